Background: an optimization exercise with open tools, aiming at small area and a short achievable clock period. Do not read the settings as production practice.
Where RTL was checked, it was by simulation tests only, not by an equivalence proof against the original.
Runs are listed by start time; runs that overlapped did not see each other's results, and the first one shown may already differ from the original design.
The series may have gaps, and a smaller design here may also do less where the tests do not look.
For runs 2 and 5 to 7, only the layout was checked, not whether the RTL still works.
Power and IR drop assume default switching activity.

### flow/config.mk
export PLATFORM = sky130hd
export DESIGN_NAME = riscv_cpu
export DESIGN_NICKNAME = riscv_cpu
export VERILOG_FILES = /design/flow/design.v
export SDC_FILE = /design/flow/constraint.sdc
export NUM_CORES = 4
export LEC_CHECK = 0
export CAP_MARGIN = 20
export CORE_MARGIN = 2
export CORE_UTILIZATION = 40
export PLACE_DENSITY = 0.6
export SLEW_MARGIN = 20
### flow/constraint.sdc
create_clock -name core_clock -period 26.0 [get_ports {clk_i}]
set_input_delay 5.2000 -clock core_clock [delete_from_list [all_inputs] [get_ports {clk_i}]]
set_output_delay 5.2000 -clock core_clock [all_outputs]
set_load 0.01 [all_outputs]
### flow/design.v
package alu_opcodes_pkg;
localparam ALU_OP_WIDTH = 5;
localparam ALU_ADD  = 5'b00000;
localparam ALU_SUB  = 5'b01000;
localparam ALU_XOR  = 5'b00100;
localparam ALU_OR   = 5'b00110;
localparam ALU_AND  = 5'b00111;
localparam ALU_SRA  = 5'b01101;
localparam ALU_SRL  = 5'b00101;
localparam ALU_SLL  = 5'b00001;
localparam ALU_LTS  = 5'b11100;
localparam ALU_LTU  = 5'b11110;
localparam ALU_GES  = 5'b11101;
localparam ALU_GEU  = 5'b11111;
localparam ALU_EQ   = 5'b11000;
localparam ALU_NE   = 5'b11001;
localparam ALU_SLTS = 5'b00010;
localparam ALU_SLTU = 5'b00011;
endpackage
package csr_pkg;
  localparam CSR_RW          = 3'b001;
  localparam CSR_RS          = 3'b010;
  localparam CSR_RC          = 3'b011;
  localparam CSR_RWI         = 3'b101;
  localparam CSR_RSI         = 3'b110;
  localparam CSR_RCI         = 3'b111;
  localparam MIE_ADDR        = 12'h304;
  localparam MTVEC_ADDR      = 12'h305;
  localparam MSCRATCH_ADDR   = 12'h340;
  localparam MEPC_ADDR       = 12'h341;
  localparam MCAUSE_ADDR     = 12'h342;
endpackage
package decoder_pkg;
  localparam LOAD_OPCODE     = 5'b00_000;
  localparam MISC_MEM_OPCODE = 5'b00_011;
  localparam OP_IMM_OPCODE   = 5'b00_100;
  localparam AUIPC_OPCODE    = 5'b00_101;
  localparam STORE_OPCODE    = 5'b01_000;
  localparam OP_OPCODE       = 5'b01_100;
  localparam LUI_OPCODE      = 5'b01_101;
  localparam BRANCH_OPCODE   = 5'b11_000;
  localparam JALR_OPCODE     = 5'b11_001;
  localparam JAL_OPCODE      = 5'b11_011;
  localparam SYSTEM_OPCODE   = 5'b11_100;
  localparam LDST_B          = 3'b000;
  localparam LDST_H          = 3'b001;
  localparam LDST_W          = 3'b010;
  localparam LDST_BU         = 3'b100;
  localparam LDST_HU         = 3'b101;
  localparam OP_A_RS1        = 2'b00;
  localparam OP_A_CURR_PC    = 2'b01;
  localparam OP_A_ZERO       = 2'b10;
  localparam OP_B_RS2        = 3'b000;
  localparam OP_B_IMM_I      = 3'b001;
  localparam OP_B_IMM_U      = 3'b010;
  localparam OP_B_IMM_S      = 3'b011;
  localparam OP_B_INCR       = 3'b100;
  localparam WB_EX_RESULT    = 2'd0;
  localparam WB_LSU_DATA     = 2'd1;
  localparam WB_CSR_DATA     = 2'd2;
endpackage
module full_adder(
                    input logic a,
                    input logic b,
                    input logic c_in,
                    output logic res,
                    output logic c_out
    );
    assign res = a ^ b ^ c_in;
    assign c_out = (a & b) | (a & c_in) | (b & c_in);
endmodule
module fulladder32(
    input logic [31:0]  a_i,
    input logic [31:0]  b_i,
    input logic         carry_i,
    output logic [31:0] sum_o,
    output logic        carry_o
    );
logic [30:0] c_in;
full_adder sum_0(
            .a(a_i[0]),
            .b(b_i[0]),
            .c_in(carry_i),
            .res(sum_o[0]),
            .c_out(c_in[0]));
full_adder full_adder_array[29:0](
                    .a(a_i[30:1]),
                    .b(b_i[30:1]),
                    .c_in(c_in[29:0]),
                    .res(sum_o[30:1]),
                    .c_out(c_in[30:1])
                    );
full_adder sum_31(
            .a(a_i[31]),
            .b(b_i[31]),
            .c_in(c_in[30]),
            .res(sum_o[31]),
            .c_out(carry_o));                  
endmodule
module alu_riscv(
  input  logic [31:0]  a_i,
  input  logic [31:0]  b_i,
  input  logic [4:0]   alu_op_i,
  output  logic          flag_o,
  output logic [31:0]  result_o
);
logic [31:0] B;
assign B = alu_op_i[3]? ~b_i: b_i;
logic [31:0] ADDER;
fulladder32 sub(.a_i(a_i[31:0]), .b_i(B[31:0]), .carry_i(alu_op_i[3]), .sum_o(ADDER[31:0]));
always_comb
 begin
case (alu_op_i)
alu_opcodes_pkg::ALU_ADD: result_o = ADDER;
alu_opcodes_pkg::ALU_SUB: result_o = ADDER;
alu_opcodes_pkg::ALU_XOR: result_o = a_i ^ b_i;
alu_opcodes_pkg::ALU_OR:  result_o = a_i | b_i;
alu_opcodes_pkg::ALU_AND: result_o = a_i & b_i;
alu_opcodes_pkg::ALU_SLL: result_o = a_i << b_i[4:0];
alu_opcodes_pkg::ALU_SRL: result_o = a_i >> b_i[4:0];
alu_opcodes_pkg::ALU_SRA: result_o = $signed(a_i) >>> b_i[4:0];
alu_opcodes_pkg::ALU_SLTS: result_o = {31'b0, ($signed(a_i)<$signed(b_i))};
alu_opcodes_pkg::ALU_SLTU: result_o = {31'b0, (a_i<b_i)};
default: result_o = 0;
endcase 
end
always_comb 
begin
case (alu_op_i)
alu_opcodes_pkg::ALU_EQ:     flag_o = a_i == b_i;                        
alu_opcodes_pkg::ALU_NE:     flag_o = a_i != b_i;                        
alu_opcodes_pkg::ALU_LTS:    flag_o = $signed(a_i) < $signed(b_i);      
alu_opcodes_pkg::ALU_GES:    flag_o = $signed(a_i) >= $signed(b_i);      
alu_opcodes_pkg::ALU_LTU:    flag_o = a_i < b_i;                         
alu_opcodes_pkg::ALU_GEU:    flag_o = a_i >= b_i;                         
default:    flag_o = 0;
endcase
end
endmodule
module decoder_riscv(
  input  logic [31:0]  fetched_instr_i,
  output logic [1:0]   a_sel_o,
  output logic [2:0]   b_sel_o,
  output logic [4:0]   alu_op_o,
  output logic [2:0]   csr_op_o,
  output logic         csr_we_o,
  output logic         mem_req_o,
  output logic         mem_we_o,
  output logic [2:0]   mem_size_o,
  output logic         gpr_we_o,
  output logic [1:0]   wb_sel_o,
  output logic         illegal_instr_o,
  output logic         branch_o,
  output logic         jal_o,
  output logic         jalr_o,
  output logic         mret_o
);
logic JALR;
logic JAL;
logic NOP;
logic UI;
logic uiPC;
logic BRANCH;
logic [1:0] SYSTEM;
logic LOAD;
logic STORE;
logic RR;
logic RI;
logic shift_i;
always_comb
case (fetched_instr_i[6:2])
decoder_pkg::LOAD_OPCODE:
    begin
             LOAD = ((&fetched_instr_i[14:13])|(&fetched_instr_i[13:12]))? 1'b0 : 1'b1; JALR = 1'b0;  RR = 1'b0; RI = 1'b0;
             NOP = 1'b0; BRANCH = 1'b0; SYSTEM = 2'b0;  STORE  = 1'b0;   UI = 1'b0; uiPC = 1'b0; JAL = 1'b0; shift_i = 1'b0;  
    end
decoder_pkg::STORE_OPCODE:    
            begin
            STORE = (fetched_instr_i[14]|&fetched_instr_i[13:12])? 1'b0: 1'b1; JALR = 1'b0; JAL = 1'b0; shift_i = 1'b0; NOP = 1'b0; BRANCH = 1'b0; 
            SYSTEM = 2'b0; LOAD = 1'b0; RR = 1'b0; RI = 1'b0; UI = 1'b0; uiPC = 1'b0;
            end
decoder_pkg::MISC_MEM_OPCODE:  
       begin
            NOP = (|fetched_instr_i[14:12])? 1'b0: 1'b1 ; JALR = 1'b0; JAL = 1'b0; shift_i = 1'b0; BRANCH = 1'b0; SYSTEM = 2'b0;
            LOAD = 1'b0; STORE  = 1'b0;  RR = 1'b0; RI = 1'b0; UI = 1'b0; uiPC = 1'b0;
       end
decoder_pkg::OP_IMM_OPCODE:
    case (fetched_instr_i[14:12])
        3'b001: 
            case (fetched_instr_i[31:25])
                   7'b0: begin   shift_i = 1'b0; RI=1'b1; JALR = 1'b0; JAL = 1'b0; NOP = 1'b0; BRANCH = 1'b0;
                    SYSTEM = 2'b0; LOAD = 1'b0; STORE  = 1'b0;  RR = 1'b0; UI = 1'b0; uiPC = 1'b0;
                   end  
                   default: begin
                        JALR = 1'b0; JAL = 1'b0; shift_i = 1'b0; NOP = 1'b0; BRANCH = 1'b0; SYSTEM = 2'b0; 
                        LOAD = 1'b0; STORE  = 1'b0;  RR = 1'b0; RI = 1'b0; UI = 1'b0; uiPC = 1'b0;
                   end
            endcase
        3'b101:
            case (fetched_instr_i[31:25])
                   7'b0, 7'b0100000: begin shift_i = 1'b1; RI = 1'b1;
                   JALR = 1'b0; JAL = 1'b0; NOP = 1'b0; BRANCH = 1'b0; SYSTEM = 2'b0; LOAD = 1'b0; STORE  = 1'b0;  RR = 1'b0; UI = 1'b0; uiPC = 1'b0;
                   end        
                   default: begin
                        JALR = 1'b0; JAL = 1'b0; shift_i = 1'b0; NOP = 1'b0; BRANCH = 1'b0; SYSTEM = 2'b0; 
                        LOAD = 1'b0; STORE  = 1'b0;  RR = 1'b0; RI = 1'b0; UI = 1'b0; uiPC = 1'b0;
                   end
            endcase
        default: begin shift_i = 1'b0; RI = 1'b1;
        JALR = 1'b0; JAL = 1'b0; NOP = 1'b0; BRANCH = 1'b0; SYSTEM = 2'b0; LOAD = 1'b0; STORE  = 1'b0;  RR = 1'b0; UI = 1'b0; uiPC = 1'b0;
        end
    endcase
decoder_pkg::AUIPC_OPCODE: 
    begin
    uiPC = 1'b1; JALR = 1'b0; JAL = 1'b0; shift_i = 1'b0; NOP = 1'b0; BRANCH = 1'b0;
    SYSTEM = 2'b0; LOAD = 1'b0; STORE  = 1'b0;  RR = 1'b0; RI = 1'b0; UI = 1'b0; 
    end
decoder_pkg::OP_OPCODE:
    case (fetched_instr_i[31:25])
        7'b0: begin RR = 1'b1;
        JALR = 1'b0; JAL = 1'b0; shift_i = 1'b0; NOP = 1'b0; BRANCH = 1'b0; 
        SYSTEM = 2'b0; LOAD = 1'b0; STORE  = 1'b0; RI = 1'b0; UI = 1'b0; uiPC = 1'b0;
        end       
        7'b0100000: 
        case(fetched_instr_i[14:12])
            3'b000, 3'b101: begin RR = 1'b1; 
            JALR = 1'b0; JAL = 1'b0; shift_i = 1'b0; NOP = 1'b0; BRANCH = 1'b0; 
            SYSTEM = 2'b0; LOAD = 1'b0; STORE  = 1'b0; RI = 1'b0; UI = 1'b0; uiPC = 1'b0;
            end  
            default: 
                   begin
                        JALR = 1'b0; JAL = 1'b0; shift_i = 1'b0; NOP = 1'b0; BRANCH = 1'b0; SYSTEM = 2'b0; 
                        LOAD = 1'b0; STORE  = 1'b0;  RR = 1'b0; RI = 1'b0; UI = 1'b0; uiPC = 1'b0;
                   end
        endcase
    default:       begin
                        JALR = 1'b0; JAL = 1'b0; shift_i = 1'b0; NOP = 1'b0; BRANCH = 1'b0; SYSTEM = 2'b0; 
                        LOAD = 1'b0; STORE  = 1'b0;  RR = 1'b0; RI = 1'b0; UI = 1'b0; uiPC = 1'b0;
                   end
    endcase
decoder_pkg::LUI_OPCODE:    begin  
    UI = 1'b1; JALR = 1'b0; JAL = 1'b0; shift_i = 1'b0; NOP = 1'b0; BRANCH = 1'b0;
    SYSTEM = 2'b0; LOAD = 1'b0; STORE  = 1'b0;  RR = 1'b0; RI = 1'b0; uiPC = 1'b0;
    end 
decoder_pkg::BRANCH_OPCODE: 
    begin
        BRANCH = (~fetched_instr_i[14]&fetched_instr_i[13])? 1'b0: 1'b1;  shift_i = 1'b0; NOP = 1'b0; SYSTEM = 2'b0;
        LOAD = 1'b0; STORE  = 1'b0;  RR = 1'b0; RI = 1'b0; UI = 1'b0; uiPC = 1'b0; JALR = 1'b0; JAL = 1'b0;
    end
decoder_pkg::JALR_OPCODE:
 begin
        JALR = (|fetched_instr_i[14:12])?1'b0 : 1'b1; JAL = 1'b0; shift_i = 1'b0; NOP = 1'b0; BRANCH = 1'b0; SYSTEM = 2'b0;
        LOAD = 1'b0; STORE  = 1'b0;  RR = 1'b0; RI = 1'b0; UI = 1'b0; uiPC = 1'b0;
 end
decoder_pkg::JAL_OPCODE:    
    begin
    JAL = 1'b1; JALR = 1'b0; shift_i = 1'b0; NOP = 1'b0; BRANCH = 1'b0; SYSTEM = 2'b0;
    LOAD = 1'b0; STORE  = 1'b0;  RR = 1'b0; RI = 1'b0; UI = 1'b0; uiPC = 1'b0;
    end
decoder_pkg::SYSTEM_OPCODE: 
    case (fetched_instr_i[14:12])
        3'b100: 
                begin
                     JALR = 1'b0; JAL = 1'b0; shift_i = 1'b0; NOP = 1'b0; BRANCH = 1'b0; SYSTEM = 2'b0;
                     LOAD = 1'b0; STORE  = 1'b0;  RR = 1'b0; RI = 1'b0; UI = 1'b0; uiPC = 1'b0; 
                end
        3'b000: 
        case(fetched_instr_i[31:7])
            25'b10000000000000, 25'b0: 
            begin
                 JALR = 1'b0; JAL = 1'b0; shift_i = 1'b1; NOP = 1'b0; BRANCH = 1'b0; SYSTEM = 2'b01;
                 LOAD = 1'b0; STORE  = 1'b0;  RR = 1'b0; RI = 1'b0; UI = 1'b0; uiPC = 1'b0; 
            end
            25'b0011000000100000000000000: 
            begin
                 JALR = 1'b0; JAL = 1'b0; shift_i = 1'b0; NOP = 1'b0; BRANCH = 1'b0; SYSTEM = 2'b10;
                 LOAD = 1'b0; STORE  = 1'b0;  RR = 1'b0; RI = 1'b0; UI = 1'b0; uiPC = 1'b0;
            end 
            default: 
            begin 
                 JALR = 1'b0; JAL = 1'b0; shift_i = 1'b0; NOP = 1'b0; BRANCH = 1'b0; SYSTEM = 2'b0;
                  LOAD = 1'b0; STORE  = 1'b0;  RR = 1'b0; RI = 1'b0; UI = 1'b0; uiPC = 1'b0;
             end
        endcase
        default:
        begin
            SYSTEM = 2'b11; JALR = 1'b0; JAL = 1'b0; shift_i = 1'b0; NOP = 1'b0; BRANCH = 1'b0;
            LOAD = 1'b0; STORE  = 1'b0;  RR = 1'b0; RI = 1'b0; UI = 1'b0; uiPC = 1'b0;
        end
    endcase
default: 
    begin 
        JALR = 1'b0; JAL = 1'b0; shift_i = 1'b0; NOP = 1'b0; BRANCH = 1'b0; SYSTEM = 2'b0;
        LOAD = 1'b0; STORE  = 1'b0;  RR = 1'b0; RI = 1'b0; UI = 1'b0; uiPC = 1'b0; 
    end
endcase
assign illegal_instr_o = ~(JALR|JAL|NOP|BRANCH|SYSTEM[1]|LOAD|STORE|RR|RI|UI|uiPC)|(~(&fetched_instr_i[1:0]))|(SYSTEM[0]&shift_i);
assign mret_o   = SYSTEM[1]&(~SYSTEM[0]);
assign wb_sel_o = SYSTEM[1]? decoder_pkg::WB_CSR_DATA : (LOAD? decoder_pkg::WB_LSU_DATA : decoder_pkg::WB_EX_RESULT);
assign a_sel_o  = (JAL|JALR|uiPC)?(decoder_pkg::OP_A_CURR_PC):((UI|NOP? decoder_pkg::OP_A_ZERO : decoder_pkg::OP_A_RS1)); 
assign b_sel_o  = (JAL|JALR)?decoder_pkg::OP_B_INCR:((UI|uiPC)? decoder_pkg::OP_B_IMM_U :((RR|BRANCH)? decoder_pkg::OP_B_RS2 : (STORE? decoder_pkg::OP_B_IMM_S: decoder_pkg::OP_B_IMM_I)) );
assign alu_op_o = (RR)? {fetched_instr_i[31:30],fetched_instr_i[14:12]} : (RI?(shift_i? {fetched_instr_i[31:30], fetched_instr_i[14:12]}:{2'b0, fetched_instr_i[14:12]}) : (BRANCH? {2'b11, fetched_instr_i[14:12]} : alu_opcodes_pkg::ALU_ADD));
assign gpr_we_o   = ((!illegal_instr_o)&((&SYSTEM) |JAL|JALR|LOAD|RI|RR|UI|uiPC))? 1'b1: 1'b0;
assign csr_we_o   = (&SYSTEM) &(!illegal_instr_o)? 1'b1 : 1'b0;
assign csr_op_o   = (&SYSTEM)&(!illegal_instr_o)? fetched_instr_i[14:12] : 3'b0;
assign jal_o      = JAL &(!illegal_instr_o)? 1'b1 : 1'b0 ;
assign jalr_o     = JALR &(!illegal_instr_o)? 1'b1 : 1'b0;
assign branch_o   = BRANCH &(!illegal_instr_o)? 1'b1 : 1'b0;
assign mem_req_o  = (LOAD|STORE)&(!illegal_instr_o)? 1'b1 : 1'b0;
assign mem_size_o = (LOAD|STORE)&(!illegal_instr_o)? fetched_instr_i[14:12] : 3'b0;
assign mem_we_o   = STORE&(!illegal_instr_o)? 1'b1 : 1'b0;
endmodule
module rf_riscv(
  input  logic        clk_i,
  input  logic        write_enable_i,
  input  logic [4:0] write_addr_i,
  input  logic [4:0] read_addr1_i,
  input  logic [4:0] read_addr2_i,
  input  logic [31:0] write_data_i,
  output logic [31:0] read_data1_o,
  output logic [31:0] read_data2_o
);
logic [31:0] rf_mem [0:31];
logic wa;
assign wa = |write_addr_i;
always_ff @(posedge clk_i) begin
if (write_enable_i & wa) rf_mem [write_addr_i] <= write_data_i;
end
assign read_data1_o = (|read_addr1_i) ? rf_mem[read_addr1_i] : 32'b0;
assign read_data2_o = (|read_addr2_i) ? rf_mem[read_addr2_i] : 32'b0;
endmodule
module csr_controller(
  input  logic        clk_i,
  input  logic        rst_i,
  input  logic        trap_i,
  input  logic [ 2:0] opcode_i,
  input  logic [11:0] addr_i,
  input  logic [31:0] pc_i,
  input  logic [31:0] mcause_i,
  input  logic [31:0] rs1_data_i,
  input  logic [31:0] imm_data_i,
  input  logic        write_enable_i,
  output logic [31:0] read_data_o,
  output logic [31:0] mie_o,
  output logic [31:0] mepc_o,
  output logic [31:0] mtvec_o
);
logic [31:0] mux_rd;
logic [4:0] we;
reg [31:0] mie_reg;
reg [31:0] mepc_reg;
reg [31:0] mtvec_reg;
reg [31:0] mcause_reg;
reg [31:0] mscratch_reg;
always_comb
case (opcode_i)
    csr_pkg::CSR_RW:  mux_rd = rs1_data_i;
    csr_pkg::CSR_RS:  mux_rd = rs1_data_i | read_data_o;
    csr_pkg::CSR_RC:  mux_rd = ~rs1_data_i & read_data_o;
    csr_pkg::CSR_RWI: mux_rd = imm_data_i;
    csr_pkg::CSR_RSI: mux_rd = imm_data_i | read_data_o;
    default:  mux_rd = ~imm_data_i & read_data_o;
endcase
always_comb
case (addr_i)
    csr_pkg::MIE_ADDR:      we = {4'b0000, write_enable_i};    
    csr_pkg::MTVEC_ADDR:    we = {3'b000, write_enable_i, 1'b0};
    csr_pkg::MSCRATCH_ADDR: we = {2'b00, write_enable_i, 2'b00};
    csr_pkg::MEPC_ADDR:     we = {1'b0, write_enable_i, 3'b000};
    default:       we = {write_enable_i, 4'b0000};
endcase
always_comb
case (addr_i)
    csr_pkg::MIE_ADDR:      read_data_o = mie_reg;
    csr_pkg::MTVEC_ADDR:    read_data_o = mtvec_reg;
    csr_pkg::MSCRATCH_ADDR: read_data_o = mscratch_reg;
    csr_pkg::MEPC_ADDR:     read_data_o = mepc_reg;
    default:       read_data_o = mcause_reg;
endcase
always_ff @(posedge clk_i)
    begin
        if (rst_i) mie_reg <=32'b0;      else if (we[0])             mie_reg <= mux_rd; 
        if (rst_i) mtvec_reg <=32'b0;    else if (we[1])           mtvec_reg <= mux_rd; 
        if (rst_i) mscratch_reg <=32'b0; else if (we[2])        mscratch_reg <= mux_rd; 
        if (rst_i) mepc_reg <=32'b0;     else if (we[3] | trap_i)   mepc_reg <= trap_i? pc_i : mux_rd; 
        if (rst_i) mcause_reg <=32'b0;   else if (we[4] | trap_i) mcause_reg <= trap_i? mcause_i : mux_rd; 
    end
assign mie_o = mie_reg;
assign mepc_o = mepc_reg;
assign mtvec_o = mtvec_reg;
endmodule
module daisy_chain(
input logic clk_i, 
input logic rst_i, 
input logic ready_i, 
input logic irq_ret_i,
input logic [15:0] masked_irq_i,
output logic  irq_o,
output logic [15:0] irq_ret_o,
output logic [31:0] irq_cause_o   
 );
logic [15:0] cause;
logic [15:0] ready;
reg   [15:0] irq_ret;
assign ready[0] = ready_i;
genvar i;
generate
  for(i = 0; i < 16; i++) begin
    assign cause[i] = ready[i] & masked_irq_i[i];
  end
endgenerate
genvar j;
generate
  for(j = 0; j < 15; j++) begin
    assign ready[j+1] = ~cause[j] & ready[j];
  end
endgenerate
assign irq_o = |cause;
assign irq_cause_o = {12'h800, cause, 4'h0};
assign irq_ret_o = irq_ret_i? irq_ret : 16'b0;
always_ff @(posedge clk_i)
if (rst_i)       irq_ret <= 16'b0;
else if (irq_o)  irq_ret <= cause;
else             irq_ret <= irq_ret;
endmodule
module interrupt_controller(
  input  logic        clk_i,
  input  logic        rst_i,
  input  logic        exception_i,
  input  logic [15:0] irq_req_i,
  input  logic [15:0] mie_i,
  input  logic        mret_i,
  output logic [15:0] irq_ret_o,
  output logic [31:0] irq_cause_o,
  output logic        irq_o
);
reg exc_h;
reg irq_h;
logic exc_set;
assign exc_set = exception_i | exc_h;
always_ff @(posedge clk_i)
exc_h <= exc_set & ~mret_i & ~rst_i;
always_ff @(posedge clk_i)
irq_h <= (irq_h | irq_o) & ~(mret_i & ~exc_set) & ~rst_i;
daisy_chain daisy_chain(
.clk_i(clk_i), 
.rst_i(rst_i), 
.ready_i(~(irq_h | exc_set)), 
.irq_ret_i(mret_i & ~exc_set),
.masked_irq_i(irq_req_i & mie_i),
.irq_o(irq_o),
.irq_ret_o(irq_ret_o),
.irq_cause_o(irq_cause_o)   
 );
endmodule
module riscv_core (
  input  logic        clk_i,
  input  logic        rst_i,
  input  logic        stall_i,
  input  logic [31:0] instr_i,
  input  logic [31:0] mem_rd_i,
  input  logic [15:0] irq_req_i,
  output logic [31:0] instr_addr_o,
  output logic [31:0] mem_addr_o,
  output logic [ 2:0] mem_size_o,
  output logic        mem_req_o,
  output logic        mem_we_o,
  output logic [31:0] mem_wd_o,
  output logic [15:0] irq_ret_o
);
logic [31:0] imm_I;
logic [31:0] imm_U;
logic [31:0] imm_S;
logic [31:0] imm_B;
logic [31:0] imm_J;
logic [31:0] imm_Z;
assign imm_I ={ {20{instr_i[31]}}, instr_i[31:20]};
assign imm_U = {instr_i[31:12], 12'h000}; 
assign imm_S ={ {20{instr_i[31]}}, instr_i[31:25], instr_i[11:7]};
assign imm_B ={ {20{instr_i[31]}}, instr_i[7], instr_i[30:25], instr_i[11:8], 1'b0};
assign imm_J ={ {12{instr_i[31]}}, instr_i[19:12], instr_i[20], instr_i[30:21], 1'b0};
assign imm_Z = { 27'b0, instr_i[19:15]};
logic [31:0] PC_jr;
reg   [31:0] PC;
logic [31:0] prev_next_PC;
logic [31:0] next_PC;
logic [31:0] PC_j;
logic [31:0] imm_PC_j;
logic [31:0] mepc;
logic [31:0] mtvec;
logic [31:0] PC_mepc;
logic [31:0] PC_mtvec;
logic [1:0] a_sel;
logic [2:0] b_sel; 
logic [1:0] wb_sel; 
logic [31:0] wb_data;
logic [31:0] rd_1;
logic        gpr_we;
logic        we_r;
logic        mem_we;
logic        mem_req;
logic jal;
logic jalr;
logic branch; 
logic alu_flag;            
logic [31:0] a_alu;
logic [31:0] b_alu;
logic [31:0] alu_result;
logic [4:0]  ALU_OP;
logic ill_instr;
logic irq;
logic [31:0] irq_cause;
logic trap;
logic mret;
logic [31:0] mie;
logic [31:0] csr_wd;
logic [2:0] csr_op;
logic csr_we;
assign trap = ill_instr | irq;
logic jump_flag;
assign jump_flag = jal | (alu_flag & branch);
assign we_r = gpr_we & ~(stall_i | trap);
assign PC_j     = branch? imm_B : imm_J;
assign imm_PC_j = jump_flag? PC_j : 32'b100;
assign PC_mtvec  = jalr? {PC_jr[31:1], 1'b0}: prev_next_PC;  
assign PC_mepc = trap? mtvec : PC_mtvec;
assign next_PC = mret? mepc: PC_mepc;
assign instr_addr_o = PC;
assign mem_we_o     = mem_we & ~trap; 
assign mem_req_o    = mem_req & ~trap;
always_comb
case (wb_sel)
    2'b00: wb_data   = alu_result;
    2'b01: wb_data   = mem_rd_i;
    default: wb_data = csr_wd;
endcase
always_comb
case (a_sel)
    2'b00: a_alu   = rd_1;
    2'b01: a_alu   = PC;
    default: a_alu = 32'b0;
endcase
always_comb
case (b_sel)
    3'b000: b_alu  = mem_wd_o;
    3'b001: b_alu  = imm_I;
    3'b010: b_alu  = imm_U;
    3'b011: b_alu  = imm_S;
    default: b_alu = 32'b100;
endcase
assign mem_addr_o = alu_result;
always_ff @(posedge clk_i)   
begin       
if (rst_i) PC <= 32'b0; 
else if (~stall_i | trap) begin
    PC <= next_PC;
 end
end
fulladder32 PC_jalr(.a_i(rd_1),
             .b_i(imm_I),
             .carry_i(1'b0),
             .sum_o(PC_jr));
fulladder32 PC_jump (.a_i(PC),
                  .b_i(imm_PC_j),
                  .carry_i(1'b0),
                  .sum_o(prev_next_PC));
csr_controller crs_cntrl(
 .clk_i(clk_i),
 .rst_i(rst_i),
 .trap_i(trap),
 .opcode_i(csr_op),
 .addr_i(instr_i[31:20]),
 .pc_i(PC),
 .mcause_i(ill_instr? 32'h0000_0002 : irq_cause),
 .rs1_data_i(rd_1),
 .imm_data_i(imm_Z),
 .write_enable_i(csr_we),
 .read_data_o(csr_wd),
 .mie_o(mie),
 .mepc_o(mepc),
 .mtvec_o(mtvec)
);
interrupt_controller irq_cntr(
                      .clk_i(clk_i),
                      .rst_i(rst_i),
                      .exception_i(ill_instr),
                      .irq_req_i(irq_req_i),
                      .mie_i(mie[15:0]),
                      .mret_i(mret),
                      .irq_ret_o(irq_ret_o),
                      .irq_cause_o(irq_cause),
                      .irq_o(irq)
);    
decoder_riscv decoder (.fetched_instr_i (instr_i),
             .a_sel_o (a_sel),
             .b_sel_o (b_sel),
             .alu_op_o (ALU_OP),
             .csr_op_o (csr_op),
             .csr_we_o (csr_we),
             .mem_req_o (mem_req),
             .mem_we_o (mem_we),
             .mem_size_o (mem_size_o),
             .gpr_we_o (gpr_we),
             .wb_sel_o (wb_sel),
             .illegal_instr_o (ill_instr),
             .branch_o (branch),
             .jal_o (jal),
             .jalr_o (jalr),
             .mret_o (mret));
rf_riscv register_file (.clk_i(clk_i),
                        .write_enable_i(we_r),
                        .write_addr_i(instr_i[11:7]),
                        .read_addr1_i(instr_i[19:15]),
                        .read_addr2_i(instr_i[24:20]),
                        .write_data_i(wb_data),
                        .read_data1_o(rd_1),
                        .read_data2_o(mem_wd_o));
alu_riscv ALU (.a_i(a_alu),
               .b_i(b_alu),
               .alu_op_i(ALU_OP),
               .flag_o(alu_flag),
               .result_o(alu_result));
endmodule
module riscv_lsu(
  input logic clk_i,
  input logic rst_i,
  input  logic        core_req_i,
  input  logic        core_we_i,
  input  logic [ 2:0] core_size_i,
  input  logic [31:0] core_addr_i,
  input  logic [31:0] core_wd_i,
  output logic [31:0] core_rd_o,
  output logic        core_stall_o,
  output logic        mem_req_o,
  output logic        mem_we_o,
  output logic [ 3:0] mem_be_o,
  output logic [31:0] mem_addr_o,
  output logic [31:0] mem_wd_o,
  input  logic [31:0] mem_rd_i,
  input  logic        mem_ready_i
);
reg stall_reg; 
assign mem_addr_o = core_addr_i;
assign mem_we_o   = core_we_i;
assign mem_req_o  = core_req_i;
assign core_stall_o = ~(mem_ready_i&stall_reg)&core_req_i;
always_ff @(posedge clk_i)
    stall_reg <= ~rst_i & core_stall_o;
always_comb
    case (core_size_i)
        decoder_pkg::LDST_B:  mem_be_o = 4'b0001<<core_addr_i[1:0];
        decoder_pkg::LDST_H:  mem_be_o = core_addr_i[1]? 4'b1100: 4'b0011;
        default: mem_be_o = 4'b1111;
    endcase
 always_comb
    case (core_size_i)
        decoder_pkg::LDST_B:  mem_wd_o = {{4{core_wd_i[7:0]}}};
        decoder_pkg::LDST_H:  mem_wd_o = {{2{core_wd_i[15:0]}}};
        default: mem_wd_o = core_wd_i;
   endcase
always_comb
    case (core_size_i)
        decoder_pkg::LDST_B:
               case (core_addr_i[1:0])
                   2'b00:    core_rd_o = {{24{mem_rd_i[7]}}, mem_rd_i[7:0]};
                   2'b01:    core_rd_o = {{24{mem_rd_i[15]}}, mem_rd_i[15:8]};
                   2'b10:    core_rd_o = {{24{mem_rd_i[23]}}, mem_rd_i[23:16]};
                   default:  core_rd_o = {{24{mem_rd_i[31]}}, mem_rd_i[31:24]};
               endcase
        decoder_pkg::LDST_BU:
               case (core_addr_i[1:0])
                   2'b00:    core_rd_o = {24'b0, mem_rd_i[7:0]};
                   2'b01:    core_rd_o = {24'b0, mem_rd_i[15:8]};
                   2'b10:    core_rd_o = {24'b0, mem_rd_i[23:16]};
                   default:  core_rd_o = {24'b0, mem_rd_i[31:24]};
               endcase
        decoder_pkg::LDST_H:  core_rd_o = (core_addr_i[1])? {{16{mem_rd_i[31]}}, mem_rd_i[31:16]} : { {16{mem_rd_i[15]}}, mem_rd_i[15:0]};
        decoder_pkg::LDST_HU:  core_rd_o = (core_addr_i[1])? {16'b0, mem_rd_i[31:16]} : {16'b0, mem_rd_i[15:0]};
        default: core_rd_o = mem_rd_i;
    endcase
endmodule
module riscv_cpu (
  input  logic        clk_i,
  input  logic        rst_i,
  output logic [31:0] instr_addr_o,
  input  logic [31:0] instr_i,
  output logic        mem_req_o,
  output logic        mem_we_o,
  output logic [ 3:0] mem_be_o,
  output logic [31:0] mem_addr_o,
  output logic [31:0] mem_wd_o,
  input  logic [31:0] mem_rd_i,
  input  logic        mem_ready_i,
  input  logic [15:0] irq_req_i,
  output logic [15:0] irq_ret_o
);
logic        stall;
logic [31:0] core_rd;
logic [31:0] core_addr;
logic [ 2:0] core_size;
logic        core_req;
logic        core_we;
logic [31:0] core_wd;
riscv_core core (
  .clk_i        (clk_i),
  .rst_i        (rst_i),
  .stall_i      (stall),
  .instr_i      (instr_i),
  .mem_rd_i     (core_rd),
  .irq_req_i    (irq_req_i),
  .instr_addr_o (instr_addr_o),
  .mem_addr_o   (core_addr),
  .mem_size_o   (core_size),
  .mem_req_o    (core_req),
  .mem_we_o     (core_we),
  .mem_wd_o     (core_wd),
  .irq_ret_o    (irq_ret_o)
);
riscv_lsu lsu (
  .clk_i        (clk_i),
  .rst_i        (rst_i),
  .core_req_i   (core_req),
  .core_we_i    (core_we),
  .core_size_i  (core_size),
  .core_addr_i  (core_addr),
  .core_wd_i    (core_wd),
  .core_rd_o    (core_rd),
  .core_stall_o (stall),
  .mem_req_o    (mem_req_o),
  .mem_we_o     (mem_we_o),
  .mem_be_o     (mem_be_o),
  .mem_addr_o   (mem_addr_o),
  .mem_wd_o     (mem_wd_o),
  .mem_rd_i     (mem_rd_i),
  .mem_ready_i  (mem_ready_i)
);
endmodule
### flow/run.sh
#!/bin/bash
# synth_recipe.tcl (not shown) runs the flow's synth.tcl, then flattens the netlist and writes it again
# the make line also repeats each setting of config.mk as NAME=value (left out here)
make -C /OpenROAD-flow-scripts/flow DESIGN_CONFIG=/design/flow/config.mk WORK_HOME=/design/flow/orfs CLKGATE_MAP_FILE= SYNTH_SCRIPT=/design/flow/synth_recipe.tcl finish
==> results of run 1 <==
power by group:
part	internal (mW)	switching [mW]	total [mW]
Clock	1.05	0.843	1.90
Sequential	2.36	0.00906	2.37
Combinational	0.421	0.912	1.33
how the worst max path moves through the flow:
stage	start	endpoint	slack, ps	depth (start not counted)
finish	instr_i[6]	mem_addr_o[31]	340	49
global route	instr_i[6]	mem_addr_o[31]	20	47
CTS	instr_i[6]	mem_addr_o[31]	50	47
detailed placement	instr_i[6]	mem_addr_o[31]	-1130	47
global placement	instr_i[6]	mem_addr_o[31]	-1220	47
floorplan	instr_i[3]	mem_addr_o[31]	20	47
per-stage QoR:
stage          hold WS (ps)  power [mW]  setup TNS [ps]  worst slack, ps
3_5_place_dp            445        3.70           -3010            -1130
4_1_cts                 453        5.57               0             48.1
3_3_place_gp            439        3.69           -2940            -1220
2_1_floorplan           431        3.06               0             23.2
5_1_grt                 468        5.75               0             22.8
6_report                451        5.60               0              339
metal layers:
metal,share of wire,track usage,vias to the layer above
met5,0.00023,0,-
met4,0.072,0.201,10
met3,0.11,0.0744,827
met2,0.45,0.507,3734
met1,0.37,0.427,28300
li1,-,-,22700
repair_timing:
action / in CTS / in global routing
hold buffers: 0 / 0
gates cloned: 0 / 0
gates resized for setup: 16 / 10
setup buffers: 0 / 0
setup endpoints to repair: 4 / 4
pin swaps: 9 / 13
logic make-up after synthesis:
| kind of cell | after synthesis | synth area share |
|---|---|---|
| AOI/OAI and AO/OA | 1297 | 0.129 |
| DFF | 1229 | 0.495 |
| and+or+nand+nor | 1294 | 0.0844 |
| muxes | 967 | 0.201 |
| buffers and inverters | 626 | 0.0423 |
| other | 1 | 0.0000534 |
| xor gates and xnor gates | 40 | 0.00499 |
| adders and majority gates | 188 | 0.0430 |
Yosys cell counts (all sizes together) (18+ instances only):
library cell	instances	share of area
o22ai	67	0.0060
a21o	41	0.0045
and2	19	0.0017
nor2b	51	0.0045
nor4	32	0.0029
nand2	396	0.021
clkbuf	272	0.015
edfxtp	1018	0.44
xnor2	22	0.0027
o211ai	39	0.0042
dfxtp	211	0.060
ha	99	0.018
nand2b	22	0.0020
a211oi	186	0.020
nand3	119	0.0092
a221oi	98	0.012
mux4	339	0.11
mux2	108	0.017
nand4	39	0.0035
o221ai	18	0.0022
a221o	20	0.0029
and3	34	0.0030
xor2	18	0.0022
buf	223	0.021
nor2	443	0.024
a22o	59	0.0077
nor3	69	0.0053
or3	29	0.0026
fa	89	0.025
a222oi	33	0.0047
inv	128	0.0068
o21ai	147	0.010
a22oi	115	0.012
a21oi	316	0.023
mux2i	520	0.075
a31oi	28	0.0025
worst reg2reg max path: cells and delay by family (launching register included):
family          cells  cell delay, ps
fa+ha+maj          31           12790
mux                 2             980
buf+inv             5             600
flops               1             390
simple gates        7            1680
xor+xnor            1             170
compound gates     12            2420
layout make-up:
class                      instances  share of cell area
antenna                           10            0.000308
clock buffer                     167              0.0437
clock inverter                    76             0.00911
inverter                         131             0.00614
multi-input combinational       3812               0.408
sequential                      1229               0.428
tap                             2325              0.0358
timing repair buffer             654              0.0686
==> metrics.md, run 1 <==
| Metric | Value |
|---|---|
| Run status | `complete, no violations` |
| Total Wirelength | `302000 um` |
| Syn_area_per_cell | `12.4 um2` |
| Vias in the first global route | `52800` |
| Filler cell count | `15600` |
| Slowest stage cell, crit path | `clkdlybuf4s50_1` |
| DIE WIDTH | `423 um` |
| Longest Clk Path Bufs | `3` |
| Critical setup path kind | `in2out` |
| Cell Count, Final, Fillers Out | `8404` |
| Hold violation count in the final report | `0` |
| Layout Utilization | `0.467` |
| Reg-to-reg endpoint | `core.PC[31]` |
| Sequential fraction of the synthesis area | `0.495` |
| CP Max Fanout | `8` |
| Worst-Margin Slew | `1280 ps` |
| DRT antenna net count | `0` |
| Sequential cell area | `0.0348 mm2` |
| VDD IR-drop max | `0.0885 mV` |
| Startpoint types | `input pin` |
| Die Area | `0.179 mm2` |
| DP Wirelength | `198000 um` |
| Max transition margin | `0.147` |
| Share of layout cells above drive strength 1 | `0.211` |
| Distinct cell type count after synthesis | `105` |
| Clock slew seen by the registers of the worst setup and hold paths | `60 ps` |
| Max cap viols | `0` |
| Fin crit period | `25660 ps` |
| Cell family with most CP delay | `adder cells` |
| Grt ovf | `0` |
| Most frequent cells in the layout | `1018 x edfxtp_1, 516 x mux2i_1, 441 x buf_4` |
| Max H-tree Level | `4` |
| Final Wtd Congestion | `1.04` |
| Period utilization | `0.987` |
| Io pins | `201` |
| Mapped Cells | `5642` |
| Via Count | `55600` |
| Post-synth EDFFs | `1018` |
| Critical Path RT | `20800 ps` |
| Site row count | `153` |
| Via density per instance | `6.61` |
| Core Region | `0.174 mm2` |
| Max Slew Vio Count | `0` |
| Worst Skew | `59.1 ps` |
| Yosys warns | `8` |
| First-pass DRT Iterations | `8` |
| DIE HEIGHT | `423 um` |
| Hold Path Class | `reg2reg` |
| CTS tree | `built` |
| Hold_sp | `core.irq_cntr.daisy_chain.irq_ret[15]` |
| CP dominant cell by count | `fa_2` |
| Clock root buffer | `clkbuf_16` |
| RSZ-0062 raised after global routing | `no` |
| Commonest non-fill, non-tap cell in the layout | `edfxtp_1` |
| Wire length per cell | `36.0 um` |
| FF+latch count, synth | `1229` |
| Largest net degree at the start of global routing | `108` |
| Number of antenna violations at the first check in global routing | `23` |
| CP Capture Type | `output port` |
| Worst Hold Path Cells | `2` |
| Area of the multi-input gates | `0.0332 mm2` |
| Worst path arrival time | `20460 ps` |
| PwrDens | `68.9 mW/mm2` |
| CTS sink cnt | `1229` |
| Reg with most FFs | `core.register_file.rf_mem` |
| Nets | `6234` |
| Setup slack, reg-to-reg | `6860 ps` |
| Critical path buffer and inverter count | `8` |
| Total CTS buffers | `135` |
| 1st-iter DRT viols | `8116` |
| PortBufs | `200` |
| First-pass GRT wire length | `418000 um` |
| Clock Latency Late Sink | `810 ps` |
| Max reg flops | `1018` |
| Ys async rst share | `0` |
| Post-route cell area | `0.0813 mm2` |
| End of the worst hold path | `core.irq_cntr.daisy_chain.irq_ret[15]` |
| DRC | `0` |
| Total track usage | `0.331` |
| Placement Cell Area | `0.0768 mm2` |
| Placed Cells | `8151` |
| Fmax | `39.0 MHz` |
| Leak | `28.6 nW` |
| Initial core utilization | `0.403` |
| Largest stage delay, worst path | `460 ps` |
| Predominant post-synthesis flop cell | `edfxtp_1` |
| Worst Reg-to-Reg Cells | `58` |
| Worst R2R Start | `core.register_file.rf_mem[15][25]` |
| Setup violators final | `0` |
| Area delta synth->final | `15.7%` |
| Cell Area, Synth | `0.0702 mm2` |
==> run 2, diff against run 1 <==
==> flow/design.v (replaced) <==
package alu_opcodes_pkg;
localparam ALU_OP_WIDTH = 5;
localparam ALU_ADD  = 5'b00000;
localparam ALU_SUB  = 5'b01000;
localparam ALU_XOR  = 5'b00100;
localparam ALU_OR   = 5'b00110;
localparam ALU_AND  = 5'b00111;
localparam ALU_SRA  = 5'b01101;
localparam ALU_SRL  = 5'b00101;
localparam ALU_SLL  = 5'b00001;
localparam ALU_LTS  = 5'b11100;
localparam ALU_LTU  = 5'b11110;
localparam ALU_GES  = 5'b11101;
localparam ALU_GEU  = 5'b11111;
localparam ALU_EQ   = 5'b11000;
localparam ALU_NE   = 5'b11001;
localparam ALU_SLTS = 5'b00010;
localparam ALU_SLTU = 5'b00011;
endpackage
package csr_pkg;
  localparam CSR_RW          = 3'b001;
  localparam CSR_RS          = 3'b010;
  localparam CSR_RC          = 3'b011;
  localparam CSR_RWI         = 3'b101;
  localparam CSR_RSI         = 3'b110;
  localparam CSR_RCI         = 3'b111;
  localparam MIE_ADDR        = 12'h304;
  localparam MTVEC_ADDR      = 12'h305;
  localparam MSCRATCH_ADDR   = 12'h340;
  localparam MEPC_ADDR       = 12'h341;
  localparam MCAUSE_ADDR     = 12'h342;
endpackage
package decoder_pkg;
  localparam LOAD_OPCODE     = 5'b00_000;
  localparam MISC_MEM_OPCODE = 5'b00_011;
  localparam OP_IMM_OPCODE   = 5'b00_100;
  localparam AUIPC_OPCODE    = 5'b00_101;
  localparam STORE_OPCODE    = 5'b01_000;
  localparam OP_OPCODE       = 5'b01_100;
  localparam LUI_OPCODE      = 5'b01_101;
  localparam BRANCH_OPCODE   = 5'b11_000;
  localparam JALR_OPCODE     = 5'b11_001;
  localparam JAL_OPCODE      = 5'b11_011;
  localparam SYSTEM_OPCODE   = 5'b11_100;
  localparam LDST_B          = 3'b000;
  localparam LDST_H          = 3'b001;
  localparam LDST_W          = 3'b010;
  localparam LDST_BU         = 3'b100;
  localparam LDST_HU         = 3'b101;
  localparam OP_A_RS1        = 2'b00;
  localparam OP_A_CURR_PC    = 2'b01;
  localparam OP_A_ZERO       = 2'b10;
  localparam OP_B_RS2        = 3'b000;
  localparam OP_B_IMM_I      = 3'b001;
  localparam OP_B_IMM_U      = 3'b010;
  localparam OP_B_IMM_S      = 3'b011;
  localparam OP_B_INCR       = 3'b100;
  localparam WB_EX_RESULT    = 2'd0;
  localparam WB_LSU_DATA     = 2'd1;
  localparam WB_CSR_DATA     = 2'd2;
endpackage
module rf_riscv(
  input  logic        clk_i,
  input  logic        write_enable_i,
  input  logic [4:0] write_addr_i,
  input  logic [4:0] read_addr1_i,
  input  logic [4:0] read_addr2_i,
  input  logic [31:0] write_data_i,
  output logic [31:0] read_data1_o,
  output logic [31:0] read_data2_o
);
logic [31:1][31:0] rf_q;
genvar i, b;
generate
  for (i = 1; i < 32; i++) begin : g_reg
    always_ff @(posedge clk_i)
      if (write_enable_i && write_addr_i == i) rf_q[i] <= write_data_i;
  end
endgenerate
logic [31:0] sel1_n, sel2_n;
rf_dec dec1 (.a_i(read_addr1_i), .sel_n_o(sel1_n));
rf_dec dec2 (.a_i(read_addr2_i), .sel_n_o(sel2_n));
generate
  for (b = 0; b < 32; b++) begin : g_bit
    logic [31:1] col;
    for (i = 1; i < 32; i++) begin : g_col
      assign col[i] = rf_q[i][b];
    end
    rf_mux m1 (.d_i(col), .sel_n_i(sel1_n), .y_o(read_data1_o[b]));
    rf_mux m2 (.d_i(col), .sel_n_i(sel2_n), .y_o(read_data2_o[b]));
  end
endgenerate
endmodule
module rf_dec(
  input  logic [4:0]  a_i,
  output logic [31:0] sel_n_o
);
assign sel_n_o = ~(32'b1 << a_i);
endmodule
module rf_mux(
  input  logic [31:1] d_i,
  input  logic [31:0] sel_n_i,
  output logic        y_o
);
assign y_o = sel_n_i[0] & (&(d_i | sel_n_i[31:1]));
endmodule
module riscv_core (
  input  logic        clk_i,
  input  logic        rst_i,
  input  logic [31:0] instr_i,
  input  logic [15:0] irq_req_i,
  output logic [31:0] instr_addr_o,
  output logic        mem_req_o,
  output logic        mem_we_o,
  output logic [ 3:0] mem_be_o,
  output logic [31:0] mem_addr_o,
  output logic [31:0] mem_wd_o,
  input  logic [31:0] mem_rd_i,
  input  logic        mem_ready_i,
  output logic [15:0] irq_ret_o
);
logic [31:0] PC;
logic ill_instr;
logic mret;
logic gpr_we;
logic csr_we;
logic [2:0] csr_op;
logic jal;
logic jalr;
logic branch;
logic mem_req;
logic mem_we;
logic JALR;
logic JAL;
logic NOP;
logic UI;
logic uiPC;
logic BRANCH;
logic [1:0] SYSTEM;
logic LOAD;
logic STORE;
logic RR;
logic RI;
logic shift_i;
always_comb
case (instr_i[6:2])
decoder_pkg::LOAD_OPCODE:
    begin
             LOAD = ((&instr_i[14:13])|(&instr_i[13:12]))? 1'b0 : 1'b1; JALR = 1'b0;  RR = 1'b0; RI = 1'b0;
             NOP = 1'b0; BRANCH = 1'b0; SYSTEM = 2'b0;  STORE  = 1'b0;   UI = 1'b0; uiPC = 1'b0; JAL = 1'b0; shift_i = 1'b0;  
    end
decoder_pkg::STORE_OPCODE:    
            begin
            STORE = (instr_i[14]|&instr_i[13:12])? 1'b0: 1'b1; JALR = 1'b0; JAL = 1'b0; shift_i = 1'b0; NOP = 1'b0; BRANCH = 1'b0; 
            SYSTEM = 2'b0; LOAD = 1'b0; RR = 1'b0; RI = 1'b0; UI = 1'b0; uiPC = 1'b0;
            end
decoder_pkg::MISC_MEM_OPCODE:  
       begin
            NOP = (|instr_i[14:12])? 1'b0: 1'b1 ; JALR = 1'b0; JAL = 1'b0; shift_i = 1'b0; BRANCH = 1'b0; SYSTEM = 2'b0;
            LOAD = 1'b0; STORE  = 1'b0;  RR = 1'b0; RI = 1'b0; UI = 1'b0; uiPC = 1'b0;
       end
decoder_pkg::OP_IMM_OPCODE:
    case (instr_i[14:12])
        3'b001: 
            case (instr_i[31:25])
                   7'b0: begin   shift_i = 1'b0; RI=1'b1; JALR = 1'b0; JAL = 1'b0; NOP = 1'b0; BRANCH = 1'b0;
                    SYSTEM = 2'b0; LOAD = 1'b0; STORE  = 1'b0;  RR = 1'b0; UI = 1'b0; uiPC = 1'b0;
                   end  
                   default: begin
                        JALR = 1'b0; JAL = 1'b0; shift_i = 1'b0; NOP = 1'b0; BRANCH = 1'b0; SYSTEM = 2'b0; 
                        LOAD = 1'b0; STORE  = 1'b0;  RR = 1'b0; RI = 1'b0; UI = 1'b0; uiPC = 1'b0;
                   end
            endcase
        3'b101:
            case (instr_i[31:25])
                   7'b0, 7'b0100000: begin shift_i = 1'b1; RI = 1'b1;
                   JALR = 1'b0; JAL = 1'b0; NOP = 1'b0; BRANCH = 1'b0; SYSTEM = 2'b0; LOAD = 1'b0; STORE  = 1'b0;  RR = 1'b0; UI = 1'b0; uiPC = 1'b0;
                   end        
                   default: begin
                        JALR = 1'b0; JAL = 1'b0; shift_i = 1'b0; NOP = 1'b0; BRANCH = 1'b0; SYSTEM = 2'b0; 
                        LOAD = 1'b0; STORE  = 1'b0;  RR = 1'b0; RI = 1'b0; UI = 1'b0; uiPC = 1'b0;
                   end
            endcase
        default: begin shift_i = 1'b0; RI = 1'b1;
        JALR = 1'b0; JAL = 1'b0; NOP = 1'b0; BRANCH = 1'b0; SYSTEM = 2'b0; LOAD = 1'b0; STORE  = 1'b0;  RR = 1'b0; UI = 1'b0; uiPC = 1'b0;
        end
    endcase
decoder_pkg::AUIPC_OPCODE: 
    begin
    uiPC = 1'b1; JALR = 1'b0; JAL = 1'b0; shift_i = 1'b0; NOP = 1'b0; BRANCH = 1'b0;
    SYSTEM = 2'b0; LOAD = 1'b0; STORE  = 1'b0;  RR = 1'b0; RI = 1'b0; UI = 1'b0; 
    end
decoder_pkg::OP_OPCODE:
    case (instr_i[31:25])
        7'b0: begin RR = 1'b1;
        JALR = 1'b0; JAL = 1'b0; shift_i = 1'b0; NOP = 1'b0; BRANCH = 1'b0; 
        SYSTEM = 2'b0; LOAD = 1'b0; STORE  = 1'b0; RI = 1'b0; UI = 1'b0; uiPC = 1'b0;
        end       
        7'b0100000: 
        case(instr_i[14:12])
            3'b000, 3'b101: begin RR = 1'b1; 
            JALR = 1'b0; JAL = 1'b0; shift_i = 1'b0; NOP = 1'b0; BRANCH = 1'b0; 
            SYSTEM = 2'b0; LOAD = 1'b0; STORE  = 1'b0; RI = 1'b0; UI = 1'b0; uiPC = 1'b0;
            end  
            default: 
                   begin
                        JALR = 1'b0; JAL = 1'b0; shift_i = 1'b0; NOP = 1'b0; BRANCH = 1'b0; SYSTEM = 2'b0; 
                        LOAD = 1'b0; STORE  = 1'b0;  RR = 1'b0; RI = 1'b0; UI = 1'b0; uiPC = 1'b0;
                   end
        endcase
    default:       begin
                        JALR = 1'b0; JAL = 1'b0; shift_i = 1'b0; NOP = 1'b0; BRANCH = 1'b0; SYSTEM = 2'b0; 
                        LOAD = 1'b0; STORE  = 1'b0;  RR = 1'b0; RI = 1'b0; UI = 1'b0; uiPC = 1'b0;
                   end
    endcase
decoder_pkg::LUI_OPCODE:    begin  
    UI = 1'b1; JALR = 1'b0; JAL = 1'b0; shift_i = 1'b0; NOP = 1'b0; BRANCH = 1'b0;
    SYSTEM = 2'b0; LOAD = 1'b0; STORE  = 1'b0;  RR = 1'b0; RI = 1'b0; uiPC = 1'b0;
    end 
decoder_pkg::BRANCH_OPCODE: 
    begin
        BRANCH = (~instr_i[14]&instr_i[13])? 1'b0: 1'b1;  shift_i = 1'b0; NOP = 1'b0; SYSTEM = 2'b0;
        LOAD = 1'b0; STORE  = 1'b0;  RR = 1'b0; RI = 1'b0; UI = 1'b0; uiPC = 1'b0; JALR = 1'b0; JAL = 1'b0;
    end
decoder_pkg::JALR_OPCODE:
 begin
        JALR = (|instr_i[14:12])?1'b0 : 1'b1; JAL = 1'b0; shift_i = 1'b0; NOP = 1'b0; BRANCH = 1'b0; SYSTEM = 2'b0;
        LOAD = 1'b0; STORE  = 1'b0;  RR = 1'b0; RI = 1'b0; UI = 1'b0; uiPC = 1'b0;
 end
decoder_pkg::JAL_OPCODE:    
    begin
    JAL = 1'b1; JALR = 1'b0; shift_i = 1'b0; NOP = 1'b0; BRANCH = 1'b0; SYSTEM = 2'b0;
    LOAD = 1'b0; STORE  = 1'b0;  RR = 1'b0; RI = 1'b0; UI = 1'b0; uiPC = 1'b0;
    end
decoder_pkg::SYSTEM_OPCODE: 
    case (instr_i[14:12])
        3'b100: 
                begin
                     JALR = 1'b0; JAL = 1'b0; shift_i = 1'b0; NOP = 1'b0; BRANCH = 1'b0; SYSTEM = 2'b0;
                     LOAD = 1'b0; STORE  = 1'b0;  RR = 1'b0; RI = 1'b0; UI = 1'b0; uiPC = 1'b0; 
                end
        3'b000: 
        case(instr_i[31:7])
            25'b10000000000000, 25'b0: 
            begin
                 JALR = 1'b0; JAL = 1'b0; shift_i = 1'b1; NOP = 1'b0; BRANCH = 1'b0; SYSTEM = 2'b01;
                 LOAD = 1'b0; STORE  = 1'b0;  RR = 1'b0; RI = 1'b0; UI = 1'b0; uiPC = 1'b0; 
            end
            25'b0011000000100000000000000: 
            begin
                 JALR = 1'b0; JAL = 1'b0; shift_i = 1'b0; NOP = 1'b0; BRANCH = 1'b0; SYSTEM = 2'b10;
                 LOAD = 1'b0; STORE  = 1'b0;  RR = 1'b0; RI = 1'b0; UI = 1'b0; uiPC = 1'b0;
            end 
            default: 
            begin 
                 JALR = 1'b0; JAL = 1'b0; shift_i = 1'b0; NOP = 1'b0; BRANCH = 1'b0; SYSTEM = 2'b0;
                  LOAD = 1'b0; STORE  = 1'b0;  RR = 1'b0; RI = 1'b0; UI = 1'b0; uiPC = 1'b0;
             end
        endcase
        default:
        begin
            SYSTEM = 2'b11; JALR = 1'b0; JAL = 1'b0; shift_i = 1'b0; NOP = 1'b0; BRANCH = 1'b0;
            LOAD = 1'b0; STORE  = 1'b0;  RR = 1'b0; RI = 1'b0; UI = 1'b0; uiPC = 1'b0;
        end
    endcase
default: 
    begin 
        JALR = 1'b0; JAL = 1'b0; shift_i = 1'b0; NOP = 1'b0; BRANCH = 1'b0; SYSTEM = 2'b0;
        LOAD = 1'b0; STORE  = 1'b0;  RR = 1'b0; RI = 1'b0; UI = 1'b0; uiPC = 1'b0; 
    end
endcase
assign ill_instr = ~(JALR|JAL|NOP|BRANCH|SYSTEM[1]|LOAD|STORE|RR|RI|UI|uiPC)|(~(&instr_i[1:0]))|(SYSTEM[0]&shift_i);
assign mret   = SYSTEM[1]&(~SYSTEM[0]);
assign gpr_we   = ((!ill_instr)&((&SYSTEM) |JAL|JALR|LOAD|RI|RR|UI|uiPC))? 1'b1: 1'b0;
assign csr_we   = (&SYSTEM) &(!ill_instr)? 1'b1 : 1'b0;
assign csr_op   = (&SYSTEM)&(!ill_instr)? instr_i[14:12] : 3'b0;
assign jal      = JAL &(!ill_instr)? 1'b1 : 1'b0 ;
assign jalr     = JALR &(!ill_instr)? 1'b1 : 1'b0;
assign branch   = BRANCH &(!ill_instr)? 1'b1 : 1'b0;
assign mem_req  = (LOAD|STORE)&(!ill_instr)? 1'b1 : 1'b0;
assign mem_we   = STORE&(!ill_instr)? 1'b1 : 1'b0;
logic [2:0] f3;
assign f3 = instr_i[14:12];
logic op6, op5, op4, op3, op2;
assign {op6, op5, op4, op3, op2} = instr_i[6:2];
logic store_fmt;
assign store_fmt = ~op6 & op5 & ~op4;
logic [31:0] imm_I;
logic [31:0] imm_U;
logic [31:0] imm_B;
logic [31:0] imm_J;
logic [31:0] imm_LS;
logic [31:0] imm_PC;
assign imm_I  = { {20{instr_i[31]}}, instr_i[31:20]};
assign imm_U  = {instr_i[31:12], 12'h000};
assign imm_B  = { {20{instr_i[31]}}, instr_i[7], instr_i[30:25], instr_i[11:8], 1'b0};
assign imm_J  = { {12{instr_i[31]}}, instr_i[19:12], instr_i[20], instr_i[30:21], 1'b0};
assign imm_LS = { {21{instr_i[31]}}, instr_i[30:25], store_fmt ? instr_i[11:7] : instr_i[24:20]};
assign imm_PC = op3 ? imm_J : (op4 ? imm_U : imm_B);
logic [31:0] rd_1;
logic [31:0] rd_2;
logic [31:0] wb_data;
logic        we_r;
rf_riscv register_file (.clk_i(clk_i),
                        .write_enable_i(we_r),
                        .write_addr_i(instr_i[11:7]),
                        .read_addr1_i(instr_i[19:15]),
                        .read_addr2_i(instr_i[24:20]),
                        .write_data_i(wb_data),
                        .read_data1_o(rd_1),
                        .read_data2_o(rd_2));
logic [31:0] alu_b;
logic        alu_sub;
logic        alu_flag;
logic [31:0] alu_result;
assign alu_b   = (op5 & ~op2 & (op4 | op6)) ? rd_2 : imm_I;
assign alu_sub = (op6 & ~op4 & ~op2) |
                 (~op6 & op4 & ~op2 & ((f3[2:1] == 2'b01) | ((f3 == 3'b000) & op5 & instr_i[30])));
logic [32:0] alu_sum;
assign alu_sum = {1'b0, rd_1} + {1'b0, alu_b ^ {32{alu_sub}}} + {32'b0, alu_sub};
logic ltu, lts, eq;
assign ltu = ~alu_sum[32];
assign lts = (rd_1[31] ^ alu_b[31]) ? rd_1[31] : alu_sum[31];
assign eq  = (rd_1 == alu_b);
logic        sh_left;
logic [31:0] sh_in, sh_out, sh_rev;
logic [32:0] sh_ext;
assign sh_left = ~f3[2];
always_comb
  for (int k = 0; k < 32; k++) sh_in[k] = sh_left ? rd_1[31-k] : rd_1[k];
assign sh_ext = $signed({instr_i[30] & rd_1[31] & ~sh_left, sh_in}) >>> alu_b[4:0];
assign sh_out = sh_ext[31:0];
always_comb
  for (int k = 0; k < 32; k++) sh_rev[k] = sh_out[31-k];
always_comb
  case (f3)
    3'b000:  alu_result = alu_sum[31:0];
    3'b001:  alu_result = sh_rev;
    3'b010:  alu_result = {31'b0, lts};
    3'b011:  alu_result = {31'b0, ltu};
    3'b100:  alu_result = rd_1 ^ alu_b;
    3'b101:  alu_result = sh_out;
    3'b110:  alu_result = rd_1 | alu_b;
    default: alu_result = rd_1 & alu_b;
  endcase
always_comb
  case (f3)
    3'b000:  alu_flag = eq;
    3'b001:  alu_flag = ~eq;
    3'b100:  alu_flag = lts;
    3'b101:  alu_flag = ~lts;
    3'b110:  alu_flag = ltu;
    3'b111:  alu_flag = ~ltu;
    default: alu_flag = 1'b0;
  endcase
logic        irq;
logic        trap;
logic        exc_set;
logic        exc_h;
logic        irq_h;
logic        irq_ready;
logic [15:0] masked_irq;
logic [15:0] cause;
logic [15:0] irq_ret;
logic [31:0] mie;
assign exc_set    = ill_instr | exc_h;
assign irq_ready  = ~(irq_h | exc_set);
assign masked_irq = irq_req_i & mie[15:0];
always_comb begin
  cause = 16'b0;
  for (int k = 15; k >= 0; k--)
    if (masked_irq[k]) cause = 16'b1 << k;
  cause = cause & {16{irq_ready}};
end
assign irq  = |cause;
assign trap = ill_instr | irq;
always_ff @(posedge clk_i)
  exc_h <= exc_set & ~mret & ~rst_i;
always_ff @(posedge clk_i)
  irq_h <= (irq_h | irq) & ~(mret & ~exc_set) & ~rst_i;
always_ff @(posedge clk_i)
  if (rst_i)    irq_ret <= 16'b0;
  else if (irq) irq_ret <= cause;
assign irq_ret_o = (mret & ~exc_set) ? irq_ret : 16'b0;
logic [31:0] mtvec;
logic [31:0] mscratch;
logic [31:0] mepc;
logic [31:0] mcause;
logic [31:0] csr_rd;
logic [31:0] csr_src;
logic [31:0] csr_wd;
logic [31:0] trap_cause;
logic        sel_mie, sel_mtvec, sel_mscratch, sel_mepc, sel_mcause;
logic [11:0] csr_addr;
assign csr_addr     = instr_i[31:20];
assign sel_mie      = csr_addr == csr_pkg::MIE_ADDR;
assign sel_mtvec    = csr_addr == csr_pkg::MTVEC_ADDR;
assign sel_mscratch = csr_addr == csr_pkg::MSCRATCH_ADDR;
assign sel_mepc     = csr_addr == csr_pkg::MEPC_ADDR;
assign sel_mcause   = ~(sel_mie | sel_mtvec | sel_mscratch | sel_mepc);
assign csr_rd = ({32{sel_mie}}      & mie)      |
                ({32{sel_mtvec}}    & mtvec)    |
                ({32{sel_mscratch}} & mscratch) |
                ({32{sel_mepc}}     & mepc)     |
                ({32{sel_mcause}}   & mcause);
assign csr_src = csr_op[2] ? {27'b0, instr_i[19:15]} : rd_1;
always_comb
  case (csr_op[1:0])
    2'b01:   csr_wd = csr_src;
    2'b10:   csr_wd = csr_src | csr_rd;
    default: csr_wd = ~csr_src & csr_rd;
  endcase
assign trap_cause = ill_instr ? 32'h0000_0002 : {12'h800, cause, 4'h0};
always_ff @(posedge clk_i) begin
  if (rst_i) mie      <= 32'b0; else if (csr_we & sel_mie)      mie      <= csr_wd;
  if (rst_i) mtvec    <= 32'b0; else if (csr_we & sel_mtvec)    mtvec    <= csr_wd;
  if (rst_i) mscratch <= 32'b0; else if (csr_we & sel_mscratch) mscratch <= csr_wd;
  if (rst_i) mepc     <= 32'b0; else if (trap) mepc   <= PC;         else if (csr_we & sel_mepc)   mepc   <= csr_wd;
  if (rst_i) mcause   <= 32'b0; else if (trap) mcause <= trap_cause; else if (csr_we & sel_mcause) mcause <= csr_wd;
end
logic [31:0] next_PC;
logic [31:0] PC_4;
logic [31:0] PC_target;
logic [31:0] agu;
logic        stall;
logic        stall_reg;
logic        jump_flag;
assign agu       = rd_1 + imm_LS;
assign PC_target = PC + imm_PC;
assign PC_4      = {PC[31:2] + 30'd1, PC[1:0]};
assign jump_flag = jal | (alu_flag & branch);
assign next_PC = mret ? mepc :
                 trap ? mtvec :
                 jalr ? {agu[31:1], 1'b0} :
                 jump_flag ? PC_target : PC_4;
always_ff @(posedge clk_i)
  if (rst_i) PC <= 32'b0;
  else if (~stall | trap) PC <= next_PC;
assign instr_addr_o = PC;
assign we_r = gpr_we & ~(stall | trap);
logic [31:0] load_data;
always_comb
  if (op6)       wb_data = op4 ? csr_rd : PC_4;             
  else if (~op4) wb_data = load_data;                       
  else if (op2)  wb_data = op5 ? imm_U : PC_target;         
  else           wb_data = alu_result;                      
assign mem_req_o  = mem_req & ~trap;
assign mem_we_o   = mem_we & ~trap;
assign mem_addr_o = agu;
assign stall = ~(mem_ready_i & stall_reg) & mem_req_o;
always_ff @(posedge clk_i)
  stall_reg <= ~rst_i & stall;
always_comb
  case (f3)
    decoder_pkg::LDST_B: mem_be_o = 4'b0001 << agu[1:0];
    decoder_pkg::LDST_H: mem_be_o = agu[1] ? 4'b1100 : 4'b0011;
    default:             mem_be_o = 4'b1111;
  endcase
always_comb
  case (f3)
    decoder_pkg::LDST_B: mem_wd_o = {4{rd_2[7:0]}};
    decoder_pkg::LDST_H: mem_wd_o = {2{rd_2[15:0]}};
    default:             mem_wd_o = rd_2;
  endcase
logic [7:0]  ld_byte;
logic [15:0] ld_half;
assign ld_byte = mem_rd_i[8*agu[1:0] +: 8];
assign ld_half = agu[1] ? mem_rd_i[31:16] : mem_rd_i[15:0];
always_comb
  case (f3)
    decoder_pkg::LDST_B:  load_data = {{24{ld_byte[7]}}, ld_byte};
    decoder_pkg::LDST_BU: load_data = {24'b0, ld_byte};
    decoder_pkg::LDST_H:  load_data = {{16{ld_half[15]}}, ld_half};
    decoder_pkg::LDST_HU: load_data = {16'b0, ld_half};
    default:              load_data = mem_rd_i;
  endcase
endmodule
module riscv_cpu (
  input  logic        clk_i,
  input  logic        rst_i,
  output logic [31:0] instr_addr_o,
  input  logic [31:0] instr_i,
  output logic        mem_req_o,
  output logic        mem_we_o,
  output logic [ 3:0] mem_be_o,
  output logic [31:0] mem_addr_o,
  output logic [31:0] mem_wd_o,
  input  logic [31:0] mem_rd_i,
  input  logic        mem_ready_i,
  input  logic [15:0] irq_req_i,
  output logic [15:0] irq_ret_o
);
riscv_core core (
  .clk_i        (clk_i),
  .rst_i        (rst_i),
  .instr_i      (instr_i),
  .irq_req_i    (irq_req_i),
  .instr_addr_o (instr_addr_o),
  .mem_req_o    (mem_req_o),
  .mem_we_o     (mem_we_o),
  .mem_be_o     (mem_be_o),
  .mem_addr_o   (mem_addr_o),
  .mem_wd_o     (mem_wd_o),
  .mem_rd_i     (mem_rd_i),
  .mem_ready_i  (mem_ready_i),
  .irq_ret_o    (irq_ret_o)
);
endmodule
==> flow/flow/run.sh (new file) <==
#!/bin/bash
# The standard layout (standard.sh), with two changes to how the layout
# is optimised; the clock period, SDC and all constraints are unchanged:
#  * repair_timing aims for extra setup slack, so the flow works on the real
#    critical paths instead of stopping once the 26 ns period is met;
#  * port buffers are plain buffers rather than clock-delay cells.
set -o pipefail
export SETUP_SLACK_MARGIN=11
export BUFFER_PORTS_ARGS="-buffer_cell sky130_fd_sc_hd__buf_2"
bash standard.sh > standard.log 2>&1
==> flow/standard.sh (new file) <==
#!/bin/bash
# synth_recipe.tcl (not shown) runs the flow's synth.tcl, then flattens the netlist and writes it again
# the make line also repeats each setting of config.mk as NAME=value (left out here)
make -C /OpenROAD-flow-scripts/flow DESIGN_CONFIG=/design/flow/config.mk WORK_HOME=/design/flow/orfs CLKGATE_MAP_FILE= SYNTH_SCRIPT=/design/flow/synth_recipe.tcl "${@:-finish}"
--- a/flow/config.mk
+++ b/flow/config.mk
@@ -8,5 +8,7 @@
 export CAP_MARGIN = 20
 export CORE_MARGIN = 2
 export CORE_UTILIZATION = 40
+export CTS_BUF_LIST = sky130_fd_sc_hd__clkbuf_8
 export PLACE_DENSITY = 0.6
 export SLEW_MARGIN = 20
+export SYNTH_HIERARCHICAL = 1
removed: flow/run.sh
==> run 2 against run 1 <==
Compared with the run above:
- still clean
- cell area down 8.6%
- flip-flop and latch count fell by 26
- combinational power is about 20% lower
- first-iteration DRC count increased by 36%
- sequential share of layout area up 3.0 points
- setup slack better by 11000 ps
- register-to-register slack improved by 11000 ps
- synthesized area is 8.8% lower
- maximum frequency increased by 71%
- critical path depth decreased by 30
- worst hold slack worse by 1.6 ps
- die area shrank 8.7%
- critical endpoint unchanged
- largest power group unchanged
==> metrics.md, run 2 <==
| Metric | Value |
|---|---|
| FF+latch count, synth | `1203 (-2.1%)` |
| Worst Hold Path Cells | `2 (unchanged)` |
| Commonest non-fill, non-tap cell in the layout | `edfxtp_1` |
| First-pass DRT Iterations | `7 (-1)` |
| RSZ-0062 raised after global routing | `yes` |
| Hold_sp | `core.mcause[27]` |
| Clock slew seen by the registers of the worst setup and hold paths | `50 ps (about the same)` |
| 1st-iter DRT viols | `11100 (+36%)` |
| Crit path from | `instr_i[15]` |
| CP Capture Type | `output port` |
| Max cap viols | `0 (unchanged)` |
| Total CTS buffers | `198 (+47%)` |
| Slowest stage cell, crit path | `nor2_1` |
| Predominant post-synthesis flop cell | `edfxtp_1` |
| DP Wirelength | `201000 um (+1.6%)` |
| Setup violators final | `0 (unchanged)` |
| Period utilization | `0.577 (-0.410)` |
| Via Count | `62300 (+12%)` |
| Layout Utilization | `0.468 (+0.00116)` |
| PwrDens | `64.8 mW/mm2 (-5.9%)` |
| Area delta synth->final | `16.0%` |
| Startpoint types | `input pin` |
| Leak | `26.4 nW (-7.9%)` |
| Worst-Margin Slew | `1230 ps (-47.6 ps)` |
| Yosys warns | `8 (unchanged)` |
| Reg-to-reg endpoint | `core.PC[23]` |
| Longest Clk Path Bufs | `3 (unchanged)` |
| Fmax | `66.6 MHz (+71%)` |
| Final Wtd Congestion | `1.05 (+1.5%)` |
| Reg with most FFs | `core.register_file.rf_q` |
| Max reg flops | `992 (-2.6%)` |
| Core Region | `0.159 mm2 (-8.9%)` |
| Filler cell count | `14700 (-6.0%)` |
| DIE HEIGHT | `404 um (-4.5%)` |
| Sequential Power Share | `0.442 (+0.019)` |
| Critical path buffer and inverter count | `4 (-4)` |
| Max Slew Vio Count | `0 (unchanged)` |
| Via density per instance | `6.94 (+4.9%)` |
| Yosys top cell by area | `edfxtp_1` |
| Cell depth of the worst setup path | `19 (-61%)` |
| Pre-CTS setup slack | `10300 ps (+11440 ps)` |
| Max transition margin | `0.175 (+0.0287)` |
| Worst Reg-to-Reg Cells | `21 (-64%)` |
| Hold Path Class | `reg2reg` |
| Site row count | `146 (-4.6%)` |
| Cell Chain, Critical Path | `buf_6 -> nor3b_4 -> buf_4 -> nand2_1 -> buf_12 -> o22ai_1 -> nor4_1 -> nand3_1 -> nor2_1 -> ha_1 -> a21o_1 -> a21o_1 -> a21oi_1 -> o21ai_0 -> a21oi_1 -> a31oi_1 -> a31oi_1 -> xnor2_1 -> buf_2` |
| Post-route cell area | `0.0743 mm2 (-8.6%)` |
| Total track usage | `0.355 (+0.0248)` |
| First-pass GRT wire length | `416000 um (-0.52%)` |
| Worst Skew | `83.8 ps (+24.7 ps)` |
| Worst R2R Start | `core.register_file.rf_q[450]` |
| CTS sink cnt | `1203 (-2.1%)` |
| Mapped Cells | `6293 (+12%)` |
| Largest stage delay, worst path | `610 ps (+150 ps)` |
| Net switching power | `1.58 mW (-10%)` |
| Cell family with most CP delay | `simple AND/OR/NAND/NOR gates` |
| Share of the synthesized area in the top cell type | `0.465 (+0.0299)` |
| Most frequent cells in the layout | `992 x edfxtp_1, 979 x o22ai_1, 715 x nor2_1` |
| Syn_area_per_cell | `10.2 um2 (-18%)` |
| Largest net degree at the start of global routing | `85 (-21%)` |
| Clk pwr share | `0.335 (-0.003)` |
| DRC | `0 (unchanged)` |
| PortBufs | `200 (unchanged)` |
| Cell Area, Synth | `0.0640 mm2 (-8.8%)` |
| CP Max Fanout | `32 (+24)` |
| Max H-tree Level | `4 (unchanged)` |
| DRT antenna net count | `0 (unchanged)` |
| Run status | `complete, no violations` |
| Grt ovf | `0 (unchanged)` |
| Setup_tns | `0 ps (unchanged)` |
| Clock Latency Late Sink | `970 ps (+160 ps)` |
| Critical setup path kind | `in2out` |
| Die Area | `0.163 mm2 (-8.7%)` |
| Comb pwr share | `0.222 (-0.016)` |
| Distinct cell type count after synthesis | `97 (-7.6%)` |
| Switching part of the total | `0.329 (+0.0141)` |
| CTS tree | `built` |
| Number of antenna violations at the first check in global routing | `23 (unchanged)` |
| Worst path arrival time | `9810 ps (-10650 ps)` |
| Synth top area cells | `edfxtp_1 47%, o22ai_1 9.6%, dfxtp_1 6.6%` |
| Setup slack, reg-to-reg | `18060 ps (+11200 ps)` |
| Hold buffer count at cts | `0 (unchanged)` |
| Share of layout cells above drive strength 1 | `0.149 (-0.0620)` |
| Fin crit period | `15010 ps (-10650 ps)` |
| Wire length per cell | `34.2 um (-4.8%)` |
| VDD IR-drop max | `0.0608 mV (-31%)` |
| Total Wirelength | `307000 um (+1.7%)` |
| Clock root buffer | `clkbuf_8` |
| Nets | `6984 (+12%)` |
| Initial core utilization | `0.403 (about the same)` |
| Pint | `3.23 mW (-16%)` |
| Min setup slack post-route | `10990 ps (+10650 ps)` |
| Sequential fraction of the synthesis area | `0.531 (+0.0357)` |
| Hold violation count in the final report | `0 (unchanged)` |
| Io pins | `201 (unchanged)` |
| Ys async rst share | `0 (unchanged)` |
| Placement Cell Area | `0.0688 mm2 (-10%)` |
| Critical Path End | `mem_addr_o[31]` |
| Post-synth EDFFs | `992 (-2.6%)` |
| Critical Path RT | `20800 ps (about the same)` |
| Count leader, synth | `edfxtp_1` |
| Commonest cells in the netlist | `992 x edfxtp_1, 980 x o22ai_1, 748 x nor2_1, 662 x nand2_1, 419 x a21oi_1` |
| Vias in the first global route | `56200 (+6.5%)` |
| DIE WIDTH | `404 um (-4.5%)` |
[run 2: cell types whose count changed after synthesis, sizes merged, moves of 60 or more]
cell | before | now
o22ai | 67 | 980
mux2i | 520 | 60
mux4 | 339 | 26
nor2 | 443 | 750
nand2 | 396 | 662
buf | 223 | 80
a211oi | 186 | 54
o21ai | 147 | 271
a21oi | 316 | 422
clkbuf | 272 | 175
a22oi | 115 | 26
fa | 89 | 3
xnor2 | 22 | 90
ha | 99 | 159
[run 2: worst min path at each step]
stage | end | slack [ps]
4_1_cts | core.mscratch[14] | 450
5_1_grt | core.mcause[27] | 470
3_5_place_dp | core.irq_ret[4] | 440
2_1_floorplan | core.irq_ret[10] | 430
6_report | core.mcause[27] | 450
3_3_place_gp | core.mie[23] | 440
[run 2: routing by layer]
metal	global-route usage	vias up	wire length, um
li1	-	25700	-
met1	0.472	30300	115000
met2	0.508	5279	126000
met3	0.133	1025	47300
met4	0.172	18	18700
met5	0.00624	-	104
[run 2: final cells by class]
class                      count  area, um2  share of cell area
multi-input combinational   4722      29300               0.395
tap                         2072       2590              0.0349
timing repair buffer         501       4110              0.0554
clock inverter               146        922              0.0124
inverter                     113        424             0.00571
sequential                  1203      34000               0.458
antenna                       16       40.0            0.000539
clock buffer                 206       2840              0.0382
[run 2: power by group through the flow]
stage | logic (mW) | registers [mW] | clock network (mW)
2_1_floorplan | 0.536 | 2.17 | 0
3_3_place_gp | 0.975 | 2.17 | 0
3_5_place_dp | 0.979 | 2.17 | 0
4_1_cts | 0.986 | 2.13 | 1.62
5_1_grt | 1.09 | 2.13 | 1.71
6_report | 1.07 | 2.13 | 1.61
[run 2: worst reg2reg max path, stage by stage (launching register included)]
cell       delay, ps
edfxtp_1         360
o22ai_1           90
nor4_1           340
nand3_1          170
nor2_1           790
mux2_2           300
buf_4            450
inv_2             60
buf_4            280
xnor2_1          190
ha_1             370
a211o_1          360
a2111oi_0        510
or4_1            390
a211oi_1         170
nor3_1           520
o2111ai_1        250
o2111ai_2        230
o21ai_1          300
a21oi_2          960
o21ai_0          280
a221o_1          390
[run 2: logic make-up after synthesis]
logic type	share of synthesized area
mux	0.0277
simple gates	0.143
compound gates	0.224
fa+ha+maj	0.0320
buf+inv	0.0228
xor+xnor	0.0189
flops	0.531
[run 2: Yosys stat by module (local to each module, per instance), a selection]
module,cells inside,flops+latches,times used
rf_mux,26,0,64
rf_dec,47,0,2
rf_riscv,1041,992,1
riscv_core,3494,211,1
[run 2: what timing repair did]
action,CTS,global route
gates resized for setup,51,153
pin swaps,2,33
gates cloned,0,17
setup buffers,0,47
endpoints found under the setup margin,15,16
[run 2: per-stage QoR]
step,total power [mW],hold slack [ps],cells
6_report,4.81,449,8979
4_1_cts,4.74,451,8897
2_1_floorplan,2.71,427,6293
3_3_place_gp,3.14,438,8543
3_5_place_dp,3.15,442,8545
5_1_grt,4.93,466,8969
==> run 3, diff against run 2 <==
--- a/flow/design.v
+++ b/flow/design.v
@@ -425,7 +425,7 @@
 logic        stall;
 logic        stall_reg;
 logic        jump_flag;
-assign agu       = rd_1 + imm_LS;
+riscv_agu agu_unit (.rs1_i(rd_1), .imm_i(imm_LS[11:0]), .sum_o(agu));
 assign PC_target = PC + imm_PC;
 assign PC_4      = {PC[31:2] + 30'd1, PC[1:0]};
 assign jump_flag = jal | (alu_flag & branch);
@@ -475,6 +475,22 @@
     default:              load_data = mem_rd_i;
   endcase
 endmodule
+module riscv_agu (
+  input  logic [31:0] rs1_i,
+  input  logic [11:0] imm_i,
+  output logic [31:0] sum_o
+);
+logic [12:0] lo;
+logic [19:0] hi_inc, hi_dec;
+assign lo     = {1'b0, rs1_i[11:0]} + {1'b0, imm_i};
+always_comb
+  for (int k = 0; k < 20; k++) begin
+    hi_inc[k] = rs1_i[12+k] ^ (&(rs1_i[12 +: 20] | ~(20'hfffff >> (20 - k))));
+    hi_dec[k] = rs1_i[12+k] ^ ~(|(rs1_i[12 +: 20] & (20'hfffff >> (20 - k))));
+  end
+assign sum_o  = {(imm_i[11] == lo[12]) ? rs1_i[31:12] :
+                 (lo[12] ? hi_inc : hi_dec), lo[11:0]};
+endmodule
 module riscv_cpu (
   input  logic        clk_i,
   input  logic        rst_i,
--- a/flow/flow/run.sh
+++ b/flow/flow/run.sh
@@ -5,6 +5,6 @@
 #    critical paths instead of stopping once the 26 ns period is met;
 #  * port buffers are plain buffers rather than clock-delay cells.
 set -o pipefail
-export SETUP_SLACK_MARGIN=11
+export SETUP_SLACK_MARGIN=12
 export BUFFER_PORTS_ARGS="-buffer_cell sky130_fd_sc_hd__buf_2"
 bash standard.sh > standard.log 2>&1
--- a/flow/config.mk
+++ b/flow/config.mk
@@ -8,7 +8,7 @@
 export CAP_MARGIN = 20
 export CORE_MARGIN = 2
 export CORE_UTILIZATION = 40
-export CTS_BUF_LIST = sky130_fd_sc_hd__clkbuf_8
+export CTS_BUF_LIST = sky130_fd_sc_hd__clkbuf_4
 export PLACE_DENSITY = 0.6
 export SLEW_MARGIN = 20
 export SYNTH_HIERARCHICAL = 1
==> run 3 against run 2 <==
Compared with the run above:
- synthesized area is 0.88% lower
- largest cell class unchanged
- combinational power up 7%
- via count increased by 2.5%
- cell count is 2.0% higher
- sequential power hardly changed
- critical path type unchanged
- die area shrank 0.87%
==> metrics.md, run 3 <==
| Metric | Value |
|---|---|
| Run status | `complete, no violations` |
| VDD IR-drop max | `0.0540 mV (-11%)` |
| Max transition margin | `0.141 (-0.0347)` |
| Site row count | `146 (unchanged)` |
| Wire length per cell | `36.2 um (+5.6%)` |
| Most frequent cells in the layout | `1004 x o22ai_1, 992 x edfxtp_1, 805 x nor2_1` |
| CTS sink cnt | `1203 (unchanged)` |
| Synth top area cells | `edfxtp_1 47%, o22ai_1 10%, dfxtp_1 6.7%` |
| Pint | `3.30 mW (+2.2%)` |
| Net switching power | `1.61 mW (+1.8%)` |
| Fmax | `70.3 MHz (+5.5%)` |
| Pre-CTS setup slack | `10500 ps (+202 ps)` |
| First-pass DRT Iterations | `8 (+1)` |
| DIE WIDTH | `402 um (-0.44%)` |
| Area delta synth->final | `21.7%` |
| Post-synthesis adder-cell area fraction | `0.0285 (-0.00346)` |
| Comb pwr share | `0.231 (+0.009)` |
| PwrDens | `63.6 mW/mm2 (-1.9%)` |
| Worst path arrival time | `9020 ps (-790 ps)` |
| Die Area | `0.162 mm2 (-0.87%)` |
| Via density per instance | `6.98 (+0.53%)` |
| Cell Count, Final, Fillers Out | `9155 (+2.0%)` |
| CP Max Fanout | `13 (-59%)` |
| Hold WS | `446 ps (-3.18 ps)` |
| CTS tree | `built` |
| Share of layout cells above drive strength 1 | `0.218 (+0.0688)` |
| Placement Cell Area | `0.0681 mm2 (-0.99%)` |
| Post-Synth XOR/XNOR Area | `0.0204 (+0.00155)` |
| Sequential Power Share | `0.432 (-0.010)` |
| Switching part of the total | `0.328 (-0.000788)` |
| Via Count | `63900 (+2.5%)` |
| Layout Utilization | `0.489 (+0.0211)` |
| Slowest stage cell, crit path | `nor4_1` |
| Grt ovf | `0 (unchanged)` |
| Largest net degree at the start of global routing | `88 (+3.5%)` |
| Total Wirelength | `331000 um (+7.6%)` |
| Max reg flops | `992 (unchanged)` |
| Total track usage | `0.392 (+0.0370)` |
| Critical path buffer and inverter count | `8 (+4)` |
| Critical setup path kind | `in2out` |
| Clock slew seen by the registers of the worst setup and hold paths | `50 ps (about the same)` |
| Largest family of logic cells by synthesized area | `compound AO/OA/AOI/OAI gates` |
| DIE HEIGHT | `402 um (-0.44%)` |
| Clk pwr share | `0.337 (+0.002)` |
| Share of the synthesized area in the top cell type | `0.469 (+0.00412)` |
| Max H-tree Level | `5 (+1)` |
| Yosys warns | `9 (+1)` |
| Max cap viols | `0 (unchanged)` |
| Cell Chain, Critical Path | `buf_16 -> and3b_4 -> nand2_8 -> buf_6 -> buf_12 -> buf_16 -> buf_12 -> o22ai_1 -> nor4_1 -> nand3_1 -> nor2_2 -> buf_4 -> nand2_1 -> nor4b_4 -> buf_6 -> a41oi_4 -> xnor2_2 -> buf_2` |
| Initial core utilization | `0.402 (-0.00169)` |
| 1st-iter DRT viols | `11100 (+0.16%)` |
| Io pins | `201 (unchanged)` |
| DRC | `0 (unchanged)` |
| CP Capture Type | `output port` |
| Cell Area, Synth | `0.0635 mm2 (-0.88%)` |
| PortBufs | `200 (unchanged)` |
| Filler cell count | `14400 (-1.9%)` |
| Post-synth EDFFs | `992 (unchanged)` |
| Power Total | `4.91 mW (+2.0%)` |
| Critical Path RT | `20800 ps (about the same)` |
| Setup_tns | `0 ps (unchanged)` |
| DP Wirelength | `203000 um (+1.2%)` |
| Distinct cell type count after synthesis | `105 (+8.2%)` |
| Number of antenna violations at the first check in global routing | `27 (+17%)` |
| Fin crit period | `14230 ps (-782 ps)` |
| Predominant post-synthesis flop cell | `edfxtp_1` |
| Mapped Cells | `6149 (-2.3%)` |
| Post-route cell area | `0.0772 mm2 (+4.0%)` |
| Nets | `7085 (+1.4%)` |
| Multiplexer share of the synthesized area | `0.0308 (+0.00304)` |
| Sequential fraction of the synthesis area | `0.536 (+0.00470)` |
| Reg with most FFs | `core.register_file.rf_q` |
| Placed Cells | `8360 (-2.2%)` |
| Min setup slack post-route | `11780 ps (+782 ps)` |
| Max Slew Vio Count | `0 (unchanged)` |
| Commonest cells in the netlist | `1024 x o22ai_1, 992 x edfxtp_1, 875 x nor2_1, 420 x nand2_1, 313 x a21oi_1` |
| Worst-Margin Slew | `1280 ps (+49.6 ps)` |
| Vias in the first global route | `58200 (+3.7%)` |
| Largest stage delay, worst path | `660 ps (+50 ps)` |
| Worst Skew | `152 ps (+67.8 ps)` |
| Core Region | `0.158 mm2 (-0.46%)` |
| Clock Latency Late Sink | `1450 ps (+480 ps)` |
| FF+latch count, synth | `1203 (unchanged)` |
| Period utilization | `0.547 (-0.0301)` |
| Yosys top cell by area | `edfxtp_1` |
| Ys async rst share | `0 (unchanged)` |
| Hold buffer count at cts | `0 (unchanged)` |
| First-pass GRT wire length | `450000 um (+8.2%)` |
| Setup violators final | `0 (unchanged)` |
| Commonest non-fill, non-tap cell in the layout | `o22ai_1` |
| RSZ-0062 raised after global routing | `yes` |
| Simple-gate share of the synthesized area | `0.139 (-0.00470)` |
| Total CTS buffers | `328 (+66%)` |
| DRT antenna net count | `0 (unchanged)` |
| Leak | `27.5 nW (+4.4%)` |
| Clock root buffer | `clkbuf_4` |
| Syn_area_per_cell | `10.3 um2 (+1.4%)` |
| Final Wtd Congestion | `1.12 (+6.8%)` |
| Count leader, synth | `o22ai_1` |
| Post-synthesis compound-gate area fraction | `0.220 (-0.00371)` |
| Cell family with most CP delay | `simple AND/OR/NAND/NOR gates` |
| Hold violation count in the final report | `0 (unchanged)` |
| Longest Clk Path Bufs | `4 (+1)` |
| Hold Path Class | `reg2reg` |
| Startpoint types | `input pin` |
run 3: cell type report:
type | count | area (um2) | area share
multi-input cells | 4554 | 29900 | 0.387
diodes | 21 | 52.6 | 0.000680
well taps | 2072 | 2590 | 0.0336
inverters | 99 | 372 | 0.00481
repair buffers | 673 | 6480 | 0.0838
flip-flops and latches | 1203 | 34000 | 0.440
clock inverters | 83 | 460 | 0.00596
clock buffers | 450 | 3380 | 0.0437
run 3: cell families after synthesis:
family / count (synthesis)
fa+ha+maj: 143
mux: 166
buf+inv: 396
xor+xnor: 148
flops: 1203
simple gates: 1938
compound gates: 2155
run 3: modules after synthesis, one instance, submodules excluded, excerpt:
module      copies in the design  flip-flops and latches
rf_mux                        64                       0
rf_dec                         2                       0
rf_riscv                       1                     992
riscv_agu                      1                       0
riscv_core                     1                     211
run 3: routing by layer:
layer,part of all wire,wire length [um],global-route usage,vias up
li1,-,-,-,26000
met1,0.35,117000,0.498,30900
met2,0.41,134000,0.554,5538
met3,0.16,53900,0.167,1311
met4,0.075,24800,0.232,42
met5,0.0013,425,0.00506,-
run 3: what timing repair did:
item | in CTS | in global routing
setup endpoints to repair | 46 | 44
pin swaps | 95 | 93
gates cloned | 38 | 1
gates resized for setup | 389 | 101
buffers inserted | 144 | 57
run 3: worst reg2reg max path, cell delays in order, from the launching register on:
cell and delay [ps]:
edfxtp_1 360, o22ai_1 90, nor2_1 180, nand4_1 330
nor2_1 760, mux2_2 290, buf_4 390, clkinv_1 400
buf_4 330, xnor2_1 180, ha_1 620, a211o_1 200
o211ai_1 140, a21o_1 240, o31ai_1 880, a31oi_1 350
o41ai_1 670, a311oi_1 210, xnor2_1 180, a221oi_1 760
o21ai_2 110, buf_4 310
run 3: worst paths after layout:
kind                                              startpoint                     endpoint  slack (ps)  cells after the start
worst min register to register              core.irq_ret[11]             core.irq_ret[11]         450                      2
worst max-delay path                             instr_i[16]               mem_addr_o[31]       11780                     18
worst max register to register  core.register_file.rf_q[322]  core.register_file.rf_q[28]       17620                     21
worst min-delay path                        core.irq_ret[11]             core.irq_ret[11]         450                      2
run 3: power by group through the flow:
| stage | sequential, mW | combinational, mW | clock (mW) |
|---|---|---|---|
| floorplan | 2.16 | 0.496 | 0 |
| global placement | 2.16 | 0.947 | 0 |
| detailed placement | 2.16 | 0.942 | 0 |
| CTS | 2.12 | 1.04 | 1.67 |
| global route | 2.12 | 1.14 | 1.77 |
| finish | 2.12 | 1.14 | 1.66 |
==> run 4, diff against run 3 <==
--- a/flow/flow/run.sh
+++ b/flow/flow/run.sh
@@ -5,6 +5,6 @@
 #    critical paths instead of stopping once the 26 ns period is met;
 #  * port buffers are plain buffers rather than clock-delay cells.
 set -o pipefail
-export SETUP_SLACK_MARGIN=12
+export SETUP_SLACK_MARGIN=11
 export BUFFER_PORTS_ARGS="-buffer_cell sky130_fd_sc_hd__buf_2"
 bash standard.sh > standard.log 2>&1
==> run 4 against run 3 <==
Compared with the run above:
- synthesized cell count unchanged
- critical endpoint is now mem_addr_o[29]
- sequential share of layout area increased by 3.1 points
- highest routed layer unchanged
- flip-flop and latch count unchanged
- die area unchanged
- still clean on timing, DRC and antenna
==> metrics.md, run 4 <==
| Metric | Value |
|---|---|
| Run status | `complete, no violations` |
| Setup slack, reg-to-reg | `17880 ps (+260 ps)` |
| Clock root buffer | `clkbuf_4` |
| Final Wtd Congestion | `1.10 (-2.0%)` |
| RSZ-0062 raised after global routing | `no` |
| Placement Cell Area | `0.0681 mm2 (about the same)` |
| CTS tree | `built` |
| First-pass GRT wire length | `427000 um (-5.1%)` |
| DRC | `0 (unchanged)` |
| Worst Reg-to-Reg Cells | `20 (-4.8%)` |
| Site row count | `146 (unchanged)` |
| Yosys top cell by area | `edfxtp_1` |
| Clk pwr share | `0.345 (+0.008)` |
| Longest Clk Path Bufs | `4 (unchanged)` |
| Startpoint types | `input pin` |
| Grt ovf | `0 (unchanged)` |
| Max reg flops | `992 (unchanged)` |
| Max Slew Vio Count | `0 (unchanged)` |
| Min setup slack post-route | `10900 ps (-878 ps)` |
| Period utilization | `0.581 (+0.0338)` |
| DRT antenna net count | `0 (unchanged)` |
| FF+latch count, synth | `1203 (unchanged)` |
| Ys async rst share | `0 (unchanged)` |
| Syn_area_per_cell | `10.3 um2 (unchanged)` |
| End of the worst hold path | `core.irq_ret[3]` |
| Post-CTS setup buffer count | `0 (-100%)` |
| Reg with most FFs | `core.register_file.rf_q` |
| Distinct cell type count after synthesis | `105 (unchanged)` |
| Core Region | `0.158 mm2 (unchanged)` |
| Critical Path RT | `20800 ps (about the same)` |
| Most frequent cells in the layout | `1024 x o22ai_1, 992 x edfxtp_1, 834 x nor2_1` |
| Predominant post-synthesis flop cell | `edfxtp_1` |
| Wire length per cell | `35.0 um (-3.2%)` |
| Commonest cells in the netlist | `1024 x o22ai_1, 992 x edfxtp_1, 875 x nor2_1, 420 x nand2_1, 313 x a21oi_1` |
| Die Area | `0.162 mm2 (unchanged)` |
| Io pins | `201 (unchanged)` |
| Largest stage delay, worst path | `590 ps (-70 ps)` |
| Share of layout cells above drive strength 1 | `0.167 (-0.0504)` |
| Mapped Cells | `6149 (unchanged)` |
| 1st-iter DRT viols | `11100 (-0.0090%)` |
| Share of the synthesized area in the top cell type | `0.469 (unchanged)` |
| Total Wirelength | `312000 um (-5.7%)` |
| Via density per instance | `6.90 (-1.0%)` |
| Hold Path Class | `reg2reg` |
| CP Max Fanout | `32 (+19)` |
| Commonest non-fill, non-tap cell in the layout | `o22ai_1` |
| DP Wirelength | `207000 um (+2.0%)` |
| Total CTS buffers | `333 (+1.5%)` |
| DIE WIDTH | `402 um (unchanged)` |
| Hold_sp | `core.irq_ret[3]` |
| Post-route cell area | `0.0722 mm2 (-6.5%)` |
| Max H-tree Level | `5 (unchanged)` |
| PwrDens | `66.4 mW/mm2 (+4.5%)` |
| Simple-gate share of the synthesized area | `0.139 (unchanged)` |
| Number of antenna violations at the first check in global routing | `28 (+3.7%)` |
| Sequential fraction of the synthesis area | `0.536 (unchanged)` |
| Cell Area, Synth | `0.0635 mm2 (unchanged)` |
| Post-Synth XOR/XNOR Area | `0.0204 (unchanged)` |
| Yosys warns | `9 (unchanged)` |
| Setup_tns | `0 ps (unchanged)` |
| Max cap viols | `0 (unchanged)` |
| Post-synthesis compound-gate area fraction | `0.220 (unchanged)` |
| PortBufs | `200 (unchanged)` |
| Pre-CTS setup slack | `10820 ps (+312 ps)` |
| Worst R2R Start | `core.register_file.rf_q[356]` |
| Post-synthesis adder-cell area fraction | `0.0285 (unchanged)` |
| Sequential Power Share | `0.442 (+0.010)` |
| Largest net degree at the start of global routing | `74 (-16%)` |
| Reg-to-reg endpoint | `core.register_file.rf_q[28]` |
| Largest family of logic cells by synthesized area | `compound AO/OA/AOI/OAI gates` |
| Total track usage | `0.371 (-0.0215)` |
| Worst Hold Path Cells | `2 (unchanged)` |
| Fmax | `66.2 MHz (-5.8%)` |
| Pint | `3.24 mW (-1.9%)` |
| Worst Skew | `166 ps (+14.8 ps)` |
| Area delta synth->final | `13.8%` |
| Cell Chain, Critical Path | `buf_2 -> nor2b_4 -> nand2_1 -> buf_4 -> o22ai_1 -> nor4_1 -> nand3_2 -> nor2_1 -> buf_4 -> and4b_1 -> nand3_2 -> or4_4 -> nor4b_4 -> a31oi_1 -> xnor2_1 -> buf_2` |
| Hold violation count in the final report | `0 (unchanged)` |
| CP Capture Type | `output port` |
| Clock Latency Late Sink | `1450 ps (about the same)` |
| Initial core utilization | `0.402 (unchanged)` |
| Placed Cells | `8366 (+0.072%)` |
| Via Count | `61500 (-3.6%)` |
| Fin crit period | `15100 ps (+878 ps)` |
| Slowest stage cell, crit path | `or4_4` |
| Hold WS | `447 ps (+0.622 ps)` |
| Filler cell count | `14900 (+3.6%)` |
| CTS sink cnt | `1203 (unchanged)` |
| Hold buffer count at cts | `0 (unchanged)` |
| Vias in the first global route | `55600 (-4.6%)` |
| Synth top area cells | `edfxtp_1 47%, o22ai_1 10%, dfxtp_1 6.7%` |
| Max transition margin | `0.143 (+0.00248)` |
| VDD IR-drop max | `0.0499 mV (-7.5%)` |
| Leak | `25.1 nW (-9.0%)` |
| First-pass DRT Iterations | `8 (unchanged)` |
| Clock slew seen by the registers of the worst setup and hold paths | `60 ps (about the same)` |
| Comb pwr share | `0.213 (-0.018)` |
| Post-synth EDFFs | `992 (unchanged)` |
| Cell Count, Final, Fillers Out | `8914 (-2.6%)` |
| Critical setup path kind | `in2out` |
| DIE HEIGHT | `402 um (unchanged)` |
| Net switching power | `1.56 mW (-3.2%)` |
| Switching part of the total | `0.325 (-0.00308)` |
| Nets | `6857 (-3.2%)` |
| Worst-Margin Slew | `1280 ps (-1.47 ps)` |
| Worst path arrival time | `9900 ps (+880 ps)` |
| Setup violators final | `0 (unchanged)` |
| Multiplexer share of the synthesized area | `0.0308 (unchanged)` |
| Count leader, synth | `o22ai_1` |
[run 4: cell counts after synthesis]
Identical to the previous run, type by type.
[run 4: per-stage QoR]
stage	util	total power, mW
after global routing	0.457	4.93
after CTS	0.456	4.76
final	0.457	4.80
after floorplan	-	2.66
after global placement	0.431	3.12
after detailed placement	0.431	3.12
[run 4: logic make-up after synthesis]
kind of cell | Yosys count
buf+inv | 396
fa+ha+maj | 143
compound gates | 2155
flops | 1203
xor+xnor | 148
simple gates | 1938
mux | 166
[run 4: how the worst max path moves through the flow]
stage / from / end / slack, ps / cells past startpoint
after CTS: instr_i[17] / mem_addr_o[29] / 11010 / 17
after global routing: instr_i[16] / mem_addr_o[29] / 11000 / 17
final: instr_i[19] / mem_addr_o[29] / 10900 / 16
after detailed placement: instr_i[17] / mem_addr_o[23] / 10820 / 18
after floorplan: instr_i[17] / mem_addr_o[31] / 11850 / 13
after global placement: instr_i[17] / mem_addr_o[27] / 10830 / 18
[run 4: layout make-up]
cell class,count,area (um2),share of cell area
clock inverter,65,337,0.00466
antenna,12,30.0,0.000416
clock buffer,469,3520,0.0488
inverter,99,372,0.00515
tap,2072,2590,0.0359
multi-input combinational,4550,28400,0.393
timing repair buffer,444,2930,0.0406
sequential,1203,34000,0.471
[run 4: modules after synthesis, one instance, submodules excluded, excerpt]
module / cell area [um2] / flops+latches / cells / times used
rf_riscv: 30000 / 992 / 1041 / 1
riscv_agu: 1090 / 0 / 151 / 1
rf_mux: 143 / 0 / 26 / 64
riscv_core: 22700 / 211 / 3199 / 1
rf_dec: 236 / 0 / 47 / 2
[run 4: critical path: cells and delay by family]
family	cells	cell delay, ps
AOI/OAI and AO/OA	2	340
xor gates and xnor gates	1	300
buffers and inverters	4	1410
and+or+nand+nor	9	2570
[run 4: power groups by stage]
| stage | Clock (mW) | Combinational, mW | Sequential [mW] |
|---|---|---|---|
| 2_1_floorplan | 0 | 0.496 | 2.16 |
| 3_3_place_gp | 0 | 0.962 | 2.16 |
| 3_5_place_dp | 0 | 0.955 | 2.16 |
| 4_1_cts | 1.68 | 0.960 | 2.12 |
| 5_1_grt | 1.78 | 1.03 | 2.12 |
| 6_report | 1.65 | 1.02 | 2.12 |
[run 4: routing by layer]
| metal | part of all wire | global-route usage |
|---|---|---|
| met5 | 0.00051 | 0 |
| met1 | 0.38 | 0.509 |
| met2 | 0.41 | 0.525 |
| met3 | 0.15 | 0.129 |
| met4 | 0.052 | 0.166 |
[run 4: what timing repair did]
item                       in CTS  in global routing
pin swaps                       0                  3
gates resized for setup        11                 32
setup endpoints to repair      14                 20
gates cloned                    0                  0
==> run 5, diff against run 4 <==
--- a/flow/design.v
+++ b/flow/design.v
@@ -102,7 +102,25 @@
   input  logic [31:0] sel_n_i,
   output logic        y_o
 );
-assign y_o = sel_n_i[0] & (&(d_i | sel_n_i[31:1]));
+logic [15:0] g_n;
+rf_grp  grp (.d_i(d_i), .sel_n_i(sel_n_i), .g_n_o(g_n));
+rf_and16 red (.g_n_i(g_n), .y_o(y_o));
+endmodule
+module rf_grp(
+  input  logic [31:1] d_i,
+  input  logic [31:0] sel_n_i,
+  output logic [15:0] g_n_o
+);
+logic [31:0] t;
+assign t = {d_i, 1'b0} | sel_n_i;
+always_comb
+  for (int k = 0; k < 16; k++) g_n_o[k] = ~(t[2*k] & t[2*k+1]);
+endmodule
+module rf_and16(
+  input  logic [15:0] g_n_i,
+  output logic        y_o
+);
+assign y_o = ~(|g_n_i);
 endmodule
 module riscv_core (
   input  logic        clk_i,
--- a/flow/flow/run.sh
+++ b/flow/flow/run.sh
@@ -5,6 +5,6 @@
 #    critical paths instead of stopping once the 26 ns period is met;
 #  * port buffers are plain buffers rather than clock-delay cells.
 set -o pipefail
-export SETUP_SLACK_MARGIN=11
+export SETUP_SLACK_MARGIN=11.5
 export BUFFER_PORTS_ARGS="-buffer_cell sky130_fd_sc_hd__buf_2"
 bash standard.sh > standard.log 2>&1
==> run 5 against run 4 <==
Compared with the run above:
- now fails the layout checks on antenna violations
- die area down 1.0%
- power up 0.29%
- sequential share of layout area down 1.2 points
- global-route usage up 1.0 points
- synthesized cell count down 5.2%
- maximum frequency up 3.1%
- critical path type unchanged
- critical path depth down 6
- sequential power about the same
- register-to-register slack worse by 380 ps
- wire length up 3.9%
- cell count down 2.5%
- synthesized area down 1.0%
==> metrics.md, run 5 <==
| Metric | Value |
|---|---|
| Cell Chain, Critical Path | `buf_2 -> nor2_1 -> nand2_1 -> buf_4 -> o22ai_1 -> nor4_1 -> and4_1 -> nor2_1 -> a21oi_1 -> buf_2` |
| Site row count | `145 (-0.68%)` |
| PwrDens | `64.9 mW/mm2 (-2.3%)` |
| CTS sink cnt | `1203 (unchanged)` |
| DRC | `0 (unchanged)` |
| Max cap viols | `0 (unchanged)` |
| CP Capture Type | `output port` |
| Initial core utilization | `0.403 (+0.00102)` |
| Reg with most FFs | `core.register_file.rf_q` |
| Hold_sp | `core.irq_ret[14]` |
| Net switching power | `1.57 mW (+0.87%)` |
| Cell Area, Synth | `0.0628 mm2 (-1.0%)` |
| First-pass DRT Iterations | `10 (+2)` |
| Via density per instance | `7.22 (+4.6%)` |
| Startpoint types | `input pin` |
| Violated checks | `antenna violations` |
| Run status | `complete, but fails checks` |
| Mapped Cells | `5829 (-5.2%)` |
| Fmax | `68.2 MHz (+3.1%)` |
| Post-synthesis compound-gate area fraction | `0.223 (+0.00225)` |
| Total Wirelength | `324000 um (+3.9%)` |
| Critical Path RT | `20800 ps (about the same)` |
| Die Area | `0.160 mm2 (-1.0%)` |
| Layout Utilization | `0.475 (+0.0180)` |
| Largest family of logic cells by synthesized area | `compound AO/OA/AOI/OAI gates` |
| Io pins | `201 (unchanged)` |
| Placement Cell Area | `0.0680 mm2 (-0.17%)` |
| Setup violators final | `0 (unchanged)` |
| Yosys warns | `10 (+1)` |
| Cell family with most CP delay | `simple AND/OR/NAND/NOR gates` |
| DIE WIDTH | `400 um (-0.50%)` |
| DP Wirelength | `211000 um (+1.8%)` |
| Number of antenna violations at the first check in global routing | `70 (+150%)` |
| Post-synthesis adder-cell area fraction | `0.0288 (+0.000291)` |
| Max Slew Vio Count | `0 (unchanged)` |
| Yosys top cell by area | `edfxtp_1` |
| Sequential Power Share | `0.441 (about the same)` |
| VDD IR-drop max | `0.0514 mV (+3.0%)` |
| FF+latch count, synth | `1203 (unchanged)` |
| Clk pwr share | `0.340 (-0.005)` |
| Clock slew seen by the registers of the worst setup and hold paths | `60 ps (about the same)` |
| Worst R2R Start | `core.register_file.rf_q[736]` |
| Period utilization | `0.564 (-0.0173)` |
| Hold Path Class | `reg2reg` |
| CP Max Fanout | `19 (-41%)` |
| Distinct cell type count after synthesis | `105 (unchanged)` |
| Max H-tree Level | `5 (unchanged)` |
| Setup_tns | `0 ps (unchanged)` |
| Syn_area_per_cell | `10.8 um2 (+4.4%)` |
| Critical path buffer and inverter count | `3 (-1)` |
| Comb pwr share | `0.220 (+0.007)` |
| Leak | `25.7 nW (+2.4%)` |
| Placed Cells | `8061 (-3.6%)` |
| Total CTS buffers | `331 (-0.60%)` |
| Ys async rst share | `0 (unchanged)` |
| Most frequent cells in the layout | `1022 x o22ai_1, 992 x edfxtp_1, 444 x clkbuf_4` |
| Nets | `6616 (-3.5%)` |
| Worst Hold Path Cells | `2 (unchanged)` |
| Via Count | `62700 (+1.9%)` |
| Share of layout cells above drive strength 1 | `0.202 (+0.0353)` |
| Worst Reg-to-Reg Cells | `21 (+5.0%)` |
| Vias in the first global route | `56400 (+1.4%)` |
| Wire length per cell | `37.3 um (+6.6%)` |
| Share of the synthesized area in the top cell type | `0.474 (+0.00478)` |
| Largest stage delay, worst path | `760 ps (+170 ps)` |
| CTS tree | `built` |
| Multiplexer share of the synthesized area | `0.0311 (+0.000314)` |
| Final Wtd Congestion | `1.13 (+2.5%)` |
| Fin crit period | `14650 ps (-449 ps)` |
| Setup slack, reg-to-reg | `17500 ps (-380 ps)` |
| Clock root buffer | `clkbuf_4` |
| Grt ovf | `0 (unchanged)` |
| Worst-Margin Slew | `1320 ps (+44.0 ps)` |
| Commonest non-fill, non-tap cell in the layout | `o22ai_1` |
| Post-route cell area | `0.0741 mm2 (+2.6%)` |
| Hold buffer count at cts | `0 (unchanged)` |
| Worst Skew | `249 ps (+82.2 ps)` |
| Hold violation count in the final report | `0 (unchanged)` |
| Max transition margin | `0.110 (-0.0335)` |
| DIE HEIGHT | `400 um (-0.50%)` |
| 1st-iter DRT viols | `12100 (+8.8%)` |
| First-pass GRT wire length | `436000 um (+2.2%)` |
| Max reg flops | `992 (unchanged)` |
| Pint | `3.24 mW (about the same)` |
| Worst path arrival time | `9450 ps (-450 ps)` |
| Predominant post-synthesis flop cell | `edfxtp_1` |
| Count leader, synth | `o22ai_1` |
| End of the worst hold path | `core.irq_ret[14]` |
| Reg-to-reg endpoint | `core.register_file.rf_q[696]` |
| Simple-gate share of the synthesized area | `0.130 (-0.00878)` |
| Largest net degree at the start of global routing | `84 (+14%)` |
| RSZ-0062 raised after global routing | `yes` |
| PortBufs | `200 (unchanged)` |
| Post-synth EDFFs | `992 (unchanged)` |
| DRT antenna net count | `1 (+1)` |
| Synth top area cells | `edfxtp_1 47%, o22ai_1 10%, dfxtp_1 6.7%` |
| Commonest cells in the netlist | `1024 x o22ai_1, 992 x edfxtp_1, 427 x nor2_1, 420 x nand2_1, 313 x a21oi_1` |
| Area delta synth->final | `17.9%` |
| Longest Clk Path Bufs | `4 (unchanged)` |
| Slowest stage cell, crit path | `nand2_1` |
| Clock Latency Late Sink | `1480 ps (+30 ps)` |
| Core Region | `0.156 mm2 (-1.3%)` |
| Critical setup path kind | `in2out` |
| Cell Count, Final, Fillers Out | `8687 (-2.5%)` |
| Switching part of the total | `0.327 (+0.00186)` |
| Total track usage | `0.381 (+0.00998)` |
| Post-Synth XOR/XNOR Area | `0.0206 (+0.000208)` |
| Sequential fraction of the synthesis area | `0.541 (+0.00546)` |
==> run 5: kinds of logic after synthesis <==
logic type               Yosys count
AND/OR/NAND/NOR                 1618
flip-flops                      1203
AO/OA/AOI/OAI                   2155
XOR/XNOR                         148
multiplexers                     166
buffers and inverters            396
adder cells (fa/ha/maj)          143
==> run 5: what timing repair did <==
| action | CTS | global route |
|---|---|---|
| pin swaps | 22 | 28 |
| endpoints found under the hold margin | 0 | 0 |
| cloned | 1 | 13 |
| gates resized for setup | 198 | 98 |
| setup buffers | 16 | 22 |
| endpoints found under the setup margin | 34 | 20 |
==> run 5: metal layers <==
layer,global-route usage,part of all wire,vias up
li1,-,-,25100
met1,0.484,0.35,30100
met2,0.523,0.40,6000
met3,0.170,0.17,1448
met4,0.244,0.082,55
met5,0,0.0012,-
==> run 5: how the worst max path moves through the flow <==
stage / startpoint / to / cells past startpoint
3_5_place_dp: instr_i[15] / mem_addr_o[23] / 15
6_report: instr_i[22] / mem_wd_o[25] / 10
3_3_place_gp: instr_i[15] / mem_addr_o[11] / 15
5_1_grt: instr_i[18] / mem_addr_o[30] / 18
4_1_cts: instr_i[19] / mem_addr_o[31] / 17
2_1_floorplan: instr_i[19] / mem_addr_o[25] / 15
==> run 5: tightest hold or removal path: stages (launching register included) <==
cell,delay (ps)
dfxtp_1,310
nand2_1,50
a21oi_1,50
==> run 5: area by class of cell <==
type	instances	area (um2)
tap	2058	2570
antenna	37	92.6
clock buffer	444	3330
multi-input combinational	4231	29000
inverter	99	372
sequential	1203	34000
clock inverter	91	465
timing repair buffer	524	4220
fill	14300	81900
==> run 5: Yosys stat by module (local to each module, per instance), excerpt <==
module,flip-flops and latches,cell area (um2),times used,cells inside
riscv_agu,0,1090,1,151
rf_grp,0,98.8,64,16
rf_riscv,992,30000,1,1041
riscv_core,211,22700,1,3199
rf_and16,0,33.8,64,5
rf_dec,0,236,2,47
==> run 5: stage by stage <==
stage | worst slack [ps] | power (mW) | hold slack (ps)
after floorplan | 12000 | 2.66 | 427
after global placement | 10180 | 3.10 | 439
after detailed placement | 10140 | 3.10 | 444
after CTS | 11520 | 4.73 | 452
after global routing | 11460 | 4.92 | 475
final | 11350 | 4.81 | 451
==> run 5: power by group through the flow <==
stage               clock network (mW)  logic, mW  registers (mW)
finish                            1.64       1.06            2.12
detailed placement                   0      0.942            2.16
global placement                     0      0.940            2.16
floorplan                            0      0.491            2.16
global route                      1.74       1.06            2.12
CTS                               1.64      0.965            2.12
==> run 6, diff against run 5 <==
--- a/flow/config.mk
+++ b/flow/config.mk
@@ -8,7 +8,9 @@
 export CAP_MARGIN = 20
 export CORE_MARGIN = 2
 export CORE_UTILIZATION = 40
-export CTS_BUF_LIST = sky130_fd_sc_hd__clkbuf_4
+export CTS_BUF_LIST = sky130_fd_sc_hd__clkbuf_8
+export CTS_CLUSTER_DIAMETER = 60
+export CTS_CLUSTER_SIZE = 16
 export PLACE_DENSITY = 0.6
 export SLEW_MARGIN = 20
 export SYNTH_HIERARCHICAL = 1
==> run 6 against run 5 <==
Compared with the run above:
- now clean on timing, DRC and antenna
- utilization fell by 0.88 points
- synthesized cell count did not move
- sequential power barely moved
- highest routed layer unchanged
==> metrics.md, run 6 <==
| Metric | Value |
|---|---|
| Fin crit period | `14610 ps (-44.5 ps)` |
| Wire length per cell | `38.6 um (+3.5%)` |
| Clock root buffer | `clkbuf_8` |
| Total Wirelength | `322000 um (-0.81%)` |
| Cell Area, Synth | `0.0628 mm2 (unchanged)` |
| Min setup slack post-route | `11390 ps (+44.5 ps)` |
| Cell Chain, Critical Path | `buf_2 -> nor2_1 -> nand2_1 -> buf_4 -> o22ai_1 -> nor4_1 -> and4_1 -> nor2_1 -> a21oi_1 -> buf_2` |
| Share of layout cells above drive strength 1 | `0.165 (-0.0374)` |
| Hold buffer count at cts | `0 (unchanged)` |
| Max cap viols | `0 (unchanged)` |
| Core Region | `0.156 mm2 (unchanged)` |
| Mapped Cells | `5829 (unchanged)` |
| Count leader, synth | `o22ai_1` |
| Area delta synth->final | `15.7%` |
| Clock slew seen by the registers of the worst setup and hold paths | `90 ps (+30 ps)` |
| Largest net degree at the start of global routing | `84 (unchanged)` |
| Startpoint types | `input pin` |
| Distinct cell type count after synthesis | `105 (unchanged)` |
| Post-route cell area | `0.0727 mm2 (-1.9%)` |
| Most frequent cells in the layout | `1023 x o22ai_1, 992 x edfxtp_1, 399 x nor2_1` |
| DRC | `0 (unchanged)` |
| Ys async rst share | `0 (unchanged)` |
| VDD IR-drop max | `0.0390 mV (-24%)` |
| Setup violators final | `0 (unchanged)` |
| Initial core utilization | `0.403 (unchanged)` |
| Largest stage delay, worst path | `770 ps (about the same)` |
| Max reg flops | `992 (unchanged)` |
| Number of antenna violations at the first check in global routing | `70 (unchanged)` |
| Via density per instance | `7.31 (+1.3%)` |
| Worst Reg-to-Reg Cells | `21 (unchanged)` |
| DP Wirelength | `211000 um (unchanged)` |
| CP Capture Type | `output port` |
| Predominant post-synthesis flop cell | `edfxtp_1` |
| Vias in the first global route | `54300 (-3.6%)` |
| Period utilization | `0.562 (-0.00171)` |
| Worst-Margin Slew | `1340 ps (+11.8 ps)` |
| Hold WS | `458 ps (+7.35 ps)` |
| Critical Path RT | `20800 ps (about the same)` |
| Fmax | `68.4 MHz (+0.30%)` |
| PwrDens | `60.8 mW/mm2 (-6.4%)` |
| CTS tree | `built` |
| Post-synth EDFFs | `992 (unchanged)` |
| Worst Skew | `113 ps (-135 ps)` |
| Reg with most FFs | `core.register_file.rf_q` |
| FF+latch count, synth | `1203 (unchanged)` |
| Share of the synthesized area in the top cell type | `0.474 (unchanged)` |
| Slowest stage cell, crit path | `nand2_1` |
| CTS sink cnt | `1203 (unchanged)` |
| Total CTS buffers | `103 (-69%)` |
| Grt ovf | `0 (unchanged)` |
| Max H-tree Level | `3 (-2)` |
| Hold Path Class | `reg2reg` |
| Total track usage | `0.376 (-0.00532)` |
| Io pins | `201 (unchanged)` |
| Pre-CTS setup slack | `10140 ps (unchanged)` |
| Commonest non-fill, non-tap cell in the layout | `o22ai_1` |
| Final Wtd Congestion | `1.13 (unchanged)` |
| Synth top area cells | `edfxtp_1 47%, o22ai_1 10%, dfxtp_1 6.7%` |
| Site row count | `145 (unchanged)` |
| Setup_tns | `0 ps (unchanged)` |
| RSZ-0062 raised after global routing | `yes` |
| Max transition margin | `0.101 (-0.00875)` |
| Syn_area_per_cell | `10.8 um2 (unchanged)` |
| Via Count | `60900 (-3.0%)` |
| Hold violation count in the final report | `0 (unchanged)` |
| PortBufs | `200 (unchanged)` |
| Longest Clk Path Bufs | `3 (-1)` |
| Max Slew Vio Count | `0 (unchanged)` |
| Sequential fraction of the synthesis area | `0.541 (unchanged)` |
| First-pass GRT wire length | `431000 um (-1.3%)` |
| Leak | `24.7 nW (-3.9%)` |
| Nets | `6395 (-3.3%)` |
| DIE HEIGHT | `400 um (unchanged)` |
| Yosys warns | `10 (unchanged)` |
| Placement Cell Area | `0.0680 mm2 (unchanged)` |
| Commonest cells in the netlist | `1024 x o22ai_1, 992 x edfxtp_1, 427 x nor2_1, 420 x nand2_1, 313 x a21oi_1` |
| Worst path arrival time | `9410 ps (-40 ps)` |
| First-pass DRT Iterations | `9 (-1)` |
| DIE WIDTH | `400 um (unchanged)` |
| CP Max Fanout | `19 (unchanged)` |
| Critical setup path kind | `in2out` |
| Die Area | `0.160 mm2 (unchanged)` |
| Yosys top cell by area | `edfxtp_1` |
| Run status | `complete, no violations` |
| Worst Hold Path Cells | `2 (unchanged)` |
| Clock Latency Late Sink | `940 ps (-540 ps)` |
| 1st-iter DRT viols | `12300 (+2.1%)` |
| DRT antenna net count | `0 (-1)` |
==> run 6: layout make-up <==
class / instances / area [um2]
repair buffers: 532 / 4350
diodes: 32 / 80.1
well taps: 2058 / 2570
inverters: 99 / 372
fillers: 14200 / 83300
clock buffers: 103 / 1420
multi-input cells: 4230 / 29000
flip-flops and latches: 1203 / 34000
clock inverters: 66 / 885
==> run 6: path summary, 6_finish.rpt <==
kind	startpoint	end	slack [ps]
worst max-delay path	instr_i[22]	mem_wd_o[25]	11390
worst min register to register	core.irq_ret[4]	core.irq_ret[4]	460
worst max register to register	core.register_file.rf_q[736]	core.register_file.rf_q[344]	18010
worst min-delay path	core.irq_ret[4]	core.irq_ret[4]	460
==> run 6: repair_timing <==
item	in CTS	in global routing
pin swaps	20	26
buffers inserted	15	23
gates cloned	0	20
setup endpoints to repair	34	20
gates resized for setup	194	109
==> run 6: cell families (layout without fill, tap and decap cells) <==
| family | Yosys count | after routing | synth area share |
|---|---|---|---|
| DFF | 1203 | 1203 | 0.541 |
| muxes | 166 | 166 | 0.0311 |
| AOI/OAI and AO/OA | 2155 | 2155 | 0.223 |
| adders and majority gates | 143 | 143 | 0.0288 |
| xor gates and xnor gates | 148 | 148 | 0.0206 |
| and+or+nand+nor | 1618 | 1618 | 0.130 |
| other | 0 | 32 | 0 |
| buffers and inverters | 396 | 800 | 0.0257 |
==> run 6: worst max-delay path: cells and delay by family <==
kind                   cells  cell delay [ps]
AND/OR/NAND/NOR            5             2730
buffers and inverters      3             1140
AO/OA/AOI/OAI              2              320
==> run 6: per-stage QoR <==
stage / std cells / util / total power [mW]
final: 8323 / 0.466 / 4.42
after global routing: 8297 / 0.466 / 4.49
after CTS: 8245 / 0.458 / 4.33
after detailed placement: 8061 / 0.436 / 3.10
after global placement: 8060 / 0.436 / 3.10
after floorplan: 5829 / - / 2.66
==> run 6: power by group <==
group          internal [mW]  switching [mW]  leakage, nW
clock                  0.534           0.716         1.20
combinational          0.293           0.758         12.8
sequential              2.12        0.000795         10.6
total                   2.94            1.48         24.7
==> run 6: metal layers <==
layer / global-route usage / vias to the layer above / share of wire
met5: 0 / - / 0.0012
met4: 0.234 / 58 / 0.079
met3: 0.152 / 1225 / 0.17
met2: 0.517 / 5655 / 0.39
met1: 0.489 / 29500 / 0.36
li1: - / 24400 / -
==> run 6: per-module statistics from Yosys (local to each module, per instance), a selection <==
module      area (um2)  times used
rf_riscv         30000           1
riscv_core       22700           1
riscv_agu         1090           1
rf_dec             236           2
rf_grp            98.8          64
rf_and16          33.8          64
==> run 7, diff against run 6 <==
--- a/flow/config.mk
+++ b/flow/config.mk
@@ -9,8 +9,9 @@
 export CORE_MARGIN = 2
 export CORE_UTILIZATION = 40
 export CTS_BUF_LIST = sky130_fd_sc_hd__clkbuf_8
-export CTS_CLUSTER_DIAMETER = 60
-export CTS_CLUSTER_SIZE = 16
+export CTS_CLUSTER_DIAMETER = 50
+export CTS_CLUSTER_SIZE = 14
 export PLACE_DENSITY = 0.6
 export SLEW_MARGIN = 20
 export SYNTH_HIERARCHICAL = 1
+export TNS_END_PERCENT = 10
==> run 7 against run 6 <==
Compared with the run above:
- synthesized cell count did not move
- still clean
- power up 2.6%
- cell area rose by 0.20%
- synthesized area did not move
- die area stayed put
- largest cell class unchanged
- global-route usage rose by 0.22 points
- maximum frequency barely moved
- combinational power about the same
- first-iteration DRC count decreased by 6.8%
- sequential share of layout area fell by 0.095 points
- count of clock-buffer cells in the layout up 31
==> metrics.md, run 7 <==
| Metric | Value |
|---|---|
| Reg-to-reg endpoint | `core.register_file.rf_q[536]` |
| Setup_tns | `0 ps (unchanged)` |
| Commonest non-fill, non-tap cell in the layout | `o22ai_1` |
| Hold violation count in the final report | `0 (unchanged)` |
| VDD IR-drop max | `0.0532 mV (+36%)` |
| Grt ovf | `0 (unchanged)` |
| Die Area | `0.160 mm2 (unchanged)` |
| Largest net degree at the start of global routing | `84 (unchanged)` |
| Distinct cell type count after synthesis | `105 (unchanged)` |
| Leak | `24.7 nW (+0.12%)` |
| Longest Clk Path Bufs | `3 (unchanged)` |
| Wire length per cell | `38.6 um (-0.11%)` |
| Setup slack, reg-to-reg | `17810 ps (-200 ps)` |
| Cell Chain, Critical Path | `buf_4 -> nor2b_4 -> buf_4 -> nand2_4 -> buf_12 -> o22ai_1 -> nor4_1 -> and4_1 -> buf_4 -> nand2_1 -> or4_4 -> nor4b_4 -> buf_4 -> a32oi_1 -> xnor2_1 -> buf_2` |
| Setup violators final | `0 (unchanged)` |
| Hold Path Class | `reg2reg` |
| Worst Hold Path Cells | `2 (unchanged)` |
| DIE HEIGHT | `400 um (unchanged)` |
| Io pins | `201 (unchanged)` |
| Max H-tree Level | `4 (+1)` |
| Startpoint types | `input pin` |
| RSZ-0062 raised after global routing | `yes` |
| Clock slew seen by the registers of the worst setup and hold paths | `70 ps (-20 ps)` |
| Via density per instance | `7.33 (+0.27%)` |
| Via Count | `61300 (+0.64%)` |
| Syn_area_per_cell | `10.8 um2 (unchanged)` |
| CTS sink cnt | `1203 (unchanged)` |
| Synth top area cells | `edfxtp_1 47%, o22ai_1 10%, dfxtp_1 6.7%` |
| Core Region | `0.156 mm2 (unchanged)` |
| Vias in the first global route | `54600 (+0.45%)` |
| Count leader, synth | `o22ai_1` |
| Area delta synth->final | `16.0%` |
| Fmax | `68.5 MHz (about the same)` |
| Critical setup path kind | `in2out` |
| CTS tree | `built` |
| Critical Path RT | `20800 ps (about the same)` |
| Predominant post-synthesis flop cell | `edfxtp_1` |
| Most frequent cells in the layout | `1024 x o22ai_1, 992 x edfxtp_1, 399 x nor2_1` |
| Worst-Margin Slew | `1300 ps (-33.3 ps)` |
| CP Capture Type | `output port` |
| Mapped Cells | `5829 (unchanged)` |
| Commonest cells in the netlist | `1024 x o22ai_1, 992 x edfxtp_1, 427 x nor2_1, 420 x nand2_1, 313 x a21oi_1` |
| Power Total | `4.53 mW (+2.6%)` |
| Cell Area, Synth | `0.0628 mm2 (unchanged)` |
| Clock Latency Late Sink | `950 ps (about the same)` |
| Total track usage | `0.378 (+0.00215)` |
| Ys async rst share | `0 (unchanged)` |
| Site row count | `145 (unchanged)` |
| PwrDens | `62.2 mW/mm2 (+2.4%)` |
| Clock root buffer | `clkbuf_8` |
| CP dominant cell by count | `buf_4` |
| GRT met2 Usage | `0.519 (+0.00256)` |
| PortBufs | `200 (unchanged)` |
| Max transition margin | `0.124 (+0.0232)` |
| DIE WIDTH | `400 um (unchanged)` |
| End of the worst hold path | `core.irq_ret[14]` |
| Final Wtd Congestion | `1.13 (unchanged)` |
| Met3 usage | `0.160 (+0.00814)` |
| Fin crit period | `14600 ps (-13.3 ps)` |
| Nets | `6406 (+0.17%)` |
| Hold buffer count at cts | `0 (unchanged)` |
| Filler cell count | `14200 (+0.21%)` |
| Post-synth EDFFs | `992 (unchanged)` |
| Reg with most FFs | `core.register_file.rf_q` |
| Initial core utilization | `0.403 (unchanged)` |
| GR Layer Usage met1 | `0.488 (-0.000572)` |
| DRC | `0 (unchanged)` |
| Run status | `complete, no violations` |
| Gr busiest metal | `met2` |
| Sequential fraction of the synthesis area | `0.541 (unchanged)` |
| First-pass DRT Iterations | `9 (unchanged)` |
| CP Max Fanout | `16 (-3)` |
| Max cap viols | `0 (unchanged)` |
| Max Slew Vio Count | `0 (unchanged)` |
| First-pass GRT wire length | `432000 um (+0.40%)` |
| Yosys warns | `10 (unchanged)` |
| Worst Skew | `99.0 ps (-14.4 ps)` |
| Slowest stage cell, crit path | `nor4_1` |
| Number of antenna violations at the first check in global routing | `69 (-1.4%)` |
| Worst R2R Start | `core.register_file.rf_q[736]` |
| Worst path arrival time | `9400 ps (about the same)` |
| Period utilization | `0.561 (about the same)` |
| Share of layout cells above drive strength 1 | `0.169 (+0.00432)` |
| Hold_sp | `core.irq_ret[14]` |
| Max reg flops | `992 (unchanged)` |
| FF+latch count, synth | `1203 (unchanged)` |
| 1st-iter DRT viols | `11500 (-6.8%)` |
| DP Wirelength | `211000 um (unchanged)` |
| Total Wirelength | `322000 um (+0.26%)` |
| Worst Reg-to-Reg Cells | `21 (unchanged)` |
| DRT antenna net count | `0 (unchanged)` |
| Total CTS buffers | `131 (+27%)` |
| Yosys top cell by area | `edfxtp_1` |
| Largest stage delay, worst path | `690 ps (-80 ps)` |
| Share of the synthesized area in the top cell type | `0.474 (unchanged)` |
==> run 7: cell counts after synthesis <==
Identical to the previous run, type by type.
==> run 7: timing repair <==
item,in CTS,in global routing
endpoints found under the setup margin,34,22
setup buffers,15,9
cloned,1,16
pin swaps,21,21
resized for setup,193,100
==> run 7: final cells by class <==
type / count / area [um2] / area share
flip-flops and latches: 1203 / 34000 / 0.467
multi-input cells: 4231 / 29000 / 0.398
repair buffers: 514 / 4080 / 0.0560
well taps: 2058 / 2570 / 0.0353
clock buffers: 134 / 1840 / 0.0253
clock inverters: 88 / 886 / 0.0122
inverters: 99 / 372 / 0.00510
diodes: 27 / 67.6 / 0.000927
==> run 7: modules after synthesis, one instance, submodules excluded, excerpt <==
| module | area [um2] | flops+latches |
|---|---|---|
| rf_and16 | 33.8 | 0 |
| rf_dec | 236 | 0 |
| rf_grp | 98.8 | 0 |
| rf_riscv | 30000 | 992 |
| riscv_agu | 1090 | 0 |
| riscv_core | 22700 | 211 |
==> run 7: stage by stage <==
stage	setup WS [ps]	util	hold slack (ps)	std cells	instance area, um2
finish	11400	0.467	452	8354	72900
global route	11410	0.467	475	8332	72800
CTS	11480	0.460	454	8299	71800
detailed placement	10140	0.436	444	8061	68000
global placement	10180	0.436	439	8060	68000
floorplan	12000	-	427	5829	62800
==> run 7: kinds of logic after synthesis <==
group | after synthesis | share of synthesized area
mux | 166 | 0.0311
buf+inv | 396 | 0.0257
fa+ha+maj | 143 | 0.0288
compound gates | 2155 | 0.223
simple gates | 1618 | 0.130
xor+xnor | 148 | 0.0206
flops | 1203 | 0.541
==> run 7: routing by layer <==
metal | up-vias | wire length, um
li1 | 24400 | -
met1 | 29700 | 115000
met2 | 5778 | 127000
met3 | 1258 | 54100
met4 | 64 | 26100
met5 | - | 390
==> run 7: critical path: cells and delay by family <==
family          cells  cell delay, ps
compound gates      2             240
xor+xnor            1             220
buf+inv             6            1390
simple gates        7            2310
==> run 7: power by group <==
| group | total, mW | internal, mW | leakage [nW] | switching [mW] |
|---|---|---|---|---|
| sequential | 2.12 | 2.12 | 10.6 | 0.000800 |
| clock | 1.36 | 0.599 | 1.40 | 0.763 |
| combinational | 1.05 | 0.294 | 12.7 | 0.761 |
==> run 7: how the worst max path moves through the flow <==
stage,from,endpoint,slack (ps),depth (start not counted)
2_1_floorplan,instr_i[19],mem_addr_o[25],12000,15
3_3_place_gp,instr_i[15],mem_addr_o[11],10180,15
3_5_place_dp,instr_i[15],mem_addr_o[23],10140,15
4_1_cts,instr_i[16],mem_addr_o[11],11480,15
5_1_grt,instr_i[17],mem_addr_o[31],11410,18
6_report,instr_i[19],mem_addr_o[30],11400,16
==> run 8, diff against run 7 <==
--- a/flow/design.v
+++ b/flow/design.v
@@ -379,7 +379,9 @@
 logic        irq_ready;
 logic [15:0] masked_irq;
 logic [15:0] cause;
-logic [15:0] irq_ret;
+logic        irq_ret_v;      
+logic [3:0]  irq_ret_idx;    
+logic [3:0]  cause_idx;
 logic [31:0] mie;
 assign exc_set    = ill_instr | exc_h;
 assign irq_ready  = ~(irq_h | exc_set);
@@ -396,10 +398,17 @@
   exc_h <= exc_set & ~mret & ~rst_i;
 always_ff @(posedge clk_i)
   irq_h <= (irq_h | irq) & ~(mret & ~exc_set) & ~rst_i;
+always_comb begin
+  cause_idx = 4'd0;
+  for (int k = 0; k < 16; k++)
+    if (cause[k]) cause_idx = cause_idx | 4'(k);
+end
+always_ff @(posedge clk_i)
+  if (rst_i)    irq_ret_v <= 1'b0;
+  else if (irq) irq_ret_v <= 1'b1;
 always_ff @(posedge clk_i)
-  if (rst_i)    irq_ret <= 16'b0;
-  else if (irq) irq_ret <= cause;
-assign irq_ret_o = (mret & ~exc_set) ? irq_ret : 16'b0;
+  if (irq) irq_ret_idx <= cause_idx;
+assign irq_ret_o = (mret & ~exc_set & irq_ret_v) ? (16'b1 << irq_ret_idx) : 16'b0;
 logic [31:0] mtvec;
 logic [31:0] mscratch;
 logic [31:0] mepc;
==> flow/flow/run.sh (replaced) <==
#!/bin/bash
# The standard layout (standard.sh), with changes only to how the layout
# is optimised; the clock period, SDC and all constraints are unchanged:
#  * repair_timing aims for extra setup slack, so the flow works on the real
#    critical paths instead of stopping once the 26 ns period is met;
#  * port buffers are plain buffers rather than clock-delay cells.
# If the routed layout is left with an antenna violation, the layout is made
# once more with a slightly different placement density.
set -o pipefail
export SETUP_SLACK_MARGIN=11.5
export BUFFER_PORTS_ARGS="-buffer_cell sky130_fd_sc_hd__buf_2"

bash standard.sh > standard.log 2>&1
status=$?

ant=orfs/reports/sky130hd/riscv_cpu/base/drt_antennas.log
if [[ $status -ne 0 || ! -f out/final.def ]] || grep -q VIOLATED "$ant" 2>/dev/null; then
  echo "first layout unusable (status $status); retrying" > retry.log
  mv orfs orfs_try1
  mv standard.log standard_try1.log
  rm -f out/final.def
  sed -E 's/PLACE_DENSITY=0.6 /PLACE_DENSITY=0.62 /' standard.sh > standard_retry.sh
  bash standard_retry.sh > standard.log 2>&1
fi
--- a/flow/config.mk
+++ b/flow/config.mk
@@ -14,4 +14,3 @@
 export PLACE_DENSITY = 0.6
 export SLEW_MARGIN = 20
 export SYNTH_HIERARCHICAL = 1
-export TNS_END_PERCENT = 10
==> run 8 against run 7 <==
Compared with the run above:
- still clean on timing, DRC and antenna
- clock skew up 27 ps
- register-to-register slack worse by 290 ps
- maximum frequency down 0.30%
- critical path type unchanged
- largest power group unchanged
==> metrics.md, run 8 <==
| Metric | Value |
|---|---|
| Post-synthesis compound-gate area fraction | `0.219 (-0.00381)` |
| CP dominant cell by count | `buf_4` |
| Setup_tns | `0 ps (unchanged)` |
| Switching part of the total | `0.335 (-0.00167)` |
| FF+latch count, synth | `1192 (-0.91%)` |
| Period utilization | `0.563 (+0.00168)` |
| Sequential Power Share | `0.473 (+0.006)` |
| Initial core utilization | `0.401 (-0.00151)` |
| Post-Synth XOR/XNOR Area | `0.0199 (-0.000715)` |
| Run status | `complete, no violations` |
| End of the worst hold path | `core.irq_ret_v` |
| Worst-Margin Slew | `1330 ps (+24.1 ps)` |
| Hold_sp | `core.irq_ret_v` |
| Hold Path Class | `reg2reg` |
| Leak | `24.7 nW (-0.17%)` |
| Pint | `2.97 mW (-1.5%)` |
| Max H-tree Level | `3 (-1)` |
| Via density per instance | `7.20 (-1.8%)` |
| Total track usage | `0.375 (-0.00294)` |
| Simple-gate share of the synthesized area | `0.122 (-0.00746)` |
| First-pass GRT wire length | `423000 um (-2.3%)` |
| Slowest stage cell, crit path | `nor4_1` |
| Post-synth EDFFs | `996 (+0.40%)` |
| Cell Chain, Critical Path | `buf_4 -> buf_6 -> and3b_1 -> nand2_1 -> buf_4 -> o22ai_1 -> nor4_1 -> and4_1 -> mux2i_1 -> a21oi_1 -> buf_2` |
| Largest family of logic cells by synthesized area | `compound AO/OA/AOI/OAI gates` |
| Clock Latency Late Sink | `960 ps (about the same)` |
| DIE HEIGHT | `399 um (-0.30%)` |
| Cell Area, Synth | `0.0625 mm2 (-0.61%)` |
| Longest Clk Path Bufs | `3 (unchanged)` |
| Startpoint types | `input pin` |
| Largest net degree at the start of global routing | `67 (-20%)` |
| CTS sink cnt | `1192 (-0.91%)` |
| CP Max Fanout | `49 (+33)` |
| Hold violation count in the final report | `0 (unchanged)` |
| Count leader, synth | `edfxtp_1` |
| Total CTS buffers | `121 (-7.6%)` |
| Critical setup path kind | `in2out` |
| Clock root buffer | `clkbuf_8` |
| Worst R2R Start | `core.register_file.rf_q[673]` |
| Area delta synth->final | `16.3%` |
| Number of antenna violations at the first check in global routing | `38 (-45%)` |
| Mapped Cells | `5728 (-1.7%)` |
| Setup violators final | `0 (unchanged)` |
| Max cap viols | `0 (unchanged)` |
| Post-synthesis adder-cell area fraction | `0.0290 (+0.000176)` |
| Reg with most FFs | `core.register_file.rf_q` |
| Via Count | `59500 (-2.9%)` |
| Core Region | `0.156 mm2 (-0.23%)` |
| Grt ovf | `0 (unchanged)` |
| Multiplexer share of the synthesized area | `0.0443 (+0.0132)` |
| Die Area | `0.159 mm2 (-0.60%)` |
| Sequential fraction of the synthesis area | `0.542 (about the same)` |
| VDD IR-drop max | `0.0435 mV (-18%)` |
| Synth top area cells | `edfxtp_1 48%, o22ai_1 9.9%, dfxtp_1 6.3%` |
| Share of layout cells above drive strength 1 | `0.176 (+0.00649)` |
| Worst Reg-to-Reg Cells | `21 (unchanged)` |
| Reg-to-reg endpoint | `core.register_file.rf_q[477]` |
| DIE WIDTH | `399 um (-0.30%)` |
| Commonest non-fill, non-tap cell in the layout | `edfxtp_1` |
| Most frequent cells in the layout | `996 x edfxtp_1, 986 x o22ai_1, 485 x nor2_1` |
| Worst path arrival time | `9440 ps (+40 ps)` |
| Comb pwr share | `0.235 (+0.002)` |
| Distinct cell type count after synthesis | `95 (-9.5%)` |
| Syn_area_per_cell | `10.9 um2 (+1.1%)` |
| DRT antenna net count | `0 (unchanged)` |
| Clock slew seen by the registers of the worst setup and hold paths | `90 ps (+20 ps)` |
| Yosys warns | `10 (unchanged)` |
| First-pass DRT Iterations | `7 (-2)` |
| 1st-iter DRT viols | `10400 (-9.3%)` |
| Net switching power | `1.49 mW (-2.2%)` |
| Placement Cell Area | `0.0677 mm2 (-0.50%)` |
| DRC | `0 (unchanged)` |
| Post-route cell area | `0.0727 mm2 (-0.30%)` |
| Ys async rst share | `0 (unchanged)` |
| Predominant post-synthesis flop cell | `edfxtp_1` |
| Critical Path RT | `20800 ps (about the same)` |
| Worst Skew | `126 ps (+26.5 ps)` |
| Max reg flops | `992 (unchanged)` |
| Setup slack, reg-to-reg | `17520 ps (-290 ps)` |
| PortBufs | `200 (unchanged)` |
| Total Wirelength | `314000 um (-2.6%)` |
| Max Slew Vio Count | `0 (unchanged)` |
| Yosys top cell by area | `edfxtp_1` |
| DP Wirelength | `203000 um (-3.9%)` |
| Clk pwr share | `0.292 (-0.008)` |
| Final Wtd Congestion | `1.05 (-7.0%)` |
| Largest stage delay, worst path | `890 ps (+200 ps)` |
| Hold buffer count at cts | `0 (unchanged)` |
| Worst Hold Path Cells | `2 (unchanged)` |
| Share of the synthesized area in the top cell type | `0.479 (+0.00482)` |
| Fmax | `68.3 MHz (-0.30%)` |
| Max transition margin | `0.107 (-0.0170)` |
| PwrDens | `61.3 mW/mm2 (-1.4%)` |
| Wire length per cell | `38.0 um (-1.5%)` |
| Filler cell count | `14300 (+0.46%)` |
| Vias in the first global route | `53500 (-2.0%)` |
| Site row count | `145 (unchanged)` |
| Io pins | `201 (unchanged)` |
| Nets | `6320 (-1.3%)` |
| CTS tree | `built` |
| Fin crit period | `14640 ps (+43.7 ps)` |
| RSZ-0062 raised after global routing | `yes` |
| Commonest cells in the netlist | `996 x edfxtp_1, 990 x o22ai_1, 515 x nor2_1, 301 x nand2_1, 282 x a21oi_1` |
| CP Capture Type | `output port` |
==> run 8: cells by family (layout without fill, tap and decap cells) <==
group                      Yosys count  count (layout)
AOI/OAI and AO/OA                 2129            2129
xor gates and xnor gates           142             142
adders and majority gates          143             143
buffers and inverters              377             822
DFF                               1192            1192
muxes                              223             223
other                                0              23
and+or+nand+nor                   1522            1523
==> run 8: stage by stage <==
stage / cells / power [mW] / util / hold slack, ps / setup slack, ps
after floorplan: 5728 / 2.64 / - / 432 / 12000
after global routing: 8235 / 4.54 / 0.466 / 503 / 11450
after CTS: 8175 / 4.38 / 0.458 / 477 / 11500
after global placement: 7965 / 3.09 / 0.434 / 443 / 10020
final: 8255 / 4.46 / 0.467 / 470 / 11360
after detailed placement: 7968 / 3.09 / 0.435 / 455 / 9970
==> run 8: power by group through the flow <==
stage,clock network [mW],registers (mW),logic [mW]
floorplan,0,2.15,0.492
global placement,0,2.15,0.937
detailed placement,0,2.15,0.944
CTS,1.31,2.11,0.962
global route,1.38,2.11,1.06
finish,1.30,2.11,1.05
==> run 8: repair_timing <==
item                                    4_1_cts  5_1_grt
endpoints found under the setup margin       39       31
gates resized for setup                     183      117
pin swaps                                    11       32
setup buffers                                 2       37
gates cloned                                  2       18
==> run 8: worst max path at each step <==
stage	end	cells past startpoint	slack, ps	startpoint
floorplan	mem_addr_o[25]	15	12000	instr_i[19]
global placement	mem_addr_o[25]	15	10020	instr_i[18]
detailed placement	mem_addr_o[25]	15	9970	instr_i[18]
CTS	mem_addr_o[31]	16	11500	instr_i[17]
global route	mem_addr_o[27]	16	11450	instr_i[16]
finish	mem_wd_o[24]	11	11360	instr_i[20]
==> run 8: metal layers <==
layer / up-vias / track usage / part of all wire
met5: - / 0 / 0.00045
met4: 22 / 0.281 / 0.096
met3: 1209 / 0.125 / 0.14
met2: 5231 / 0.535 / 0.41
met1: 28900 / 0.470 / 0.35
li1: 24100 / - / -
==> run 8: area by class of cell <==
class                           instances  area (um2)  area share
Sequential cell                      1192       33800       0.466
Multi-Input combinational cell       4160       29000       0.399
Timing Repair Buffer                  514        4210      0.0579
Tap cell                             2058        2570      0.0354
Clock buffer                          121        1670      0.0229
Clock inverter                         82         916      0.0126
Inverter                              105         394     0.00542
Antenna cell                           23        57.6    0.000792
==> run 8: Yosys stat by module (local to each module, per instance), excerpt <==
module      times used  area (um2)
riscv_core           1       22400
riscv_agu            1        1090
rf_grp              64        98.8
rf_riscv             1       30000
rf_and16            64        33.8
rf_dec               2         236
==> run 8: worst max-delay path: cells and delay by family <==
kind / cells / cell delay (ps)
and+or+nand+nor: 4 / 1860
buffers and inverters: 4 / 1440
muxes: 1 / 130
AOI/OAI and AO/OA: 2 / 730
==> run 9, diff against run 8 <==
--- a/flow/config.mk
+++ b/flow/config.mk
@@ -5,12 +5,12 @@
 export SDC_FILE = /design/flow/constraint.sdc
 export NUM_CORES = 4
 export LEC_CHECK = 0
-export CAP_MARGIN = 20
+export CAP_MARGIN = 5
 export CORE_MARGIN = 2
 export CORE_UTILIZATION = 40
 export CTS_BUF_LIST = sky130_fd_sc_hd__clkbuf_8
 export CTS_CLUSTER_DIAMETER = 50
 export CTS_CLUSTER_SIZE = 14
 export PLACE_DENSITY = 0.6
-export SLEW_MARGIN = 20
+export SLEW_MARGIN = 5
 export SYNTH_HIERARCHICAL = 1
==> run 9 against run 8 <==
Compared with the run above:
- the layout now fails its checks (max-capacitance violations, max-slew violations)
- synthesized area unchanged
- clock power is 11% higher
- utilization fell by 0.17 points
- flip-flop and latch count unchanged
- via count decreased by 0.64%
- sequential share of layout area up 0.17 points
- setup slack improved by 6.6 ps
- count of clock-buffer cells in the layout is 14 higher
- wire length shrank 0.88%
- largest cell class unchanged
==> metrics.md, run 9 <==
| Metric | Value |
|---|---|
| DRT antenna net count | `0 (unchanged)` |
| Share of the synthesized area in the top cell type | `0.479 (unchanged)` |
| Clock slew seen by the registers of the worst setup and hold paths | `80 ps (about the same)` |
| Switching part of the total | `0.326 (-0.00854)` |
| PortBufs | `200 (unchanged)` |
| Setup_tns | `0 ps (unchanged)` |
| Ys async rst share | `0 (unchanged)` |
| Distinct cell type count after synthesis | `95 (unchanged)` |
| Min setup slack post-route | `11370 ps (+6.60 ps)` |
| PwrDens | `63.2 mW/mm2 (+3.1%)` |
| Commonest cells in the netlist | `996 x edfxtp_1, 990 x o22ai_1, 515 x nor2_1, 301 x nand2_1, 282 x a21oi_1` |
| Core Region | `0.156 mm2 (unchanged)` |
| Wire length per cell | `37.8 um (-0.66%)` |
| Mapped Cells | `5728 (unchanged)` |
| Post-route cell area | `0.0724 mm2 (-0.36%)` |
| DRC | `0 (unchanged)` |
| Largest net degree at the start of global routing | `67 (unchanged)` |
| Leak | `24.6 nW (-0.36%)` |
| Clock Latency Late Sink | `940 ps (-20 ps)` |
| Hold Path Class | `reg2reg` |
| Net switching power | `1.49 mW (+0.11%)` |
| Max reg flops | `992 (unchanged)` |
| Setup slack, reg-to-reg | `17340 ps (-180 ps)` |
| First-pass DRT Iterations | `8 (+1)` |
| Sequential fraction of the synthesis area | `0.542 (unchanged)` |
| DP Wirelength | `203000 um (-0.21%)` |
| Placement Cell Area | `0.0676 mm2 (-0.16%)` |
| Max Slew Vio Count | `2 (+2)` |
| Hold buffer count at cts | `0 (unchanged)` |
| Commonest non-fill, non-tap cell in the layout | `edfxtp_1` |
| Max cap viols | `1 (+1)` |
| Syn_area_per_cell | `10.9 um2 (unchanged)` |
| Longest Clk Path Bufs | `3 (unchanged)` |
| Worst Reg-to-Reg Cells | `22 (+4.8%)` |
| Io pins | `201 (unchanged)` |
| Total CTS buffers | `130 (+7.4%)` |
| Startpoint types | `input pin` |
| Number of antenna violations at the first check in global routing | `32 (-16%)` |
| Period utilization | `0.563 (about the same)` |
| CP Capture Type | `output port` |
| Share of layout cells above drive strength 1 | `0.172 (-0.00366)` |
| Predominant post-synthesis flop cell | `edfxtp_1` |
| 1st-iter DRT viols | `10700 (+2.4%)` |
| Most frequent cells in the layout | `996 x edfxtp_1, 988 x o22ai_1, 485 x nor2_1` |
| Worst-Margin Slew | `1560 ps (+229 ps)` |
| DIE WIDTH | `399 um (unchanged)` |
| Hold WS | `473 ps (+2.47 ps)` |
| Worst R2R Start | `core.register_file.rf_q[673]` |
| Total track usage | `0.375 (+0.000386)` |
| Critical Path RT | `20800 ps (about the same)` |
| Max H-tree Level | `4 (+1)` |
| Via density per instance | `7.17 (-0.42%)` |
| CTS tree | `built` |
| Post-synthesis compound-gate area fraction | `0.219 (unchanged)` |
| CP Max Fanout | `32 (-35%)` |
| FF+latch count, synth | `1192 (unchanged)` |
| Cell Area, Synth | `0.0625 mm2 (unchanged)` |
| Filler cell count | `14300 (-0.14%)` |
| Yosys warns | `10 (unchanged)` |
| Clock root buffer | `clkbuf_8` |
| Grt ovf | `0 (unchanged)` |
| Fmax | `68.3 MHz (about the same)` |
| Setup violators final | `0 (unchanged)` |
| Area delta synth->final | `15.9%` |
| Power Total | `4.58 mW (+2.7%)` |
| CTS sink cnt | `1192 (unchanged)` |
| Max transition margin | `-0.0471 (-0.154)` |
| Worst Skew | `87.7 ps (-37.8 ps)` |
| RSZ-0062 raised after global routing | `no` |
| Reg with most FFs | `core.register_file.rf_q` |
| End of the worst hold path | `core.irq_ret_v` |
| Post-synthesis adder-cell area fraction | `0.0290 (unchanged)` |
| Post-synth EDFFs | `996 (unchanged)` |
| First-pass GRT wire length | `423000 um (about the same)` |
| Pre-CTS setup slack | `9990 ps (+15.4 ps)` |
| Run status | `complete, but fails checks` |
| Violated checks | `max-capacitance violations, max-slew violations` |
| Simple-gate share of the synthesized area | `0.122 (unchanged)` |
| Site row count | `145 (unchanged)` |
| Yosys top cell by area | `edfxtp_1` |
| Via Count | `59100 (-0.64%)` |
| Post-Synth XOR/XNOR Area | `0.0199 (unchanged)` |
| DIE HEIGHT | `399 um (unchanged)` |
| Worst path arrival time | `9430 ps (about the same)` |
| Pint | `3.09 mW (+4.0%)` |
| Hold violation count in the final report | `0 (unchanged)` |
| Sequential Power Share | `0.460 (-0.013)` |
| Synth top area cells | `edfxtp_1 48%, o22ai_1 9.9%, dfxtp_1 6.3%` |
| Fin crit period | `14630 ps (-6.60 ps)` |
| Total Wirelength | `311000 um (-0.88%)` |
| Final Wtd Congestion | `1.05 (unchanged)` |
| Multiplexer share of the synthesized area | `0.0443 (unchanged)` |
| VDD IR-drop max | `0.0440 mV (+1.3%)` |
| Count leader, synth | `edfxtp_1` |
| Vias in the first global route | `53200 (-0.61%)` |
| Largest family of logic cells by synthesized area | `compound AO/OA/AOI/OAI gates` |
| Comb pwr share | `0.226 (-0.009)` |
| Worst Hold Path Cells | `2 (unchanged)` |
| Initial core utilization | `0.401 (unchanged)` |
| Clk pwr share | `0.314 (+0.022)` |
| Hold_sp | `core.irq_ret_v` |
| Die Area | `0.159 mm2 (unchanged)` |
| Reg-to-reg endpoint | `core.PC[23]` |
| Critical setup path kind | `in2out` |
| Nets | `6307 (-0.21%)` |
## run 9: cell counts after synthesis
Identical to the previous run, type by type.
## run 9: repair_timing
item,4_1_cts,5_1_grt
setup buffers,4,25
hold endpoints to repair,0,0
endpoints found under the setup margin,40,28
resized for setup,177,94
pin swaps,9,23
gates cloned,2,9
## run 9: modules after synthesis (local to each module, per instance), excerpt
module      cell area, um2  cells inside  flops+latches
rf_dec                 236            47              0
riscv_agu             1090           151              0
rf_and16              33.8             5              0
rf_riscv             30000          1041            992
riscv_core           22400          3098            200
rf_grp                98.8            16              0
## run 9: how the worst max path moves through the flow
stage               depth (start not counted)        endpoint        start  slack, ps
floorplan                                  15  mem_addr_o[25]  instr_i[19]      12000
global placement                           15  mem_addr_o[25]  instr_i[18]      10020
detailed placement                         15  mem_addr_o[23]  instr_i[18]       9990
CTS                                        16  mem_addr_o[25]  instr_i[17]      11500
global route                               17  mem_addr_o[31]  instr_i[17]      11460
finish                                     10    mem_wd_o[24]  instr_i[22]      11370
## run 9: worst max-delay path, cell delays in order
cell,delay [ps]
buf_2,460
nor2_1,360
nand2_1,160
buf_4,460
o22ai_1,200
nor4_2,1220
and4_1,440
nor2_1,70
a21oi_1,550
buf_2,250
## run 9: cells by family after synthesis
family,Yosys count
DFF,1192
buffers and inverters,377
adders and majority gates,143
and+or+nand+nor,1522
xor gates and xnor gates,142
muxes,223
AOI/OAI and AO/OA,2129
## run 9: area by class of cell
| cell class | count | area (um2) | share of cell area |
|---|---|---|---|
| multi-input combinational | 4159 | 28800 | 0.397 |
| antenna | 13 | 32.5 | 0.000449 |
| timing repair buffer | 493 | 3850 | 0.0531 |
| sequential | 1192 | 33800 | 0.467 |
| inverter | 105 | 394 | 0.00544 |
| clock inverter | 82 | 1100 | 0.0152 |
| clock buffer | 135 | 1860 | 0.0257 |
| tap | 2058 | 2570 | 0.0356 |
## run 9: power groups by stage
stage | clock network (mW) | logic [mW] | registers, mW
3_5_place_dp | 0 | 0.940 | 2.15
5_1_grt | 1.52 | 1.04 | 2.11
2_1_floorplan | 0 | 0.492 | 2.15
3_3_place_gp | 0 | 0.937 | 2.15
6_report | 1.44 | 1.03 | 2.11
4_1_cts | 1.45 | 0.959 | 2.11
## run 9: layer usage
metal  wire (um)  up-vias  global-route usage  part of all wire
met5         250        -                   0           0.00080
met4       29900       32               0.286             0.096
met3       44000     1143               0.116              0.14
met2      127000     5167               0.532              0.41
met1      110000    28700               0.477              0.35
li1            -    24000                   -                 -
## run 9: per-stage QoR
stage	util	instances
after floorplan	-	5728
after global placement	0.434	7965
after detailed placement	0.434	7965
after CTS	0.459	8188
after global routing	0.465	8228
final	0.465	8237
==> run 10, diff against run 9 <==
--- a/flow/flow/run.sh
+++ b/flow/flow/run.sh
@@ -7,7 +7,7 @@
 # If the routed layout is left with an antenna violation, the layout is made
 # once more with a slightly different placement density.
 set -o pipefail
-export SETUP_SLACK_MARGIN=11.5
+export SETUP_SLACK_MARGIN=12
 export BUFFER_PORTS_ARGS="-buffer_cell sky130_fd_sc_hd__buf_2"
 
 bash standard.sh > standard.log 2>&1
--- a/flow/config.mk
+++ b/flow/config.mk
@@ -5,12 +5,12 @@
 export SDC_FILE = /design/flow/constraint.sdc
 export NUM_CORES = 4
 export LEC_CHECK = 0
-export CAP_MARGIN = 5
+export CAP_MARGIN = 20
 export CORE_MARGIN = 2
 export CORE_UTILIZATION = 40
 export CTS_BUF_LIST = sky130_fd_sc_hd__clkbuf_8
 export CTS_CLUSTER_DIAMETER = 50
 export CTS_CLUSTER_SIZE = 14
 export PLACE_DENSITY = 0.6
-export SLEW_MARGIN = 5
+export SLEW_MARGIN = 20
 export SYNTH_HIERARCHICAL = 1
==> run 10 against run 9 <==
Compared with the run above:
- the run now finishes clean
- cell count is 3.3% higher
- wire length up 7.5%
- global-route usage grew 3.1 points
- first-iteration DRC count is 1.5% lower
- flip-flop and latch count stayed put
- critical endpoint is now mem_addr_o[30]
==> metrics.md, run 10 <==
| Metric | Value |
|---|---|
| End of the worst hold path | `core.exc_h` |
| Total Wirelength | `335000 um (+7.5%)` |
| VDD IR-drop max | `0.0644 mV (+46%)` |
| Hold Path Class | `reg2reg` |
| Ys async rst share | `0 (unchanged)` |
| Wire length per cell | `39.3 um (+4.1%)` |
| Worst path arrival time | `9190 ps (-240 ps)` |
| Share of layout cells above drive strength 1 | `0.230 (+0.0583)` |
| Largest net degree at the start of global routing | `76 (+13%)` |
| Die Area | `0.159 mm2 (unchanged)` |
| CP dominant cell by count | `buf_4` |
| Comb pwr share | `0.249 (+0.023)` |
| Final Wtd Congestion | `1.05 (+0.31%)` |
| Share of the synthesized area in the top cell type | `0.479 (unchanged)` |
| Via density per instance | `7.25 (+1.1%)` |
| Clk pwr share | `0.297 (-0.017)` |
| Clock root buffer | `clkbuf_8` |
| Worst Skew | `103 ps (+15.7 ps)` |
| First-pass DRT Iterations | `7 (-1)` |
| Commonest non-fill, non-tap cell in the layout | `edfxtp_1` |
| First-pass GRT wire length | `450000 um (+6.6%)` |
| RSZ-0062 raised after global routing | `yes` |
| Post-synth EDFFs | `996 (unchanged)` |
| Pint | `3.08 mW (-0.13%)` |
| Via Count | `61700 (+4.4%)` |
| Clock slew seen by the registers of the worst setup and hold paths | `90 ps (about the same)` |
| Sequential fraction of the synthesis area | `0.542 (unchanged)` |
| Worst-Margin Slew | `1340 ps (-212 ps)` |
| Fmax | `69.5 MHz (+1.7%)` |
| CP Max Fanout | `17 (-47%)` |
| Startpoint types | `input pin` |
| Slowest stage cell, crit path | `nor4_1` |
| Placed Cells | `7979 (+0.18%)` |
| DP Wirelength | `207000 um (+2.2%)` |
| Largest stage delay, worst path | `1080 ps (-140 ps)` |
| Most frequent cells in the layout | `996 x edfxtp_1, 949 x o22ai_1, 482 x nor2_1` |
| Setup_tns | `0 ps (unchanged)` |
| Total track usage | `0.406 (+0.0309)` |
| Yosys top cell by area | `edfxtp_1` |
| Io pins | `201 (unchanged)` |
| Worst R2R Start | `core.register_file.rf_q[769]` |
| DIE WIDTH | `399 um (unchanged)` |
| Run status | `complete, no violations` |
| Synth top area cells | `edfxtp_1 48%, o22ai_1 9.9%, dfxtp_1 6.3%` |
| CTS tree | `built` |
| Max reg flops | `992 (unchanged)` |
| Hold_sp | `core.exc_h` |
| Worst Reg-to-Reg Cells | `19 (-14%)` |
| Sequential Power Share | `0.453 (-0.007)` |
| Critical path buffer and inverter count | `7 (+4)` |
| Hold buffer count at cts | `0 (unchanged)` |
| Yosys warns | `10 (unchanged)` |
| CTS sink cnt | `1192 (unchanged)` |
| Cell Chain, Critical Path | `buf_16 -> and3b_2 -> nand2_8 -> buf_12 -> buf_16 -> buf_4 -> buf_4 -> o22ai_1 -> nor4_1 -> and4_1 -> buf_4 -> nor2_1 -> a32oi_1 -> xnor2_1 -> buf_2` |
| Area of the multi-input gates | `0.0305 mm2 (+6.1%)` |
| Vias in the first global route | `55200 (+3.8%)` |
| Hold violation count in the final report | `0 (unchanged)` |
| Critical setup path kind | `in2out` |
| Met2 routed WL | `134000 um (+5.7%)` |
| Critical Path RT | `20800 ps (about the same)` |
| Setup slack, reg-to-reg | `17590 ps (+250 ps)` |
| DRT antenna net count | `0 (unchanged)` |
| Setup violators final | `0 (unchanged)` |
| FF+latch count, synth | `1192 (unchanged)` |
| Clock Latency Late Sink | `1000 ps (+60 ps)` |
| Uppermost layer routed | `met5` |
| Commonest cells in the netlist | `996 x edfxtp_1, 990 x o22ai_1, 515 x nor2_1, 301 x nand2_1, 282 x a21oi_1` |
| Filler cell count | `13700 (-3.7%)` |
| Area delta synth->final | `23.7%` |
| Cell family with most CP delay | `simple AND/OR/NAND/NOR gates` |
| DIE HEIGHT | `399 um (unchanged)` |
| Grt ovf | `0 (unchanged)` |
| CP Capture Type | `output port` |
| Core Region | `0.156 mm2 (unchanged)` |
| Longest Clk Path Bufs | `3 (unchanged)` |
| Period utilization | `0.554 (-0.00929)` |
| Layout Utilization | `0.496 (+0.0312)` |
| Max cap viols | `0 (-1)` |
| Syn_area_per_cell | `10.9 um2 (unchanged)` |
| Cell Count, Final, Fillers Out | `8506 (+3.3%)` |
| DRC | `0 (unchanged)` |
| Max transition margin | `0.0955 (+0.143)` |
| Reg-to-reg endpoint | `core.register_file.rf_q[213]` |
| Max Slew Vio Count | `0 (-2)` |
| Site row count | `145 (unchanged)` |
| 1st-iter DRT viols | `10500 (-1.5%)` |
| Total CTS buffers | `130 (unchanged)` |
| Count leader, synth | `edfxtp_1` |
| Nets | `6558 (+4.0%)` |
| Fin crit period | `14390 ps (-242 ps)` |
| Number of antenna violations at the first check in global routing | `55 (+72%)` |
| PwrDens | `60.2 mW/mm2 (-4.9%)` |
| Switching part of the total | `0.337 (+0.0108)` |
| Sequential cell area | `0.0338 mm2 (unchanged)` |
| Net switching power | `1.57 mW (+4.9%)` |
| DR WL met3 | `51900 um (+18%)` |
| Max H-tree Level | `4 (unchanged)` |
| Cell Area, Synth | `0.0625 mm2 (unchanged)` |
| Leak | `26.7 nW (+8.8%)` |
| PortBufs | `200 (unchanged)` |
| Mapped Cells | `5728 (unchanged)` |
| Distinct cell type count after synthesis | `95 (unchanged)` |
| Initial core utilization | `0.401 (unchanged)` |
| Hold WS | `491 ps (+18.4 ps)` |
| Worst Hold Path Cells | `2 (unchanged)` |
| Reg with most FFs | `core.register_file.rf_q` |
| Predominant post-synthesis flop cell | `edfxtp_1` |
| Wl on met1 | `113000 um (+2.4%)` |
run 10: metal layers:
metal | vias to the layer above | GRT usage
met3 | 1516 | 0.172
met2 | 5757 | 0.565
met5 | - | 0
met1 | 29800 | 0.486
li1 | 24600 | -
met4 | 38 | 0.335
run 10: through the flow:
step | setup slack [ps] | instance area (um2) | total power [mW]
6_report | 11610 | 77200 | 4.65
5_1_grt | 11660 | 77200 | 4.72
4_1_cts | 11870 | 75500 | 4.53
3_5_place_dp | 10230 | 67800 | 3.09
3_3_place_gp | 10140 | 67700 | 3.09
2_1_floorplan | 12050 | 62500 | 2.64
run 10: worst min-delay path, delay by kind of cell, from the launching register on:
family	cells	cell delay, ps
AOI/OAI and AO/OA	1	50
buffers and inverters	1	60
DFF	1	340
run 10: logic make-up after synthesis:
group                      synth area share
DFF                                   0.542
AOI/OAI and AO/OA                     0.219
xor gates and xnor gates             0.0199
adders and majority gates            0.0290
buffers and inverters                0.0239
muxes                                0.0443
and+or+nand+nor                       0.122
run 10: area by class of cell:
class,instances,area share
inverters,105,0.00510
clock buffers,131,0.0233
diodes,28,0.000907
multi-input cells,4165,0.395
well taps,2058,0.0333
repair buffers,738,0.0915
clock inverters,89,0.0129
flip-flops and latches,1192,0.438
run 10: what timing repair did:
action | 4_1_cts | 5_1_grt
gates cloned | 38 | 7
resized for setup | 484 | 134
endpoints found under the setup margin | 69 | 40
pin swaps | 82 | 75
buffers inserted | 147 | 82
run 10: worst max-delay path by stage:
stage / start / to / depth (start not counted) / slack [ps]
after detailed placement: instr_i[18] / mem_addr_o[11] / 14 / 10230
after CTS: instr_i[19] / mem_addr_o[30] / 19 / 11870
final: instr_i[16] / mem_addr_o[30] / 15 / 11610
after global routing: instr_i[19] / mem_addr_o[27] / 18 / 11660
after floorplan: instr_i[17] / mem_addr_o[31] / 15 / 12050
after global placement: instr_i[18] / mem_addr_o[11] / 14 / 10140
run 10: power groups by stage:
stage | Clock (mW) | Combinational [mW] | Sequential [mW]
after floorplan | 0 | 0.492 | 2.15
after global placement | 0 | 0.936 | 2.15
after detailed placement | 0 | 0.938 | 2.15
after CTS | 1.38 | 1.04 | 2.11
after global routing | 1.45 | 1.16 | 2.11
final | 1.38 | 1.16 | 2.11
run 10: modules after synthesis (local to each module, per instance), a selection:
| module | cells | area (um2) |
|---|---|---|
| rf_riscv | 1041 | 30000 |
| riscv_agu | 151 | 1090 |
| rf_dec | 47 | 236 |
| rf_and16 | 5 | 33.8 |
| rf_grp | 16 | 98.8 |
| riscv_core | 3098 | 22400 |
==> run 11, diff against run 10 <==
--- a/flow/flow/run.sh
+++ b/flow/flow/run.sh
@@ -7,7 +7,7 @@
 # If the routed layout is left with an antenna violation, the layout is made
 # once more with a slightly different placement density.
 set -o pipefail
-export SETUP_SLACK_MARGIN=12
+export SETUP_SLACK_MARGIN=11
 export BUFFER_PORTS_ARGS="-buffer_cell sky130_fd_sc_hd__buf_2"
 
 bash standard.sh > standard.log 2>&1
==> run 11 against run 10 <==
Compared with the run above:
- flip-flop and latch count unchanged
- sequential share of layout area up 3.9 points
- combinational power down 12%
- setup slack worse by 670 ps
- first-iteration DRC count down 2.2%
- critical path type unchanged
- synthesized area unchanged
- count of clock-buffer cells in the layout down 10
- register-to-register slack about the same
- largest cell class unchanged
- cell count down 3.7%
- clock skew up 17 ps
==> metrics.md, run 11 <==
| Metric | Value |
|---|---|
| Run status | `complete, no violations` |
| Worst-Margin Slew | `1380 ps (+34.7 ps)` |
| Critical Path End | `mem_wd_o[24]` |
| Fmax | `66.4 MHz (-4.5%)` |
| Post-synthesis adder-cell area fraction | `0.0290 (unchanged)` |
| Period utilization | `0.579 (+0.0259)` |
| Longest Clk Path Bufs | `3 (unchanged)` |
| Ys async rst share | `0 (unchanged)` |
| Max cap viols | `0 (unchanged)` |
| Distinct cell type count after synthesis | `95 (unchanged)` |
| Max transition margin | `0.0730 (-0.0225)` |
| First-pass GRT wire length | `421000 um (-6.6%)` |
| Clock slew seen by the registers of the worst setup and hold paths | `90 ps (about the same)` |
| Area delta synth->final | `13.5%` |
| Clock root buffer | `clkbuf_8` |
| DP Wirelength | `203000 um (-1.9%)` |
| Io pins | `201 (unchanged)` |
| Total track usage | `0.373 (-0.0331)` |
| Count leader, synth | `edfxtp_1` |
| DIE WIDTH | `399 um (unchanged)` |
| Clock Latency Late Sink | `950 ps (-50 ps)` |
| Worst path arrival time | `9860 ps (+670 ps)` |
| Vias in the first global route | `53300 (-3.5%)` |
| Yosys top cell by area | `edfxtp_1` |
| RSZ-0062 raised after global routing | `yes` |
| 1st-iter DRT viols | `10300 (-2.2%)` |
| Reg-to-reg endpoint | `core.PC[22]` |
| Core Region | `0.156 mm2 (unchanged)` |
| Post-route cell area | `0.0709 mm2 (-8.2%)` |
| Via Count | `58600 (-5.0%)` |
| Via density per instance | `7.16 (-1.3%)` |
| Worst R2R Start | `core.register_file.rf_q[673]` |
| Commonest non-fill, non-tap cell in the layout | `edfxtp_1` |
| Cell Count, Final, Fillers Out | `8192 (-3.7%)` |
| Cell Area, Synth | `0.0625 mm2 (unchanged)` |
| Reg with most FFs | `core.register_file.rf_q` |
| Multiplexer share of the synthesized area | `0.0443 (unchanged)` |
| VDD IR-drop max | `0.0445 mV (-31%)` |
| Largest family of logic cells by synthesized area | `compound AO/OA/AOI/OAI gates` |
| Setup_tns | `0 ps (unchanged)` |
| Largest net degree at the start of global routing | `67 (-12%)` |
| Max reg flops | `992 (unchanged)` |
| Predominant post-synthesis flop cell | `edfxtp_1` |
| First-pass DRT Iterations | `7 (unchanged)` |
| Hold violation count in the final report | `0 (unchanged)` |
| Nets | `6260 (-4.5%)` |
| Wire length per cell | `37.5 um (-4.6%)` |
| Syn_area_per_cell | `10.9 um2 (unchanged)` |
| Post-synthesis compound-gate area fraction | `0.219 (unchanged)` |
| Total CTS buffers | `121 (-6.9%)` |
| PwrDens | `62.4 mW/mm2 (+3.7%)` |
| Final Wtd Congestion | `1.05 (-0.30%)` |
| Setup violators final | `0 (unchanged)` |
| Power Total | `4.42 mW (-4.8%)` |
| Post-synth EDFFs | `996 (unchanged)` |
| Setup slack, reg-to-reg | `17580 ps (about the same)` |
| FF+latch count, synth | `1192 (unchanged)` |
| Number of antenna violations at the first check in global routing | `37 (-33%)` |
| Most frequent cells in the layout | `996 x edfxtp_1, 990 x o22ai_1, 484 x nor2_1` |
| Critical Path RT | `20800 ps (about the same)` |
| Max H-tree Level | `3 (-1)` |
| Grt ovf | `0 (unchanged)` |
| Share of the synthesized area in the top cell type | `0.479 (unchanged)` |
| Leak | `23.7 nW (-11%)` |
| Sequential fraction of the synthesis area | `0.542 (unchanged)` |
| CP Max Fanout | `49 (+32)` |
| DIE HEIGHT | `399 um (unchanged)` |
| Worst Reg-to-Reg Cells | `22 (+3)` |
| CTS sink cnt | `1192 (unchanged)` |
| Simple-gate share of the synthesized area | `0.122 (unchanged)` |
| Yosys warns | `10 (unchanged)` |
| Fin crit period | `15060 ps (+673 ps)` |
| Filler cell count | `14500 (+5.4%)` |
| Die Area | `0.159 mm2 (unchanged)` |
| Total Wirelength | `307000 um (-8.1%)` |
| Mapped Cells | `5728 (unchanged)` |
| Startpoint types | `input pin` |
| Post-Synth XOR/XNOR Area | `0.0199 (unchanged)` |
| Placement Cell Area | `0.0677 mm2 (-0.22%)` |
| CTS tree | `built` |
| Synth top area cells | `edfxtp_1 48%, o22ai_1 9.9%, dfxtp_1 6.3%` |
| Initial core utilization | `0.401 (unchanged)` |
| Max Slew Vio Count | `0 (unchanged)` |
| Site row count | `145 (unchanged)` |
| Placed Cells | `7968 (-0.14%)` |
| Post-CTS setup buffer count | `0 (-100%)` |
| DRC | `0 (unchanged)` |
| CP Capture Type | `output port` |
| Hold Path Class | `reg2reg` |
| Crit path from | `instr_i[20]` |
| Hold buffer count at cts | `0 (unchanged)` |
| Share of layout cells above drive strength 1 | `0.157 (-0.0738)` |
| DRT antenna net count | `0 (unchanged)` |
| Critical setup path kind | `in2out` |
| Worst Skew | `121 ps (+17.3 ps)` |
| Commonest cells in the netlist | `996 x edfxtp_1, 990 x o22ai_1, 515 x nor2_1, 301 x nand2_1, 282 x a21oi_1` |
| PortBufs | `200 (unchanged)` |
[run 11: cell counts after synthesis]
Identical to the previous run, type by type.
[run 11: worst min-delay path by stage]
stage	end	slack (ps)	startpoint	cells after the start
2_1_floorplan	core.irq_ret_v	430	core.irq_ret_v	2
3_3_place_gp	core.irq_ret_v	440	core.irq_ret_v	2
3_5_place_dp	core.irq_ret_v	450	core.irq_ret_v	2
4_1_cts	core.irq_ret_v	480	core.irq_ret_v	2
5_1_grt	core.irq_ret_v	500	core.irq_ret_v	2
6_report	core.irq_ret_v	470	core.irq_ret_v	2
[run 11: per-stage QoR]
step	hold slack [ps]	setup WS, ps	util
final	470	10940	0.455
after CTS	477	11020	0.453
after floorplan	432	12000	-
after global routing	503	10960	0.455
after detailed placement	455	9970	0.435
after global placement	443	10020	0.434
[run 11: kinds of logic after synthesis]
kind of cell / after synthesis
adders and majority gates: 143
DFF: 1192
xor gates and xnor gates: 142
muxes: 223
AOI/OAI and AO/OA: 2129
buffers and inverters: 377
and+or+nand+nor: 1522
[run 11: report_power, final]
group	internal [mW]	switching [mW]
combinational	0.280	0.738
clock	0.562	0.738
sequential	2.10	0.00194
[run 11: critical path, stage by stage]
cell and delay, ps:
buf_4 140, buf_4 630, and3b_1 320, nand2_1 100, buf_4 540, o22ai_1 210, nor4_1 790, and4_1 880
mux2i_1 160, a21oi_1 580, buf_2 260
[run 11: modules after synthesis, one instance, submodules excluded, a selection]
module      cells inside  area (um2)  copies in the design  flip-flops and latches
rf_riscv            1041       30000                     1                     992
riscv_core          3098       22400                     1                     200
riscv_agu            151        1090                     1                       0
rf_dec                47         236                     2                       0
rf_grp                16        98.8                    64                       0
rf_and16               5        33.8                    64                       0
[run 11: routing by layer]
| metal | share of wire | track usage | up-vias |
|---|---|---|---|
| met1 | 0.36 | 0.468 | 28600 |
| met2 | 0.41 | 0.528 | 4963 |
| met3 | 0.14 | 0.126 | 1108 |
| met5 | 0.00056 | 0 | - |
| met4 | 0.095 | 0.284 | 26 |
| li1 | - | - | 23900 |
[run 11: cell type report]
cell class / instances / area (um2) / area share
inverter: 105 / 394 / 0.00556
timing repair buffer: 455 / 3070 / 0.0433
clock buffer: 121 / 1670 / 0.0235
tap: 2058 / 2570 / 0.0363
antenna: 20 / 50.0 / 0.000706
clock inverter: 82 / 916 / 0.0129
sequential: 1192 / 33800 / 0.477
multi-input combinational: 4159 / 28400 / 0.401
[run 11: what timing repair did]
| action | 4_1_cts | 5_1_grt |
|---|---|---|
| gates resized for setup | 48 | 47 |
| cloned | 0 | 0 |
| pin swaps | 0 | 2 |
| endpoints found under the setup margin | 24 | 22 |
==> run 12, diff against run 11 <==
--- a/flow/flow/run.sh
+++ b/flow/flow/run.sh
@@ -7,7 +7,7 @@
 # If the routed layout is left with an antenna violation, the layout is made
 # once more with a slightly different placement density.
 set -o pipefail
-export SETUP_SLACK_MARGIN=11
+export SETUP_SLACK_MARGIN=11.5
 export BUFFER_PORTS_ARGS="-buffer_cell sky130_fd_sc_hd__buf_2"
 
 bash standard.sh > standard.log 2>&1
@@ -19,6 +19,6 @@
   mv orfs orfs_try1
   mv standard.log standard_try1.log
   rm -f out/final.def
-  sed -E 's/PLACE_DENSITY=0.6 /PLACE_DENSITY=0.62 /' standard.sh > standard_retry.sh
+  sed -E 's/PLACE_DENSITY=0.65 /PLACE_DENSITY=0.67 /' standard.sh > standard_retry.sh
   bash standard_retry.sh > standard.log 2>&1
 fi
--- a/flow/config.mk
+++ b/flow/config.mk
@@ -7,10 +7,10 @@
 export LEC_CHECK = 0
 export CAP_MARGIN = 20
 export CORE_MARGIN = 2
-export CORE_UTILIZATION = 40
+export CORE_UTILIZATION = 47
 export CTS_BUF_LIST = sky130_fd_sc_hd__clkbuf_8
 export CTS_CLUSTER_DIAMETER = 50
 export CTS_CLUSTER_SIZE = 14
-export PLACE_DENSITY = 0.6
+export PLACE_DENSITY = 0.65
 export SLEW_MARGIN = 20
 export SYNTH_HIERARCHICAL = 1
==> run 12 against run 11 <==
Compared with the run above:
- now fails the layout checks on max-capacitance violations
- setup slack better by 240 ps
- count of clock-buffer cells in the layout increased by 14
- worst hold slack gained 9.1 ps
- cell area grew 1.9%
- maximum frequency increased by 1.6%
- wire length increased by 5.1%
- non-clock buffer count up 71
==> metrics.md, run 12 <==
| Metric | Value |
|---|---|
| Mapped Cells | `5728 (unchanged)` |
| Largest net degree at the start of global routing | `83 (+24%)` |
| Via Count | `60500 (+3.2%)` |
| Die Area | `0.136 mm2 (-15%)` |
| Clock root buffer | `clkbuf_8` |
| Critical path buffer and inverter count | `4 (unchanged)` |
| Setup_tns | `0 ps (unchanged)` |
| Worst-Margin Slew | `1460 ps (+77.6 ps)` |
| Post-route cell area | `0.0722 mm2 (+1.9%)` |
| Vias in the first global route | `54300 (+1.8%)` |
| DRT antenna net count | `0 (unchanged)` |
| Total Wirelength | `323000 um (+5.1%)` |
| Max reg flops | `992 (unchanged)` |
| Post-synthesis adder-cell area fraction | `0.0290 (unchanged)` |
| Multiplexer share of the synthesized area | `0.0443 (unchanged)` |
| FF+latch count, synth | `1192 (unchanged)` |
| Post-synth EDFFs | `996 (unchanged)` |
| Count leader, synth | `edfxtp_1` |
| Number of antenna violations at the first check in global routing | `50 (+35%)` |
| Hold buffer count at cts | `0 (unchanged)` |
| Filler cell count | `11400 (-22%)` |
| Io pins | `201 (unchanged)` |
| Sequential fraction of the synthesis area | `0.542 (unchanged)` |
| Fin crit period | `14820 ps (-241 ps)` |
| DP Wirelength | `217000 um (+6.7%)` |
| Yosys top cell by area | `edfxtp_1` |
| Period utilization | `0.570 (-0.00925)` |
| Hold violation count in the final report | `0 (unchanged)` |
| Final Wtd Congestion | `1.09 (+3.9%)` |
| Slowest stage cell, crit path | `nor4_1` |
| Hold Path Class | `reg2reg` |
| CTS tree | `built` |
| Total CTS buffers | `131 (+8.3%)` |
| Cell family with most CP delay | `simple AND/OR/NAND/NOR gates` |
| Critical setup path kind | `in2out` |
| Most frequent cells in the layout | `996 x edfxtp_1, 989 x o22ai_1, 485 x nor2_1` |
| Violated checks | `max-capacitance violations` |
| Distinct cell type count after synthesis | `95 (unchanged)` |
| Run status | `complete, but fails checks` |
| PwrDens | `62.8 mW/mm2 (+0.59%)` |
| CP Max Fanout | `32 (-35%)` |
| Commonest cells in the netlist | `996 x edfxtp_1, 990 x o22ai_1, 515 x nor2_1, 301 x nand2_1, 282 x a21oi_1` |
| Commonest non-fill, non-tap cell in the layout | `edfxtp_1` |
| Clock Latency Late Sink | `970 ps (+20 ps)` |
| Max cap viols | `1 (+1)` |
| Share of the synthesized area in the top cell type | `0.479 (unchanged)` |
| Largest stage delay, worst path | `1180 ps (+300 ps)` |
| Total track usage | `0.458 (+0.0850)` |
| 1st-iter DRT viols | `10900 (+6.1%)` |
| Core Region | `0.132 mm2 (-15%)` |
| Ys async rst share | `0 (unchanged)` |
| Synth top area cells | `edfxtp_1 48%, o22ai_1 9.9%, dfxtp_1 6.3%` |
| CP Capture Type | `output port` |
| Max H-tree Level | `4 (+1)` |
| Clock slew seen by the registers of the worst setup and hold paths | `80 ps (about the same)` |
| Predominant post-synthesis flop cell | `edfxtp_1` |
| Worst Skew | `94.8 ps (-25.9 ps)` |
| Critical Path RT | `20800 ps (about the same)` |
| First-pass DRT Iterations | `8 (+1)` |
| Max transition margin | `0.0200 (-0.0530)` |
| DRC | `0 (unchanged)` |
| Post-Synth XOR/XNOR Area | `0.0199 (unchanged)` |
| Placement Cell Area | `0.0676 mm2 (-0.18%)` |
| Sequential cell area | `0.0338 mm2 (unchanged)` |
| Via density per instance | `7.57 (+5.8%)` |
| RSZ-0062 raised after global routing | `no` |
| VDD IR-drop max | `0.0586 mV (+32%)` |
| Leak | `24.7 nW (+4.1%)` |
| CTS sink cnt | `1192 (unchanged)` |
| Grt ovf | `0 (unchanged)` |
| Worst path arrival time | `9620 ps (-240 ps)` |
| Max Slew Vio Count | `0 (unchanged)` |
| Area of the multi-input gates | `0.0288 mm2 (+1.5%)` |
| Site row count | `133 (-8.3%)` |
| DIE WIDTH | `369 um (-7.7%)` |
| Post-synthesis compound-gate area fraction | `0.219 (unchanged)` |
| Initial core utilization | `0.474 (+0.0732)` |
| Nets | `6341 (+1.3%)` |
| Cell Chain, Critical Path | `buf_2 -> nor2b_1 -> nand2_1 -> buf_4 -> o22ai_1 -> nor4_1 -> and4_1 -> buf_4 -> mux2i_1 -> a21oi_1 -> buf_2` |
| Largest family of logic cells by synthesized area | `compound AO/OA/AOI/OAI gates` |
| Fmax | `67.5 MHz (+1.6%)` |
| Wire length per cell | `40.4 um (+7.7%)` |
| Share of layout cells above drive strength 1 | `0.173 (+0.0167)` |
| Cell Area, Synth | `0.0625 mm2 (unchanged)` |
| Longest Clk Path Bufs | `3 (unchanged)` |
| Reg with most FFs | `core.register_file.rf_q` |
| Area delta synth->final | `15.7%` |
| First-pass GRT wire length | `437000 um (+3.9%)` |
| Setup violators final | `0 (unchanged)` |
| Yosys warns | `10 (unchanged)` |
| PortBufs | `200 (unchanged)` |
| DIE HEIGHT | `369 um (-7.7%)` |
| Syn_area_per_cell | `10.9 um2 (unchanged)` |
| Startpoint types | `input pin` |
| Simple-gate share of the synthesized area | `0.122 (unchanged)` |
==> run 12: path summary, 6_finish.rpt <==
kind	startpoint	to	slack, ps	depth (start not counted)
worst max-delay path	instr_i[22]	mem_wd_o[31]	11180	11
worst min-delay path	core.irq_ret_v	core.irq_ret_v	480	2
worst max register to register	core.register_file.rf_q[418]	core.register_file.rf_q[957]	17400	19
worst min register to register	core.irq_ret_v	core.irq_ret_v	480	2
==> run 12: repair_timing <==
| action | in CTS | in global routing |
|---|---|---|
| pin swaps | 14 | 20 |
| buffers inserted | 12 | 14 |
| gates cloned | 7 | 4 |
| gates resized for setup | 184 | 58 |
| setup endpoints to repair | 34 | 24 |
==> run 12: worst min-delay path: stages, from the launching register on <==
cell and delay (ps):
dfxtp_1 330, nor2_1 50, nor2_1 70
==> run 12: kinds of logic after synthesis <==
| logic type | Yosys count |
|---|---|
| and+or+nand+nor | 1522 |
| buffers and inverters | 377 |
| muxes | 223 |
| AOI/OAI and AO/OA | 2129 |
| xor gates and xnor gates | 142 |
| adders and majority gates | 143 |
| DFF | 1192 |
==> run 12: power breakdown <==
part           internal, mW  total [mW]  leakage (nW)  switching, mW
Clock                 0.618        1.37          1.40          0.755
Sequential             2.11        2.11          10.5        0.00182
Combinational         0.298        1.05          12.8          0.757
==> run 12: cell type report <==
cell class                 count  share of cell area
inverter                     105             0.00546
multi-input combinational   4159               0.399
clock inverter                83              0.0123
tap                         1755              0.0304
antenna                       39             0.00135
timing repair buffer         526              0.0574
sequential                  1192               0.468
clock buffer                 135              0.0257
==> run 12: through the flow <==
| step | hold WS, ps | util | worst slack, ps | power (mW) | std cells |
|---|---|---|---|---|---|
| after floorplan | 432 | - | 12000 | 2.64 | 5728 |
| after global placement | 451 | 0.513 | 10340 | 3.11 | 7697 |
| after detailed placement | 463 | 0.513 | 10320 | 3.11 | 7699 |
| after CTS | 481 | 0.543 | 11470 | 4.45 | 7936 |
| after global routing | 513 | 0.548 | 11480 | 4.61 | 7957 |
| final | 479 | 0.549 | 11180 | 4.53 | 7994 |
==> run 12: per-module statistics from Yosys, one instance, submodules excluded, excerpt <==
module      copies in the design  flops+latches  cells inside  area [um2]
rf_riscv                       1            992          1041       30000
rf_and16                      64              0             5        33.8
riscv_agu                      1              0           151        1090
rf_grp                        64              0            16        98.8
riscv_core                     1            200          3098       22400
rf_dec                         2              0            47         236
==> run 12: metal layers <==
metal | vias up | GRT usage | share of wire
li1 | 24100 | - | -
met1 | 29600 | 0.602 | 0.37
met2 | 5604 | 0.641 | 0.40
met3 | 1122 | 0.194 | 0.16
met4 | 34 | 0.234 | 0.066
met5 | - | 0.000356 | 0.0012

[re-timing with driven ports]
No port has a modelled driver above. Below, the same layouts with a new extraction and two added sets of constraints. Step 1 assumes that a clkbuf_16 drives the clock port and a buf_2 every other input. Step 2 adds t to the input delays and takes it off the output delays; t is the mean of the earliest and latest rising clock arrival at the registers after step 1. Input paths then give back, and output paths get back, about the clock's delay inside the block. Three values: ideal, step 1, step 2; two values: the first two.
| run | t, ns | slack for setup (ns) | slew at the worst register clock pin (ns) | pins driven straight from the clock port |
|---|---|---|---|---|
| run 1 | 0.859 | 0.339 / 0.297 / -0.003 | 0.07 / 0.07 | 1 |
| run 2 | 1.002 | 10.993 / 10.865 / 10.865 | 0.07 / 0.07 | 1 |
| run 3 | 1.461 | 11.775 / 11.469 / 11.199 | 0.08 / 0.08 | 1 |
| run 4 | 1.451 | 10.897 / 10.863 / 10.863 | 0.08 / 0.08 | 1 |
| run 5 | 1.433 | 11.346 / 11.237 / 11.061 | 0.08 / 0.08 | 1 |
| run 6 | 0.961 | 11.390 / 11.298 / 11.298 | 0.11 / 0.11 | 1 |
| run 7 | 0.978 | 11.404 / 11.296 / 11.296 | 0.10 / 0.10 | 1 |
| run 8 | 0.984 | 11.360 / 11.283 / 10.993 | 0.10 / 0.10 | 1 |
| run 9 | 0.981 | 11.367 / 11.292 / 10.853 | 0.10 / 0.10 | 1 |
| run 10 | 1.041 | 11.608 / 11.405 / 11.067 | 0.10 / 0.10 | 1 |
| run 11 | 0.980 | 10.936 / 10.860 / 10.860 | 0.10 / 0.10 | 1 |
| run 12 | 1.011 | 11.176 / 11.155 / 10.896 | 0.10 / 0.10 | 1 |
With both steps, setup timing fails in run 1, where it was met with ideal ports. For run 3, which loses most, drivers alone change the setup slack by -0.306 ns; drivers and shift together by -0.576 ns.
